What follows belongs to an exercise in optimizing a design on an open flow for small area; a production flow would make more cautious choices.
At most, simulation tests tie the RTL to the original design; equivalence was not proved.
The runs stand in the order in which they began. Some may have run side by side, so a run need not build on the results above it, and the first need not be the original design.
Not every run is shown, and edits may drop behaviour that the tests do not exercise.
Function not checked in runs 2 and 12: the RTL went through the layout flow alone.
Power and IR drop assume default switching activity.

## run.sh

```bash
#!/bin/bash
# synth_recipe.tcl (not shown) runs the flow's synth.tcl, then flattens the netlist and writes it again
# the make line also repeats each setting of config.mk as NAME=value (left out here)
make -C /OpenROAD-flow-scripts/flow DESIGN_CONFIG=/design/flow/config.mk WORK_HOME=/design/flow/orfs CLKGATE_MAP_FILE= SYNTH_SCRIPT=/design/flow/synth_recipe.tcl finish
```

## config.mk

```make
export PLATFORM = sky130hd
export DESIGN_NAME = SisArrayMM
export DESIGN_NICKNAME = SisArrayMM
export VERILOG_FILES = /design/flow/design.v
export SDC_FILE = /design/flow/constraint.sdc
export NUM_CORES = 4
export LEC_CHECK = 0
export CAP_MARGIN = 20
export CORE_MARGIN = 2
export CORE_UTILIZATION = 40
export SLEW_MARGIN = 20
```

## constraint.sdc

```tcl
create_clock -name core_clock -period 8.0 [get_ports {clk}]
set_input_delay 1.6000 -clock core_clock [delete_from_list [all_inputs] [get_ports {clk}]]
set_output_delay 1.6000 -clock core_clock [all_outputs]
set_load 0.01 [all_outputs]
```

## design.v

```verilog
module pe #(
    parameter data_size = 16
    ) (
    input wire clk,
    input wire reset,
    input wire [data_size - 1 : 0] in_a,
    input wire [data_size - 1 : 0] in_b,
    input wire [data_size - 1 : 0] in_c,
    output reg [data_size - 1 : 0] out_a,
    output reg [data_size - 1 : 0] out_b,
    output reg [data_size - 1 : 0] out_c
    );
    always @(posedge clk) begin
        if (reset) begin
            out_a <= 0;
            out_b <= 0;
            out_c <= 0;
        end else begin
            out_c <= in_c + (in_a * in_b);
            out_a <= in_a;
            out_b <= in_b;
        end
    end
endmodule
module SisArrayMM #(
    parameter data_size = 16,
    parameter grid_size = 3
    ) (
    input  wire clk,
    input  wire reset,
    input  wire [data_size - 1 : 0] a1,
    input  wire [data_size - 1 : 0] a2,
    input  wire [data_size - 1 : 0] a3,
    input  wire [data_size - 1 : 0] b1,
    input  wire [data_size - 1 : 0] b2,
    input  wire [data_size - 1 : 0] b3,
    output wire [data_size - 1 : 0] c13,
    output wire [data_size - 1 : 0] c23,
    output wire [data_size - 1 : 0] c31,
    output wire [data_size - 1 : 0] c32,
    output wire [data_size - 1 : 0] c33
    );
    wire [data_size - 1 : 0] a_in [grid_size : 0] [grid_size : 0];
    wire [data_size - 1 : 0] b_in [grid_size : 0] [grid_size : 0];
    wire [data_size - 1 : 0] c_in [grid_size : 0] [grid_size : 0];
    wire [data_size - 1 : 0] a_out [grid_size : 0] [grid_size : 0];
    wire [data_size - 1 : 0] b_out [grid_size : 0] [grid_size : 0];
    wire [data_size - 1 : 0] c_out [grid_size : 0] [grid_size : 0];
    assign a_in [1][1] = a_out [1 - 1][1 - 0]  ;
    assign b_in [1][1] = b_out [1 - 0][1 - 1]  ;
    assign c_in [1][1] = c_out [1 - 1][1 - 1]  ;
    assign a_in [1][2] = a_out [1 - 1][2 - 0]  ;
    assign b_in [1][2] = b_out [1 - 0][2 - 1];
    assign c_in [1][2] = c_out [1 - 1][2 - 1]  ;
    assign a_in [1][3] = a_out [1 - 1][3 - 0]  ;
    assign b_in [1][3] = b_out [1 - 0][3 - 1];
    assign c_in [1][3] = c_out [1 - 1][3 - 1]  ;
    assign a_in [2][1] = a_out [2 - 1][1 - 0];
    assign b_in [2][1] = b_out [2 - 0][1 - 1]  ;
    assign c_in [2][1] = c_out [2 - 1][1 - 1]  ;
    assign a_in [2][2] = a_out [2 - 1][2 - 0];
    assign b_in [2][2] = b_out [2 - 0][2 - 1];
    assign c_in [2][2] = c_out [2 - 1][2 - 1];
    assign a_in [2][3] = a_out [2 - 1][3 - 0];
    assign b_in [2][3] = b_out [2 - 0][3 - 1];
    assign c_in [2][3] = c_out [2 - 1][3 - 1];
    assign a_in [3][1] = a_out [3 - 1][1 - 0];
    assign b_in [3][1] = b_out [3 - 0][1 - 1]  ;
    assign c_in [3][1] = c_out [3 - 1][1 - 1]  ;
    assign a_in [3][2] = a_out [3 - 1][2 - 0];
    assign b_in [3][2] = b_out [3 - 0][2 - 1];
    assign c_in [3][2] = c_out [3 - 1][2 - 1];
    assign a_in [3][3] = a_out [3 - 1][3 - 0];
    assign b_in [3][3] = b_out [3 - 0][3 - 1];
    assign c_in [3][3] = c_out [3 - 1][3 - 1];
    assign a_out [1 - 1][1 - 0] = a1;
    assign a_out [1 - 1][2 - 0] = a2;
    assign a_out [1 - 1][3 - 0] = a3;
    assign b_out [1 - 0][1 - 1] = b1;
    assign b_out [2 - 0][1 - 1] = b2;
    assign b_out [3 - 0][1 - 1] = b3;
    assign c_out [1 - 1][1 - 1] = 0;
    assign c_out [1 - 1][2 - 1] = 0;
    assign c_out [1 - 1][3 - 1] = 0;
    assign c_out [2 - 1][1 - 1] = 0;
    assign c_out [3 - 1][1 - 1] = 0;
    assign c13 = c_out [1][3];
    assign c23 = c_out [2][3];
    assign c31 = c_out [3][1];
    assign c32 = c_out [3][2];
    assign c33 = c_out [3][3];
    pe pe11 (   .clk(clk),
                .reset(reset),
                .in_a(a_in [1][1]),
                .in_b(b_in [1][1]),
                .in_c(c_in [1][1]),
                .out_a(a_out [1][1]),
                .out_b(b_out [1][1]),
                .out_c(c_out [1][1])
            );
    pe pe12 (   .clk(clk),
                .reset(reset),
                .in_a(a_in [1][2]),
                .in_b(b_in [1][2]),
                .in_c(c_in [1][2]),
                .out_a(a_out [1][2]),
                .out_b(b_out [1][2]),
                .out_c(c_out [1][2])
            );
    pe pe13 (   .clk(clk),
                .reset(reset),
                .in_a(a_in [1][3]),
                .in_b(b_in [1][3]),
                .in_c(c_in [1][3]),
                .out_a(a_out [1][3]),
                .out_b(b_out [1][3]),
                .out_c(c_out [1][3])
            );
    pe pe21 (   .clk(clk),
                .reset(reset),
                .in_a(a_in [2][1]),
                .in_b(b_in [2][1]),
                .in_c(c_in [2][1]),
                .out_a(a_out [2][1]),
                .out_b(b_out [2][1]),
                .out_c(c_out [2][1])
            );
    pe pe22 (   .clk(clk),
                .reset(reset),
                .in_a(a_in [2][2]),
                .in_b(b_in [2][2]),
                .in_c(c_in [2][2]),
                .out_a(a_out [2][2]),
                .out_b(b_out [2][2]),
                .out_c(c_out [2][2])
            );
    pe pe23 (   .clk(clk),
                .reset(reset),
                .in_a(a_in [2][3]),
                .in_b(b_in [2][3]),
                .in_c(c_in [2][3]),
                .out_a(a_out [2][3]),
                .out_b(b_out [2][3]),
                .out_c(c_out [2][3])
            );
    pe pe31 (   .clk(clk),
                .reset(reset),
                .in_a(a_in [3][1]),
                .in_b(b_in [3][1]),
                .in_c(c_in [3][1]),
                .out_a(a_out [3][1]),
                .out_b(b_out [3][1]),
                .out_c(c_out [3][1])
            );
    pe pe32 (   .clk(clk),
                .reset(reset),
                .in_a(a_in [3][2]),
                .in_b(b_in [3][2]),
                .in_c(c_in [3][2]),
                .out_a(a_out [3][2]),
                .out_b(b_out [3][2]),
                .out_c(c_out [3][2])
            );
    pe pe33 (   .clk(clk),
                .reset(reset),
                .in_a(a_in [3][3]),
                .in_b(b_in [3][3]),
                .in_c(c_in [3][3]),
                .out_a(a_out [3][3]),
                .out_b(b_out [3][3]),
                .out_c(c_out [3][3])
            );
endmodule
```

==> out/metrics.cfg, run 1 <==
[outcome]
run_status=timing/DRC/antenna clean

[synth]
netlist_top_cells_area=fa_1 (34%), dfxtp_1 (15%), ha_1 (12%)
ys_types=39
synth_cells=5145
synth.avg_cell_area_um2=8.95
synth_fp_nets=6472
ys_ff_latch=336
yosysSeqAreaShare_pct=14.6
synth_top_area_cell=fa_1
netlist_area_mm2=0.0460
yosysWarnings=2
netlist.area_leader.share_pct=33.7

[clocking]
cts_tree=built
path_clk_slew_ns=0.06
insertion_delay_ns=0.61
clock_sinks=336
htreeDepth=2
cts-root-buf=clkbuf_16
hold_buffers=0
post_cts_resized=0
postCtsSetupBuffers=0
cts_inserted_buffers=43
clk_path_buf_depth=3

[worst_setup_path]
startpoint_type=input port
max_stage_delay_ns=0.75
critPathMostFrequentCell=fa_1
cp.required_ns=8.47
reg2reg_depth=17
crit_chain=clkdlybuf4s50_1, and2_1, fa_1, inv_1, fa_1, fa_1, fa_1, inv_1, fa_1, inv_1, fa_1, inv_1, ha_1, nand2_1, o21ai_0, or4_1, o22ai_1, xor2_1, nor2_1
r2r_end=pe23.out_c[14]
critical_path.top_delay_family=adder cells
worstPathArrival_ns=7.17
cp_slowest_cell=clkdlybuf4s50_1
reg2reg_setup_slack_ns=2.26
critPathLaunch=b3[1]
rr_startpoint=pe22.out_b[2]
critPathBufInv=5
end_kind=flop
critPathMaxFanout=16
critical_path_class=in -> reg

[worst_hold_path]
worstHoldPathCells=1
hp-start=pe11.out_a[15]
hold_class=reg -> reg
hold_end=pe21.out_a[15]

[timing]
hold_violations=0
rsz0062_at_grt=false
fin_skew_ns=0.0217
fin_crit_sh_pct=83.8
slew_headroom_pct=41.7
setup_viol_count_final=0
finalMaxSlewViolations=0
max_freq_mhz=149
worstMarginPinSlew_ns=0.873
fin_tns_setup_ns=0
finalCriticalPeriod_ns=6.71

[place]
dpl.cell_count=6668
io_buffers=177
gp_congestion=0.876
dp_hpwl_um=88700

[floorplanning]
die_h_um=343
die-area_mm2=0.118
die_w_um=343
coreArea_mm2=0.114
start_util_pct=40.3
ioPinCount=178
rows=124

[route]
drt_iter0_drc=1564
drt-total-wl_um=112000
drc=0
drtPass1Iterations=5
vias=31700
wire_per_inst_um=16.6
antenna_left=0
vias_per_cell=4.70

[cells_and_area]
layout_common_cells=inv_1 (1171), fa_1 (776), nand2_1 (727), and2_1 (524), ha_1 (453)
drive_above_1_share_pct=2.12
n_antenna_cell=0
synthToLayoutAreaGrowth_pct=10.0
finalNonFillerCells=6746
final_common_cell=inv_1
nets=6528

[pwr]
powerDensity_mw_per_mm2=194
finalPower_w=0.00981
leakagePower_nw=24.2
vdd_ir_drop_max_mv=0.224

[global_route]
grt_pass1_wl_um=184000
grt_overflow_total=0
first_global_vias=34200
gr-usage-all-layers_pct=19.7
grt_max_degree=155
antenna_found_initial=0

[job]
maxCapViolCount=0

==> synth_stat cells, drive strengths merged <==
cell type / number
nor4: 6
nor2b: 239
xnor2: 239
a41oi: 1
a21o: 47
xnor3: 9
nor3: 19
inv: 1171
nand2b: 13
nor2: 115
a21oi: 50
a2111oi: 9
dfxtp: 336
nand3: 4
a41o: 1
o22ai: 5
a31oi: 6
or4: 5
o41a: 3
buf: 24
and2: 524
o21ai: 49
o31a: 4
xor2: 94
nand4: 7
ha: 453
o31ai: 8
nand2: 729
o21a: 26
a211oi: 17
fa: 776
clkbuf: 156
==> per-stage QoR <==
step / worst slack, ns / area (µm²) / hold slack (ns) / util [%]
finish: 1.29 / 50700 / 0.498 / 44.4
global route: 1.05 / 50700 / 0.507 / 44.4
CTS: 1.37 / 50700 / 0.498 / 44.4
detailed placement: 0.701 / 49100 / 0.489 / 43.0
global placement: 0.715 / 49100 / 0.488 / 43.0
floorplan: 1.58 / 46000 / 0.438 / -
==> area by class of cell <==
class / instances / area (µm²)
fillers: 11300 / 63500
inverters: 1171 / 4400
flip-flops and latches: 336 / 6730
repair buffers: 191 / 1890
clock inverters: 27 / 354
well taps: 1512 / 1890
clock buffers: 51 / 1180
multi-input cells: 3458 / 34200
==> kinds of logic (layout without fill, tap and decap cells) <==
logic type / count (synthesis) / after routing / synth area share, %
XOR/XNOR: 342 / 342 / 6.86
AND/OR/NAND/NOR: 1661 / 1661 / 17.9
AO/OA/AOI/OAI: 226 / 226 / 3.46
buffers and inverters: 1351 / 1440 / 11.1
adder cells (fa/ha/maj): 1229 / 1229 / 46.1
flip-flops: 336 / 336 / 14.6
==> power breakdown <==
part	internal [W]	leakage [nW]	total, W	switching, W
clock	0.00128	0.748	0.00210	0.000812
sequential	0.00194	2.78	0.00218	0.000241
combinational	0.00249	20.7	0.00553	0.00303
total	0.00572	24.2	0.00981	0.00409
==> worst max-delay path by stage <==
stage                                 to  cells past startpoint
final                     pe31.out_c[14]                     19
after global routing      pe11.out_c[15]                     18
after CTS                 pe31.out_c[14]                     19
after detailed placement  pe31.out_c[14]                     19
after global placement    pe31.out_c[14]                     18
after floorplan           pe31.out_c[14]                     18
==> metal layers <==
metal	track usage [%]	routed length (µm)	up-vias
li1	-	-	15100
met1	27.5	52500	15800
met2	32.3	51400	679
met3	2.74	5410	145
met4	4.69	2490	0
met5	0	0	-
## Run 2: large edit since run 1, in outline
design.v: 173 -> 3589 lines; modules unchanged: 0
  SisArrayMM: edited, 149 -> 3577 lines, shown in part
  fa: new, 4 lines
  ha: new, 4 lines
  hai: new, 4 lines
  removed: pe
==> module SisArrayMM as of run 2, first 60 of 3577 lines <==
module SisArrayMM #(
    parameter data_size = 16,
    parameter grid_size = 3
    ) (
    input  wire clk,
    input  wire reset,
    input  wire [data_size - 1 : 0] a1,
    input  wire [data_size - 1 : 0] a2,
    input  wire [data_size - 1 : 0] a3,
    input  wire [data_size - 1 : 0] b1,
    input  wire [data_size - 1 : 0] b2,
    input  wire [data_size - 1 : 0] b3,
    output wire [data_size - 1 : 0] c13,
    output wire [data_size - 1 : 0] c23,
    output wire [data_size - 1 : 0] c31,
    output wire [data_size - 1 : 0] c32,
    output wire [data_size - 1 : 0] c33
    );
    reg r1, r2;
    always @(posedge clk) begin
        r1 <= reset;
        r2 <= r1;
    end
    wire rz = reset | r1 | r2;
    reg [15:0] a1_1, a1_2, a2_1, b1_1, b1_2, b2_1;
    always @(posedge clk) begin
        a1_1 <= a1;
        a1_2 <= a1_1;
        a2_1 <= a2;
        b1_1 <= b1;
        b1_2 <= b1_1;
        b2_1 <= b2;
    end
    reg [15:0] r13, r23, r31, r32, r33, q2;
    assign c13 = r13;
    assign c23 = r23;
    assign c31 = r31;
    assign c32 = r32;
    assign c33 = r33;
    reg [17:0] p23;
    reg [17:0] p32;
    reg [16:0] q1;
    wire p_1 = ~(a3[0] & b1_2[0]);
    wire p_2 = ~(a3[0] & b1_2[1]);
    wire p_3 = ~(a3[0] & b1_2[2]);
    wire p_4 = ~(a3[0] & b1_2[3]);
    wire p_5 = ~(a3[0] & b1_2[4]);
    wire p_6 = ~(a3[0] & b1_2[5]);
    wire p_7 = ~(a3[0] & b1_2[6]);
    wire p_8 = ~(a3[0] & b1_2[7]);
    wire p_9 = ~(a3[0] & b1_2[8]);
    wire p_10 = ~(a3[0] & b1_2[9]);
    wire p_11 = ~(a3[0] & b1_2[10]);
    wire p_12 = ~(a3[0] & b1_2[11]);
    wire p_13 = ~(a3[0] & b1_2[12]);
    wire p_14 = ~(a3[0] & b1_2[13]);
    wire p_15 = ~(a3[0] & b1_2[14]);
    wire p_16 = ~(a3[0] & b1_2[15]);
    wire p_17 = ~(a3[1] & b1_2[0]);
    wire p_18 = ~(a3[1] & b1_2[1]);
==> module fa as of run 2 <==
module fa (input wire a, input wire b, input wire c, output wire s, output wire co);
    assign s = a ^ b ^ c;
    assign co = (a & b) | (a & c) | (b & c);
endmodule
==> module ha as of run 2 <==
module ha (input wire a, input wire b, output wire s, output wire co);
    assign s = a ^ b;
    assign co = a & b;
endmodule
==> module hai as of run 2 <==
module hai (input wire a, input wire b, output wire s, output wire con);
    assign s = a ^ b;
    assign con = a | b;
endmodule
--- a/config.mk
+++ b/config.mk
@@ -10,2 +10,4 @@
 export CORE_UTILIZATION = 40
 export SLEW_MARGIN = 20
+export SYNTH_HIERARCHICAL = 1
+export SYNTH_MINIMUM_KEEP_SIZE = 0
==> run 2 against run 1 <==
Compared with the run above:
- now fails the layout checks on setup timing
- critical path depth rose by 2
- synthesized cell count down 38%
- register-to-register slack got worse by 1.7 ns
- clock power shrank 29%
- die area fell by 29%
- first-iteration DRC count rose by 59%
- worst hold slack got worse by 0.14 ns
- clock skew rose by 0.011 ns
- combinational power grew 130%
==> out/metrics.cfg, run 2 <==
[synth]
ys_types=19
yosysWarnings=7
synth_edf_count=0
netlist_top_cells_area=fa_1 (54%), dfxtp_1 (15%), nand2_1 (14%)
synth_fp_nets=4241
synth-main-ff-cell=dfxtp_1
netlist_area_mm2=0.0325
synth.avg_cell_area_um2=10.2
netlist.area_leader.share_pct=54.2
synth_cells=3195
ys_ff_latch=247
yosysSeqAreaShare_pct=15.2
yosysMostFrequentCell=nand2_1
netlist_top_cells_count=nand2_1 (1222), fa_1 (879), dfxtp_1 (247), xnor2_1 (214), inv_1 (209)
synthArstFlopShare_pct=0
synth_top_area_cell=fa_1

[clocking]
cts-root-buf=clkbuf_16
htreeDepth=1
cts_tree=built
clk_path_buf_depth=3
insertion_delay_ns=0.62
path_clk_slew_ns=0.07
cts_inserted_buffers=31
clock_sinks=247

[route]
vias=24600
drt_iter0_drc=2482
antenna_left=0
drtPass1Iterations=6
drt-met1-wl_um=42300
drt-total-wl_um=117000
vias_per_cell=5.34
dr_wl_met3_um=14800
drc=0
met2_length_um=53300
wire_per_inst_um=25.5
highest_layer=met5

[job]
maxCapViolCount=0

[outcome]
run_status=finished with violations
violations=setup timing

[timing]
finalMaxSlewViolations=0
fin_crit_sh_pct=104
slew_headroom_pct=54.4
setup_viol_count_final=3
rsz0062_at_grt=true
worstMarginPinSlew_ns=0.682
fin_skew_ns=0.0327
finalCriticalPeriod_ns=8.33
fin_hold_ws_ns=0.355
max_freq_mhz=120
hold_violations=0
setup_slack_ns=-0.332

[worst_setup_path]
worstPathArrival_ns=8.82
cp.required_ns=8.49
critical_path_class=in -> reg
critPathMaxFanout=9
startpoint_type=input port
end_kind=flop

[cells_and_area]
nets=4568
drive_above_1_share_pct=14.7
n_antenna_cell=0
nFillCells=7491
top_regs=p23 x18, p32 x18, q1 x17
layout_common_cells=nand2_1 (1214), fa_1 (776), buf_4 (270), dfxtp_1 (247), xnor2_1 (210)
synthToLayoutAreaGrowth_pct=21.2
final_common_cell=nand2_1
multi_input_area_mm2=0.0262
seq_area_mm2=0.00494

[floorplanning]
rows=104
ioPinCount=178
coreArea_mm2=0.0804
die_w_um=289
start_util_pct=40.4
die_h_um=289
die-area_mm2=0.0835

[global_route]
gr-usage-all-layers_pct=28.7
antenna_found_initial=6
grt_overflow_total=0
first_global_vias=26800
grt_pass1_wl_um=172000
grt_max_degree=44

[place]
gp_congestion=1.06
io_buffers=177
dp_hpwl_um=95200

[worst_hold_path]
hold_class=reg -> reg

[pwr]
vdd_ir_drop_max_mv=0.975
powerDensity_mw_per_mm2=408
finalPower_w=0.0161
leakagePower_nw=15.4

==> run 2: cell types whose count changed in the layout (fill, tap and decap cells not counted), sizes merged, moves of 39 or more <==
cell           change
nand2            +493
and2             -452
dfxtp             -89
a21o              -47
xor2              -46
nor2b            -239
ha               -384
buf              +329
a21oi             -50
o21ai             -49
inv              -961
nor2             -109
clkdlybuf4s50     -39
fa               +103
==> run 2: final timing paths <==
check | start | to | slack (ns) | depth (start not counted)
max | b2[7] | q1[16] | -0.33 | 21
min | q1[1] | q2[1] | 0.36 | 1
max reg2reg | b1_2[1] | r13[15] | 0.58 | 23
min reg2reg | q1[1] | q2[1] | 0.36 | 1
==> run 2: final cells by class <==
| cell class | count | area share, % |
|---|---|---|
| Multi-Input combinational cell | 2516 | 66.6 |
| Timing Repair Buffer | 517 | 12.8 |
| Sequential cell | 247 | 12.6 |
| Tap cell | 1060 | 3.37 |
| Clock buffer | 40 | 2.18 |
| Inverter | 209 | 1.99 |
| Clock inverter | 16 | 0.534 |
==> run 2: timing repair <==
action	in CTS	in global routing
gates resized for setup	108	60
setup buffers	14	14
endpoints found under the setup margin	5	5
hold buffers	0	0
gates cloned	2	1
pin swaps	51	53
==> run 2: layer usage <==
| metal | GRT usage (%) | vias up |
|---|---|---|
| met3 | 9.21 | 356 |
| met5 | 0 | - |
| met4 | 13.1 | 10 |
| met2 | 45.3 | 1697 |
| li1 | - | 9939 |
| met1 | 36.2 | 12600 |
==> run 2: cell families after synthesis <==
group / Yosys count / share of synthesized area [%]
xor gates and xnor gates: 264 / 7.18
adders and majority gates: 948 / 56.8
buffers and inverters: 432 / 5.12
DFF: 247 / 15.2
and+or+nand+nor: 1304 / 15.6
==> run 2: through the flow <==
step	cells	util, %	area [µm²]	setup TNS, ns	worst slack (ns)
4_1_cts	4591	48.6	39100	-0.483	-0.346
2_1_floorplan	3195	-	32900	-0.989	-0.476
5_1_grt	4605	48.9	39400	-0.981	-0.510
6_report	4605	48.9	39400	-0.408	-0.332
3_5_place_dp	4519	46.8	37600	-6.52	-1.21
3_3_place_gp	4519	46.8	37600	-6.08	-1.18
==> run 2: critical path, stage by stage <==
cell	delay, ns
clkdlybuf4s50_1	0.64
buf_4	0.35
nand2_1	0.16
fa_1	0.57
fa_1	0.46
fa_1	0.43
fa_1	0.48
fa_1	0.57
fa_1	0.47
fa_2	0.37
fa_2	0.35
fa_2	0.35
fa_2	0.35
fa_2	0.37
fa_2	0.36
xnor2_2	0.16
xnor2_2	0.14
xnor2_1	0.14
xnor2_1	0.22
xnor2_1	0.17
xnor2_1	0.10
==> run 2: power by group <==
group / internal, W / switching, W
Sequential: 0.00171 / 0.000123
Clock: 0.000888 / 0.000612
Combinational: 0.00637 / 0.00636
==> run 2: Yosys stat by module, one instance, submodules excluded <==
module | cell area [µm²] | cells inside
SisArrayMM | 13200 | 2040
fa | 20.0 | 1
hai | 23.8 | 4
==> run 3: too many edits to list; what changed since run 2 <==
design.v: 3589 -> 3701 lines; modules unchanged: 2
  SisArrayMM: edited, 3577 -> 3687 lines, shown in part
  xor2: new, 3 lines
  or2: new, 3 lines
  removed: hai
==> module SisArrayMM as of run 3, first 62 of 3687 lines <==
module SisArrayMM #(
    parameter data_size = 16,
    parameter grid_size = 3
    ) (
    input  wire clk,
    input  wire reset,
    input  wire [data_size - 1 : 0] a1,
    input  wire [data_size - 1 : 0] a2,
    input  wire [data_size - 1 : 0] a3,
    input  wire [data_size - 1 : 0] b1,
    input  wire [data_size - 1 : 0] b2,
    input  wire [data_size - 1 : 0] b3,
    output wire [data_size - 1 : 0] c13,
    output wire [data_size - 1 : 0] c23,
    output wire [data_size - 1 : 0] c31,
    output wire [data_size - 1 : 0] c32,
    output wire [data_size - 1 : 0] c33
    );
    reg r1, r2;
    always @(posedge clk) begin
        r1 <= reset;
        r2 <= r1;
    end
    wire rz = reset | r1 | r2;
    reg [15:0] a1_1, a1_2, a2_1, b1_1, b1_2, b2_1;
    always @(posedge clk) begin
        a1_1 <= a1;
        a1_2 <= a1_1;
        a2_1 <= a2;
        b1_1 <= b1;
        b1_2 <= b1_1;
        b2_1 <= b2;
    end
    assign c23 = r23;
    assign c32 = r32;
    assign c33 = r33;
    reg [16:0] r13;
    reg [16:0] r31;
    reg [18:0] p23;
    reg [15:0] r23;
    reg [18:0] p32;
    reg [15:0] r32;
    reg [18:0] q1;
    reg [15:0] q2;
    reg [15:0] r33;
    wire pp_1 = ~(a3[0] & b1_2[0]);
    wire pp_2 = ~(a3[0] & b1_2[1]);
    wire pp_3 = ~(a3[0] & b1_2[2]);
    wire pp_4 = ~(a3[0] & b1_2[3]);
    wire pp_5 = ~(a3[0] & b1_2[4]);
    wire pp_6 = ~(a3[0] & b1_2[5]);
    wire pp_7 = ~(a3[0] & b1_2[6]);
    wire pp_8 = ~(a3[0] & b1_2[7]);
    wire pp_9 = ~(a3[0] & b1_2[8]);
    wire pp_10 = ~(a3[0] & b1_2[9]);
    wire pp_11 = ~(a3[0] & b1_2[10]);
    wire pp_12 = ~(a3[0] & b1_2[11]);
    wire pp_13 = ~(a3[0] & b1_2[12]);
    wire pp_14 = ~(a3[0] & b1_2[13]);
    wire pp_15 = ~(a3[0] & b1_2[14]);
    wire pp_16 = ~(a3[0] & b1_2[15]);
    wire pp_17 = ~(a3[1] & b1_2[0]);
==> module xor2 as of run 3 <==
module xor2 (input wire a, input wire b, output wire y);
    assign y = a ^ b;
endmodule
==> module or2 as of run 3 <==
module or2 (input wire a, input wire b, output wire y);
    assign y = a | b;
endmodule
==> run 3 against run 2 <==
Compared with the run above:
- largest power group unchanged
- critical endpoint is now q1[18]
- critical path type unchanged
- sequential share of layout area rose by 0.73 points
- the run now finishes clean
- worst hold slack got worse by 0.030 ns
- non-clock buffer count fell by 72
- final area fell by 3.2%
==> out/metrics.cfg, run 3 <==
[timing]
finalMaxSlewViolations=0
rsz0062_at_grt=false
slew_headroom_pct=43.8
max_freq_mhz=129
setup_viol_count_final=0
fin_skew_ns=0.0248
hold_violations=0
setup_slack_ns=0.235
worstMarginPinSlew_ns=0.842
finalCriticalPeriod_ns=7.76
fin_crit_sh_pct=97.1

[worst_setup_path]
critical_path_class=in -> reg
max_stage_delay_ns=0.53
end_kind=flop
cp_slowest_cell=fa_1
startpoint_type=input port
crit_chain=clkdlybuf4s50_1, buf_12, buf_4, nand2_1, fa_1, fa_1, fa_1, fa_1, fa_1, fa_1, fa_1, fa_1, xor2_1, buf_4, xnor3_1, xnor3_1, xnor3_1, xnor3_1, xnor3_1
cp.required_ns=8.45
r2r_end=r13[16]
critPathMaxFanout=15
critPathLaunch=b3[2]
critical_path.top_delay_family=adder cells
reg2reg_setup_slack_ns=1.26
reg2reg_depth=20
worstPathArrival_ns=8.21
rr_startpoint=b1_2[1]
critPathMostFrequentCell=fa_1
critPathBufInv=4

[global_route]
antenna_found_initial=6
first_global_vias=26100
gr-usage-all-layers_pct=27.3
grt_overflow_total=0
grt_max_degree=77
grt_pass1_wl_um=165000

[pwr]
leakagePower_nw=13.7
vdd_ir_drop_max_mv=0.835
powerDensity_mw_per_mm2=437

[cells_and_area]
final_common_cell=nand2_1
nets=4297
drive_above_1_share_pct=10.4
n_antenna_cell=0
layout_common_cells=nand2_1 (1224), fa_1 (862), dfxtp_1 (253), buf_4 (220), xnor2_1 (193)
multi_input_area_mm2=0.0262
final_area_mm2=0.0381
nFillCells=7402
top_regs=p23 x19, p32 x19, q1 x19
seq_area_mm2=0.00506
synthToLayoutAreaGrowth_pct=18.1

[place]
place_area_mm2=0.0369
post-place-ws_ns=-0.572
gp_congestion=0.954
io_buffers=177
dp_hpwl_um=86800

[clocking]
path_clk_slew_ns=0.06
hold_buffers=0
clock_sinks=253
clk_path_buf_depth=3
insertion_delay_ns=0.57
cts-root-buf=clkbuf_16
cts_tree=built
postCtsSetupBuffers=0
htreeDepth=2
cts_inserted_buffers=34

[synth]
synthMuxAreaShare_pct=0
synth_xor_area_share_pct=9.24
synth_top_area_cell=fa_1
synth-main-ff-cell=dfxtp_1
netlist_top_cells_count=nand2_1 (1224), fa_1 (879), dfxtp_1 (253), clkbuf_1 (212), xnor2_1 (195)
netlist_top_cells_area=fa_1 (55%), dfxtp_1 (16%), nand2_1 (14%)
yosysMostFrequentCell=nand2_1
synth_cells=3094
synthArstFlopShare_pct=0
netlist.area_leader.share_pct=54.5
ys_types=18
synth_fp_nets=4071
synth.avg_cell_area_um2=10.4
synth_edf_count=0
netlist_area_mm2=0.0323
synth_fa_ha_area_share_pct=54.5
synth_compound_area_share_pct=0
ys_ff_latch=253
synthSimpleGateAreaFrac_pct=17.1
yosysWarnings=7
yosysSeqAreaShare_pct=15.7
synth_top_family_by_area=adder cells

[worst_hold_path]
hp-start=q1[2]
hold_end=q2[2]
hold_class=reg -> reg
worstHoldPathCells=0

[floorplanning]
die_w_um=288
coreArea_mm2=0.0802
ioPinCount=178
rows=104
start_util_pct=40.3
die_h_um=288
die-area_mm2=0.0829

[route]
drtPass1Iterations=6
drt_iter0_drc=2309
drc=0
antenna_left=0
drt-total-wl_um=109000
wire_per_inst_um=24.7
vias_per_cell=5.31
vias=23400

[job]
maxCapViolCount=0

[outcome]
run_status=timing/DRC/antenna clean

run 3: metal layers:
| layer | wire, µm | GRT usage, % |
|---|---|---|
| met1 | 44300 | 37.6 |
| met2 | 49100 | 42.4 |
| met3 | 11700 | 6.87 |
| met4 | 3620 | 8.68 |
| met5 | 58 | 0 |
run 3: layout make-up:
class | instances | area share (%)
repair buffers | 445 | 11.5
well taps | 1060 | 3.48
clock inverters | 16 | 0.532
clock buffers | 45 | 2.53
multi-input cells | 2578 | 68.6
inverters | 8 | 0.0788
flip-flops and latches | 253 | 13.3
run 3: cell families (layout without fill, tap and decap cells):
| family | after synthesis | count (layout) |
|---|---|---|
| buffers and inverters | 263 | 514 |
| flip-flops | 253 | 253 |
| XOR/XNOR | 324 | 324 |
| AND/OR/NAND/NOR | 1375 | 1375 |
| adder cells (fa/ha/maj) | 879 | 879 |
run 3: stage by stage:
stage / util, % / hold slack (ns) / total power (W) / std cells / setup TNS, ns
3_5_place_dp: 46.1 / 0.314 / 0.0150 / 4344 / -2.23
5_1_grt: 47.5 / 0.334 / 0.0182 / 4405 / 0
3_3_place_gp: 46.1 / 0.312 / 0.0149 / 4344 / -1.53
2_1_floorplan: - / 0.310 / 0.0112 / 3094 / -0.00775
6_report: 47.5 / 0.326 / 0.0167 / 4405 / 0
4_1_cts: 47.5 / 0.327 / 0.0168 / 4405 / 0
run 3: how the worst max path moves through the flow:
stage,endpoint,cells past startpoint
floorplan,r13[16],22
global placement,r31[16],22
detailed placement,r31[16],22
CTS,r31[16],22
global route,r13[16],21
finish,q1[18],19
run 3: where the power goes:
| part | total (W) | internal, W | switching [W] |
|---|---|---|---|
| Sequential | 0.00188 | 0.00174 | 0.000145 |
| Combinational | 0.0131 | 0.00692 | 0.00620 |
| Clock | 0.00165 | 0.000983 | 0.000664 |
run 3: per-module statistics from Yosys (local to each module, per instance):
module	area, µm²	flops+latches	copies in the design	cells inside
xor2	8.76	0	69	1
or2	6.26	0	69	1
fa	20.0	0	879	1
SisArrayMM	13600	253	1	2077
run 3: repair_timing:
action	4_1_cts	5_1_grt
endpoints found under the setup margin	0	2
resized for setup	0	8
endpoints found under the hold margin	0	0
==> run 4, diff against run 3 <==
--- a/config.mk
+++ b/config.mk
@@ -8,5 +8,5 @@
 export CAP_MARGIN = 20
 export CORE_MARGIN = 2
-export CORE_UTILIZATION = 40
+export CORE_UTILIZATION = 60
 export SLEW_MARGIN = 20
 export SYNTH_HIERARCHICAL = 1
==> run 4 against run 3 <==
Compared with the run above:
- maximum frequency decreased by 1.0%
- clock skew shrank 0.014 ns
- synthesized area unchanged
- sequential share of layout area grew 0.20 points
- clock power is 7% lower
- highest routed layer unchanged
- non-clock buffer count is 17 higher
- global-route usage up 13 points
- still clean on timing, DRC and antenna
- first-iteration DRC count is 19% higher
- via count is 4.7% higher
- worst setup slack got worse by 0.082 ns
- final area shrank 1.5%
==> out/metrics.cfg, run 4 <==
[route]
wire_per_inst_um=26.6
vias=24500
drt-total-wl_um=107000
vias_per_cell=6.06
drtPass1Iterations=6
drt_iter0_drc=2750
drc=0
antenna_left=0

[floorplanning]
die-area_mm2=0.0556
die_w_um=236
ioPinCount=178
die_h_um=236
rows=84
start_util_pct=61.0
coreArea_mm2=0.0529

[synth]
synth_cells=3094
synth-main-ff-cell=dfxtp_1
netlist_area_mm2=0.0323
synth_top_area_cell=fa_1
synth_edf_count=0
yosysMostFrequentCell=nand2_1
yosysSeqAreaShare_pct=15.7
netlist_top_cells_count=nand2_1 (1224), fa_1 (879), dfxtp_1 (253), clkbuf_1 (212), xnor2_1 (195)
synth.avg_cell_area_um2=10.4
synthArstFlopShare_pct=0
synth_fp_nets=4071
ys_types=18
netlist_top_cells_area=fa_1 (55%), dfxtp_1 (16%), nand2_1 (14%)
yosysWarnings=7
ys_ff_latch=253
netlist.area_leader.share_pct=54.5

[clocking]
htreeDepth=1
postCtsSetupBuffers=0
path_clk_slew_ns=0.06
cts-root-buf=clkbuf_16
clk_path_buf_depth=3
insertion_delay_ns=0.60
cts_inserted_buffers=30
clock_sinks=253
cts_tree=built

[worst_setup_path]
cp_slowest_cell=fa_1
startpoint_type=input port
crit_chain=clkdlybuf4s50_1, buf_4, buf_6, nand2_1, fa_1, fa_1, fa_1, fa_1, fa_1, fa_1, fa_1, fa_1, xor2_1, buf_4, xnor3_1, xnor3_1, xnor3_1, xnor3_1, xnor3_1
critPathMostFrequentCell=fa_1
reg2reg_depth=21
critPathLaunch=a3[1]
rr_startpoint=b1_2[2]
crit_end=q1[18]
max_stage_delay_ns=0.57
worstPathArrival_ns=8.33
critPathMaxFanout=29
r2r_end=r13[16]
end_kind=flop
reg2reg_setup_slack_ns=1.18
critical_path_class=in -> reg
cp.required_ns=8.48

[timing]
rsz0062_at_grt=false
hold_violations=0
fin_hold_ws_ns=0.331
finalCriticalPeriod_ns=7.85
worstMarginPinSlew_ns=0.882
fin_crit_sh_pct=98.1
setup_viol_count_final=0
setup_slack_ns=0.154
max_freq_mhz=127
fin_skew_ns=0.0108
slew_headroom_pct=41.1
finalMaxSlewViolations=0

[place]
gp_congestion=1.06
place_area_mm2=0.0364
post-place-ws_ns=-0.693
io_buffers=177
dp_hpwl_um=86300

[cells_and_area]
final_common_cell=nand2_1
drive_above_1_share_pct=10.6
top_regs=p23 x19, p32 x19, q1 x19
final_area_mm2=0.0375
final_util_pct=71.0
synthToLayoutAreaGrowth_pct=16.4
layout_common_cells=nand2_1 (1224), fa_1 (864), dfxtp_1 (253), buf_4 (249), xnor2_1 (194)
nets=4310
n_antenna_cell=0

[pwr]
leakagePower_nw=13.7
finalPower_w=0.0169
powerDensity_mw_per_mm2=451
vdd_ir_drop_max_mv=1.89

[job]
maxCapViolCount=0

[global_route]
first_global_vias=27400
gr-usage-all-layers_pct=40.0
antenna_found_initial=2
grt_pass1_wl_um=164000
grt_max_degree=77
grt_overflow_total=0

[outcome]
run_status=timing/DRC/antenna clean

[worst_hold_path]
hold_class=reg -> reg

## run 4: cell count changes in the layout (fill, tap and decap cells not counted), sizes merged
cell	before	now
buf	272	288
clkbuf	45	38
bufinv	4	7
clkinv	7	5
clkdlybuf4s50	173	174
inv	13	12
## run 4: final cells by class
class / count / area, µm²
inverter: 8 / 30.0
multi-input combinational: 2578 / 26200
timing repair buffer: 462 / 4340
fill: 3839 / 15300
sequential: 253 / 5060
clock inverter: 16 / 285
clock buffer: 38 / 821
tap: 688 / 861
## run 4: report_power, final
group / switching, W / total (W) / internal (W)
sequential: 0.000144 / 0.00188 / 0.00174
clock: 0.000580 / 0.00153 / 0.000952
combinational: 0.00654 / 0.0135 / 0.00698
total: 0.00727 / 0.0169 / 0.00968
## run 4: logic make-up after synthesis
kind of cell	Yosys count	share of synthesized area, %
fa+ha+maj	879	54.5
simple gates	1375	17.1
flops	253	15.7
buf+inv	263	3.41
xor+xnor	324	9.24
## run 4: repair_timing
item	in CTS	in global routing
endpoints found under the setup margin	1	3
hold endpoints to repair	0	0
pin swaps	2	4
resized for setup	1	5
hold buffers	0	0
## run 4: critical path: cells and delay by family
| family | cells | cell delay [ns] |
|---|---|---|
| adders and majority gates | 8 | 3.68 |
| and+or+nand+nor | 1 | 0.14 |
| buffers and inverters | 4 | 1.07 |
| xor gates and xnor gates | 6 | 1.80 |
## run 4: metrics by stage
| step | cells | setup TNS [ns] |
|---|---|---|
| floorplan | 3094 | -0.00775 |
| global placement | 3989 | -1.56 |
| detailed placement | 3989 | -1.93 |
| CTS | 4043 | 0 |
| global route | 4043 | 0 |
| finish | 4043 | 0 |
## run 4: how the worst min path moves through the flow
stage / start / end / depth (start not counted)
2_1_floorplan: q1[10] / q2[10] / 0
6_report: q1[2] / q2[2] / 0
3_3_place_gp: q1[3] / q2[3] / 0
4_1_cts: q1[2] / q2[2] / 0
3_5_place_dp: q1[2] / q2[2] / 0
5_1_grt: q1[2] / q2[2] / 0
## run 4: modules after synthesis (local to each module, per instance)
module      cells inside  copies in the design  area (µm²)  flops+latches
fa                     1                   879        20.0              0
or2                    1                    69        6.26              0
xor2                   1                    69        8.76              0
SisArrayMM          2077                     1       13600            253
## run 4: per-layer routing
| layer | up-vias | track usage (%) | routed length [µm] |
|---|---|---|---|
| met3 | 494 | 9.83 | 13000 |
| met5 | - | 0 | 27 |
| li1 | 9569 | - | - |
| met1 | 12400 | 51.9 | 37900 |
| met4 | 4 | 22.5 | 7290 |
| met2 | 2050 | 62.3 | 49200 |
==> run 5, diff against run 4 <==
--- a/config.mk
+++ b/config.mk
@@ -6,8 +6,9 @@
 export NUM_CORES = 4
 export LEC_CHECK = 0
-export CAP_MARGIN = 20
+export CAP_MARGIN = 0
 export CORE_MARGIN = 2
-export CORE_UTILIZATION = 60
-export SLEW_MARGIN = 20
+export CORE_UTILIZATION = 65
+export CTS_BUF_LIST = sky130_fd_sc_hd__clkbuf_4 sky130_fd_sc_hd__clkbuf_8
+export SLEW_MARGIN = 0
 export SYNTH_HIERARCHICAL = 1
 export SYNTH_MINIMUM_KEEP_SIZE = 0
==> run 5 against run 4 <==
Compared with the run above:
- critical path type unchanged
- die area down 7.6%
- combinational power is essentially flat
- count of clock-buffer cells in the layout is 20 higher
- largest power group unchanged
- non-clock buffer count fell by 18
- maximum frequency rose by 0.50%
- still clean on timing, DRC and antenna
==> out/metrics.cfg, run 5 <==
[cells_and_area]
layout_common_cells=nand2_1 (1224), fa_1 (865), dfxtp_1 (253), buf_4 (226), xnor2_1 (190)
drive_above_1_share_pct=11.1
final_area_mm2=0.0375
final_common_cell=nand2_1
top_regs=p23 x19, p32 x19, q1 x19
final_util_pct=76.6
synthToLayoutAreaGrowth_pct=16.3
nets=4308

[floorplanning]
coreArea_mm2=0.0490
die_h_um=227
rows=81
die-area_mm2=0.0514
die_w_um=227
ioPinCount=178
start_util_pct=65.9

[synth]
ys_types=18
yosysSeqAreaShare_pct=15.7
netlist_top_cells_area=fa_1 (55%), dfxtp_1 (16%), nand2_1 (14%)
netlist.area_leader.share_pct=54.5
synth_edf_count=0
yosysMostFrequentCell=nand2_1
synthArstFlopShare_pct=0
synth.avg_cell_area_um2=10.4
ys_ff_latch=253
synth-main-ff-cell=dfxtp_1
netlist_area_mm2=0.0323
synth_fp_nets=4071
netlist_top_cells_count=nand2_1 (1224), fa_1 (879), dfxtp_1 (253), clkbuf_1 (212), xnor2_1 (195)
synth_cells=3094
synth_top_area_cell=fa_1
yosysWarnings=7

[place]
post-place-ws_ns=-0.727
gp_congestion=1.09
place_area_mm2=0.0363
io_buffers=177
dp_hpwl_um=86900

[route]
vias_per_cell=6.21
drtPass1Iterations=6
drt-total-wl_um=110000
vias=25100
wire_per_inst_um=27.2
drc=0
drt_iter0_drc=3374
antenna_left=0

[timing]
fin_skew_ns=0.0531
hold_violations=0
setup_slack_ns=0.193
setup_viol_count_final=0
fin_hold_ws_ns=0.330
slew_headroom_pct=39.2
finalCriticalPeriod_ns=7.81
max_freq_mhz=128
finalMaxSlewViolations=0
rsz0062_at_grt=false
worstMarginPinSlew_ns=0.910
fin_crit_sh_pct=97.6

[worst_setup_path]
max_stage_delay_ns=0.53
cp_slowest_cell=clkdlybuf4s50_1
crit_chain=clkdlybuf4s50_1, buf_12, nand2_1, fa_2, fa_1, fa_2, fa_1, fa_2, fa_1, fa_2, fa_1, fa_2, fa_2, fa_2, fa_2, fa_1, xnor2_2, xnor2_2, xnor2_2, xnor2_1, xnor3_1, nand2_1
critPathMostFrequentCell=fa_2
critPathMaxFanout=6
startpoint_type=input port
end_kind=flop
worstPathArrival_ns=8.33
critical_path_class=in -> reg
cp.required_ns=8.53

[worst_hold_path]
hold_class=reg -> reg

[clocking]
cts_inserted_buffers=46
postCtsSetupBuffers=0
clock_sinks=253
cts-root-buf=clkbuf_8
path_clk_slew_ns=0.06
insertion_delay_ns=0.69
clk_path_buf_depth=3
cts_tree=built
htreeDepth=2
hold_buffers=0

[pwr]
vdd_ir_drop_max_mv=2.53
powerDensity_mw_per_mm2=459
finalPower_w=0.0172
leakagePower_nw=13.6

[global_route]
grt_overflow_total=0
grt_max_degree=77
grt_pass1_wl_um=166000
first_global_vias=28300
antenna_found_initial=4
gr-usage-all-layers_pct=45.1

[outcome]
run_status=timing/DRC/antenna clean

[job]
maxCapViolCount=0

## run 5: cell counts after synthesis
No cell type changed its count.
## run 5: logic make-up (layout without fill, tap and decap cells)
kind of cell	count (synthesis)	in the layout	share of synthesized area (%)
and+or+nand+nor	1375	1375	17.1
xor gates and xnor gates	324	324	9.24
buffers and inverters	263	535	3.41
adders and majority gates	879	879	54.5
DFF	253	253	15.7
other	0	3	0
## run 5: final timing paths
path | from | to | slack, ns | cells past startpoint
hold / removal | q1[6] | q2[6] | 0.33 | 0
hold reg to reg | q1[6] | q2[6] | 0.33 | 0
setup / recovery | b3[3] | r31[16] | 0.19 | 22
setup reg to reg | b1_2[2] | r13[16] | 0.96 | 20
## run 5: cell type report
| class | instances | area [µm²] |
|---|---|---|
| antenna | 3 | 7.51 |
| clock buffer | 58 | 767 |
| clock inverter | 25 | 357 |
| fill | 3164 | 11400 |
| inverter | 8 | 30.0 |
| multi-input combinational | 2578 | 26200 |
| sequential | 253 | 5060 |
| tap | 664 | 831 |
| timing repair buffer | 444 | 4270 |
## run 5: per-module statistics from Yosys, one instance, submodules excluded
module / cell area [µm²] / flops+latches
xor2: 8.76 / 0
fa: 20.0 / 0
or2: 6.26 / 0
SisArrayMM: 13600 / 253
## run 5: routing by layer
metal	global-route usage [%]	vias to the layer above	part of all wire, %
met5	0	-	0.012
met4	28.9	2	8.0
met3	14.5	634	14
met2	69.1	2388	45
met1	55.5	12500	33
li1	-	9568	-
## run 5: critical path, delay by kind of cell
kind	cells	cell delay [ns]
adders and majority gates	13	4.91
xor gates and xnor gates	5	0.99
and+or+nand+nor	2	0.13
buffers and inverters	2	0.68
## run 5: timing repair
| item | 4_1_cts | 5_1_grt |
|---|---|---|
| setup endpoints to repair | 1 | 3 |
| pin swaps | 1 | 8 |
| cloned | 0 | 0 |
| gates resized for setup | 0 | 8 |
## run 5: metrics by stage
step	std cells	TNS, ns
after floorplan	3094	-0.00775
after global placement	3947	-2.00
after detailed placement	3947	-3.49
after CTS	4030	0
after global routing	4031	0
final	4033	0
## run 5: power by group
part           internal (W)  switching, W
Combinational       0.00702       0.00677
Sequential          0.00174      0.000152
Clock              0.000899      0.000630
Total               0.00966       0.00755
==> run 6: too many edits to list; what changed since run 5 <==
design.v: 3701 -> 3579 lines; modules unchanged: 4
  SisArrayMM: edited, 3687 -> 3553 lines, shown in part
  bpp: new, 3 lines
  oai22: new, 3 lines
  nor2: new, 3 lines
  bpp0: new, 3 lines
==> module SisArrayMM, changes in run 6, first 57 of 6891 lines <==
@@ -25,16 +25,17 @@
     reg [15:0] a1_1, a1_2, a2_1, b1_1, b1_2, b2_1;
     always @(posedge clk) begin
-        a1_1 <= a1;
+        a1_1 <= ~a1;
         a1_2 <= a1_1;
-        a2_1 <= a2;
-        b1_1 <= b1;
+        a2_1 <= ~a2;
+        b1_1 <= ~b1;
         b1_2 <= b1_1;
-        b2_1 <= b2;
+        b2_1 <= ~b2;
     end
     assign c23 = r23;
     assign c32 = r32;
     assign c33 = r33;
-    reg [16:0] r13;
-    reg [16:0] r31;
+    wire [15:0] nb1 = ~b1, nb2 = ~b2, nb3 = ~b3;
+    reg [18:0] r13;
+    reg [18:0] r31;
     reg [18:0] p23;
     reg [15:0] r23;
@@ -44,411 +45,399 @@
     reg [15:0] q2;
     reg [15:0] r33;
-    wire pp_1 = ~(a3[0] & b1_2[0]);
-    wire pp_2 = ~(a3[0] & b1_2[1]);
-    wire pp_3 = ~(a3[0] & b1_2[2]);
-    wire pp_4 = ~(a3[0] & b1_2[3]);
-    wire pp_5 = ~(a3[0] & b1_2[4]);
-    wire pp_6 = ~(a3[0] & b1_2[5]);
-    wire pp_7 = ~(a3[0] & b1_2[6]);
-    wire pp_8 = ~(a3[0] & b1_2[7]);
-    wire pp_9 = ~(a3[0] & b1_2[8]);
-    wire pp_10 = ~(a3[0] & b1_2[9]);
-    wire pp_11 = ~(a3[0] & b1_2[10]);
-    wire pp_12 = ~(a3[0] & b1_2[11]);
-    wire pp_13 = ~(a3[0] & b1_2[12]);
-    wire pp_14 = ~(a3[0] & b1_2[13]);
-    wire pp_15 = ~(a3[0] & b1_2[14]);
-    wire pp_16 = ~(a3[0] & b1_2[15]);
-    wire pp_17 = ~(a3[1] & b1_2[0]);
-    wire pp_18 = ~(a3[1] & b1_2[1]);
-    wire pp_19 = ~(a3[1] & b1_2[2]);
-    wire pp_20 = ~(a3[1] & b1_2[3]);
-    wire pp_21 = ~(a3[1] & b1_2[4]);
-    wire pp_22 = ~(a3[1] & b1_2[5]);
-    wire pp_23 = ~(a3[1] & b1_2[6]);
-    wire pp_24 = ~(a3[1] & b1_2[7]);
-    wire pp_25 = ~(a3[1] & b1_2[8]);
-    wire pp_26 = ~(a3[1] & b1_2[9]);
-    wire pp_27 = ~(a3[1] & b1_2[10]);
-    wire pp_28 = ~(a3[1] & b1_2[11]);
-    wire pp_29 = ~(a3[1] & b1_2[12]);
-    wire pp_30 = ~(a3[1] & b1_2[13]);
==> module bpp as of run 6 <==
module bpp (input wire p1, input wire p0, input wire one, input wire two, input wire neg, output wire y);
    assign y = ~((one & p1) | (two & p0)) ^ neg;
endmodule
==> module oai22 as of run 6 <==
module oai22 (input wire a1, input wire a2, input wire b1, input wire b2, output wire y);
    assign y = ~((a1 | a2) & (b1 | b2));
endmodule
==> module nor2 as of run 6 <==
module nor2 (input wire a, input wire b, output wire y);
    assign y = ~(a | b);
endmodule
==> module bpp0 as of run 6 <==
module bpp0 (input wire p1, input wire one, input wire neg, output wire y);
    assign y = ~(one & p1) ^ neg;
endmodule
==> config.mk (replaced) <==
export PLATFORM = sky130hd
export DESIGN_NAME = SisArrayMM
export DESIGN_NICKNAME = SisArrayMM
export VERILOG_FILES = /design/flow/design.v
export SDC_FILE = /design/flow/constraint.sdc
export NUM_CORES = 4
export LEC_CHECK = 0
export CAP_MARGIN = 20
export CORE_MARGIN = 2
export CORE_UTILIZATION = 60
export SLEW_MARGIN = 20
export SYNTH_HIERARCHICAL = 1
export SYNTH_MINIMUM_KEEP_SIZE = 0
==> run 6 against run 5 <==
Compared with the run above:
- utilization decreased by 5.2 points
- synthesized area decreased by 11%
- combinational power about the same
- largest cell class unchanged
- largest power group unchanged
==> out/metrics.cfg, run 6 <==
[route]
vias=23700
antenna_left=0
drc=0
drt_iter0_drc=2664
vias_per_cell=6.48
drt-total-wl_um=97900
wire_per_inst_um=26.8
drtPass1Iterations=5

[floorplanning]
start_util_pct=60.6
die_w_um=223
rows=80
ioPinCount=178
die-area_mm2=0.0498
coreArea_mm2=0.0475
die_h_um=223

[clocking]
cts_inserted_buffers=30
cts_tree=built
insertion_delay_ns=0.61
hold_buffers=0
htreeDepth=1
postCtsSetupBuffers=0
clk_path_buf_depth=3
cts-root-buf=clkbuf_16
path_clk_slew_ns=0.06
post_cts_resized=0
clock_sinks=257

[timing]
slew_headroom_pct=33.4
max_freq_mhz=132
fin_tns_setup_ns=0
setup_viol_count_final=0
rsz0062_at_grt=false
finalCriticalPeriod_ns=7.58
hold_violations=0
fin_crit_sh_pct=94.8
worstMarginPinSlew_ns=0.991
fin_skew_ns=0.0259
finalMaxSlewViolations=0

[synth]
netlist.area_leader.share_pct=34.8
synth_fp_nets=3302
netlist_top_cells_count=xor2_1 (668), o22ai_1 (576), fa_1 (501), dfxtp_1 (257), xnor2_1 (152)
synth.avg_cell_area_um2=11.0
synth_top_area_cell=fa_1
ys_types=16
ys_ff_latch=257
yosysWarnings=7
synth_cells=2628
netlist_area_mm2=0.0288
yosysSeqAreaShare_pct=17.9
synthArstFlopShare_pct=0
synth-main-ff-cell=dfxtp_1
synth_edf_count=0
netlist_top_cells_area=fa_1 (35%), xor2_1 (20%), dfxtp_1 (18%)
yosysMostFrequentCell=xor2_1

[global_route]
antenna_found_initial=5
first_global_vias=25100
gr-usage-all-layers_pct=40.0
grt_overflow_total=0
grt_pass1_wl_um=150000
grt_max_degree=83

[cells_and_area]
layout_common_cells=xor2_1 (668), o22ai_1 (576), fa_1 (501), dfxtp_1 (257), buf_4 (203)
final_common_cell=xor2_1
final_util_pct=71.4
drive_above_1_share_pct=9.73
finalNonFillerCells=3650
synthToLayoutAreaGrowth_pct=17.8
nFillCells=3532
nets=3682

[worst_hold_path]
hold_end=q2[9]
hp-start=q1[9]
hold_class=reg -> reg
worstHoldPathCells=0

[place]
io_buffers=177
dpl.cell_count=3591
gp_congestion=1.01
dp_hpwl_um=76100

[worst_setup_path]
r2r_end=r31[14]
critPathMaxFanout=9
reg2reg_depth=15
end_kind=flop
worstPathArrival_ns=8.07
rr_startpoint=a1_2[1]
critical_path_class=in -> reg
cp.required_ns=8.49
startpoint_type=input port
reg2reg_setup_slack_ns=1.73

[pwr]
vdd_ir_drop_max_mv=1.30
leakagePower_nw=14.0
powerDensity_mw_per_mm2=509

[job]
maxCapViolCount=0

[outcome]
run_status=timing/DRC/antenna clean

[run 6: how the worst max path moves through the flow]
stage,startpoint,endpoint,slack (ns),depth (start not counted)
after floorplan,b3[0],r31[14],0.06,17
after global placement,a1[3],q1[18],-0.04,18
after detailed placement,a1[3],q1[18],-0.15,18
after CTS,a1[3],q1[18],0.46,18
after global routing,a1[3],q1[18],0.20,18
final,a1[3],q1[18],0.42,18
[run 6: area by class of cell]
type	instances	area, µm²	area share [%]
well taps	615	769	2.27
diodes	3	7.51	0.0221
flip-flops and latches	257	5140	15.2
clock inverters	21	275	0.811
clock buffers	35	811	2.39
multi-input cells	2250	23200	68.4
repair buffers	388	3410	10.0
inverters	81	312	0.918
[run 6: cell families (layout without fill, tap and decap cells)]
family | count (synthesis) | after routing | synth area share (%)
AOI/OAI and AO/OA | 611 | 611 | 13.1
DFF | 257 | 257 | 17.9
and+or+nand+nor | 242 | 242 | 4.00
xor gates and xnor gates | 821 | 821 | 25.0
other | 0 | 3 | 0
adders and majority gates | 576 | 576 | 38.1
buffers and inverters | 121 | 525 | 1.99
[run 6: power by group]
part	switching, W	internal, W	leakage [nW]
Combinational	0.00702	0.00675	11.3
Clock	0.000616	0.000897	0.531
Sequential	0.000135	0.00184	2.14
[run 6: critical path, cell delays in order]
cell	delay, ns
clkdlybuf4s50_1	0.50
xnor2_1	0.79
o22ai_1	0.20
xor2_1	0.20
fa_1	0.47
fa_1	0.47
fa_1	0.42
fa_1	0.46
fa_1	0.53
fa_1	0.43
ha_1	0.21
fa_1	0.37
fa_1	0.40
xnor2_1	0.15
xnor2_1	0.20
xnor2_1	0.16
xnor2_1	0.17
xnor3_1	0.33
[run 6: per-stage QoR]
stage / hold slack, ns / total power, W / setup slack [ns] / instance area [µm²]
after floorplan: 0.310 / 0.0114 / 0.0618 / 28900
after global placement: 0.313 / 0.0154 / -0.0367 / 32800
after detailed placement: 0.312 / 0.0156 / -0.155 / 32800
after CTS: 0.327 / 0.0174 / 0.459 / 33900
after global routing: 0.333 / 0.0190 / 0.197 / 33900
final: 0.328 / 0.0173 / 0.416 / 33900
[run 6: modules after synthesis, one instance, submodules excluded]
module / cells inside / flip-flops and latches / cell area, µm²
fa: 1 / 0 / 20.0
oai22: 1 / 0 / 6.26
ha: 1 / 0 / 12.5
nor2: 1 / 0 / 3.75
xor2: 1 / 0 / 8.76
SisArrayMM: 756 / 257 / 8310
[run 6: layer usage]
layer	vias to the layer above	wire [µm]	track usage, %
li1	9926	-	-
met1	11600	36500	52.2
met2	1695	44300	62.1
met3	414	10700	9.13
met4	0	6410	21.8
met5	-	0	0
==> run 7, diff against run 6 <==
--- a/config.mk
+++ b/config.mk
@@ -9,4 +9,5 @@
 export CORE_MARGIN = 2
 export CORE_UTILIZATION = 60
+export GPL_TIMING_DRIVEN = 0
 export SLEW_MARGIN = 20
 export SYNTH_HIERARCHICAL = 1
==> run 7 against run 6 <==
Compared with the run above:
- register-to-register slack lost 0.04 ns
- via count shrank 0.20%
- synthesized area is the same
- clock skew grew 0.017 ns
- final area shrank 0.17%
- count of clock-buffer cells in the layout grew 4
- maximum frequency shrank 3.0%
- die area is the same
- sequential power is essentially flat
- largest power group unchanged
- highest routed layer unchanged
==> out/metrics.cfg, run 7 <==
[outcome]
run_status=timing/DRC/antenna clean

[timing]
setup_slack_ns=0.182
finalMaxSlewViolations=0
slew_headroom_pct=25.3
hold_violations=0
fin_tns_setup_ns=0
fin_skew_ns=0.0431
fin_crit_sh_pct=97.7
finalCriticalPeriod_ns=7.82
setup_viol_count_final=0
fin_hold_ws_ns=0.328
worstMarginPinSlew_ns=1.12
max_freq_mhz=128

[floorplanning]
ioPinCount=178
die-area_mm2=0.0498
die_w_um=223
start_util_pct=60.6
coreArea_mm2=0.0475
rows=80
die_h_um=223

[global_route]
grt_max_degree=46
grt_pass1_wl_um=149000
grt_overflow_total=0
gr-usage-all-layers_pct=39.7
first_global_vias=25100
antenna_found_initial=0

[worst_setup_path]
rr_startpoint=b1_2[1]
startpoint_type=input port
critPathMaxFanout=12
cp.required_ns=8.48
worstPathArrival_ns=8.30
end_kind=flop
critPathLaunch=b2[11]
critical_path_class=in -> reg

[route]
drc=0
antenna_left=0
drt-total-wl_um=97300
vias=23600
drt_iter0_drc=2916
wire_per_inst_um=27.4
vias_per_cell=6.65
drtPass1Iterations=7

[synth]
netlist.area_leader.share_pct=34.8
yosysMostFrequentCell=xor2_1
yosysWarnings=7
synth_top_area_cell=fa_1
netlist_top_cells_area=fa_1 (35%), xor2_1 (20%), dfxtp_1 (18%)
synth_fp_nets=3302
netlist_top_cells_count=xor2_1 (668), o22ai_1 (576), fa_1 (501), dfxtp_1 (257), xnor2_1 (152)
synth_edf_count=0
synthArstFlopShare_pct=0
synth-main-ff-cell=dfxtp_1
synth_cells=2628
ys_types=16
synth.avg_cell_area_um2=11.0
yosysSeqAreaShare_pct=17.9
ys_ff_latch=257
netlist_area_mm2=0.0288

[job]
maxCapViolCount=0

[place]
place_area_mm2=0.0324
dp_hpwl_um=69500
post-place-ws_ns=-1.76
io_buffers=177
gp_congestion=0.971

[cells_and_area]
seq_area_mm2=0.00514
drive_above_1_share_pct=8.28
synthToLayoutAreaGrowth_pct=17.6
nFillCells=3584
layout_common_cells=xor2_1 (668), o22ai_1 (576), fa_1 (501), dfxtp_1 (257), clkdlybuf4s50_1 (144)
final_area_mm2=0.0339
nets=3585
final_common_cell=xor2_1
multi_input_area_mm2=0.0236

[clocking]
insertion_delay_ns=0.62
cts_tree=built
clock_sinks=257
path_clk_slew_ns=0.06
cts-root-buf=clkbuf_16
clk_path_buf_depth=3
cts_inserted_buffers=31
htreeDepth=1

[pwr]
powerDensity_mw_per_mm2=501
vdd_ir_drop_max_mv=1.96
leakagePower_nw=13.8

[worst_hold_path]
hold_class=reg -> reg
hp-start=q1[3]

==> run 7: cell counts after synthesis <==
Identical to the previous run, type by type.
==> run 7: worst paths after layout <==
kind	slack, ns	cells after the start	end
hold / removal	0.33	0	q2[3]
setup reg to reg	1.69	15	r13[14]
hold reg to reg	0.33	0	q2[3]
setup / recovery	0.18	17	q1[18]
==> run 7: stage by stage <==
| stage | total power, W | instances | utilization (%) |
|---|---|---|---|
| floorplan | 0.0114 | 2628 | - |
| global placement | 0.0150 | 3420 | 66.0 |
| detailed placement | 0.0152 | 3469 | 68.1 |
| CTS | 0.0170 | 3531 | 70.6 |
| global route | 0.0187 | 3549 | 71.3 |
| finish | 0.0170 | 3550 | 71.3 |
==> run 7: layout make-up <==
| cell class | instances | area share, % |
|---|---|---|
| Antenna cell | 1 | 0.00739 |
| Buffer | 40 | 0.798 |
| Clock buffer | 39 | 2.53 |
| Clock inverter | 17 | 0.709 |
| Inverter | 81 | 0.953 |
| Multi-Input combinational cell | 2250 | 69.5 |
| Sequential cell | 257 | 15.2 |
| Tap cell | 615 | 2.27 |
| Timing Repair Buffer | 246 | 7.95 |
| Timing Repair inverter | 4 | 0.0886 |
==> run 7: routing by layer <==
| metal | wire [µm] | vias up | track usage (%) |
|---|---|---|---|
| met3 | 11400 | 449 | 9.75 |
| met2 | 43600 | 1794 | 61.5 |
| met5 | 0 | - | 0 |
| met4 | 6420 | 0 | 22.3 |
| li1 | - | 9727 | - |
| met1 | 35900 | 11600 | 51.4 |
==> run 7: where the power goes <==
part	leakage (nW)	internal (W)	switching (W)	total [W]
logic	11.1	0.00654	0.00690	0.0134
clock network	0.536	0.000919	0.000611	0.00153
registers	2.14	0.00184	0.000156	0.00199
total	13.8	0.00930	0.00767	0.0170
==> run 7: cell families (layout without fill, tap and decap cells) <==
| logic type | after synthesis | in the layout | synth area share (%) |
|---|---|---|---|
| AOI/OAI and AO/OA | 611 | 611 | 13.1 |
| DFF | 257 | 257 | 17.9 |
| buffers and inverters | 121 | 427 | 1.99 |
| adders and majority gates | 576 | 576 | 38.1 |
| other | 0 | 1 | 0 |
| xor gates and xnor gates | 821 | 821 | 25.0 |
| and+or+nand+nor | 242 | 242 | 4.00 |
==> run 7: per-module statistics from Yosys (local to each module, per instance) <==
module      cells inside  area, µm²  times used  flops+latches
xor2                   1       8.76         648              0
fa                     1       20.0         501              0
ha                     1       12.5          75              0
oai22                  1       6.26         576              0
nor2                   1       3.75          72              0
SisArrayMM           756       8310           1            257
==> run 7: repair_timing <==
action,in CTS,in global routing
setup endpoints to repair,27,18
hold buffers,0,0
buffers inserted,2,18
pin swaps,0,5
cloned,4,0
resized for setup,16,34
==> run 7: critical path: stages <==
cell and delay, ns:
clkdlybuf4s50_1 0.93, inv_1 0.37, o22ai_1 0.28, xor2_1 0.23, fa_1 0.48, fa_1 0.54
fa_1 0.41, fa_1 0.45, fa_1 0.54, fa_1 0.45, fa_1 0.44, fa_1 0.42
xnor2_1 0.27, xnor2_1 0.18, xnor2_1 0.16, xnor2_1 0.16, xnor3_1 0.37
==> run 8: too many edits to list; what changed since run 7 <==
design.v: 3579 -> 3540 lines; modules unchanged: 8
  SisArrayMM: edited, 3553 -> 3514 lines, shown in part
==> module SisArrayMM, changes in run 8, first 45 of 6438 lines <==
@@ -36,11 +36,11 @@
     assign c33 = r33;
     wire [15:0] nb1 = ~b1, nb2 = ~b2, nb3 = ~b3;
-    reg [18:0] r13;
-    reg [18:0] r31;
-    reg [18:0] p23;
+    reg [16:0] r13;
+    reg [16:0] r31;
+    reg [17:0] p23;
     reg [15:0] r23;
-    reg [18:0] p32;
+    reg [17:0] p32;
     reg [15:0] r32;
-    reg [18:0] q1;
+    reg [17:0] q1;
     reg [15:0] q2;
     reg [15:0] r33;
@@ -63,380 +63,372 @@
     wire bp_17, bs_18;
     nor2 ubs_18 (.a(bo_1), .b(b1_2[0]), .y(bs_18));
-    xor2 ubp_17 (.a(bs_18), .b(a3[1]), .y(bp_17));
-    wire bp_19, bs_20;
-    oai22 ubs_20 (.a1(bo_1), .a2(b1_2[1]), .b1(bt_2), .b2(b1_2[0]), .y(bs_20));
-    xor2 ubp_19 (.a(bs_20), .b(a3[1]), .y(bp_19));
-    wire bp_21, bs_22;
-    oai22 ubs_22 (.a1(bo_1), .a2(b1_2[2]), .b1(bt_2), .b2(b1_2[1]), .y(bs_22));
-    xor2 ubp_21 (.a(bs_22), .b(a3[1]), .y(bp_21));
-    wire bp_23, bs_24;
-    oai22 ubs_24 (.a1(bo_1), .a2(b1_2[3]), .b1(bt_2), .b2(b1_2[2]), .y(bs_24));
-    xor2 ubp_23 (.a(bs_24), .b(a3[1]), .y(bp_23));
-    wire bp_25, bs_26;
-    oai22 ubs_26 (.a1(bo_1), .a2(b1_2[4]), .b1(bt_2), .b2(b1_2[3]), .y(bs_26));
-    xor2 ubp_25 (.a(bs_26), .b(a3[1]), .y(bp_25));
-    wire bp_27, bs_28;
-    oai22 ubs_28 (.a1(bo_1), .a2(b1_2[5]), .b1(bt_2), .b2(b1_2[4]), .y(bs_28));
-    xor2 ubp_27 (.a(bs_28), .b(a3[1]), .y(bp_27));
-    wire bp_29, bs_30;
-    oai22 ubs_30 (.a1(bo_1), .a2(b1_2[6]), .b1(bt_2), .b2(b1_2[5]), .y(bs_30));
-    xor2 ubp_29 (.a(bs_30), .b(a3[1]), .y(bp_29));
-    wire bp_31, bs_32;
-    oai22 ubs_32 (.a1(bo_1), .a2(b1_2[7]), .b1(bt_2), .b2(b1_2[6]), .y(bs_32));
-    xor2 ubp_31 (.a(bs_32), .b(a3[1]), .y(bp_31));
-    wire bp_33, bs_34;
-    oai22 ubs_34 (.a1(bo_1), .a2(b1_2[8]), .b1(bt_2), .b2(b1_2[7]), .y(bs_34));
-    xor2 ubp_33 (.a(bs_34), .b(a3[1]), .y(bp_33));
removed: run.sh
==> flow/run.sh (new file) <==
#!/bin/bash
# Layout flow: the standard ORFS flow (standard.sh), unchanged except
# that the port buffers that global placement inserts are sky130 buf_1
# cells instead of the default delay buffer (clkdlybuf4s50_1); the resizer
# still resizes them as timing and slew need.
set -uo pipefail
bash standard.sh synth > synth.log 2>&1 || exit 1
bash standard.sh "BUFFER_PORTS_ARGS=-buffer_cell sky130_fd_sc_hd__buf_1" finish > layout.log 2>&1
==> standard.sh (new file) <==
#!/bin/bash
# synth_recipe.tcl (not shown) runs the flow's synth.tcl, then flattens the netlist and writes it again
# the make line also repeats each setting of config.mk as NAME=value (left out here)
make -C /OpenROAD-flow-scripts/flow DESIGN_CONFIG=/design/flow/config.mk WORK_HOME=/design/flow/orfs CLKGATE_MAP_FILE= SYNTH_SCRIPT=/design/flow/synth_recipe.tcl "${@:-finish}"
==> run 8 against run 7 <==
Compared with the run above:
- still clean on timing, DRC and antenna
- synthesized cell count is 2.4% lower
- power is 1.0% lower
- non-clock buffer count is 20 higher
- synthesized area is 4.0% lower
- maximum frequency is 0.66% lower
- routed wire length hardly changed
- utilization is 1.8 points lower
- combinational power hardly changed
- global-route usage is 1.3 points higher
- worst setup slack worse by 0.052 ns
- worst hold slack worse by 0.0012 ns
- count of clock-buffer cells in the layout is 3 lower
- largest cell class unchanged
- highest routed layer is now met5
==> out/metrics.cfg, run 8 <==
[worst_setup_path]
critical_path.top_delay_family=adder cells
critical_path_class=in -> reg
cp_slowest_cell=fa_1
worstPathArrival_ns=8.35
rr_startpoint=b1_1[2]
critPathBufInv=4
startpoint_type=input port
max_stage_delay_ns=0.54
critPathLaunch=a3[5]
critPathMaxFanout=19
critPathMostFrequentCell=fa_1
end_kind=flop
cp.required_ns=8.48
crit_chain=clkbuf_4, buf_12, xnor2_2, buf_6, buf_6, o22ai_1, xor2_1, fa_1, fa_1, fa_1, fa_1, fa_1, fa_1, ha_1, fa_1, fa_1, xor2_1, xnor2_1, xnor2_1, xnor3_1, xnor3_1

[clocking]
insertion_delay_ns=0.61
clk_path_buf_depth=3
path_clk_slew_ns=0.06
cts-root-buf=clkbuf_16
cts_tree=built
clock_sinks=250
cts_inserted_buffers=29
htreeDepth=1

[synth]
yosysWarnings=7
synth_edf_count=0
yosysSeqAreaShare_pct=18.1
netlist_top_cells_count=o22ai_1 (576), xor2_1 (530), fa_1 (497), dfxtp_1 (250), nor2_1 (180)
ys_ff_latch=250
synth_top_area_cell=fa_1
netlist_area_mm2=0.0277
synth_cells=2565
yosysMostFrequentCell=o22ai_1
synth_fp_nets=3194
synth.avg_cell_area_um2=10.8
ys_types=19
synth-main-ff-cell=dfxtp_1
synthArstFlopShare_pct=0
netlist.area_leader.share_pct=35.9
netlist_top_cells_area=fa_1 (36%), dfxtp_1 (18%), xor2_1 (17%)

[timing]
max_freq_mhz=127
finalCriticalPeriod_ns=7.87
hold_violations=0
slew_headroom_pct=31.1
fin_crit_sh_pct=98.4
setup_slack_ns=0.130
fin_hold_ws_ns=0.326
rsz0062_at_grt=true
setup_viol_count_final=0
worstMarginPinSlew_ns=1.03
fin_skew_ns=0.0183
fin_tns_setup_ns=0
finalMaxSlewViolations=0

[route]
vias=23100
drt_iter0_drc=2921
antenna_left=0
vias_per_cell=6.67
drt-total-wl_um=97300
wire_per_inst_um=28.1
drc=0
drtPass1Iterations=6

[cells_and_area]
drive_above_1_share_pct=8.88
synthToLayoutAreaGrowth_pct=14.2
final_util_pct=69.5
layout_common_cells=o22ai_1 (576), xor2_1 (530), fa_1 (497), dfxtp_1 (250), nor2_1 (179)
top_regs=p23 x18, p32 x18, q1 x18
final_common_cell=o22ai_1
nets=3467

[floorplanning]
die_h_um=219
die-area_mm2=0.0479
coreArea_mm2=0.0455
ioPinCount=178
die_w_um=219
start_util_pct=60.9
rows=78

[place]
io_buffers=177
post-place-ws_ns=-1.23
dp_hpwl_um=72500
gp_congestion=0.978

[pwr]
finalPower_w=0.0168
leakagePower_nw=12.7
vdd_ir_drop_max_mv=3.62
powerDensity_mw_per_mm2=531

[global_route]
grt_overflow_total=0
grt_pass1_wl_um=146000
first_global_vias=23800
antenna_found_initial=2
grt_max_degree=46
gr-usage-all-layers_pct=41.1

[outcome]
run_status=timing/DRC/antenna clean

[job]
maxCapViolCount=0

[worst_hold_path]
hp-start=q1[7]
hold_class=reg -> reg

-- run 8: cell types whose count changed after synthesis, moves of 9 or more --
cell / delta
xor2_1: -138
xnor3_1: +10
nor2_1: +62
xnor2_1: +21
buf_2: +17
ha_1: -41
clkbuf_1: +9
-- run 8: final cells by class --
cell class,count,area [µm²]
antenna,2,5.00
buffer,66,395
clock buffer,36,812
clock inverter,18,243
fill,3505,13900
inverter,89,349
multi-input combinational,2160,22400
sequential,250,5000
tap,600,751
timing repair buffer,240,1610
timing repair inverter,2,12.5
-- run 8: cell families after synthesis --
| group | share of synthesized area, % |
|---|---|
| and+or+nand+nor | 5.01 |
| xor gates and xnor gates | 23.1 |
| adders and majority gates | 37.5 |
| AOI/OAI and AO/OA | 13.7 |
| buffers and inverters | 2.63 |
| DFF | 18.1 |
-- run 8: final timing paths --
kind,to,slack [ns],depth (start not counted)
hold / removal,q2[7],0.33,0
setup reg to reg,p23[17],2.29,14
hold reg to reg,q2[7],0.33,0
setup / recovery,q1[17],0.13,21
-- run 8: Yosys stat by module, one instance, submodules excluded --
| module | copies in the design | flops+latches | cells inside |
|---|---|---|---|
| SisArrayMM | 1 | 250 | 810 |
| oai22 | 576 | 0 | 1 |
| ha | 34 | 0 | 1 |
| nor2 | 144 | 0 | 1 |
| fa | 497 | 0 | 1 |
| xor2 | 504 | 0 | 1 |
-- run 8: per-stage QoR --
| stage | cell area, µm² | cells |
|---|---|---|
| 2_1_floorplan | 27700 | 2565 |
| 3_3_place_gp | 29100 | 3342 |
| 3_5_place_dp | 30100 | 3382 |
| 4_1_cts | 31200 | 3442 |
| 5_1_grt | 31600 | 3461 |
| 6_report | 31600 | 3463 |
-- run 8: timing repair --
action / 4_1_cts / 5_1_grt
hold buffers: 0 / 0
setup buffers: 4 / 18
resized for setup: 14 / 50
cloned: 2 / 2
pin swaps: 1 / 2
setup endpoints to repair: 4 / 2
-- run 8: per-layer routing --
| metal | routed length [µm] | vias to the layer above | GRT usage [%] |
|---|---|---|---|
| met2 | 41900 | 1871 | 60.1 |
| li1 | - | 9464 | - |
| met4 | 5730 | 2 | 20.4 |
| met1 | 36400 | 11400 | 56.5 |
| met5 | 13 | - | 0 |
| met3 | 13300 | 385 | 11.4 |
-- run 8: report_power, final --
part           internal (W)  switching (W)
sequential          0.00180       0.000154
clock              0.000860       0.000604
combinational       0.00664        0.00673
==> run 9, diff against run 8 <==
--- a/config.mk
+++ b/config.mk
@@ -9,5 +9,4 @@
 export CORE_MARGIN = 2
 export CORE_UTILIZATION = 60
-export GPL_TIMING_DRIVEN = 0
 export SLEW_MARGIN = 20
 export SYNTH_HIERARCHICAL = 1
==> run 9 against run 8 <==
Compared with the run above:
- still clean
- final area decreased by 0.59%
- power increased by 0.41%
- register-to-register slack improved by 0.03 ns
- combinational power about the same
- utilization decreased by 0.41 points
- critical path type unchanged
==> out/metrics.cfg, run 9 <==
[outcome]
run_status=timing/DRC/antenna clean

[floorplanning]
rows=78
die_w_um=219
die_h_um=219
die-area_mm2=0.0479
start_util_pct=60.9
coreArea_mm2=0.0455
ioPinCount=178

[worst_setup_path]
max_stage_delay_ns=0.82
worstPathArrival_ns=8.03
critical_path.top_delay_family=adder cells
crit_chain=buf_1, nor3_1, a21oi_1, o22ai_1, xor2_1, fa_1, fa_1, fa_1, fa_1, fa_1, fa_1, ha_1, fa_1, fa_1, xor2_1, xnor2_1, xnor2_1, xnor3_1, xnor3_1
cp.required_ns=8.48
critPathMaxFanout=9
cp_slowest_cell=a21oi_1
critPathMostFrequentCell=fa_1
critical_path_class=in -> reg
end_kind=flop
critPathBufInv=1
startpoint_type=input port

[synth]
ys_ff_latch=250
synthArstFlopShare_pct=0
synth_compound_area_share_pct=13.7
synth.avg_cell_area_um2=10.8
synthSimpleGateAreaFrac_pct=5.01
netlist_top_cells_count=o22ai_1 (576), xor2_1 (530), fa_1 (497), dfxtp_1 (250), nor2_1 (180)
yosysSeqAreaShare_pct=18.1
synth_fa_ha_area_share_pct=37.5
netlist_area_mm2=0.0277
synth_fp_nets=3194
netlist.area_leader.share_pct=35.9
yosysMostFrequentCell=o22ai_1
yosysWarnings=7
synth_top_area_cell=fa_1
ys_types=19
synth_top_family_by_area=adder cells
synth-main-ff-cell=dfxtp_1
synth_cells=2565
synthMuxAreaShare_pct=0
synth_edf_count=0
synth_xor_area_share_pct=23.1
netlist_top_cells_area=fa_1 (36%), dfxtp_1 (18%), xor2_1 (17%)

[route]
dr_wl_met3_um=13400
vias=23200
vias_per_cell=6.59
drt-met1-wl_um=37900
met2_length_um=42500
highest_layer=met5
drt-total-wl_um=99000
drc=0
wire_per_inst_um=28.1
antenna_left=0
drtPass1Iterations=6
drt_iter0_drc=3047

[clocking]
cts_inserted_buffers=30
cts-root-buf=clkbuf_16
insertion_delay_ns=0.61
post_cts_resized=0
path_clk_slew_ns=0.06
hold_buffers=0
clock_sinks=250
htreeDepth=1
postCtsSetupBuffers=0
clk_path_buf_depth=3
cts_tree=built

[cells_and_area]
top_regs=p23 x18, p32 x18, q1 x18
nets=3529
synthToLayoutAreaGrowth_pct=13.5
final_common_cell=o22ai_1
finalNonFillerCells=3525
layout_common_cells=o22ai_1 (576), xor2_1 (530), fa_1 (497), dfxtp_1 (250), buf_4 (188)
drive_above_1_share_pct=9.34

[timing]
rsz0062_at_grt=false
fin_tns_setup_ns=0
hold_violations=0
setup_viol_count_final=0
fin_crit_sh_pct=94.4
fin_hold_ws_ns=0.326
slew_headroom_pct=21.3
max_freq_mhz=132
finalCriticalPeriod_ns=7.55
finalMaxSlewViolations=0
worstMarginPinSlew_ns=1.17
fin_skew_ns=0.0129

[global_route]
antenna_found_initial=4
grt_overflow_total=0
grt_max_degree=79
gr-usage-all-layers_pct=42.0
first_global_vias=23800
grt_pass1_wl_um=148000

[place]
dp_hpwl_um=77400
dpl.cell_count=3468
io_buffers=177
gp_congestion=1.02

[pwr]
powerDensity_mw_per_mm2=537
vdd_ir_drop_max_mv=1.49
leakagePower_nw=12.8

[job]
maxCapViolCount=0

[worst_hold_path]
hold_class=reg -> reg

## run 9: cell counts after synthesis
Identical to the previous run, type by type.
## run 9: cells by family after synthesis
group                      Yosys count
adders and majority gates          531
DFF                                250
and+or+nand+nor                    303
buffers and inverters              156
xor gates and xnor gates           714
AOI/OAI and AO/OA                  611
## run 9: final timing paths
kind / start / endpoint / slack, ns / cells past startpoint
worst max-delay path: a1[3] / q1[17] / 0.45 / 19
worst min-delay path: q1[9] / q2[9] / 0.33 / 0
worst max register to register: a1_1[3] / p32[12] / 2.32 / 14
worst min register to register: q1[9] / q2[9] / 0.33 / 0
## run 9: layer usage
metal,up-vias,track usage (%)
met3,313,12.0
met2,1753,61.6
li1,9578,-
met4,4,18.4
met5,-,0.521
met1,11600,58.1
## run 9: final cells by class
cell class | count | area [µm²]
Multi-Input combinational cell | 2159 | 22100
Antenna cell | 3 | 7.51
Sequential cell | 250 | 5000
Inverter | 89 | 338
Clock inverter | 22 | 294
Tap cell | 600 | 751
Fill cell | 3540 | 14100
Timing Repair Buffer | 370 | 2190
Clock buffer | 32 | 778
## run 9: power breakdown
part | total [W] | internal, W | switching (W) | leakage (nW)
combinational | 0.0134 | 0.00665 | 0.00674 | 10.2
clock | 0.00150 | 0.000875 | 0.000622 | 0.521
sequential | 0.00197 | 0.00180 | 0.000164 | 2.08
total | 0.0169 | 0.00933 | 0.00753 | 12.8
## run 9: modules after synthesis (local to each module, per instance)
module / flops+latches / times used / area (µm²) / cells inside
SisArrayMM: 250 / 1 / 8750 / 810
fa: 0 / 497 / 20.0 / 1
ha: 0 / 34 / 12.5 / 1
nor2: 0 / 144 / 3.75 / 1
oai22: 0 / 576 / 6.26 / 1
xor2: 0 / 504 / 8.76 / 1
## run 9: per-stage QoR
| step | setup slack, ns | area, µm² | utilization (%) | power (W) |
|---|---|---|---|---|
| global route | 0.257 | 31400 | 69.1 | 0.0183 |
| CTS | 0.443 | 31400 | 69.0 | 0.0169 |
| finish | 0.449 | 31400 | 69.1 | 0.0169 |
| global placement | -0.0297 | 30300 | 66.7 | 0.0149 |
| floorplan | 0.0455 | 27700 | - | 0.0112 |
| detailed placement | -0.180 | 30300 | 66.7 | 0.0152 |
==> run 10, diff against run 9 <==
--- a/design.v
+++ b/design.v
@@ -36,9 +36,9 @@
     assign c33 = r33;
     wire [15:0] nb1 = ~b1, nb2 = ~b2, nb3 = ~b3;
-    reg [16:0] r13;
-    reg [16:0] r31;
-    reg [17:0] p23;
+    reg [15:0] r13;
+    reg [15:0] r31;
+    reg [16:0] p23;
     reg [15:0] r23;
-    reg [17:0] p32;
+    reg [16:0] p32;
     reg [15:0] r32;
     reg [17:0] q1;
@@ -413,4 +413,5 @@
     wire x_295 = x_294 ^ c_277;
     wire x_296 = x_295 ^ c_279;
+    wire x_297 = x_296 ^ c_281;
     always @(posedge clk) r13[0] <= ~rz & bs_18;
     always @(posedge clk) r13[1] <= ~rz & s_170;
@@ -428,7 +429,5 @@
     always @(posedge clk) r13[13] <= ~rz & s_266;
     always @(posedge clk) r13[14] <= ~rz & s_280;
-    always @(posedge clk) r13[15] <= ~rz & x_296;
-    always @(posedge clk) r13[16] <= ~rz & c_281;
-    wire x_297 = r13[15] ^ r13[16];
+    always @(posedge clk) r13[15] <= ~rz & x_297;
     assign c13[0] = r13[0];
     assign c13[1] = r13[1];
@@ -446,5 +445,5 @@
     assign c13[13] = r13[13];
     assign c13[14] = r13[14];
-    assign c13[15] = x_297;
+    assign c13[15] = r13[15];
     wire bo_298 = ~(b3[0] ^ 1'b0);
     wire bt_299 = ~((b3[1] ^ b3[0]) & (b3[0] ~^ 1'b0));
@@ -815,4 +814,5 @@
     wire x_592 = x_591 ^ c_574;
     wire x_593 = x_592 ^ c_576;
+    wire x_594 = x_593 ^ c_578;
     always @(posedge clk) r31[0] <= ~rz & bs_315;
     always @(posedge clk) r31[1] <= ~rz & s_467;
@@ -830,7 +830,5 @@
     always @(posedge clk) r31[13] <= ~rz & s_563;
     always @(posedge clk) r31[14] <= ~rz & s_577;
-    always @(posedge clk) r31[15] <= ~rz & x_593;
-    always @(posedge clk) r31[16] <= ~rz & c_578;
-    wire x_594 = r31[15] ^ r31[16];
+    always @(posedge clk) r31[15] <= ~rz & x_594;
     assign c31[0] = r31[0];
     assign c31[1] = r31[1];
@@ -848,5 +846,5 @@
     assign c31[13] = r31[13];
     assign c31[14] = r31[14];
-    assign c31[15] = x_594;
+    assign c31[15] = r31[15];
     wire bp_595, bs_596;
     nor2 ubs_596 (.a(bo_1), .b(b2_1[0]), .y(bs_596));
@@ -1515,64 +1513,66 @@
     fa us_1114 (.a(s_1110), .b(s_1112), .c(c_1085), .s(s_1114), .co(c_1115));
     wire s_1116, c_1117;
-    fa us_1116 (.a(bs_736), .b(bs_903), .c(bp_623), .s(s_1116), .co(c_1117));
+    fa us_1116 (.a(c_1087), .b(s_1114), .c(c_1089), .s(s_1116), .co(c_1117));
     wire s_1118, c_1119;
-    fa us_1118 (.a(bp_651), .b(bp_675), .c(bp_695), .s(s_1118), .co(c_1119));
+    fa us_1118 (.a(bs_736), .b(bs_903), .c(bp_623), .s(s_1118), .co(c_1119));
     wire s_1120, c_1121;
-    fa us_1120 (.a(bp_711), .b(bp_723), .c(bp_731), .s(s_1120), .co(c_1121));
+    fa us_1120 (.a(bp_651), .b(bp_675), .c(bp_695), .s(s_1120), .co(c_1121));
     wire s_1122, c_1123;
-    fa us_1122 (.a(bp_784), .b(bp_813), .c(bp_838), .s(s_1122), .co(c_1123));
+    fa us_1122 (.a(bp_711), .b(bp_723), .c(bp_731), .s(s_1122), .co(c_1123));
     wire s_1124, c_1125;
-    fa us_1124 (.a(bp_859), .b(bp_876), .c(bp_889), .s(s_1124), .co(c_1125));
+    fa us_1124 (.a(bp_784), .b(bp_813), .c(bp_838), .s(s_1124), .co(c_1125));
     wire s_1126, c_1127;
-    fa us_1126 (.a(bp_898), .b(c_1091), .c(c_1093), .s(s_1126), .co(c_1127));
+    fa us_1126 (.a(bp_859), .b(bp_876), .c(bp_889), .s(s_1126), .co(c_1127));
     wire s_1128, c_1129;
-    fa us_1128 (.a(c_1095), .b(c_1097), .c(c_1099), .s(s_1128), .co(c_1129));
+    fa us_1128 (.a(bp_898), .b(c_1091), .c(c_1093), .s(s_1128), .co(c_1129));
     wire s_1130, c_1131;
-    fa us_1130 (.a(s_1116), .b(s_1118), .c(s_1120), .s(s_1130), .co(c_1131));
+    fa us_1130 (.a(c_1095), .b(c_1097), .c(c_1099), .s(s_1130), .co(c_1131));
     wire s_1132, c_1133;
-    fa us_1132 (.a(s_1122), .b(s_1124), .c(c_1101), .s(s_1132), .co(c_1133));
+    fa us_1132 (.a(s_1118), .b(s_1120), .c(s_1122), .s(s_1132), .co(c_1133));
     wire s_1134, c_1135;
-    fa us_1134 (.a(c_1103), .b(c_1105), .c(s_1126), .s(s_1134), .co(c_1135));
+    fa us_1134 (.a(s_1124), .b(s_1126), .c(c_1101), .s(s_1134), .co(c_1135));
     wire s_1136, c_1137;
-    fa us_1136 (.a(s_1128), .b(s_1130), .c(c_1107), .s(s_1136), .co(c_1137));
+    fa us_1136 (.a(c_1103), .b(c_1105), .c(s_1128), .s(s_1136), .co(c_1137));
     wire s_1138, c_1139;
-    fa us_1138 (.a(s_1132), .b(c_1109), .c(s_1134), .s(s_1138), .co(c_1139));
+    fa us_1138 (.a(s_1130), .b(s_1132), .c(c_1107), .s(s_1138), .co(c_1139));
     wire s_1140, c_1141;
-    fa us_1140 (.a(s_1136), .b(c_1111), .c(s_1138), .s(s_1140), .co(c_1141));
+    fa us_1140 (.a(s_1134), .b(c_1109), .c(s_1136), .s(s_1140), .co(c_1141));
     wire s_1142, c_1143;
-    fa us_1142 (.a(c_1113), .b(s_1140), .c(c_1115), .s(s_1142), .co(c_1143));
-    wire x_1144 = bs_626 ^ bs_654;
-    wire x_1145 = bs_678 ^ bs_698;
-    wire x_1146 = bs_714 ^ bs_726;
-    wire x_1147 = bs_734 ^ bs_738;
-    wire x_1148 = bs_787 ^ bs_816;
-    wire x_1149 = bs_841 ^ bs_862;
-    wire x_1150 = bs_879 ^ bs_892;
-    wire x_1151 = bs_901 ^ bs_906;
-    wire x_1152 = bp_735 ^ np_169;
-    wire x_1153 = bp_902 ^ np_907;
-    wire x_1154 = x_1144 ^ x_1145;
-    wire x_1155 = x_1146 ^ x_1147;
-    wire x_1156 = x_1148 ^ x_1149;
-    wire x_1157 = x_1150 ^ x_1151;
-    wire x_1158 = x_1152 ^ x_1153;
-    wire x_1159 = x_1154 ^ x_1155;
-    wire x_1160 = x_1156 ^ x_1157;
-    wire x_1161 = c_1117 ^ x_1158;
-    wire x_1162 = x_1159 ^ x_1160;
-    wire x_1163 = c_1119 ^ c_1121;
-    wire x_1164 = c_1123 ^ c_1125;
-    wire x_1165 = x_1161 ^ x_1162;
-    wire x_1166 = x_1163 ^ x_1164;
-    wire x_1167 = x_1165 ^ x_1166;
-    wire x_1168 = c_1127 ^ c_1129;
-    wire x_1169 = c_1131 ^ x_1167;
-    wire x_1170 = x_1168 ^ c_1133;
-    wire x_1171 = x_1169 ^ x_1170;
-    wire x_1172 = c_1135 ^ x_1171;
-    wire x_1173 = c_1137 ^ x_1172;
-    wire x_1174 = c_1139 ^ x_1173;
-    wire x_1175 = x_1174 ^ c_1141;
-    wire x_1176 = x_1175 ^ c_1143;
+    fa us_1142 (.a(s_1138), .b(c_1111), .c(s_1140), .s(s_1142), .co(c_1143));
+    wire s_1144, c_1145;
+    fa us_1144 (.a(c_1113), .b(s_1142), .c(c_1115), .s(s_1144), .co(c_1145));
+    wire x_1146 = bs_626 ^ bs_654;
+    wire x_1147 = bs_678 ^ bs_698;
+    wire x_1148 = bs_714 ^ bs_726;
+    wire x_1149 = bs_734 ^ bs_738;
+    wire x_1150 = bs_787 ^ bs_816;
+    wire x_1151 = bs_841 ^ bs_862;
+    wire x_1152 = bs_879 ^ bs_892;
+    wire x_1153 = bs_901 ^ bs_906;
+    wire x_1154 = bp_735 ^ np_169;
+    wire x_1155 = bp_902 ^ np_907;
+    wire x_1156 = x_1146 ^ x_1147;
+    wire x_1157 = x_1148 ^ x_1149;
+    wire x_1158 = x_1150 ^ x_1151;
+    wire x_1159 = x_1152 ^ x_1153;
+    wire x_1160 = x_1154 ^ x_1155;
+    wire x_1161 = x_1156 ^ x_1157;
+    wire x_1162 = x_1158 ^ x_1159;
+    wire x_1163 = c_1119 ^ x_1160;
+    wire x_1164 = x_1161 ^ x_1162;
+    wire x_1165 = c_1121 ^ c_1123;
+    wire x_1166 = c_1125 ^ c_1127;
+    wire x_1167 = x_1163 ^ x_1164;
+    wire x_1168 = x_1165 ^ x_1166;
+    wire x_1169 = x_1167 ^ x_1168;
+    wire x_1170 = c_1129 ^ c_1131;
+    wire x_1171 = c_1133 ^ x_1169;
+    wire x_1172 = x_1170 ^ c_1135;
+    wire x_1173 = x_1171 ^ x_1172;
+    wire x_1174 = c_1137 ^ x_1173;
+    wire x_1175 = c_1139 ^ x_1174;
+    wire x_1176 = c_1141 ^ x_1175;
+    wire x_1177 = x_1176 ^ c_1143;
+    wire x_1178 = x_1177 ^ c_1145;
     always @(posedge clk) p23[0] <= s_908;
     always @(posedge clk) p23[1] <= s_912;
@@ -1588,14 +1588,11 @@
     always @(posedge clk) p23[11] <= s_1062;
     always @(posedge clk) p23[12] <= s_1088;
-    always @(posedge clk) p23[13] <= c_1087;
-    always @(posedge clk) p23[14] <= s_1114;
-    always @(posedge clk) p23[15] <= c_1089;
-    always @(posedge clk) p23[16] <= s_1142;
-    always @(posedge clk) p23[17] <= x_1176;
-    wire s_1177, c_1178;
-    fa us_1177 (.a(p23[13]), .b(p23[14]), .c(p23[15]), .s(s_1177), .co(c_1178));
+    always @(posedge clk) p23[13] <= s_1116;
+    always @(posedge clk) p23[14] <= s_1144;
+    always @(posedge clk) p23[15] <= c_1117;
+    always @(posedge clk) p23[16] <= x_1178;
     wire s_1179, c_1180;
-    ha us_1179 (.a(p23[16]), .b(c_1178), .s(s_1179), .co(c_1180));
-    wire x_1181 = p23[17] ^ c_1180;
+    ha us_1179 (.a(p23[14]), .b(p23[15]), .s(s_1179), .co(c_1180));
+    wire x_1181 = p23[16] ^ c_1180;
     always @(posedge clk) r23[0] <= ~rz & p23[0];
     always @(posedge clk) r23[1] <= ~rz & p23[1];
@@ -1611,5 +1608,5 @@
     always @(posedge clk) r23[11] <= ~rz & p23[11];
     always @(posedge clk) r23[12] <= ~rz & p23[12];
-    always @(posedge clk) r23[13] <= ~rz & s_1177;
+    always @(posedge clk) r23[13] <= ~rz & p23[13];
     always @(posedge clk) r23[14] <= ~rz & s_1179;
     always @(posedge clk) r23[15] <= ~rz & x_1181;
@@ -2280,64 +2277,66 @@
     fa us_1701 (.a(s_1697), .b(s_1699), .c(c_1672), .s(s_1701), .co(c_1702));
     wire s_1703, c_1704;
-    fa us_1703 (.a(bs_1323), .b(bs_1490), .c(bp_1210), .s(s_1703), .co(c_1704));
+    fa us_1703 (.a(c_1674), .b(s_1701), .c(c_1676), .s(s_1703), .co(c_1704));
     wire s_1705, c_1706;
-    fa us_1705 (.a(bp_1238), .b(bp_1262), .c(bp_1282), .s(s_1705), .co(c_1706));
+    fa us_1705 (.a(bs_1323), .b(bs_1490), .c(bp_1210), .s(s_1705), .co(c_1706));
     wire s_1707, c_1708;
-    fa us_1707 (.a(bp_1298), .b(bp_1310), .c(bp_1318), .s(s_1707), .co(c_1708));
+    fa us_1707 (.a(bp_1238), .b(bp_1262), .c(bp_1282), .s(s_1707), .co(c_1708));
     wire s_1709, c_1710;
-    fa us_1709 (.a(bp_1371), .b(bp_1400), .c(bp_1425), .s(s_1709), .co(c_1710));
+    fa us_1709 (.a(bp_1298), .b(bp_1310), .c(bp_1318), .s(s_1709), .co(c_1710));
     wire s_1711, c_1712;
-    fa us_1711 (.a(bp_1446), .b(bp_1463), .c(bp_1476), .s(s_1711), .co(c_1712));
+    fa us_1711 (.a(bp_1371), .b(bp_1400), .c(bp_1425), .s(s_1711), .co(c_1712));
     wire s_1713, c_1714;
-    fa us_1713 (.a(bp_1485), .b(c_1678), .c(c_1680), .s(s_1713), .co(c_1714));
+    fa us_1713 (.a(bp_1446), .b(bp_1463), .c(bp_1476), .s(s_1713), .co(c_1714));
     wire s_1715, c_1716;
-    fa us_1715 (.a(c_1682), .b(c_1684), .c(c_1686), .s(s_1715), .co(c_1716));
+    fa us_1715 (.a(bp_1485), .b(c_1678), .c(c_1680), .s(s_1715), .co(c_1716));
     wire s_1717, c_1718;
-    fa us_1717 (.a(s_1703), .b(s_1705), .c(s_1707), .s(s_1717), .co(c_1718));
+    fa us_1717 (.a(c_1682), .b(c_1684), .c(c_1686), .s(s_1717), .co(c_1718));
     wire s_1719, c_1720;
-    fa us_1719 (.a(s_1709), .b(s_1711), .c(c_1688), .s(s_1719), .co(c_1720));
+    fa us_1719 (.a(s_1705), .b(s_1707), .c(s_1709), .s(s_1719), .co(c_1720));
     wire s_1721, c_1722;
-    fa us_1721 (.a(c_1690), .b(c_1692), .c(s_1713), .s(s_1721), .co(c_1722));
+    fa us_1721 (.a(s_1711), .b(s_1713), .c(c_1688), .s(s_1721), .co(c_1722));
     wire s_1723, c_1724;
-    fa us_1723 (.a(s_1715), .b(s_1717), .c(c_1694), .s(s_1723), .co(c_1724));
+    fa us_1723 (.a(c_1690), .b(c_1692), .c(s_1715), .s(s_1723), .co(c_1724));
     wire s_1725, c_1726;
-    fa us_1725 (.a(s_1719), .b(c_1696), .c(s_1721), .s(s_1725), .co(c_1726));
+    fa us_1725 (.a(s_1717), .b(s_1719), .c(c_1694), .s(s_1725), .co(c_1726));
     wire s_1727, c_1728;
-    fa us_1727 (.a(s_1723), .b(c_1698), .c(s_1725), .s(s_1727), .co(c_1728));
+    fa us_1727 (.a(s_1721), .b(c_1696), .c(s_1723), .s(s_1727), .co(c_1728));
     wire s_1729, c_1730;
-    fa us_1729 (.a(c_1700), .b(s_1727), .c(c_1702), .s(s_1729), .co(c_1730));
-    wire x_1731 = bs_1213 ^ bs_1241;
-    wire x_1732 = bs_1265 ^ bs_1285;
-    wire x_1733 = bs_1301 ^ bs_1313;
-    wire x_1734 = bs_1321 ^ bs_1325;
-    wire x_1735 = bs_1374 ^ bs_1403;
-    wire x_1736 = bs_1428 ^ bs_1449;
-    wire x_1737 = bs_1466 ^ bs_1479;
-    wire x_1738 = bs_1488 ^ bs_1493;
-    wire x_1739 = bp_1322 ^ np_466;
-    wire x_1740 = bp_1489 ^ np_1494;
-    wire x_1741 = x_1731 ^ x_1732;
-    wire x_1742 = x_1733 ^ x_1734;
-    wire x_1743 = x_1735 ^ x_1736;
-    wire x_1744 = x_1737 ^ x_1738;
-    wire x_1745 = x_1739 ^ x_1740;
-    wire x_1746 = x_1741 ^ x_1742;
-    wire x_1747 = x_1743 ^ x_1744;
-    wire x_1748 = c_1704 ^ x_1745;
-    wire x_1749 = x_1746 ^ x_1747;
-    wire x_1750 = c_1706 ^ c_1708;
-    wire x_1751 = c_1710 ^ c_1712;
-    wire x_1752 = x_1748 ^ x_1749;
-    wire x_1753 = x_1750 ^ x_1751;
-    wire x_1754 = x_1752 ^ x_1753;
-    wire x_1755 = c_1714 ^ c_1716;
-    wire x_1756 = c_1718 ^ x_1754;
-    wire x_1757 = x_1755 ^ c_1720;
-    wire x_1758 = x_1756 ^ x_1757;
-    wire x_1759 = c_1722 ^ x_1758;
-    wire x_1760 = c_1724 ^ x_1759;
-    wire x_1761 = c_1726 ^ x_1760;
-    wire x_1762 = x_1761 ^ c_1728;
-    wire x_1763 = x_1762 ^ c_1730;
+    fa us_1729 (.a(s_1725), .b(c_1698), .c(s_1727), .s(s_1729), .co(c_1730));
+    wire s_1731, c_1732;
+    fa us_1731 (.a(c_1700), .b(s_1729), .c(c_1702), .s(s_1731), .co(c_1732));
+    wire x_1733 = bs_1213 ^ bs_1241;
+    wire x_1734 = bs_1265 ^ bs_1285;
+    wire x_1735 = bs_1301 ^ bs_1313;
+    wire x_1736 = bs_1321 ^ bs_1325;
+    wire x_1737 = bs_1374 ^ bs_1403;
+    wire x_1738 = bs_1428 ^ bs_1449;
+    wire x_1739 = bs_1466 ^ bs_1479;
+    wire x_1740 = bs_1488 ^ bs_1493;
+    wire x_1741 = bp_1322 ^ np_466;
+    wire x_1742 = bp_1489 ^ np_1494;
+    wire x_1743 = x_1733 ^ x_1734;
+    wire x_1744 = x_1735 ^ x_1736;
+    wire x_1745 = x_1737 ^ x_1738;
+    wire x_1746 = x_1739 ^ x_1740;
+    wire x_1747 = x_1741 ^ x_1742;
+    wire x_1748 = x_1743 ^ x_1744;
+    wire x_1749 = x_1745 ^ x_1746;
+    wire x_1750 = c_1706 ^ x_1747;
+    wire x_1751 = x_1748 ^ x_1749;
+    wire x_1752 = c_1708 ^ c_1710;
+    wire x_1753 = c_1712 ^ c_1714;
+    wire x_1754 = x_1750 ^ x_1751;
+    wire x_1755 = x_1752 ^ x_1753;
+    wire x_1756 = x_1754 ^ x_1755;
+    wire x_1757 = c_1716 ^ c_1718;
+    wire x_1758 = c_1720 ^ x_1756;
+    wire x_1759 = x_1757 ^ c_1722;
+    wire x_1760 = x_1758 ^ x_1759;
+    wire x_1761 = c_1724 ^ x_1760;
+    wire x_1762 = c_1726 ^ x_1761;
+    wire x_1763 = c_1728 ^ x_1762;
+    wire x_1764 = x_1763 ^ c_1730;
+    wire x_1765 = x_1764 ^ c_1732;
     always @(posedge clk) p32[0] <= s_1495;
     always @(posedge clk) p32[1] <= s_1499;
@@ -2353,14 +2352,11 @@
     always @(posedge clk) p32[11] <= s_1649;
     always @(posedge clk) p32[12] <= s_1675;
-    always @(posedge clk) p32[13] <= c_1674;
-    always @(posedge clk) p32[14] <= s_1701;
-    always @(posedge clk) p32[15] <= c_1676;
-    always @(posedge clk) p32[16] <= s_1729;
-    always @(posedge clk) p32[17] <= x_1763;
-    wire s_1764, c_1765;
-    fa us_1764 (.a(p32[13]), .b(p32[14]), .c(p32[15]), .s(s_1764), .co(c_1765));
+    always @(posedge clk) p32[13] <= s_1703;
+    always @(posedge clk) p32[14] <= s_1731;
+    always @(posedge clk) p32[15] <= c_1704;
+    always @(posedge clk) p32[16] <= x_1765;
     wire s_1766, c_1767;
-    ha us_1766 (.a(p32[16]), .b(c_1765), .s(s_1766), .co(c_1767));
-    wire x_1768 = p32[17] ^ c_1767;
+    ha us_1766 (.a(p32[14]), .b(p32[15]), .s(s_1766), .co(c_1767));
+    wire x_1768 = p32[16] ^ c_1767;
     always @(posedge clk) r32[0] <= ~rz & p32[0];
     always @(posedge clk) r32[1] <= ~rz & p32[1];
@@ -2376,5 +2372,5 @@
     always @(posedge clk) r32[11] <= ~rz & p32[11];
     always @(posedge clk) r32[12] <= ~rz & p32[12];
-    always @(posedge clk) r32[13] <= ~rz & s_1764;
+    always @(posedge clk) r32[13] <= ~rz & p32[13];
     always @(posedge clk) r32[14] <= ~rz & s_1766;
     always @(posedge clk) r32[15] <= ~rz & x_1768;
@@ -3279,41 +3275,41 @@
     fa us_2450 (.a(s_2446), .b(c_2413), .c(s_2448), .s(s_2450), .co(c_2451));
     wire s_2452, c_2453;
-    fa us_2452 (.a(bs_1924), .b(bs_2071), .c(bs_2215), .s(s_2452), .co(c_2453));
+    fa us_2452 (.a(c_2415), .b(s_2450), .c(c_2417), .s(s_2452), .co(c_2453));
     wire s_2454, c_2455;
-    fa us_2454 (.a(bp_1810), .b(bp_1839), .c(bp_1864), .s(s_2454), .co(c_2455));
+    fa us_2454 (.a(bs_1924), .b(bs_2071), .c(bs_2215), .s(s_2454), .co(c_2455));
     wire s_2456, c_2457;
-    fa us_2456 (.a(bp_1885), .b(bp_1902), .c(bp_1915), .s(s_2456), .co(c_2457));
+    fa us_2456 (.a(bp_1810), .b(bp_1839), .c(bp_1864), .s(s_2456), .co(c_2457));
     wire s_2458, c_2459;
-    fa us_2458 (.a(bp_1962), .b(bp_1990), .c(bp_2014), .s(s_2458), .co(c_2459));
+    fa us_2458 (.a(bp_1885), .b(bp_1902), .c(bp_1915), .s(s_2458), .co(c_2459));
     wire s_2460, c_2461;
-    fa us_2460 (.a(bp_2034), .b(bp_2050), .c(bp_2062), .s(s_2460), .co(c_2461));
+    fa us_2460 (.a(bp_1962), .b(bp_1990), .c(bp_2014), .s(s_2460), .co(c_2461));
     wire s_2462, c_2463;
-    fa us_2462 (.a(bp_2106), .b(bp_2134), .c(bp_2158), .s(s_2462), .co(c_2463));
+    fa us_2462 (.a(bp_2034), .b(bp_2050), .c(bp_2062), .s(s_2462), .co(c_2463));
     wire s_2464, c_2465;
-    fa us_2464 (.a(bp_2178), .b(bp_2194), .c(bp_2206), .s(s_2464), .co(c_2465));
+    fa us_2464 (.a(bp_2106), .b(bp_2134), .c(bp_2158), .s(s_2464), .co(c_2465));
     wire s_2466, c_2467;
-    fa us_2466 (.a(s_2452), .b(c_2419), .c(c_2421), .s(s_2466), .co(c_2467));
+    fa us_2466 (.a(bp_2178), .b(bp_2194), .c(bp_2206), .s(s_2466), .co(c_2467));
     wire s_2468, c_2469;
-    fa us_2468 (.a(c_2423), .b(c_2425), .c(c_2427), .s(s_2468), .co(c_2469));
+    fa us_2468 (.a(s_2454), .b(c_2419), .c(c_2421), .s(s_2468), .co(c_2469));
     wire s_2470, c_2471;
-    fa us_2470 (.a(c_2429), .b(c_2431), .c(s_2454), .s(s_2470), .co(c_2471));
+    fa us_2470 (.a(c_2423), .b(c_2425), .c(c_2427), .s(s_2470), .co(c_2471));
     wire s_2472, c_2473;
-    fa us_2472 (.a(s_2456), .b(s_2458), .c(s_2460), .s(s_2472), .co(c_2473));
+    fa us_2472 (.a(c_2429), .b(c_2431), .c(s_2456), .s(s_2472), .co(c_2473));
     wire s_2474, c_2475;
-    fa us_2474 (.a(s_2462), .b(s_2464), .c(c_2433), .s(s_2474), .co(c_2475));
+    fa us_2474 (.a(s_2458), .b(s_2460), .c(s_2462), .s(s_2474), .co(c_2475));
     wire s_2476, c_2477;
-    fa us_2476 (.a(c_2435), .b(c_2437), .c(c_2439), .s(s_2476), .co(c_2477));
+    fa us_2476 (.a(s_2464), .b(s_2466), .c(c_2433), .s(s_2476), .co(c_2477));
     wire s_2478, c_2479;
-    fa us_2478 (.a(s_2466), .b(s_2468), .c(s_2470), .s(s_2478), .co(c_2479));
+    fa us_2478 (.a(c_2435), .b(c_2437), .c(c_2439), .s(s_2478), .co(c_2479));
     wire s_2480, c_2481;
-    fa us_2480 (.a(s_2472), .b(c_2441), .c(s_2474), .s(s_2480), .co(c_2481));
+    fa us_2480 (.a(s_2468), .b(s_2470), .c(s_2472), .s(s_2480), .co(c_2481));
     wire s_2482, c_2483;
-    fa us_2482 (.a(c_2443), .b(c_2445), .c(s_2476), .s(s_2482), .co(c_2483));
+    fa us_2482 (.a(s_2474), .b(c_2441), .c(s_2476), .s(s_2482), .co(c_2483));
     wire s_2484, c_2485;
-    fa us_2484 (.a(s_2478), .b(c_2447), .c(s_2480), .s(s_2484), .co(c_2485));
+    fa us_2484 (.a(c_2443), .b(c_2445), .c(s_2478), .s(s_2484), .co(c_2485));
     wire s_2486, c_2487;
-    fa us_2486 (.a(s_2482), .b(c_2449), .c(s_2484), .s(s_2486), .co(c_2487));
+    fa us_2486 (.a(s_2480), .b(c_2447), .c(s_2482), .s(s_2486), .co(c_2487));
     wire s_2488, c_2489;
-    ha us_2488 (.a(c_2451), .b(s_2486), .s(s_2488), .co(c_2489));
+    fa us_2488 (.a(s_2484), .b(c_2449), .c(s_2486), .s(s_2488), .co(c_2489));
     wire s_2490, c_2491;
     fa us_2490 (.a(bp_1812), .b(bp_1841), .c(bp_1866), .s(s_2490), .co(c_2491));
@@ -3333,9 +3329,9 @@
     fa us_2504 (.a(bp_2208), .b(bp_2214), .c(bp_2216), .s(s_2504), .co(c_2505));
     wire s_2506, c_2507;
-    fa us_2506 (.a(c_2453), .b(c_2455), .c(c_2457), .s(s_2506), .co(c_2507));
+    fa us_2506 (.a(c_2455), .b(c_2457), .c(c_2459), .s(s_2506), .co(c_2507));
     wire s_2508, c_2509;
-    fa us_2508 (.a(c_2459), .b(c_2461), .c(c_2463), .s(s_2508), .co(c_2509));
+    fa us_2508 (.a(c_2461), .b(c_2463), .c(c_2465), .s(s_2508), .co(c_2509));
     wire s_2510, c_2511;
-    fa us_2510 (.a(c_2465), .b(s_2490), .c(s_2492), .s(s_2510), .co(c_2511));
+    fa us_2510 (.a(c_2467), .b(s_2490), .c(s_2492), .s(s_2510), .co(c_2511));
     wire s_2512, c_2513;
     fa us_2512 (.a(s_2494), .b(s_2496), .c(s_2498), .s(s_2512), .co(c_2513));
@@ -3343,19 +3339,19 @@
     fa us_2514 (.a(s_2500), .b(s_2502), .c(s_2504), .s(s_2514), .co(c_2515));
     wire s_2516, c_2517;
-    fa us_2516 (.a(c_2467), .b(c_2469), .c(c_2471), .s(s_2516), .co(c_2517));
+    fa us_2516 (.a(c_2469), .b(c_2471), .c(c_2473), .s(s_2516), .co(c_2517));
     wire s_2518, c_2519;
-    fa us_2518 (.a(c_2473), .b(s_2506), .c(s_2508), .s(s_2518), .co(c_2519));
+    fa us_2518 (.a(c_2475), .b(s_2506), .c(s_2508), .s(s_2518), .co(c_2519));
     wire s_2520, c_2521;
     fa us_2520 (.a(s_2510), .b(s_2512), .c(s_2514), .s(s_2520), .co(c_2521));
     wire s_2522, c_2523;
-    fa us_2522 (.a(c_2475), .b(c_2477), .c(c_2479), .s(s_2522), .co(c_2523));
+    fa us_2522 (.a(c_2477), .b(c_2479), .c(c_2481), .s(s_2522), .co(c_2523));
     wire s_2524, c_2525;
     fa us_2524 (.a(s_2516), .b(s_2518), .c(s_2520), .s(s_2524), .co(c_2525));
     wire s_2526, c_2527;
-    fa us_2526 (.a(c_2481), .b(c_2483), .c(s_2522), .s(s_2526), .co(c_2527));
+    fa us_2526 (.a(c_2483), .b(c_2485), .c(s_2522), .s(s_2526), .co(c_2527));
     wire s_2528, c_2529;
-    fa us_2528 (.a(s_2524), .b(c_2485), .c(s_2526), .s(s_2528), .co(c_2529));
+    fa us_2528 (.a(s_2524), .b(c_2487), .c(s_2526), .s(s_2528), .co(c_2529));
     wire s_2530, c_2531;
-    fa us_2530 (.a(c_2487), .b(s_2528), .c(c_2489), .s(s_2530), .co(c_2531));
+    ha us_2530 (.a(c_2489), .b(s_2528), .s(s_2530), .co(c_2531));
     wire s_2532, c_2533;
     fa us_2532 (.a(bs_1933), .b(bs_2079), .c(bs_2223), .s(s_2532), .co(c_2533));
@@ -3464,20 +3460,18 @@
     always @(posedge clk) q1[9] <= s_2384;
     always @(posedge clk) q1[10] <= s_2416;
-    always @(posedge clk) q1[11] <= c_2415;
-    always @(posedge clk) q1[12] <= s_2450;
-    always @(posedge clk) q1[13] <= c_2417;
-    always @(posedge clk) q1[14] <= s_2488;
+    always @(posedge clk) q1[11] <= s_2452;
+    always @(posedge clk) q1[12] <= c_2451;
+    always @(posedge clk) q1[13] <= s_2488;
+    always @(posedge clk) q1[14] <= c_2453;
     always @(posedge clk) q1[15] <= s_2530;
     always @(posedge clk) q1[16] <= s_2574;
     always @(posedge clk) q1[17] <= x_2626;
     wire s_2627, c_2628;
-    fa us_2627 (.a(q1[11]), .b(q1[12]), .c(q1[13]), .s(s_2627), .co(c_2628));
+    fa us_2627 (.a(q1[12]), .b(q1[13]), .c(q1[14]), .s(s_2627), .co(c_2628));
     wire s_2629, c_2630;
-    ha us_2629 (.a(q1[14]), .b(c_2628), .s(s_2629), .co(c_2630));
+    ha us_2629 (.a(q1[15]), .b(c_2628), .s(s_2629), .co(c_2630));
     wire s_2631, c_2632;
-    ha us_2631 (.a(q1[15]), .b(c_2630), .s(s_2631), .co(c_2632));
-    wire s_2633, c_2634;
-    ha us_2633 (.a(q1[16]), .b(c_2632), .s(s_2633), .co(c_2634));
-    wire x_2635 = q1[17] ^ c_2634;
+    ha us_2631 (.a(q1[16]), .b(c_2630), .s(s_2631), .co(c_2632));
+    wire x_2633 = q1[17] ^ c_2632;
     always @(posedge clk) q2[0] <= q1[0];
     always @(posedge clk) q2[1] <= q1[1];
@@ -3491,9 +3485,9 @@
     always @(posedge clk) q2[9] <= q1[9];
     always @(posedge clk) q2[10] <= q1[10];
-    always @(posedge clk) q2[11] <= s_2627;
-    always @(posedge clk) q2[12] <= s_2629;
-    always @(posedge clk) q2[13] <= s_2631;
-    always @(posedge clk) q2[14] <= s_2633;
-    always @(posedge clk) q2[15] <= x_2635;
+    always @(posedge clk) q2[11] <= q1[11];
+    always @(posedge clk) q2[12] <= s_2627;
+    always @(posedge clk) q2[13] <= s_2629;
+    always @(posedge clk) q2[14] <= s_2631;
+    always @(posedge clk) q2[15] <= x_2633;
     always @(posedge clk) r33[0] <= ~rz & q2[0];
     always @(posedge clk) r33[1] <= ~rz & q2[1];
--- a/config.mk
+++ b/config.mk
@@ -9,4 +9,6 @@
 export CORE_MARGIN = 2
 export CORE_UTILIZATION = 60
+export CTS_CLUSTER_DIAMETER = 70
+export CTS_CLUSTER_SIZE = 30
 export SLEW_MARGIN = 20
 export SYNTH_HIERARCHICAL = 1
==> run 10 against run 9 <==
Compared with the run above:
- worst hold slack worse by 0.0049 ns
- worst setup slack better by 0.29 ns
- power up 4.2%
- synthesized cell count down 1.5%
- count of clock-buffer cells in the layout fell by 7
- routed wire length is 0.18% lower
- sequential power down 3%
- maximum frequency increased by 4.0%
- non-clock buffer count shrank 23
- critical path depth is the same
- cell count fell by 1.2%
- sequential share of layout area fell by 0.081 points
- critical path type unchanged
==> out/metrics.cfg, run 10 <==
[outcome]
run_status=timing/DRC/antenna clean

[route]
wire_per_inst_um=28.4
vias_per_cell=6.66
vias=23200
drc=0
drtPass1Iterations=7
antenna_left=0
drt-total-wl_um=98900
drt_iter0_drc=3286

[synth]
yosysSeqAreaShare_pct=18.0
yosysWarnings=7
netlist.area_leader.share_pct=36.4
synth.avg_cell_area_um2=10.8
ys_types=19
ys_ff_latch=246
yosysMostFrequentCell=o22ai_1
synth_edf_count=0
netlist_top_cells_area=fa_1 (36%), dfxtp_1 (18%), xor2_1 (17%)
synth_top_area_cell=fa_1
synth_cells=2526
netlist_top_cells_count=o22ai_1 (576), xor2_1 (526), fa_1 (497), dfxtp_1 (246), nor2_1 (180)
synth-main-ff-cell=dfxtp_1
synthArstFlopShare_pct=0
netlist_area_mm2=0.0273
synth_fp_nets=3154

[worst_setup_path]
startpoint_type=input port
critical_path_class=in -> reg
crit_chain=buf_1, nor3_1, a21oi_1, buf_4, o22ai_1, xor2_1, fa_1, fa_1, fa_1, fa_1, fa_1, fa_1, ha_1, fa_1, xor2_1, xnor2_1, xnor2_1, xnor3_1, xnor3_1
critical_path.top_delay_family=adder cells
critPathBufInv=2
max_stage_delay_ns=0.54
critPathMostFrequentCell=fa_1
critPathMaxFanout=6
worstPathArrival_ns=7.74
cp_slowest_cell=fa_1
end_kind=flop
cp.required_ns=8.48

[place]
dpl.cell_count=3438
io_buffers=177
gp_congestion=1.06
dp_hpwl_um=78500

[global_route]
antenna_found_initial=4
grt_pass1_wl_um=150000
grt_overflow_total=0
first_global_vias=24000
gr-usage-met3_pct=14.5
gr-usage-all-layers_pct=42.8
grt_max_degree=77
met2_usage_pct=59.4
use_met1_pct=61.4
top_usage_layer=met1

[cells_and_area]
nets=3493
finalNonFillerCells=3484
synthToLayoutAreaGrowth_pct=13.7
top_regs=q1 x18, p23 x17, p32 x17
largest_reg_flops=18
final_common_cell=o22ai_1
drive_above_1_share_pct=8.39
top_register=q1
nFillCells=3478
layout_common_cells=o22ai_1 (576), xor2_1 (526), fa_1 (497), dfxtp_1 (246), nor2_1 (180)

[timing]
rsz0062_at_grt=false
finalCriticalPeriod_ns=7.26
fin_skew_ns=0.0192
max_freq_mhz=138
slew_headroom_pct=37.0
finalMaxSlewViolations=0
fin_crit_sh_pct=90.8
fin_tns_setup_ns=0
fin_hold_ws_ns=0.321
worstMarginPinSlew_ns=0.939
hold_violations=0
setup_viol_count_final=0

[clocking]
postCtsSetupBuffers=0
cts-root-buf=clkbuf_16
clk_path_buf_depth=3
htreeDepth=1
clock_sinks=246
cts_inserted_buffers=25
post_cts_resized=0
path_clk_slew_ns=0.09
insertion_delay_ns=0.59
cts_tree=built
hold_buffers=0

[pwr]
vdd_ir_drop_max_mv=1.16
powerDensity_mw_per_mm2=565
leakagePower_nw=12.6

[floorplanning]
die-area_mm2=0.0473
rows=78
ioPinCount=178
start_util_pct=60.5
die_h_um=217
coreArea_mm2=0.0452
die_w_um=217

[job]
maxCapViolCount=0

[worst_hold_path]
hold_class=reg -> reg

run 10: kinds of logic after synthesis:
family	count (synthesis)	share of synthesized area [%]
xor+xnor	714	23.4
compound gates	611	13.8
fa+ha+maj	530	37.9
simple gates	301	5.03
flops	246	18.0
buf+inv	124	1.79
run 10: metrics by stage:
step / area (µm²) / setup WS [ns] / util [%] / power [W]
2_1_floorplan: 27400 / 0.00696 / - / 0.0114
3_3_place_gp: 30000 / 0.285 / 66.5 / 0.0152
3_5_place_dp: 30000 / 0.264 / 66.5 / 0.0156
4_1_cts: 31100 / 0.868 / 68.7 / 0.0174
5_1_grt: 31100 / 0.565 / 68.8 / 0.0190
6_report: 31100 / 0.737 / 68.8 / 0.0176
run 10: modules after synthesis (local to each module, per instance):
module,copies in the design,area (µm²)
SisArrayMM,1,8410
fa,497,20.0
ha,33,12.5
nor2,144,3.75
oai22,576,6.26
xor2,504,8.76
run 10: metal layers:
metal  share of wire (%)  wire length, µm
met5               0.023               23
met2                  41            40200
met4                 5.0             4990
met3                  14            14200
met1                  40            39500
run 10: cell type report:
cell class,instances,area (µm²),area share (%)
Timing Repair Buffer,347,2000,6.45
Tap cell,600,751,2.42
Inverter,89,342,1.10
Sequential cell,246,4920,15.9
Clock inverter,20,393,1.26
Multi-Input combinational cell,2156,22000,70.9
Clock buffer,25,626,2.01
Antenna cell,1,2.50,0.00805
run 10: worst paths after layout:
path | startpoint | end | slack (ns) | cells after the start
setup / recovery | a1[3] | q1[17] | 0.74 | 19
setup reg to reg | b1_2[0] | r13[15] | 1.75 | 21
hold / removal | q1[5] | q2[5] | 0.32 | 0
hold reg to reg | q1[5] | q2[5] | 0.32 | 0
run 10: worst reg2reg max path, stage by stage (launching register included):
cell and delay [ns]:
dfxtp_1 0.78, o22ai_1 0.21, xor2_1 0.19, ha_1 0.20, fa_1 0.36, ha_1 0.20, fa_1 0.36, ha_1 0.20
fa_1 0.37, ha_1 0.21, fa_1 0.37, ha_1 0.20, fa_1 0.40, ha_1 0.21, fa_1 0.37, ha_1 0.20
fa_1 0.38, xnor2_1 0.15, xnor2_1 0.21, xnor2_1 0.16, xnor3_1 0.33, nor2_1 0.12
run 10: power breakdown:
group	switching, W	internal (W)	total, W
clock	0.000732	0.000700	0.00143
combinational	0.00725	0.00696	0.0142
sequential	0.000144	0.00177	0.00191
total	0.00813	0.00943	0.0176
==> run 11, diff against run 10 <==
--- a/config.mk
+++ b/config.mk
@@ -9,6 +9,6 @@
 export CORE_MARGIN = 2
 export CORE_UTILIZATION = 60
-export CTS_CLUSTER_DIAMETER = 70
-export CTS_CLUSTER_SIZE = 30
+export CTS_CLUSTER_DIAMETER = 100
+export CTS_CLUSTER_SIZE = 24
 export SLEW_MARGIN = 20
 export SYNTH_HIERARCHICAL = 1
==> run 11 against run 10 <==
Compared with the run above:
- still clean
- count of clock-buffer cells in the layout decreased by 8
- global-route usage is 0.47 points lower
- sequential share of layout area rose by 0.24 points
- die area unchanged
- clock power down 32%
- routed wire length shrank 0.73%
- highest routed layer unchanged
==> out/metrics.cfg, run 11 <==
[cells_and_area]
nets=3485
final_area_mm2=0.0306
layout_common_cells=o22ai_1 (576), xor2_1 (526), fa_1 (497), dfxtp_1 (246), nor2_1 (180)
largest_reg_flops=18
top_register=q1
nFillCells=3558
top_regs=q1 x18, p23 x17, p32 x17
final_common_cell=o22ai_1
finalNonFillerCells=3466
synthToLayoutAreaGrowth_pct=12.0
drive_above_1_share_pct=7.79

[synth]
synth_xor_area_share_pct=23.4
netlist_area_mm2=0.0273
yosysWarnings=7
synthSimpleGateAreaFrac_pct=5.03
yosysSeqAreaShare_pct=18.0
netlist.area_leader.share_pct=36.4
ys_ff_latch=246
synthArstFlopShare_pct=0
synth_top_family_by_area=adder cells
synth_compound_area_share_pct=13.8
synth_fa_ha_area_share_pct=37.9
yosysMostFrequentCell=o22ai_1
ys_types=19
synth_edf_count=0
synth-main-ff-cell=dfxtp_1
netlist_top_cells_count=o22ai_1 (576), xor2_1 (526), fa_1 (497), dfxtp_1 (246), nor2_1 (180)
synth_cells=2526
synth_top_area_cell=fa_1
synthMuxAreaShare_pct=0
synth.avg_cell_area_um2=10.8
netlist_top_cells_area=fa_1 (36%), dfxtp_1 (18%), xor2_1 (17%)
synth_fp_nets=3154

[worst_hold_path]
hold_class=reg -> reg

[worst_setup_path]
cp_slowest_cell=fa_1
crit_chain=clkbuf_2, inv_1, nor3_1, a21oi_1, buf_4, o22ai_1, xor2_1, fa_1, fa_1, fa_1, fa_1, fa_1, fa_1, ha_1, fa_1, xor2_1, xnor2_1, xnor2_1, xnor3_1, xnor3_1
max_stage_delay_ns=0.53
end_kind=flop
critPathMostFrequentCell=fa_1
critical_path_class=in -> reg
critPathBufInv=3
worstPathArrival_ns=7.74
startpoint_type=input port
cp.required_ns=8.41
critPathMaxFanout=11
critical_path.top_delay_family=adder cells

[timing]
setup_viol_count_final=0
fin_crit_sh_pct=91.6
fin_skew_ns=0.0299
finalCriticalPeriod_ns=7.33
finalMaxSlewViolations=0
slew_headroom_pct=37.6
hold_violations=0
fin_hold_ws_ns=0.310
worstMarginPinSlew_ns=0.934
max_freq_mhz=136
setup_slack_ns=0.672
rsz0062_at_grt=false
fin_tns_setup_ns=0

[floorplanning]
rows=78
coreArea_mm2=0.0452
ioPinCount=178
start_util_pct=60.5
die_w_um=217
die-area_mm2=0.0473
die_h_um=217

[outcome]
run_status=timing/DRC/antenna clean

[pwr]
powerDensity_mw_per_mm2=550
leakagePower_nw=12.4
vdd_ir_drop_max_mv=1.16

[route]
vias_per_cell=6.66
wire_per_inst_um=28.3
drt_iter0_drc=3148
antenna_left=0
vias=23100
drtPass1Iterations=8
drt-total-wl_um=98100
drc=0

[place]
place_area_mm2=0.0300
gp_congestion=1.06
io_buffers=177
dp_hpwl_um=78500
dpl.cell_count=3438
post-place-ws_ns=0.264

[clocking]
insertion_delay_ns=0.55
clk_path_buf_depth=3
clock_sinks=246
hold_buffers=0
cts_tree=built
cts_inserted_buffers=17
path_clk_slew_ns=0.11
post_cts_resized=0
htreeDepth=1
cts-root-buf=clkbuf_16
postCtsSetupBuffers=0

[global_route]
antenna_found_initial=5
grt_pass1_wl_um=148000
gr-usage-all-layers_pct=42.4
first_global_vias=23800
grt_max_degree=77
grt_overflow_total=0

[job]
maxCapViolCount=0

run 11: power by group:
part / internal, W / total, W / switching, W
clock: 0.000447 / 0.000967 / 0.000519
sequential: 0.00177 / 0.00191 / 0.000142
combinational: 0.00688 / 0.0140 / 0.00707
run 11: path summary, 6_finish.rpt:
check           from       to  slack, ns  cells past startpoint
max            a2[5]   q1[17]       0.67                     20
min            q1[3]    q2[3]       0.31                      0
max reg2reg  b1_2[0]  r13[15]       1.74                     21
min reg2reg    q1[3]    q2[3]       0.31                      0
run 11: per-module statistics from Yosys (local to each module, per instance):
module      cells inside  flip-flops and latches
xor2                   1                       0
fa                     1                       0
oai22                  1                       0
ha                     1                       0
SisArrayMM           772                     246
nor2                   1                       0
run 11: area by class of cell:
| class | instances | area, µm² | share of cell area (%) |
|---|---|---|---|
| antenna | 2 | 5.00 | 0.0163 |
| clock buffer | 17 | 425 | 1.39 |
| clock inverter | 9 | 134 | 0.437 |
| inverter | 89 | 342 | 1.12 |
| multi-input combinational | 2156 | 22000 | 72.0 |
| sequential | 246 | 4920 | 16.1 |
| tap | 600 | 751 | 2.45 |
| timing repair buffer | 347 | 2000 | 6.54 |
run 11: logic make-up (layout without fill, tap and decap cells):
logic type | count (synthesis) | after routing
fa+ha+maj | 530 | 530
flops | 246 | 246
other cells | 0 | 2
xor+xnor | 714 | 714
simple gates | 301 | 301
buf+inv | 124 | 462
compound gates | 611 | 611
run 11: metrics by stage:
step / utilization, % / power [W]
after global routing: 67.7 / 0.0183
after CTS: 67.7 / 0.0167
after global placement: 66.5 / 0.0152
final: 67.7 / 0.0168
after floorplan: - / 0.0114
after detailed placement: 66.5 / 0.0156
run 11: layer usage:
| layer | global-route usage [%] | part of all wire (%) |
|---|---|---|
| met2 | 58.6 | 40 |
| met4 | 17.6 | 5.2 |
| met3 | 13.8 | 15 |
| met1 | 61.1 | 40 |
| met5 | 0 | 0.023 |
==> run 12: too many edits to list; what changed since run 11 <==
design.v: 3534 -> 3585 lines; modules unchanged: 8
  SisArrayMM: edited, 3508 -> 3556 lines, shown in part
  and2: new, 3 lines
==> module SisArrayMM, changes in run 12, first 59 of 4712 lines <==
@@ -38,9 +38,9 @@
     reg [15:0] r13;
     reg [15:0] r31;
-    reg [16:0] p23;
+    reg [15:0] p23;
     reg [15:0] r23;
-    reg [16:0] p32;
+    reg [15:0] p32;
     reg [15:0] r32;
-    reg [17:0] q1;
+    reg [15:0] q1;
     reg [15:0] q2;
     reg [15:0] r33;
@@ -63,5 +63,5 @@
     wire bp_17, bs_18;
     nor2 ubs_18 (.a(bo_1), .b(b1_2[0]), .y(bs_18));
-    wire nn_19 = ~a3[1];
+    wire nn_19 = ~(a3[1]);
     nor2 ubp_17 (.a(nn_19), .b(bs_18), .y(bp_17));
     wire bp_20, bs_21;
@@ -112,5 +112,5 @@
     wire bp_50, bs_51;
     nor2 ubs_51 (.a(bo_3), .b(b1_2[0]), .y(bs_51));
-    wire nn_52 = ~a3[3];
+    wire nn_52 = ~(a3[3]);
     nor2 ubp_50 (.a(nn_52), .b(bs_51), .y(bp_50));
     wire bp_53, bs_54;
@@ -155,5 +155,5 @@
     wire bp_79, bs_80;
     nor2 ubs_80 (.a(bo_5), .b(b1_2[0]), .y(bs_80));
-    wire nn_81 = ~a3[5];
+    wire nn_81 = ~(a3[5]);
     nor2 ubp_79 (.a(nn_81), .b(bs_80), .y(bp_79));
     wire bp_82, bs_83;
@@ -192,5 +192,5 @@
     wire bp_104, bs_105;
     nor2 ubs_105 (.a(bo_7), .b(b1_2[0]), .y(bs_105));
-    wire nn_106 = ~a3[7];
+    wire nn_106 = ~(a3[7]);
     nor2 ubp_104 (.a(nn_106), .b(bs_105), .y(bp_104));
     wire bp_107, bs_108;
@@ -223,5 +223,5 @@
     wire bp_125, bs_126;
     nor2 ubs_126 (.a(bo_9), .b(b1_2[0]), .y(bs_126));
-    wire nn_127 = ~a3[9];
+    wire nn_127 = ~(a3[9]);
     nor2 ubp_125 (.a(nn_127), .b(bs_126), .y(bp_125));
     wire bp_128, bs_129;
@@ -248,5 +248,5 @@
     wire bp_142, bs_143;
     nor2 ubs_143 (.a(bo_11), .b(b1_2[0]), .y(bs_143));
-    wire nn_144 = ~a3[11];
+    wire nn_144 = ~(a3[11]);
     nor2 ubp_142 (.a(nn_144), .b(bs_143), .y(bp_142));
     wire bp_145, bs_146;
@@ -267,5 +267,5 @@
     wire bp_155, bs_156;
     nor2 ubs_156 (.a(bo_13), .b(b1_2[0]), .y(bs_156));
-    wire nn_157 = ~a3[13];
==> module and2 as of run 12 <==
module and2 (input wire a, input wire b, output wire y);
    assign y = a & b;
endmodule
==> run 12 against run 11 <==
Compared with the run above:
- count of clock-buffer cells in the layout grew 1
- worst setup slack worse by 0.13 ns
- sequential share of layout area shrank 0.43 points
- highest routed layer unchanged
==> out/metrics.cfg, run 12 <==
[route]
vias=22900
drt-total-wl_um=93000
vias_per_cell=6.53
drtPass1Iterations=8
wire_per_inst_um=26.5
antenna_left=0
drc=0
drt_iter0_drc=2811

[clocking]
cts-root-buf=clkbuf_16
path_clk_slew_ns=0.09
htreeDepth=1
cts_tree=built
clock_sinks=242
postCtsSetupBuffers=0
hold_buffers=0
clk_path_buf_depth=3
cts_inserted_buffers=17
post_cts_resized=0
insertion_delay_ns=0.56

[global_route]
grt_max_degree=77
antenna_found_initial=4
first_global_vias=23600
grt_pass1_wl_um=141000
gr-usage-all-layers_pct=39.6
grt_overflow_total=0

[cells_and_area]
nets=3557
synthToLayoutAreaGrowth_pct=12.0
nFillCells=3711
drive_above_1_share_pct=7.66
seq_area_mm2=0.00485
final_area_mm2=0.0310
final_common_cell=o22ai_1
final_util_pct=68.2
multi_input_area_mm2=0.0224
layout_common_cells=o22ai_1 (576), xor2_1 (525), fa_1 (497), dfxtp_1 (240), xnor2_1 (176)

[worst_setup_path]
critPathMostFrequentCell=fa_1
reg2reg_setup_slack_ns=0.55
end_kind=flop
worstPathArrival_ns=7.89
critPathMaxFanout=28
startpoint_type=flop
crit_chain=clkinvlp_4, buf_4, xor2_1, fa_1, fa_1, fa_1, fa_1, ha_1, fa_1, ha_1, fa_1, ha_1, fa_1, ha_1, fa_1, ha_1, fa_1, ha_1, xnor2_1, xnor2_1, xnor2_1, xnor2_1, xnor3_1
max_stage_delay_ns=0.55
cp_slowest_cell=dfxtp_1
critPathBufInv=2
critical_path_class=reg -> reg
reg2reg_depth=23
cp.required_ns=8.44
crit_cells=23
critical_path.top_delay_family=adder cells

[synth]
ys_types=23
synth.avg_cell_area_um2=10.8
yosysWarnings=7
netlist_area_mm2=0.0276
synth_fp_nets=3216
synth_top_area_cell=fa_1
netlist_top_cells_area=fa_1 (36%), dfxtp_1 (18%), xor2_1 (17%)
synth_cells=2562
synthArstFlopShare_pct=0
netlist.area_leader.share_pct=36.0
ys_ff_latch=242
synth_edf_count=0
synth-main-ff-cell=dfxtp_1
yosysMostFrequentCell=o22ai_1
yosysSeqAreaShare_pct=17.5
netlist_top_cells_count=o22ai_1 (576), xor2_1 (525), fa_1 (497), dfxtp_1 (242), xnor2_1 (184)

[timing]
finalCriticalPeriod_ns=7.45
fin_skew_ns=0.0184
max_freq_mhz=134
finalMaxSlewViolations=0
fin_crit_sh_pct=93.2
rsz0062_at_grt=false
hold_violations=0
worstMarginPinSlew_ns=1.08
fin_hold_ws_ns=0.364
fin_tns_setup_ns=0
slew_headroom_pct=27.7
setup_viol_count_final=0

[pwr]
powerDensity_mw_per_mm2=511
leakagePower_nw=12.7
vdd_ir_drop_max_mv=1.03
finalPower_w=0.0158
p_int_w=0.00868
seqPwrFrac_pct=11.8
pwr-share-comb_pct=82.0
swShare_pct=45.1
power.switching_w=0.00713
clockPowerShare_pct=6.2

[floorplanning]
die_w_um=219
die_h_um=219
rows=78
start_util_pct=60.9
ioPinCount=178
die-area_mm2=0.0478
coreArea_mm2=0.0454

[place]
place_area_mm2=0.0304
dp_hpwl_um=70500
gp_congestion=1.01
io_buffers=177

[worst_hold_path]
hold_class=reg -> reg
worstHoldPathCells=0

[outcome]
run_status=timing/DRC/antenna clean

[job]
maxCapViolCount=0

-- run 12: per-stage QoR --
step	setup WS, ns	instances
after global routing	0.271	3511
after floorplan	-0.0657	2562
after CTS	0.560	3511
after detailed placement	0.284	3484
after global placement	0.366	3484
final	0.547	3513
-- run 12: area by class of cell --
class / count / area share, %
Multi-Input combinational cell: 2187 / 72.3
Sequential cell: 242 / 15.7
Timing Repair Buffer: 345 / 6.37
Tap cell: 600 / 2.42
Clock buffer: 18 / 1.39
Inverter: 110 / 1.36
Clock inverter: 9 / 0.465
Antenna cell: 2 / 0.0162
-- run 12: logic make-up (layout without fill, tap and decap cells) --
logic type | count (synthesis) | after routing | share of synthesized area, %
adders and majority gates | 556 | 556 | 38.7
buffers and inverters | 133 | 482 | 1.82
AOI/OAI and AO/OA | 611 | 611 | 13.7
xor gates and xnor gates | 718 | 718 | 23.2
and+or+nand+nor | 302 | 302 | 5.11
other | 0 | 2 | 0
DFF | 242 | 242 | 17.5
-- run 12: per-layer routing --
metal | share of wire, % | track usage (%) | vias up
li1 | - | - | 9619
met5 | 0.025 | 0 | -
met4 | 6.2 | 19.8 | 4
met1 | 37 | 51.6 | 11400
met3 | 11 | 9.55 | 323
met2 | 46 | 62.0 | 1570
-- run 12: final timing paths --
check | from | endpoint
setup / recovery | a2_1[1] | q2[15]
hold reg to reg | b1_1[15] | b1_2[15]
setup reg to reg | a2_1[1] | q2[15]
hold / removal | b1_1[15] | b1_2[15]
-- run 12: per-module statistics from Yosys (local to each module, per instance) --
module | flops+latches | area (µm²) | times used | cells inside
fa | 0 | 20.0 | 497 | 1
nor2 | 0 | 3.75 | 144 | 1
ha | 0 | 12.5 | 59 | 1
oai22 | 0 | 6.26 | 576 | 1
xor2 | 0 | 8.76 | 504 | 1
SisArrayMM | 242 | 8390 | 1 | 782
-- run 12: power by group through the flow --
stage                     Combinational, W  Sequential (W)  Clock (W)
after floorplan                    0.00918         0.00187          0
after global placement              0.0126         0.00188          0
after detailed placement            0.0129         0.00188          0
after CTS                           0.0130         0.00186    0.00100
after global routing                0.0144         0.00188    0.00104
final                               0.0130         0.00186   0.000985
==> run 13, diff against run 12 <==
==> design.v: back to that of run 10 <==
--- a/config.mk
+++ b/config.mk
@@ -8,5 +8,5 @@
 export CAP_MARGIN = 20
 export CORE_MARGIN = 2
-export CORE_UTILIZATION = 60
+export CORE_UTILIZATION = 70
 export CTS_CLUSTER_DIAMETER = 100
 export CTS_CLUSTER_SIZE = 24
==> run 13 against run 12 <==
Compared with the run above:
- global-route usage increased by 10 points
- first-iteration DRC count increased by 29%
- worst hold slack lost 0.032 ns
- cell count shrank 3.7%
- synthesized cell count is 1.4% lower
- synthesized area decreased by 1.1%
- sequential share of layout area increased by 0.53 points
- highest routed layer unchanged
==> out/metrics.cfg, run 13 <==
[global_route]
grt_max_degree=77
antenna_found_initial=5
gr-usage-all-layers_pct=50.0
first_global_vias=24800
grt_pass1_wl_um=151000
grt_overflow_total=0

[pwr]
seqPwrFrac_pct=11.2
powerDensity_mw_per_mm2=568
clockPowerShare_pct=5.3
pwr-share-comb_pct=83.6
power.switching_w=0.00808
swShare_pct=46.8
p_int_w=0.00921
vdd_ir_drop_max_mv=0.954
leakagePower_nw=12.3

[synth]
synth_cells=2526
netlist.area_leader.share_pct=36.4
synth.avg_cell_area_um2=10.8
synthArstFlopShare_pct=0
synth_top_area_cell=fa_1
yosysSeqAreaShare_pct=18.0
ys_types=19
netlist_top_cells_count=o22ai_1 (576), xor2_1 (526), fa_1 (497), dfxtp_1 (246), nor2_1 (180)
yosysMostFrequentCell=o22ai_1
synth_edf_count=0
synth-main-ff-cell=dfxtp_1
synth_fp_nets=3154
netlist_top_cells_area=fa_1 (36%), dfxtp_1 (18%), xor2_1 (17%)
yosysWarnings=7
netlist_area_mm2=0.0273
ys_ff_latch=246

[route]
drt_iter0_drc=3634
vias=24100
vias_per_cell=7.13
antenna_left=0
drt-met1-wl_um=35500
drtPass1Iterations=8
drc=0
highest_layer=met5
met2_length_um=41300
wire_per_inst_um=29.6
dr_wl_met3_um=17100
drt-total-wl_um=100000

[cells_and_area]
final_common_cell=o22ai_1
top_regs=q1 x18, p23 x17, p32 x17
top_register=q1
seq_area_mm2=0.00492
drive_above_1_share_pct=7.65
largest_reg_flops=18
layout_common_cells=o22ai_1 (576), xor2_1 (526), fa_1 (497), dfxtp_1 (246), nor2_1 (180)
nets=3482
multi_input_area_mm2=0.0220
nFillCells=2538
synthToLayoutAreaGrowth_pct=11.3

[floorplanning]
ioPinCount=178
die_h_um=202
die-area_mm2=0.0406
start_util_pct=70.9
rows=72
die_w_um=202
coreArea_mm2=0.0386

[timing]
fin_skew_ns=0.0245
max_freq_mhz=134
fin_crit_sh_pct=93.0
setup_viol_count_final=0
finalMaxSlewViolations=0
worstMarginPinSlew_ns=0.994
hold_violations=0
finalCriticalPeriod_ns=7.44
fin_hold_ws_ns=0.333
slew_headroom_pct=33.3
rsz0062_at_grt=false
fin_tns_setup_ns=0

[worst_setup_path]
critPathMaxFanout=9
reg2reg_setup_slack_ns=1.56
startpoint_type=input port
reg2reg_depth=21
r2r_end=r13[15]
cp.required_ns=8.43
worstPathArrival_ns=7.87
rr_startpoint=b1_2[0]
end_kind=flop
critical_path_class=in -> reg

[worst_hold_path]
hold_end=q2[5]
worstHoldPathCells=0
hold_class=reg -> reg
hp-start=q1[5]

[clocking]
htreeDepth=1
post_cts_resized=0
hold_buffers=0
path_clk_slew_ns=0.10
clock_sinks=246
cts_inserted_buffers=16
postCtsSetupBuffers=0
cts-root-buf=clkbuf_16
cts_tree=built
clk_path_buf_depth=3
insertion_delay_ns=0.54

[outcome]
run_status=timing/DRC/antenna clean

[place]
dp_hpwl_um=78200
gp_congestion=1.09
io_buffers=177

[job]
maxCapViolCount=0

## run 13: how the worst max path moves through the flow
stage                from  cells after the start  endpoint
floorplan           a2[0]                     16    q1[11]
global placement    a1[0]                     16    q1[11]
detailed placement  a1[0]                     16    q1[11]
CTS                 a3[0]                     22   r13[15]
global route        a1[0]                     16    q1[11]
finish              a1[0]                     16    q1[11]
## run 13: logic make-up (layout without fill, tap and decap cells)
kind of cell	count (synthesis)	count (layout)	share of synthesized area [%]
XOR/XNOR	714	714	23.4
other	0	5	0
buffers and inverters	124	459	1.79
adder cells (fa/ha/maj)	530	530	37.9
AO/OA/AOI/OAI	611	611	13.8
AND/OR/NAND/NOR	301	301	5.03
flip-flops	246	246	18.0
## run 13: layout make-up
type	count	share of cell area [%]
clock buffer	18	1.41
sequential	246	16.2
multi-input combinational	2156	72.4
inverter	89	1.12
antenna	5	0.0411
clock inverter	7	0.263
tap	518	2.13
timing repair buffer	345	6.49
## run 13: power groups by stage
| stage | Combinational [W] | Sequential [W] | Clock, W |
|---|---|---|---|
| CTS | 0.0140 | 0.00193 | 0.000907 |
| detailed placement | 0.0138 | 0.00195 | 0 |
| floorplan | 0.00949 | 0.00192 | 0 |
| finish | 0.0144 | 0.00193 | 0.000909 |
| global route | 0.0155 | 0.00195 | 0.000939 |
| global placement | 0.0132 | 0.00193 | 0 |
## run 13: layer usage
metal,up-vias,track usage (%)
met4,6,23.7
met1,11600,67.0
met2,2449,70.9
met5,-,0
li1,9476,-
met3,582,20.7
## run 13: modules after synthesis (local to each module, per instance)
module,cell area (µm²),copies in the design
ha,12.5,33
oai22,6.26,576
SisArrayMM,8410,1
xor2,8.76,504
fa,20.0,497
nor2,3.75,144
## run 13: critical path: stages
cell    delay [ns]
buf_1         0.07
inv_1         0.16
nor2_1        0.61
nor2_1        0.38
fa_1          0.52
fa_1          0.42
fa_1          0.47
fa_1          0.43
fa_1          0.39
fa_1          0.39
fa_1          0.40
fa_1          0.39
fa_1          0.40
fa_1          0.39
fa_1          0.40
fa_1          0.45
## run 13: stage by stage
stage,instance area [µm²],cells,power (W),util [%],setup slack (ns)
final,30400,3384,0.0173,78.9,0.561
after global routing,30400,3380,0.0184,78.9,0.366
after CTS,30400,3379,0.0168,78.9,0.716
after detailed placement,29900,3354,0.0157,77.6,0.143
after global placement,29900,3354,0.0151,77.6,0.192
after floorplan,27400,2526,0.0114,-,0.00696
==> run 14, diff against run 13 <==
--- a/config.mk
+++ b/config.mk
@@ -8,7 +8,8 @@
 export CAP_MARGIN = 20
 export CORE_MARGIN = 2
-export CORE_UTILIZATION = 70
+export CORE_UTILIZATION = 75
 export CTS_CLUSTER_DIAMETER = 100
 export CTS_CLUSTER_SIZE = 24
+export PLACE_DENSITY = 0.8
 export SLEW_MARGIN = 20
 export SYNTH_HIERARCHICAL = 1
==> run 14 against run 13 <==
Compared with the run above:
- final area shrank 0.85%
- worst hold slack got worse by 0.00083 ns
- die area down 6.5%
- non-clock buffer count is 13 lower
- critical path type unchanged
- via count grew 1.3%
- still clean
==> out/metrics.cfg, run 14 <==
[global_route]
grt_overflow_total=0
gr-usage-all-layers_pct=51.2
first_global_vias=24800
grt_pass1_wl_um=145000
antenna_found_initial=3
grt_max_degree=77

[floorplanning]
rows=69
coreArea_mm2=0.0357
start_util_pct=76.5
ioPinCount=178
die_h_um=195
die_w_um=195
die-area_mm2=0.0380

[clocking]
post_cts_resized=0
cts_inserted_buffers=15
insertion_delay_ns=0.54
postCtsSetupBuffers=0
clock_sinks=246
cts_tree=built
hold_buffers=0
cts-root-buf=clkbuf_16
htreeDepth=1
clk_path_buf_depth=3
path_clk_slew_ns=0.10

[pwr]
leakagePower_nw=12.2
powerDensity_mw_per_mm2=565
seqPwrFrac_pct=11.4
p_int_w=0.00911
swShare_pct=46.5
vdd_ir_drop_max_mv=1.27
power.switching_w=0.00792
clockPowerShare_pct=4.9
pwr-share-comb_pct=83.7

[worst_setup_path]
startpoint_type=input port
worstPathArrival_ns=8.22
reg2reg_depth=21
end_kind=flop
critical_path_class=in -> reg
cp.required_ns=8.42
critPathMaxFanout=7

[timing]
rsz0062_at_grt=false
finalCriticalPeriod_ns=7.79
fin_skew_ns=0.0177
fin_hold_ws_ns=0.332
finalMaxSlewViolations=0
setup_viol_count_final=0
fin_crit_sh_pct=97.4
worstMarginPinSlew_ns=1.17
max_freq_mhz=128
hold_violations=0
slew_headroom_pct=21.9

[worst_hold_path]
worstHoldPathCells=0
hold_class=reg -> reg

[synth]
netlist_area_mm2=0.0273
synth_fp_nets=3154
ys_types=19
yosysSeqAreaShare_pct=18.0
ys_ff_latch=246
synth.avg_cell_area_um2=10.8
netlist_top_cells_count=o22ai_1 (576), xor2_1 (526), fa_1 (497), dfxtp_1 (246), nor2_1 (180)
synth_top_area_cell=fa_1
yosysWarnings=7
synthArstFlopShare_pct=0
yosysMostFrequentCell=o22ai_1
synth_cells=2526
netlist.area_leader.share_pct=36.4
synth_edf_count=0
netlist_top_cells_area=fa_1 (36%), dfxtp_1 (18%), xor2_1 (17%)
synth-main-ff-cell=dfxtp_1

[cells_and_area]
final_area_mm2=0.0302
layout_common_cells=o22ai_1 (576), xor2_1 (526), fa_1 (497), dfxtp_1 (246), nor2_1 (180)
largest_reg_flops=18
top_register=q1
seq_area_mm2=0.00492
nFillCells=2016
nets=3468
top_regs=q1 x18, p23 x17, p32 x17
synthToLayoutAreaGrowth_pct=10.4
multi_input_area_mm2=0.0220
drive_above_1_share_pct=7.14
final_common_cell=o22ai_1

[route]
drtPass1Iterations=11
vias_per_cell=7.38
drt-total-wl_um=96200
vias=24400
wire_per_inst_um=29.1
drt_iter0_drc=3913
antenna_left=0
drc=0

[place]
gp_congestion=1.13
place_area_mm2=0.0297
io_buffers=177
dp_hpwl_um=74600

[outcome]
run_status=timing/DRC/antenna clean

[job]
maxCapViolCount=0

[run 14: cell types whose count changed in the layout (fill, tap and decap cells not counted), moves of 2 or more]
| cell | delta |
|---|---|
| inv_12 | -2 |
| clkbuf_16 | -2 |
| buf_4 | -11 |
| buf_12 | -2 |
| diode_2 | -3 |
[run 14: path summary, 6_finish.rpt]
| check | from | to | slack, ns |
|---|---|---|---|
| worst min-delay path | q1[8] | q2[8] | 0.33 |
| worst max-delay path | b1[0] | q1[11] | 0.21 |
| worst min register to register | q1[8] | q2[8] | 0.33 |
| worst max register to register | a1_2[0] | r31[15] | 1.53 |
[run 14: modules after synthesis, one instance, submodules excluded]
| module | times used | flops+latches | cells | area (µm²) |
|---|---|---|---|---|
| SisArrayMM | 1 | 246 | 772 | 8410 |
| fa | 497 | 0 | 1 | 20.0 |
| ha | 33 | 0 | 1 | 12.5 |
| nor2 | 144 | 0 | 1 | 3.75 |
| oai22 | 576 | 0 | 1 | 6.26 |
| xor2 | 504 | 0 | 1 | 8.76 |
[run 14: cell families (layout without fill, tap and decap cells)]
logic type | after synthesis | after routing | share of synthesized area (%)
buffers and inverters | 124 | 442 | 1.79
other | 0 | 2 | 0
and+or+nand+nor | 301 | 301 | 5.03
adders and majority gates | 530 | 530 | 37.9
AOI/OAI and AO/OA | 611 | 611 | 13.8
xor gates and xnor gates | 714 | 714 | 23.4
DFF | 246 | 246 | 18.0
[run 14: critical path, cell delays in order]
cell and delay, ns:
buf_1 0.20, inv_1 0.24, nor2_1 0.64, nor2_1 0.36, fa_1 0.53, fa_1 0.43
fa_1 0.49, fa_1 0.45, fa_1 0.39, fa_1 0.38, fa_1 0.41, fa_1 0.41
fa_1 0.40, fa_1 0.41, fa_1 0.40, fa_1 0.45
[run 14: per-stage QoR]
| step | total power, W | setup WS, ns | instances | setup TNS (ns) | util (%) |
|---|---|---|---|---|---|
| after global placement | 0.0148 | 0.0701 | 3284 | 0 | 83.1 |
| after detailed placement | 0.0156 | -0.0428 | 3284 | -0.0428 | 83.1 |
| after global routing | 0.0183 | 0.306 | 3305 | 0 | 84.4 |
| after CTS | 0.0166 | 0.494 | 3305 | 0 | 84.4 |
| final | 0.0170 | 0.205 | 3307 | 0 | 84.4 |
| after floorplan | 0.0114 | 0.00696 | 2526 | 0 | - |
[run 14: routing by layer]
metal	up-vias	global-route usage [%]	share of wire [%]
met1	11700	67.5	34
met2	2601	71.2	40
met3	676	22.6	18
met5	-	4.34	0.24
li1	9439	-	-
met4	4	26.7	7.5
[run 14: final cells by class]
type,count,area share [%]
Timing Repair Buffer,332,6.14
Clock inverter,4,0.174
Sequential cell,246,16.3
Tap cell,461,1.91
Multi-Input combinational cell,2156,73.0
Clock buffer,17,1.30
Antenna cell,2,0.0166
Inverter,89,1.13
[run 14: power groups by stage]
stage	combinational [W]	sequential, W	clock (W)
2_1_floorplan	0.00949	0.00192	0
3_3_place_gp	0.0129	0.00193	0
3_5_place_dp	0.0136	0.00195	0
4_1_cts	0.0139	0.00193	0.000828
5_1_grt	0.0155	0.00195	0.000865
6_report	0.0143	0.00193	0.000835
==> run 15, diff against run 14 <==
--- a/config.mk
+++ b/config.mk
@@ -11,5 +11,4 @@
 export CTS_CLUSTER_DIAMETER = 100
 export CTS_CLUSTER_SIZE = 24
-export PLACE_DENSITY = 0.8
 export SLEW_MARGIN = 20
 export SYNTH_HIERARCHICAL = 1
==> run 15 against run 14 <==
Compared with the run above:
- sequential power about the same
- critical path depth unchanged
- clock power about the same
- first-iteration DRC count unchanged
- routed wire length unchanged
- worst setup slack unchanged
- count of clock-buffer cells in the layout unchanged
==> out/metrics.cfg, run 15 <==
[outcome]
run_status=timing/DRC/antenna clean

[route]
drtPass1Iterations=11
wire_per_inst_um=29.1
drc=0
drt-total-wl_um=96200
vias_per_cell=7.38
vias=24400
drt_iter0_drc=3913
antenna_left=0

[worst_setup_path]
max_stage_delay_ns=0.64
cp_slowest_cell=nor2_1
end_kind=flop
startpoint_type=input port
crit_chain=buf_1, inv_1, nor2_1, nor2_1, fa_1, fa_1, fa_1, fa_1, fa_1, fa_1, fa_1, fa_1, fa_1, fa_1, fa_1, fa_1
r2r_end=r31[15]
critPathMaxFanout=7
critical_path_class=in -> reg
critPathMostFrequentCell=fa_1
rr_startpoint=a1_2[0]
critical_path.top_delay_family=adder cells
worstPathArrival_ns=8.22
reg2reg_depth=21
cp.required_ns=8.42
critPathBufInv=2
reg2reg_setup_slack_ns=1.53

[clocking]
post_cts_resized=0
clk_path_buf_depth=3
hold_buffers=0
clock_sinks=246
cts_tree=built
htreeDepth=1
insertion_delay_ns=0.54
path_clk_slew_ns=0.10
cts-root-buf=clkbuf_16
postCtsSetupBuffers=0
cts_inserted_buffers=15

[place]
dp_hpwl_um=74600
post-place-ws_ns=-0.0428
io_buffers=177
gp_congestion=1.13
dpl.cell_count=3284

[timing]
fin_skew_ns=0.0177
setup_viol_count_final=0
worstMarginPinSlew_ns=1.17
fin_crit_sh_pct=97.4
rsz0062_at_grt=false
max_freq_mhz=128
finalCriticalPeriod_ns=7.79
finalMaxSlewViolations=0
slew_headroom_pct=21.9
hold_violations=0
setup_slack_ns=0.205

[synth]
netlist_area_mm2=0.0273
yosysSeqAreaShare_pct=18.0
synth-main-ff-cell=dfxtp_1
netlist_top_cells_area=fa_1 (36%), dfxtp_1 (18%), xor2_1 (17%)
yosysWarnings=7
yosysMostFrequentCell=o22ai_1
synth_top_area_cell=fa_1
synth_fp_nets=3154
netlist_top_cells_count=o22ai_1 (576), xor2_1 (526), fa_1 (497), dfxtp_1 (246), nor2_1 (180)
synthArstFlopShare_pct=0
synth.avg_cell_area_um2=10.8
synth_cells=2526
ys_ff_latch=246
synth_edf_count=0
ys_types=19
netlist.area_leader.share_pct=36.4

[pwr]
vdd_ir_drop_max_mv=1.27
powerDensity_mw_per_mm2=565
leakagePower_nw=12.2

[worst_hold_path]
hold_end=q2[8]
hold_class=reg -> reg
hp-start=q1[8]
worstHoldPathCells=0

[cells_and_area]
nets=3468
top_regs=q1 x18, p23 x17, p32 x17
largest_reg_flops=18
top_register=q1
finalNonFillerCells=3307
drive_above_1_share_pct=7.14
final_common_cell=o22ai_1
nFillCells=2016
layout_common_cells=o22ai_1 (576), xor2_1 (526), fa_1 (497), dfxtp_1 (246), nor2_1 (180)
synthToLayoutAreaGrowth_pct=10.4

[job]
maxCapViolCount=0

[floorplanning]
rows=69
die-area_mm2=0.0380
ioPinCount=178
start_util_pct=76.5
coreArea_mm2=0.0357
die_h_um=195
die_w_um=195

[global_route]
first_global_vias=24800
grt_overflow_total=0
antenna_found_initial=3
grt_max_degree=77
gr-usage-all-layers_pct=51.2
grt_pass1_wl_um=145000

-- run 15: layout make-up --
cell class              instances  area [µm²]  area share (%)
multi-input cells            2156       22000            73.0
well taps                     461         577            1.91
inverters                      89         342            1.13
clock inverters                 4        52.6           0.174
repair buffers                332        1850            6.14
flip-flops and latches        246        4920            16.3
clock buffers                  17         393            1.30
diodes                          2        5.00          0.0166
-- run 15: stage by stage --
stage	utilization [%]	cell area (µm²)	power, W	setup TNS [ns]	hold slack, ns
floorplan	-	27400	0.0114	0	0.310
global placement	83.1	29700	0.0148	0	0.311
detailed placement	83.1	29700	0.0156	-0.0428	0.314
CTS	84.4	30200	0.0166	0	0.334
global route	84.4	30200	0.0183	0	0.343
finish	84.4	30200	0.0170	0	0.332
-- run 15: cell families after synthesis --
group,Yosys count,share of synthesized area (%)
XOR/XNOR,714,23.4
buffers and inverters,124,1.79
AND/OR/NAND/NOR,301,5.03
adder cells (fa/ha/maj),530,37.9
AO/OA/AOI/OAI,611,13.8
flip-flops,246,18.0
-- run 15: metal layers --
layer	track usage, %	vias up	wire [µm]
met3	22.6	676	17800
met5	4.34	-	228
li1	-	9439	-
met2	71.2	2601	38700
met4	26.7	4	7250
met1	67.5	11700	32300
-- run 15: Yosys stat by module, one instance, submodules excluded --
module      cells  cell area (µm²)  times used
ha              1             12.5          33
SisArrayMM    772             8410           1
xor2            1             8.76         504
oai22           1             6.26         576
fa              1             20.0         497
nor2            1             3.75         144
-- run 15: where the power goes --
part | total (W) | leakage (nW) | internal, W | switching, W
clock | 0.000835 | 0.218 | 0.000364 | 0.000471
sequential | 0.00193 | 2.05 | 0.00177 | 0.000162
combinational | 0.0143 | 9.97 | 0.00698 | 0.00729
-- run 15: worst max path at each step --
stage,start,endpoint,slack [ns],depth (start not counted)
after floorplan,a2[0],q1[11],0.007,16
after global placement,b1[0],q1[11],0.07,16
after detailed placement,b1[0],q1[11],-0.04,16
after CTS,b1[0],q1[11],0.49,16
after global routing,b1[0],q1[11],0.31,16
final,b1[0],q1[11],0.21,16
==> run 16, diff against run 15 <==
--- a/flow/run.sh
+++ b/flow/run.sh
@@ -6,3 +6,3 @@
 set -uo pipefail
 bash standard.sh synth > synth.log 2>&1 || exit 1
-bash standard.sh "BUFFER_PORTS_ARGS=-buffer_cell sky130_fd_sc_hd__buf_1" finish > layout.log 2>&1
+bash standard.sh "BUFFER_PORTS_ARGS=-buffer_cell sky130_fd_sc_hd__buf_1" GPL_KEEP_OVERFLOW=0 finish > layout.log 2>&1
==> run 16 against run 15 <==
Compared with the run above:
- the run now fails in 5_1_grt
- synthesized area is the same
- synthesized cell count is the same
==> out/metrics.cfg, run 16 <==
[synth]
synth_xor_area_share_pct=23.4
yosysMostFrequentCell=o22ai_1
ys_types=19
ys_ff_latch=246
netlist.area_leader.share_pct=36.4
yosysWarnings=7
synth_fa_ha_area_share_pct=37.9
synth_compound_area_share_pct=13.8
netlist_area_mm2=0.0273
yosysSeqAreaShare_pct=18.0
synth_top_area_cell=fa_1
synth_edf_count=0
synth_cells=2526
synth.avg_cell_area_um2=10.8
synthMuxAreaShare_pct=0
netlist_top_cells_area=fa_1 (36%), dfxtp_1 (18%), xor2_1 (17%)
synth_top_family_by_area=adder cells
synth-main-ff-cell=dfxtp_1
netlist_top_cells_count=o22ai_1 (576), xor2_1 (526), fa_1 (497), dfxtp_1 (246), nor2_1 (180)
synth_fp_nets=3154
synthSimpleGateAreaFrac_pct=5.03
synthArstFlopShare_pct=0

[place]
post-place-ws_ns=-1.49
dp_hpwl_um=77600
gp_congestion=1.04
io_buffers=177

[outcome]
lastStage=5_1_grt
error=[ERROR GRT-0232] Routing congestion too high. Check the congestion heatmap in the GUI.
run_status=did not finish

[clocking]
htreeDepth=1
cts_inserted_buffers=15
clock_sinks=246
hold_buffers=0
cts-root-buf=clkbuf_16
clk_path_buf_depth=3

[timing]
worst_endpoint=r31[15]$_DFF_P_/D
worstEndpointType=register data pin

[floorplanning]
die_w_um=195
rows=69
die_h_um=195
start_util_pct=76.5
ioPinCount=178

[global_route]
grt_max_degree=46

-- run 16: cell counts after synthesis --
Identical to the previous run, type by type.
-- run 16: stage by stage --
stage | hold slack, ns | setup TNS [ns] | cells | utilization, % | instance area (µm²)
after CTS | 0.340 | -0.0640 | 3195 | 83.6 | 29900
after detailed placement | 0.313 | -20.28 | 3165 | 82.0 | 29300
after global placement | 0.310 | -107.14 | 3129 | 79.6 | 28400
after floorplan | 0.310 | 0 | 2526 | - | 27400
-- run 16: modules after synthesis, one instance, submodules excluded --
module	cells inside	copies in the design	flops+latches	cell area, µm²
nor2	1	144	0	3.75
xor2	1	504	0	8.76
ha	1	33	0	12.5
oai22	1	576	0	6.26
fa	1	497	0	20.0
SisArrayMM	772	1	246	8410
-- run 16: worst max path at each step --
stage | startpoint | to | slack (ns) | cells past startpoint
after CTS | b2[1] | q1[11] | -0.06 | 16
after floorplan | a2[0] | q1[11] | 0.007 | 16
after detailed placement | a3[0] | q1[11] | -1.49 | 17
after global placement | a3[3] | q1[17] | -3.72 | 17
-- run 16: cells by family after synthesis --
logic type | count (synthesis)
flops | 246
compound gates | 611
buf+inv | 124
xor+xnor | 714
simple gates | 301
fa+ha+maj | 530
-- run 16: timing repair --
item / CTS
setup buffers: 4
cloned: 5
endpoints found under the hold margin: 0
pin swaps: 0
endpoints found under the setup margin: 20
resized for setup: 14
-- run 16: power by group through the flow --
stage	combinational [W]	clock, W	sequential [W]
2_1_floorplan	0.00949	0	0.00192
3_3_place_gp	0.0127	0	0.00194
3_5_place_dp	0.0138	0	0.00196
4_1_cts	0.0141	0.000844	0.00195
==> run 17, diff against run 16 <==
--- a/flow/run.sh
+++ b/flow/run.sh
@@ -6,3 +6,3 @@
 set -uo pipefail
 bash standard.sh synth > synth.log 2>&1 || exit 1
-bash standard.sh "BUFFER_PORTS_ARGS=-buffer_cell sky130_fd_sc_hd__buf_1" GPL_KEEP_OVERFLOW=0 finish > layout.log 2>&1
+bash standard.sh "BUFFER_PORTS_ARGS=-buffer_cell sky130_fd_sc_hd__buf_1" finish > layout.log 2>&1
--- a/config.mk
+++ b/config.mk
@@ -9,6 +9,6 @@
 export CORE_MARGIN = 2
 export CORE_UTILIZATION = 75
-export CTS_CLUSTER_DIAMETER = 100
-export CTS_CLUSTER_SIZE = 24
+export CTS_CLUSTER_DIAMETER = 80
+export CTS_CLUSTER_SIZE = 28
 export SLEW_MARGIN = 20
 export SYNTH_HIERARCHICAL = 1
==> run 17 against run 16 <==
Compared with the run above:
- the run now finishes clean
- synthesized area stayed put
- synthesized cell count did not move
==> out/metrics.cfg, run 17 <==
[outcome]
run_status=timing/DRC/antenna clean

[synth]
netlist_top_cells_area=fa_1 (36%), dfxtp_1 (18%), xor2_1 (17%)
yosysWarnings=7
synth_top_area_cell=fa_1
yosysMostFrequentCell=o22ai_1
synthArstFlopShare_pct=0
synth_edf_count=0
netlist_area_mm2=0.0273
ys_ff_latch=246
synth_fp_nets=3154
ys_types=19
netlist.area_leader.share_pct=36.4
yosysSeqAreaShare_pct=18.0
synth_cells=2526
synth-main-ff-cell=dfxtp_1
synth.avg_cell_area_um2=10.8
netlist_top_cells_count=o22ai_1 (576), xor2_1 (526), fa_1 (497), dfxtp_1 (246), nor2_1 (180)

[floorplanning]
die_w_um=195
die-area_mm2=0.0380
start_util_pct=76.5
die_h_um=195
ioPinCount=178
rows=69
coreArea_mm2=0.0357

[timing]
slew_headroom_pct=24.6
fin_hold_ws_ns=0.335
hold_violations=0
fin_tns_setup_ns=0
finalCriticalPeriod_ns=7.85
fin_skew_ns=0.0411
worstMarginPinSlew_ns=1.13
finalMaxSlewViolations=0
setup_viol_count_final=0
rsz0062_at_grt=false
setup_slack_ns=0.150
max_freq_mhz=127
fin_crit_sh_pct=98.1

[route]
wire_per_inst_um=29.3
drt-total-wl_um=97200
vias=24400
drc=0
antenna_left=0
drtPass1Iterations=12
vias_per_cell=7.36
drt_iter0_drc=3945

[cells_and_area]
largest_reg_flops=18
layout_common_cells=o22ai_1 (576), xor2_1 (526), fa_1 (497), dfxtp_1 (246), nor2_1 (180)
top_register=q1
synthToLayoutAreaGrowth_pct=11.1
final_area_mm2=0.0304
drive_above_1_share_pct=7.47
final_common_cell=o22ai_1
top_regs=q1 x18, p23 x17, p32 x17
nets=3471

[clocking]
insertion_delay_ns=0.57
postCtsSetupBuffers=0
post_cts_resized=0
htreeDepth=1
clk_path_buf_depth=3
cts_inserted_buffers=18
cts_tree=built
path_clk_slew_ns=0.10
clock_sinks=246
cts-root-buf=clkbuf_16
hold_buffers=0

[worst_setup_path]
critical_path_class=in -> reg
worstPathArrival_ns=8.31
startpoint_type=input port
cp.required_ns=8.46
critPathMaxFanout=7
end_kind=flop

[place]
place_area_mm2=0.0297
dp_hpwl_um=74600
gp_congestion=1.13
post-place-ws_ns=-0.0428
io_buffers=177

[global_route]
antenna_found_initial=4
first_global_vias=25100
grt_overflow_total=0
grt_pass1_wl_um=147000
gr-usage-all-layers_pct=51.7
grt_max_degree=77

[pwr]
power.switching_w=0.00810
clockPowerShare_pct=6.0
vdd_ir_drop_max_mv=1.29
pwr-share-comb_pct=82.9
powerDensity_mw_per_mm2=571
p_int_w=0.00926
swShare_pct=46.7
leakagePower_nw=12.3
seqPwrFrac_pct=11.2

[worst_hold_path]
hold_class=reg -> reg

[job]
maxCapViolCount=0

run 17: worst paths after layout:
check	startpoint	endpoint	slack [ns]	cells past startpoint
setup / recovery	b1[0]	q1[11]	0.15	16
hold / removal	q1[8]	q2[8]	0.34	0
setup reg to reg	a1_2[0]	r31[15]	1.57	21
hold reg to reg	q1[8]	q2[8]	0.34	0
run 17: per-stage QoR:
stage / instances / total power, W / util (%)
global route: 3315 / 0.0185 / 84.9
global placement: 3284 / 0.0148 / 83.1
detailed placement: 3284 / 0.0156 / 83.1
finish: 3320 / 0.0174 / 85.0
CTS: 3314 / 0.0170 / 84.9
floorplan: 2526 / 0.0114 / -
run 17: routing by layer:
layer | up-vias | part of all wire, % | GRT usage [%]
met3 | 696 | 19 | 25.4
li1 | 9459 | - | -
met1 | 11700 | 33 | 66.5
met2 | 2570 | 40 | 71.7
met4 | 0 | 8.0 | 28.4
met5 | - | 0 | 0
run 17: power by group through the flow:
stage,clock (W),combinational (W),sequential [W]
2_1_floorplan,0,0.00949,0.00192
3_3_place_gp,0,0.0129,0.00193
3_5_place_dp,0,0.0136,0.00195
4_1_cts,0.00104,0.0140,0.00193
5_1_grt,0.00108,0.0155,0.00195
6_report,0.00104,0.0144,0.00194
run 17: cells by family after synthesis:
group	count (synthesis)	share of synthesized area, %
compound gates	611	13.8
xor+xnor	714	23.4
fa+ha+maj	530	37.9
buf+inv	124	1.79
flops	246	18.0
simple gates	301	5.03
run 17: final cells by class:
type                       count  area, µm²
multi-input combinational   2156      22000
fill                        1985       5370
sequential                   246       4920
timing repair buffer         332       1850
tap                          461        577
clock buffer                  19        464
inverter                      89        342
clock inverter                11        171
antenna                        6       15.0
run 17: per-module statistics from Yosys (local to each module, per instance):
module | cell area (µm²) | flip-flops and latches
nor2 | 3.75 | 0
ha | 12.5 | 0
oai22 | 6.26 | 0
SisArrayMM | 8410 | 246
xor2 | 8.76 | 0
fa | 20.0 | 0
run 17: critical path: stages:
cell and delay (ns):
buf_1 0.19, inv_1 0.24, nor2_1 0.72, nor2_1 0.40, fa_1 0.54, fa_1 0.42, fa_1 0.50, fa_1 0.46
fa_1 0.39, fa_1 0.38, fa_1 0.41, fa_1 0.41, fa_1 0.40, fa_1 0.41, fa_1 0.40, fa_1 0.44
==> run 18, diff against run 17 <==
--- a/config.mk
+++ b/config.mk
@@ -8,7 +8,7 @@
 export CAP_MARGIN = 20
 export CORE_MARGIN = 2
-export CORE_UTILIZATION = 75
-export CTS_CLUSTER_DIAMETER = 80
-export CTS_CLUSTER_SIZE = 28
+export CORE_UTILIZATION = 78
+export CTS_CLUSTER_DIAMETER = 100
+export CTS_CLUSTER_SIZE = 24
 export SLEW_MARGIN = 20
 export SYNTH_HIERARCHICAL = 1
==> run 18 against run 17 <==
Compared with the run above:
- worst hold slack worse by 0.0034 ns
- first-iteration DRC count increased by 25%
- register-to-register slack worse by 0.21 ns
- synthesized area is the same
- non-clock buffer count decreased by 8
- flip-flop and latch count unchanged
- clock skew down 0.022 ns
- synthesized cell count is the same
- largest power group unchanged
- highest routed layer is now met5
==> out/metrics.cfg, run 18 <==
[clocking]
htreeDepth=1
clk_path_buf_depth=3
insertion_delay_ns=0.54
path_clk_slew_ns=0.11
cts_inserted_buffers=15
hold_buffers=0
cts_tree=built
postCtsSetupBuffers=0
post_cts_resized=0
clock_sinks=246
cts-root-buf=clkbuf_16

[floorplanning]
rows=68
coreArea_mm2=0.0345
die-area_mm2=0.0366
die_w_um=191
start_util_pct=79.1
ioPinCount=178
die_h_um=191

[synth]
synth_edf_count=0
synth_top_family_by_area=adder cells
synth_xor_area_share_pct=23.4
ys_types=19
yosysMostFrequentCell=o22ai_1
netlist.area_leader.share_pct=36.4
ys_ff_latch=246
synth_fa_ha_area_share_pct=37.9
synth_compound_area_share_pct=13.8
yosysSeqAreaShare_pct=18.0
netlist_top_cells_area=fa_1 (36%), dfxtp_1 (18%), xor2_1 (17%)
netlist_area_mm2=0.0273
synth_top_area_cell=fa_1
yosysWarnings=7
synthSimpleGateAreaFrac_pct=5.03
synthArstFlopShare_pct=0
synth.avg_cell_area_um2=10.8
synth-main-ff-cell=dfxtp_1
synth_cells=2526
netlist_top_cells_count=o22ai_1 (576), xor2_1 (526), fa_1 (497), dfxtp_1 (246), nor2_1 (180)
synth_fp_nets=3154
synthMuxAreaShare_pct=0

[timing]
fin_skew_ns=0.0194
slew_headroom_pct=22.8
finalCriticalPeriod_ns=7.83
fin_tns_setup_ns=0
max_freq_mhz=128
setup_slack_ns=0.174
hold_violations=0
fin_crit_sh_pct=97.8
rsz0062_at_grt=false
finalMaxSlewViolations=0
setup_viol_count_final=0
worstMarginPinSlew_ns=1.15

[worst_setup_path]
r2r_end=r31[15]
end_kind=flop
cp.required_ns=8.47
reg2reg_setup_slack_ns=1.36
reg2reg_depth=21
critPathMaxFanout=21
crit_chain=clkbuf_2, inv_1, nor2_1, a21oi_2, buf_4, o22ai_1, xor2_1, fa_1, fa_1, fa_1, ha_1, fa_1, ha_1, fa_1, ha_1, fa_1, ha_1, fa_1, xnor2_1, xnor2_1, xnor2_1, xnor3_1, nor2_1
max_stage_delay_ns=0.60
cp_slowest_cell=fa_1
startpoint_type=input port
worstPathArrival_ns=8.30
crit_cells=23
critPathMostFrequentCell=fa_1
critPathBufInv=3
rr_startpoint=a1_2[0]
critical_path.top_delay_family=adder cells
critical_path_class=in -> reg

[global_route]
antenna_found_initial=3
gr-usage-all-layers_pct=57.0
first_global_vias=25900
grt_max_degree=77
grt_pass1_wl_um=153000
grt_overflow_total=0

[pwr]
finalPower_w=0.0171
power.switching_w=0.00805
clockPowerShare_pct=5.0
powerDensity_mw_per_mm2=568
vdd_ir_drop_max_mv=1.97
seqPwrFrac_pct=11.3
swShare_pct=47.1
leakagePower_nw=12.2
pwr-share-comb_pct=83.6
p_int_w=0.00905

[place]
dp_hpwl_um=76400
gp_congestion=1.11
post-place-ws_ns=0.106
dpl.cell_count=3270
io_buffers=177

[cells_and_area]
top_regs=q1 x18, p23 x17, p32 x17
layout_common_cells=o22ai_1 (576), xor2_1 (526), fa_1 (497), dfxtp_1 (246), nor2_1 (180)
synthToLayoutAreaGrowth_pct=10.2
drive_above_1_share_pct=6.80
nets=3460
largest_reg_flops=18
top_register=q1
finalNonFillerCells=3294
final_common_cell=o22ai_1

[outcome]
run_status=timing/DRC/antenna clean

[route]
wire_per_inst_um=30.8
drt_iter0_drc=4926
drc=0
antenna_left=0
vias=25100
vias_per_cell=7.63
drt-total-wl_um=102000
drtPass1Iterations=11

[job]
maxCapViolCount=0

[worst_hold_path]
hold_class=reg -> reg
hp-start=q1[0]
worstHoldPathCells=0
hold_end=q2[0]

run 18: cell types whose count changed in the layout (fill, tap and decap cells not counted), moves of 3 or more:
| cell | previous run | this run |
|---|---|---|
| buf_4 | 154 | 144 |
| clkbuf_16 | 18 | 15 |
| diode_2 | 6 | 2 |
| inv_16 | 4 | 0 |
run 18: cell type report:
cell class,count,area [µm²]
Timing Repair Buffer,324,1820
Inverter,89,342
Antenna cell,2,5.00
Sequential cell,246,4920
Multi-Input combinational cell,2156,22000
Tap cell,455,569
Clock inverter,4,45.0
Clock buffer,18,397
Fill cell,1739,4430
run 18: Yosys stat by module, one instance, submodules excluded:
| module | flip-flops and latches | copies in the design | cells | cell area, µm² |
|---|---|---|---|---|
| fa | 0 | 497 | 1 | 20.0 |
| nor2 | 0 | 144 | 1 | 3.75 |
| xor2 | 0 | 504 | 1 | 8.76 |
| ha | 0 | 33 | 1 | 12.5 |
| oai22 | 0 | 576 | 1 | 6.26 |
| SisArrayMM | 246 | 1 | 772 | 8410 |
run 18: cells by family after synthesis:
logic type	Yosys count
AOI/OAI and AO/OA	611
and+or+nand+nor	301
buffers and inverters	124
DFF	246
adders and majority gates	530
xor gates and xnor gates	714
run 18: per-layer routing:
metal  share of wire, %  vias up  wire (µm)  global-route usage, %
li1                   -     9420          -                      -
met5               0.12        -        121                   2.34
met2                 39     2977      40000                   77.6
met3                 19      934      19600                   30.3
met4                9.9        6      10000                   38.3
met1                 31    11800      31800                   69.8
run 18: power groups by stage:
stage	logic, W	registers, W	clock network (W)
floorplan	0.00949	0.00192	0
global placement	0.0128	0.00193	0
detailed placement	0.0136	0.00196	0
finish	0.0143	0.00194	0.000863
CTS	0.0138	0.00193	0.000844
global route	0.0153	0.00196	0.000886
run 18: per-stage QoR:
step / instance area (µm²) / hold WS [ns] / utilization (%)
finish: 30100 / 0.332 / 87.2
global route: 30100 / 0.344 / 87.2
CTS: 30100 / 0.340 / 87.2
detailed placement: 29700 / 0.314 / 85.9
global placement: 29700 / 0.311 / 85.9
floorplan: 27400 / 0.310 / -
run 18: how the worst max path moves through the flow:
stage / slack (ns) / startpoint / endpoint
3_5_place_dp: 0.11 / a1[1] / q1[11]
6_report: 0.17 / a3[1] / r13[15]
3_3_place_gp: 0.16 / b1[0] / q1[11]
5_1_grt: 0.11 / a3[3] / r13[15]
2_1_floorplan: 0.007 / a2[0] / q1[11]
4_1_cts: 0.58 / a3[1] / r13[15]

afterwards: timing with drivers on the ports:
The flow's constraints put no driver on any port. The routed layouts listed below were extracted and timed again, unchanged, in two steps.
Step 1 sets driving cells, clkbuf_16 on the clock port and buf_2 on the other inputs (assumed; they add their load-dependent delay and slew).
Step 2 times the ports against the registers' clock, not the clock port: input delays grow and output delays shrink by t, the midpoint of the rising clock arrivals with the driver on.
Three values: no drivers, after step 1, after step 2; two values: the first two.
run	shift t [ns]	setup slack, ns	slew at the worst register clock pin (ns)
run 1	0.665	1.294 / 1.337 / 0.672	0.07 / 0.07
run 2	0.670	-0.332 / -0.315 / -0.985	0.07 / 0.07
run 3	0.627	0.235 / 0.276 / -0.352	0.07 / 0.07
run 4	0.653	0.154 / 0.187 / -0.466	0.07 / 0.07
run 5	0.714	0.193 / 0.221 / -0.493	0.08 / 0.08
run 6	0.657	0.416 / 0.451 / -0.206	0.07 / 0.07
run 7	0.663	0.182 / 0.223 / -0.441	0.07 / 0.07
run 8	0.657	0.130 / 0.159 / -0.498	0.07 / 0.07
run 9	0.665	0.449 / 0.487 / -0.178	0.07 / 0.07
run 10	0.649	0.737 / 0.763 / 0.113	0.09 / 0.09
run 11	0.597	0.672 / 0.710 / 0.113	0.11 / 0.11
run 12	0.617	0.547 / 0.547 / 0.120	0.10 / 0.10
run 13	0.593	0.561 / 0.598 / 0.005	0.11 / 0.11
run 14	0.591	0.205 / 0.240 / -0.351	0.10 / 0.10
run 15	0.591	0.205 / 0.240 / -0.351	0.10 / 0.10
run 17	0.609	0.150 / 0.181 / -0.428	0.11 / 0.11
run 18	0.588	0.174 / 0.202 / -0.386	0.11 / 0.11
Met with ideal ports but missed after step 2: setup timing in 11 of these runs. The setup slack of run 5, which loses most, moves by +0.028 ns with the drivers and by -0.686 ns with both steps.
